What follows belongs to an exercise in optimizing a design on an open flow for small area; a production flow would make more cautious choices. At most, simulation tests tie the RTL to the original design; equivalence was not proved. Order is by start time. A run may have started before the one above it ended, and the first run may already hold edits. Some runs may be left out. An edit can pass the tests and still lose a function that they never use. The RTL of runs 1, 3 and 4 was laid out without a check of its function. Power figures rest on the tool's default switching activity, not on a simulated workload.

`flow/config.mk`:
```
export PLATFORM = sky130hd
export DESIGN_NAME = vga_top
export DESIGN_NICKNAME = vga_top
export VERILOG_FILES = /design/flow/design.v
export SDC_FILE = /design/flow/constraint.sdc
export NUM_CORES = 4
export LEC_CHECK = 0
export CAP_MARGIN = 20
export CORE_MARGIN = 2
export CORE_UTILIZATION = 40
export SLEW_MARGIN = 20
```
`flow/run.sh`:
```
#!/bin/bash
# synth_recipe.tcl (not shown) runs the flow's synth.tcl, then flattens the netlist and writes it again
# the make line also repeats each setting of config.mk as NAME=value (left out here)
make -C /OpenROAD-flow-scripts/flow DESIGN_CONFIG=/design/flow/config.mk WORK_HOME=/design/flow/orfs CLKGATE_MAP_FILE= SYNTH_SCRIPT=/design/flow/synth_recipe.tcl finish
```
`flow/design.v`:
```
`timescale 1ns / 1ps
module vga_top(clk, ACL_MISO, ACL_MOSI, ACL_SCLK, ACL_CSN, reset, en, del, switch_input, vga_r, vga_g, vga_b, h_sync, v_sync, LED);
    input clk, reset, en, del;
    input [5:0] switch_input;
    input ACL_MISO; 
    output ACL_MOSI, ACL_SCLK, ACL_CSN;
    output [1:0] LED;
    output reg [3:0] vga_r, vga_g, vga_b;
    output h_sync, v_sync;
    wire ce, ce_fall, ledOn, char, clean_en, clean_del;
    wire [5:0] letter1; 
    wire [5:0] letter2;
    wire [5:0] letter3;
    wire [1:0] acl_data; 
    clk_divider clkDiv (clk, reset, ce, ce_fall);
    accelerometer_SPI acl(
        .clk(clk),
        .rst(reset),
        .ce(ce),
        .ce_fall(ce_fall),
        .miso(ACL_MISO), 
        .sclk(ACL_SCLK), 
        .mosi(ACL_MOSI), 
        .cs(ACL_CSN), 
        .acl_data(acl_data) 
    ); 
    debouncer debEN(clk, reset, en, clean_en);
    debouncer debDEL(clk, reset, del, clean_del);
    letter_decoder ltrd(
        .clk(clk), 
        .rst(reset), 
        .en(clean_en), 
        .del(clean_del), 
        .switch_input(switch_input), 
        .tilt_input(acl_data),   
        .letter1(letter1), 
        .letter2(letter2), 
        .letter3(letter3)
    );
    vga_controller vga_con(clk, reset, ce, letter1, letter2, letter3, h_sync, v_sync, ledOn, char);
    always@(posedge clk)
    if (reset) begin
        vga_r <= 0;
        vga_g <= 0;
        vga_b <= 0;
    end
    else if (ce) begin
        vga_r <= (ledOn) ? (char ? 255: 0) : 0; 
        vga_g <= (ledOn) ? (char ? 255: 0) : 0;
        vga_b <= (ledOn) ? (char ? 0: 255) : 0;
    end    
    assign LED[1:0] = acl_data[1:0];
endmodule
`timescale 1ns / 1ps
module clk_divider(clk, reset, ce, ce_fall);
    input clk, reset;
    output ce, ce_fall;
    reg [1:0] cnt;
    localparam toggleVal = 1;
    reg tempClk;
    assign ce      = ~reset & ~(cnt < toggleVal) & ~tempClk;
    assign ce_fall = ~reset & ~(cnt < toggleVal) &  tempClk;
    always@(posedge clk) begin        
        if (reset) begin
            cnt <=0;
            tempClk <= 0;
        end
        else begin
            if(cnt < toggleVal)
                cnt <= cnt + 1;
            else begin
                cnt <= 0;
                tempClk <= ~tempClk;
            end  
       end
    end
endmodule
`timescale 1ns / 1ps
module debouncer(
    input clk,
    input rst,
    input trigger,
    output reg button  
    );
    reg [20:0]counter;
    localparam [20:0] max_num = 20'b10000000000000000000;
    always @(posedge clk) begin
    if (rst)
    begin
        button <= 1'b0;
        counter <= 0;
    end
    else if (trigger)
    begin
        if (button == 1) 
            begin
            counter <= 0;
            end
        else begin
            if (counter == max_num) 
                begin
                button <= 1'b1;
                end
            else 
                begin
                counter <= counter + 1'b1;
                end
        end
    end
    else
        begin
            button <= 0;
        end
    end
endmodule
`timescale 1ns / 1ps
 module letter_decoder (
    input clk, 
    input rst, 
    input en, 
    input del, 
    input [5:0] switch_input, 
    input [1:0] tilt_input,   
    output reg [5:0]letter1, 
    output reg [5:0]letter2, 
    output reg [5:0]letter3 
    );
    reg [5:0]letter_buffer;  
    reg [1:0] current_position;  
    reg flagDel, flagEN;
    reg [1:0] prev_tilt_input; 
    always @(*) begin
        case (switch_input)
            6'b000000, 6'b000001, 6'b000010, 6'b000011, 
            6'b000100, 6'b000101, 6'b000110, 6'b000111, 
            6'b001000, 6'b001001, 6'b001010, 6'b001011, 
            6'b001100, 6'b001101, 6'b001110, 6'b001111, 
            6'b010000, 6'b010001, 6'b010010, 6'b010011, 
            6'b010100, 6'b010101, 6'b010110, 6'b010111, 
            6'b011000, 6'b011001                            
                    : letter_buffer = switch_input; 
            default: letter_buffer = 6'b111111;    
        endcase
    end 
    always @(posedge clk) begin
        if (rst) begin
            letter1 <= 6'b111111;
            letter2 <= 6'b111111;
            letter3 <= 6'b111111;
            current_position <= 2'b00;
            flagEN <= 0;
            flagDel <= 0;
            prev_tilt_input <= 2'b00;  
        end
        else begin
        if (en & ~flagEN) begin
            case (current_position)
                2'b00: letter1 <= letter_buffer;
                2'b01: letter2 <= letter_buffer;
                2'b10: letter3 <= letter_buffer;
            endcase
            flagEN <= 1;
        end else if (~en) flagEN <= 0;
        if (del & !flagDel) begin
            case (current_position)
                2'b00: 
letter1 <= 6'b111111;  
                2'b01: letter2 <= 6'b111111;  
                2'b10: letter3 <= 6'b111111;  
            endcase
            flagDel <= 1;  
        end else if (!del) flagDel <= 0;  
        if (tilt_input == 2'b01 && prev_tilt_input != 2'b01) begin
            if (current_position > 2'b00)
                current_position <= current_position - 1;
        end
        else if (tilt_input == 2'b10 && prev_tilt_input != 2'b10) begin
            if (current_position < 2'b10)
                current_position <= current_position + 1;
        end
        prev_tilt_input <= tilt_input;
        end
    end
endmodule
`timescale 1ns / 1ps
`timescale 1ns / 1ps
module vga_controller(clk, rst, ce, letter_sel_ONE, letter_sel_TWO, letter_sel_THREE, h_sync, v_sync, led_on, char);
    input clk;
    input rst;   
    input ce;    
    input wire [5:0] letter_sel_ONE;
    input wire [5:0] letter_sel_TWO;
    input wire [5:0] letter_sel_THREE;
    output reg h_sync, v_sync, led_on, char;
    localparam TOTAL_WIDTH = 800;
    localparam TOTAL_HEIGHT = 525;
    localparam ACTIVE_WIDTH = 640;
    localparam ACTIVE_HEIGHT = 480;
    localparam H_SYNC_COLUMN = 704;
    localparam V_SYNC_LINE = 523;
    reg [11:0] widthPos;
    reg [11:0] heightPos;
    wire enable = ((widthPos >=50 & widthPos < 690) & (heightPos >=33 & heightPos < 513)) ? 1'b1: 1'b0;
    wire bmapenableONE = ((widthPos >= 220 & widthPos < 300) & ( heightPos >= 160 & heightPos < 320)) ? 1'b1: 1'b0;
    wire bmapenableTWO = ((widthPos >= 320 & widthPos < 400) & ( heightPos >= 160 & heightPos < 320)) ? 1'b1: 1'b0;
    wire bmapenableTHREE = ((widthPos >= 420 & widthPos < 500) & ( heightPos >= 160 & heightPos < 320)) ? 1'b1: 1'b0;
    wire [5:0] curr_letter_sel;
    assign curr_letter_sel = bmapenableONE ? letter_sel_ONE : (bmapenableTWO ? letter_sel_TWO : letter_sel_THREE);
    reg [2:0] x;
    reg [3:0] y; 
    reg [7:0] bmap [0:15];    
    always @(posedge clk) if (ce) begin
        case (curr_letter_sel)
            6'b000000:
            begin
                bmap[0] <= 8'b00000000;	
                bmap[1] <= 8'b00000000;	
                bmap[2] <= 8'b00010000;	 
                bmap[3] <= 8'b00111000;	 
                bmap[4] <= 8'b01101100;	 
                bmap[5] <= 8'b11000110;	 
                bmap[6] <= 8'b11000110;	 
                bmap[7] <= 8'b11111110;	 
                bmap[8] <= 8'b11111110;	 
                bmap[9] <= 8'b11000110;	 
                bmap[10] <= 8'b11000110;	 
                bmap[11] <= 8'b11000110;	 
                bmap[12] <= 8'b00000000;	
                bmap[13] <= 8'b00000000;	
                bmap[14] <= 8'b00000000;	
                bmap[15] <= 8'b00000000;	
            end
            6'b000001:
            begin
                bmap[0] <= 8'b00000000;	
                bmap[1] <= 8'b00000000;	
                bmap[2] <= 8'b11111100;	 
                bmap[3] <= 8'b11111110;	 
                bmap[4] <= 8'b11000110;	 
                bmap[5] <= 8'b11000110;	 
                bmap[6] <= 8'b11111100;	 
                bmap[7] <= 8'b11111100;	 
                bmap[8] <= 8'b11000110;	 
                bmap[9] <= 8'b11000110;	 
                bmap[10] <= 8'b11111110;	 
                bmap[11] <= 8'b11111100;	 
                bmap[12] <= 8'b00000000;	
                bmap[13] <= 8'b00000000;	
                bmap[14] <= 8'b00000000;	
                bmap[15] <= 8'b00000000;	
            end
            6'b000010:
            begin
                bmap[0] <= 8'b00000000;	
                bmap[1] <= 8'b00000000;	
                bmap[2] <= 8'b01111100;	 
                bmap[3] <= 8'b11111110;	 
                bmap[4] <= 8'b11000000;	 
                bmap[5] <= 8'b11000000;	 
                bmap[6] <= 8'b11000000;	 
                bmap[7] <= 8'b11000000;	 
                bmap[8] <= 8'b11000000;	 
                bmap[9] <= 8'b11000000;	 
                bmap[10] <= 8'b11111110;	 
                bmap[11] <= 8'b01111100;	 
                bmap[12] <= 8'b00000000;	
                bmap[13] <= 8'b00000000;	
                bmap[14] <= 8'b00000000;	
                bmap[15] <= 8'b00000000;	
            end
            6'b000011:
            begin
                bmap[0] <= 8'b00000000;	
                bmap[1] <= 8'b00000000;	
                bmap[2] <= 8'b11111100;	 
                bmap[3] <= 8'b11111110;	 
                bmap[4] <= 8'b11000110;	 
                bmap[5] <= 8'b11000110;	 
                bmap[6] <= 8'b11000110;	 
                bmap[7] <= 8'b11000110;	 
                bmap[8] <= 8'b11000110;	 
                bmap[9] <= 8'b11000110;	 
                bmap[10] <= 8'b11111110;	 
                bmap[11] <= 8'b11111100;	 
                bmap[12] <= 8'b00000000;	
                bmap[13] <= 8'b00000000;	
                bmap[14] <= 8'b00000000;	
                bmap[15] <= 8'b00000000;	
            end
            6'b000100:
            begin
                bmap[0] <= 8'b00000000;	
                bmap[1] <= 8'b00000000;	
                bmap[2] <= 8'b11111110;	 
                bmap[3] <= 8'b11111110;	 
                bmap[4] <= 8'b11000000;	 
                bmap[5] <= 8'b11000000;	 
                bmap[6] <= 8'b11111100;	 
                bmap[7] <= 8'b11111100;	 
                bmap[8] <= 8'b11000000;	 
                bmap[9] <= 8'b11000000;	 
                bmap[10] <= 8'b11111110;	 
                bmap[11] <= 8'b11111110;	 
                bmap[12] <= 8'b00000000;	
                bmap[13] <= 8'b00000000;	
                bmap[14] <= 8'b00000000;	
                bmap[15] <= 8'b00000000;	
            end
            6'b000101:
            begin
                bmap[0] <= 8'b00000000;	
                bmap[1] <= 8'b00000000;	
                bmap[2] <= 8'b11111110;	 
                bmap[3] <= 8'b11111110;	 
                bmap[4] <= 8'b11000000;	 
                bmap[5] <= 8'b11000000;	 
                bmap[6] <= 8'b11111100;	 
                bmap[7] <= 8'b11111100;	 
                bmap[8] <= 8'b11000000;	 
                bmap[9] <= 8'b11000000;	 
                bmap[10] <= 8'b11000000;	 
                bmap[11] <= 8'b11000000;	 
                bmap[12] <= 8'b00000000;	
                bmap[13] <= 8'b00000000;	
                bmap[14] <= 8'b00000000;	
                bmap[15] <= 8'b00000000;	
            end
            6'b000110:
            begin
                bmap[0] <= 8'b00000000;	
                bmap[1] <= 8'b00000000;	
                bmap[2] <= 8'b01111100;	 
                bmap[3] <= 8'b11111110;	 
                bmap[4] <= 8'b11000000;	 
                bmap[5] <= 8'b11000000;	 
                bmap[6] <= 8'b11111110;	 
                bmap[7] <= 8'b11111110;	 
                bmap[8] <= 8'b11000110;	 
                bmap[9] <= 8'b11000110;	 
                bmap[10] <= 8'b11111110;	 
                bmap[11] <= 8'b01110110;	 
                bmap[12] <= 8'b00000000;	
                bmap[13] <= 8'b00000000;	
                bmap[14] <= 8'b00000000;	
                bmap[15] <= 8'b00000000;	
            end
            6'b000111:
            begin
                bmap[0] <= 8'b00000000;	
                bmap[1] <= 8'b00000000;	
                bmap[2] <= 8'b11000110;	 
                bmap[3] <= 8'b11000110;	 
                bmap[4] <= 8'b11000110;	 
                bmap[5] <= 8'b11000110;	 
                bmap[6] <=  8'b11111110;	 
                bmap[7] <=  8'b11111110;	 
                bmap[8] <= 8'b11000110;	 
                bmap[9] <= 8'b11000110;	 
                bmap[10] <= 8'b11000110;	 
                bmap[11] <= 8'b11000110;	 
                bmap[12] <= 8'b00000000;	
                bmap[13] <= 8'b00000000;	
                bmap[14] <= 8'b00000000;	
                bmap[15] <= 8'b00000000;	
            end
            6'b001000:
            begin
                bmap[0] <= 8'b00000000;	
                bmap[1] <= 8'b00000000;	
                bmap[2] <= 8'b11111110;	 
                bmap[3] <= 8'b11111110;	 
                bmap[4] <= 8'b00110000;	 
                bmap[5] <= 8'b00110000;	 
                bmap[6] <=  8'b00110000;	 
                bmap[7] <=  8'b00110000;	 
                bmap[8] <= 8'b00110000;	 
                bmap[9] <= 8'b00110000;	 
                bmap[10] <= 8'b11111110;	 
                bmap[11] <= 8'b11111110;	 
                bmap[12] <= 8'b00000000;	
                bmap[13] <= 8'b00000000;	
                bmap[14] <= 8'b00000000;	
                bmap[15] <= 8'b00000000;	
            end
            6'b001001:
            begin
                bmap[0] <= 8'b00000000;	
                bmap[1] <= 8'b00000000;	
                bmap[2] <= 8'b11111110;	 
                bmap[3] <= 8'b11111110;	 
                bmap[4] <= 8'b00011000;	 
                bmap[5] <= 8'b00011000;	 
                bmap[6] <=  8'b00011000;	 
                bmap[7] <=  8'b00011000;	 
                bmap[8] <= 8'b00011000;	 
                bmap[9] <= 8'b00011000;	 
                bmap[10] <= 8'b11111000;	 
                bmap[11] <= 8'b01111000;	 
                bmap[12] <= 8'b00000000;	
                bmap[13] <= 8'b00000000;	
                bmap[14] <= 8'b00000000;	
                bmap[15] <= 8'b00000000;	
            end
            6'b001010:
            begin
                bmap[0] <= 8'b00000000;	
                bmap[1] <= 8'b00000000;	
                bmap[2] <= 8'b11000110;	 
                bmap[3] <=  8'b11001100;	 
                bmap[4] <= 8'b11011000;	 
                bmap[5] <= 8'b11110000;	 
                bmap[6] <=  8'b11100000;	 
                bmap[7] <=  8'b11100000;	 
                bmap[8] <=  8'b11110000;	 
                bmap[9] <= 8'b11011000;	 
                bmap[10] <= 8'b11001100;	 
                bmap[11] <= 8'b11000110;	 
                bmap[12] <= 8'b00000000;	
                bmap[13] <= 8'b00000000;	
                bmap[14] <= 8'b00000000;	
                bmap[15] <= 8'b00000000;	
            end
            6'b001011:
            begin
                bmap[0] <= 8'b00000000;	
                bmap[1] <= 8'b00000000;	
                bmap[2] <= 8'b11000000;	 
                bmap[3] <=  8'b11000000;	 
                bmap[4] <=  8'b11000000;	 
                bmap[5] <=  8'b11000000;	 
                bmap[6] <=  8'b11000000;	 
                bmap[7] <=  8'b11000000;	 
                bmap[8] <=  8'b11000000;	 
                bmap[9] <=  8'b11000000;	 
                bmap[10] <= 8'b11111110;	 
                bmap[11] <= 8'b11111110;	 
                bmap[12] <= 8'b00000000;	
                bmap[13] <= 8'b00000000;	
                bmap[14] <= 8'b00000000;	
                bmap[15] <= 8'b00000000;	
            end
            6'b001100:
            begin
                bmap[0] <= 8'b00000000;	
                bmap[1] <= 8'b00000000;	
                bmap[2] <=8'b11000110;	 
                bmap[3] <= 8'b11000110;	 
                bmap[4] <= 8'b11101110;	 
                bmap[5] <=  8'b11111110;	 
                bmap[6] <=  8'b11010110;	 
                bmap[7] <=  8'b11000110;	 
                bmap[8] <=  8'b11000110;	 
                bmap[9] <=  8'b11000110;	 
                bmap[10] <= 8'b11000110;	 
                bmap[11] <= 8'b11000110;	 
                bmap[12] <= 8'b00000000;	
                bmap[13] <= 8'b00000000;	
                bmap[14] <= 8'b00000000;	
                bmap[15] <= 8'b00000000;	
            end
            6'b001101:
            begin
                bmap[0] <= 8'b00000000;	
                bmap[1] <= 8'b00000000;	
                bmap[2] <= 8'b11000110;	 
                bmap[3] <= 8'b11000110;	 
                bmap[4] <= 8'b11100110;	 
                bmap[5] <= 8'b11110110;	 
                bmap[6] <=  8'b11111110;	 
                bmap[7] <=  8'b11011110;	 
                bmap[8] <= 8'b11001110;	 
                bmap[9] <= 8'b11000110;	 
                bmap[10] <= 8'b11000110;	 
                bmap[11] <= 8'b11000110;	 
                bmap[12] <= 8'b00000000;	
                bmap[13] <= 8'b00000000;	
                bmap[14] <= 8'b00000000;	
                bmap[15] <= 8'b00000000;	
            end
            6'b001110:
            begin
                bmap[0] <= 8'b00000000;	
                bmap[1] <= 8'b00000000;	
                bmap[2] <= 8'b01111100;	 
                bmap[3] <= 8'b11111110;	 
                bmap[4] <= 8'b11000110;	 
                bmap[5] <= 8'b11000110;	 
                bmap[6] <=  8'b11000110;	 
                bmap[7] <=  8'b11000110;	 
                bmap[8] <= 8'b11000110;	 
                bmap[9] <= 8'b11000110;	 
                bmap[10] <= 8'b11111110;	 
                bmap[11] <= 8'b01111100;	 
                bmap[12] <= 8'b00000000;	
                bmap[13] <= 8'b00000000;	
                bmap[14] <= 8'b00000000;	
                bmap[15] <= 8'b00000000;	
            end
            6'b001111:
            begin
                bmap[0] <= 8'b00000000;	
                bmap[1] <= 8'b00000000;	
                bmap[2] <= 8'b11111100;	 
                bmap[3] <= 8'b11111110;	 
                bmap[4] <= 8'b11000110;	 
                bmap[5] <= 8'b11000110;	 
                bmap[6] <=  8'b11111110;	 
                bmap[7] <=  8'b11111100;	 
                bmap[8] <= 8'b11000000;	 
                bmap[9] <= 8'b11000000;	 
                bmap[10] <= 8'b11000000;	 
                bmap[11] <= 8'b11000000;	 
                bmap[12] <= 8'b00000000;	
                bmap[13] <= 8'b00000000;	
                bmap[14] <= 8'b00000000;	
                bmap[15] <= 8'b00000000;	
            end
            6'b010000:
            begin
                bmap[0] <= 8'b00000000;	
                bmap[1] <= 8'b00000000;	
                bmap[2] <= 8'b11111100;	 
                bmap[3] <= 8'b11111110;	 
                bmap[4] <= 8'b11000110;	 
                bmap[5] <= 8'b11000110;	 
                bmap[6] <=  8'b11000110;	 
                bmap[7] <=  8'b11000110;	 
                bmap[8] <=  8'b11010110;	 
                bmap[9] <= 8'b11111110;	 
                bmap[10] <= 8'b01101100;	 
                bmap[11] <= 8'b00000110;	 
                bmap[12] <= 8'b00000000;	
                bmap[13] <= 8'b00000000;	
                bmap[14] <= 8'b00000000;	
                bmap[15] <= 8'b00000000;	
            end
            6'b010001:
            begin
                bmap[0] <= 8'b00000000;	
                bmap[1] <= 8'b00000000;	
                bmap[2] <= 8'b11111100;	 
                bmap[3] <= 8'b11111110;	 
                bmap[4] <= 8'b11000110;	 
                bmap[5] <= 8'b11000110;	 
                bmap[6] <= 8'b11111110;	 
                bmap[7] <= 8'b11111100;	 
                bmap[8] <= 8'b11011000;	 
                bmap[9] <=  8'b11001100;	 
                bmap[10] <= 8'b11000110;	 
                bmap[11] <= 8'b11000110;	 
                bmap[12] <= 8'b00000000;	
                bmap[13] <= 8'b00000000;	
                bmap[14] <= 8'b00000000;	
                bmap[15] <= 8'b00000000;	
            end
            6'b010010:
            begin
                bmap[0] <= 8'b00000000;	
                bmap[1] <= 8'b00000000;	
                bmap[2] <= 8'b01111100;	 
                bmap[3] <= 8'b11111110;	 
                bmap[4] <= 8'b11000000;	 
                bmap[5] <=  8'b11000000;	 
                bmap[6] <=  8'b11111100;	 
                bmap[7] <=  8'b01111110;	 
                bmap[8] <= 8'b00000110;	 
                bmap[9] <= 8'b00000110;	 
                bmap[10] <= 8'b11111110;	 
                bmap[11] <= 8'b01111100;	 
                bmap[12] <= 8'b00000000;	
                bmap[13] <= 8'b00000000;	
                bmap[14] <= 8'b00000000;	
                bmap[15] <= 8'b00000000;	
            end
            6'b010011:
            begin
                bmap[0] <= 8'b00000000;	
                bmap[1] <= 8'b00000000;	
                bmap[2] <= 8'b11111110;	 
                bmap[3] <= 8'b11111110;	 
                bmap[4] <= 8'b00110000;	 
                bmap[5] <= 8'b00110000;	 
                bmap[6] <=  8'b00110000;	 
                bmap[7] <=  8'b00110000;	 
                bmap[8] <= 8'b00110000;	 
                bmap[9] <= 8'b00110000;	 
                bmap[10] <= 8'b00110000;	 
                bmap[11] <= 8'b00110000;	 
                bmap[12] <= 8'b00000000;	
                bmap[13] <= 8'b00000000;	
                bmap[14] <= 8'b00000000;	
                bmap[15] <= 8'b00000000;	
            end
            6'b010100:
            begin
                bmap[0] <= 8'b00000000;	
                bmap[1] <= 8'b00000000;	
                bmap[2] <=8'b11000110;	 
                bmap[3] <= 8'b11000110;	 
                bmap[4] <= 8'b11000110;	 
                bmap[5] <= 8'b11000110;	 
                bmap[6] <=  8'b11000110;	 
                bmap[7] <=  8'b11000110;	 
                bmap[8] <= 8'b11000110;	 
                bmap[9] <= 8'b11000110;	 
                bmap[10] <= 8'b11111110;	 
                bmap[11] <= 8'b01111100;	 
                bmap[12] <= 8'b00000000;	
                bmap[13] <= 8'b00000000;	
                bmap[14] <= 8'b00000000;	
                bmap[15] <= 8'b00000000;	
            end
            6'b010101: 
            begin
                bmap[0] <= 8'b00000000;	
                bmap[1] <= 8'b00000000;	
                bmap[2] <= 8'b11000110;	 
                bmap[3] <= 8'b11000110;	 
                bmap[4] <= 8'b11000110;	 
                bmap[5] <=8'b11000110;	 
                bmap[6] <=8'b11000110;	 
                bmap[7] <= 8'b11000110;	 
                bmap[8] <= 8'b11000110;	 
                bmap[9] <= 8'b01101100;	 
                bmap[10] <= 8'b00111000;	 
                bmap[11] <= 8'b00010000;	 
                bmap[12] <= 8'b00000000;	
                bmap[13] <= 8'b00000000;	
                bmap[14] <= 8'b00000000;	
                bmap[15] <= 8'b00000000;	
            end
            6'b010110:
            begin
                bmap[0] <= 8'b00000000;	
                bmap[1] <= 8'b00000000;	
                bmap[2] <= 8'b11000110;	 
                bmap[3] <= 8'b11000110;	 
                bmap[4] <= 8'b11000110;	 
                bmap[5] <= 8'b11000110;	 
                bmap[6] <= 8'b11000110;	 
                bmap[7] <= 8'b11000110;	 
                bmap[8] <= 8'b11010110;	 
                bmap[9] <= 8'b11111110;	 
                bmap[10] <= 8'b11101110;	 
                bmap[11] <= 8'b11000110;	 
                bmap[12] <= 8'b00000000;	
                bmap[13] <= 8'b00000000;	
                bmap[14] <= 8'b00000000;	
                bmap[15] <= 8'b00000000;	
            end
            6'b010111:
            begin
                bmap[0] <= 8'b00000000;	
                bmap[1] <= 8'b00000000;	
                bmap[2] <= 8'b11000110;	 
                bmap[3] <=  8'b11000110;	 
                bmap[4] <= 8'b01101100;	 
                bmap[5] <= 8'b00111000;	 
                bmap[6] <=  8'b00111000;	 
                bmap[7] <=  8'b00111000;	 
                bmap[8] <= 8'b00111000;	 
                bmap[9] <= 8'b01101100;	 
                bmap[10] <= 8'b11000110;	 
                bmap[11] <= 8'b11000110;	 
                bmap[12] <= 8'b00000000;	
                bmap[13] <= 8'b00000000;	
                bmap[14] <= 8'b00000000;	
                bmap[15] <= 8'b00000000;	
            end
            6'b011000:
            begin
                bmap[0] <= 8'b00000000;	
                bmap[1] <= 8'b00000000;	
                bmap[2] <= 8'b11000110;	 
                bmap[3] <= 8'b11000110;	 
                bmap[4] <= 8'b01101100;	 
                bmap[5] <= 8'b00111000;	 
                bmap[6] <=  8'b00011000;	 
                bmap[7] <=  8'b00011000;	 
                bmap[8] <= 8'b00011000;	 
                bmap[9] <= 8'b00011000;	 
                bmap[10] <= 8'b00011000;	 
                bmap[11] <= 8'b00011000;	 
                bmap[12] <= 8'b00000000;	
                bmap[13] <= 8'b00000000;	
                bmap[14] <= 8'b00000000;	
                bmap[15] <= 8'b00000000;	
            end
            6'b011001:
            begin
                bmap[0] <= 8'b00000000;	
                bmap[1] <= 8'b00000000;	
                bmap[2] <= 8'b11111110;	 
                bmap[3] <= 8'b11111110;	 
                bmap[4] <= 8'b00000110;	 
                bmap[5] <= 8'b00001100;	 
                bmap[6] <=  8'b00011000;	 
                bmap[7] <=  8'b00110000;	 
                bmap[8] <= 8'b01100000;	 
                bmap[9] <= 8'b11000000;	 
                bmap[10] <= 8'b11111110;	 
                bmap[11] <= 8'b11111110;	 
                bmap[12] <= 8'b00000000;	
                bmap[13] <= 8'b00000000;	
                bmap[14] <= 8'b00000000;	
                bmap[15] <= 8'b00000000;	
            end
            6'b111111:  
            begin
                bmap[0]   <= 8'b00000000;
                bmap[1]   <= 8'b00000000;
                bmap[2]   <= 8'b00000000;
                bmap[3]   <= 8'b00000000;
                bmap[4]   <= 8'b00000000;
                bmap[5]   <= 8'b00000000;
                bmap[6]   <= 8'b00000000;
                bmap[7]   <= 8'b00000000;
                bmap[8]   <= 8'b00000000;
                bmap[9]   <= 8'b00000000;
                bmap[10]  <= 8'b00000000;
                bmap[11]  <= 8'b00000000;
                bmap[12]  <= 8'b00000000;
                bmap[13]  <= 8'b00000000;
                bmap[14]  <= 8'b00000000;
                bmap[15]  <= 8'b00000000;
            end          
        endcase
    end
    always@(posedge clk)
    if (rst) begin
        widthPos <= 0;
        heightPos <= 0;
    end
    else if (ce)
    begin
        if(widthPos < TOTAL_WIDTH -1)
        begin 
            widthPos <= widthPos + 1;
        end
        else
        begin
            widthPos <=0;
            if(heightPos < TOTAL_HEIGHT -1)
            begin
                heightPos <= heightPos + 1;
            end
            else
            begin
                 heightPos <= 0;
            end       
        end
    end
    always@(posedge clk)
    if (rst)
        h_sync <= 1'b0;
    else if (ce)
    begin
        if (widthPos < H_SYNC_COLUMN)
        begin
            h_sync <= 1'b1;
        end
        else
        begin
            h_sync <= 1'b0;
        end
    end
    always@(posedge clk)
    if (rst)
        v_sync <= 1'b0;
    else if (ce)
    begin
        if (heightPos < V_SYNC_LINE)
        begin
            v_sync <= 1'b1;
        end
        else
        begin
            v_sync <= 1'b0;
        end
   end
    always @(*) begin
        if (bmapenableONE) begin
            x = (widthPos - 220)/10;
            y = (heightPos - 160)/10;
        end
        else if (bmapenableTWO) begin
            x = (widthPos - 320)/10;
            y = (heightPos - 160)/10;
        end
        else if (bmapenableTHREE) begin
            x = (widthPos - 420)/10;
            y = (heightPos - 160)/10;
        end
        else begin
            x = 0;
            y = 0;
        end
    end
    always@(posedge clk)
    if (rst) begin
        led_on <= 1'b0;
        char <= 1'b0;
    end
    else if (ce) begin
        if (enable) begin
            if(bmapenableONE) begin
                led_on <= 1'b1;
                char <= bmap[y][3'd7 - x];
            end
            else if ( bmapenableTWO) begin
                led_on <= 1'b1;
                char <= bmap[y][3'd7 - x];
            end            
            else if (bmapenableTHREE) begin
                led_on <= 1'b1;
                char <= bmap[y][3'd7 - x];
            end
            else begin
                led_on <= 1'b1;
                char <= 1'b0;
            end
        end
        else begin
            led_on <= 1'b0;
            char <= 1'b0;
        end
    end
endmodule
`timescale 1ns / 1ps
module accelerometer_SPI(
    input clk,                   
    input rst,                   
    input ce,                    
    input ce_fall,               
    input miso,                  
	output sclk,				 
    output reg mosi,              
    output reg cs,               
    output [1:0] acl_data  
    );
	reg sclk_control;		
	reg clk_counter;
	reg clk_reg;	
	always @(posedge clk) begin
		if (rst) begin
			clk_counter <= 1'b0;
			clk_reg <= 1'b1;
		end
		else if (ce) begin
		clk_counter <= clk_counter + 1;
		if(clk_counter == 1'b1)
			clk_reg <= ~clk_reg;          
		end
	end
	localparam [7:0] write_instr = 8'h0A;			 
	localparam [7:0] mode_reg_addr = 8'h2D;			 
	localparam [7:0] mode_wr_data = 8'h02;			 
    localparam [7:0] read_instr = 8'h0B;			 
    localparam [7:0] x_LSB_addr = 8'h0E;			 
    reg [1:0] temp_DATA;			    
    reg [15:0] X;						 
    reg [15:0] Y;					     
    reg [15:0] Z;						 
    reg [31:0] counter;         		 
    wire latch_data;
    localparam [6:0] POWER_UP    = 7'h00,		 
					 BEGIN_SPIW  = 7'h01,		
					 SEND_WCMD7   = 7'h02,		 
					 SEND_WCMD6   = 7'h03,
					 SEND_WCMD5   = 7'h04,
					 SEND_WCMD4   = 7'h05,
					 SEND_WCMD3   = 7'h06,
					 SEND_WCMD2   = 7'h07,
					 SEND_WCMD1   = 7'h08,
					 SEND_WCMD0   = 7'h09,
					 SEND_WADDR7  = 7'h0A,		
					 SEND_WADDR6  = 7'h0B,
					 SEND_WADDR5  = 7'h0C,
					 SEND_WADDR4  = 7'h0D,
					 SEND_WADDR3  = 7'h0E,
					 SEND_WADDR2  = 7'h0F,
					 SEND_WADDR1  = 7'h10,
					 SEND_WADDR0  = 7'h11,
					 SEND_BYTE7  = 7'h12,		
					 SEND_BYTE6  = 7'h13,
					 SEND_BYTE5  = 7'h14,
					 SEND_BYTE4  = 7'h15,
					 SEND_BYTE3  = 7'h16,
					 SEND_BYTE2  = 7'h17,
					 SEND_BYTE1  = 7'h18,
					 SEND_BYTE0  = 7'h19,
					 WAIT        = 7'h1A,
					 BEGIN_SPIR  = 7'h1B,
					 SEND_RCMD7  = 7'h1C,		
					 SEND_RCMD6  = 7'h1D,
					 SEND_RCMD5  = 7'h1E,
					 SEND_RCMD4  = 7'h1F,
					 SEND_RCMD3  = 7'h20,
					 SEND_RCMD2  = 7'h21,
                     SEND_RCMD1  = 7'h22,
					 SEND_RCMD0  = 7'h23,
					 SEND_RADDR7 = 7'h24,		
					 SEND_RADDR6 = 7'h25,
					 SEND_RADDR5 = 7'h26,
					 SEND_RADDR4 = 7'h27,
					 SEND_RADDR3 = 7'h28,
					 SEND_RADDR2 = 7'h29,
                     SEND_RADDR1 = 7'h2A,
                     SEND_RADDR0 = 7'h2B,
					 REC_XLSB7	 = 7'h2C,
					 REC_XLSB6	 = 7'h2D,
					 REC_XLSB5	 = 7'h2E,
					 REC_XLSB4	 = 7'h2F,
					 REC_XLSB3	 = 7'h30,
					 REC_XLSB2	 = 7'h31,
					 REC_XLSB1	 = 7'h32,
					 REC_XLSB0	 = 7'h33,
					 REC_XMSB7	 = 7'h34,
					 REC_XMSB6	 = 7'h35,
					 REC_XMSB5	 = 7'h36,
					 REC_XMSB4	 = 7'h37,
					 REC_XMSB3	 = 7'h38,
					 REC_XMSB2	 = 7'h39,
					 REC_XMSB1	 = 7'h3A,
					 REC_XMSB0	 = 7'h3B,
					 REC_YLSB7	 = 7'h3C,
					 REC_YLSB6	 = 7'h3D,
					 REC_YLSB5	 = 7'h3E,
					 REC_YLSB4	 = 7'h3F,
					 REC_YLSB3	 = 7'h40,
					 REC_YLSB2	 = 7'h41,
					 REC_YLSB1	 = 7'h42,
					 REC_YLSB0	 = 7'h43,
					 REC_YMSB7	 = 7'h44,
					 REC_YMSB6	 = 7'h45,
					 REC_YMSB5	 = 7'h46,
					 REC_YMSB4	 = 7'h47,
					 REC_YMSB3	 = 7'h48,
					 REC_YMSB2	 = 7'h49,
					 REC_YMSB1	 = 7'h4A,
					 REC_YMSB0	 = 7'h4B,
					 REC_ZLSB7	 = 7'h4C,
					 REC_ZLSB6	 = 7'h4D,
					 REC_ZLSB5	 = 7'h4E,
					 REC_ZLSB4	 = 7'h4F,
					 REC_ZLSB3	 = 7'h50,
					 REC_ZLSB2	 = 7'h51,
					 REC_ZLSB1	 = 7'h52,
					 REC_ZLSB0	 = 7'h53,
					 REC_ZMSB7	 = 7'h54,
					 REC_ZMSB6	 = 7'h55,
					 REC_ZMSB5	 = 7'h56,
					 REC_ZMSB4	 = 7'h57,
					 REC_ZMSB3	 = 7'h58,
					 REC_ZMSB2	 = 7'h59,
					 REC_ZMSB1	 = 7'h5A,
					 REC_ZMSB0	 = 7'h5B,
					 END_SPI	 = 7'h5C;	 
    reg [6:0] state_reg;          
    always @(posedge clk) begin
      if (rst) begin
        state_reg <= POWER_UP;
        counter <= 32'b0;
        cs <= 1'b1;
        mosi <= 1'b0;
        sclk_control <= 1'b0;
        X <= 16'b0;
        Y <= 16'b0;
        Z <= 16'b0;
      end
      else if (ce) begin
        counter <= counter + 1;                              
        case(state_reg)
            POWER_UP    : begin
                            if(counter == 32'd23999)		 
                                state_reg <= BEGIN_SPIW;
			end
			BEGIN_SPIW	: begin						 
							if(counter == 32'd24001) begin
								state_reg <= SEND_WCMD7;
								cs <= 1'b0;			 
							end	
			end
            SEND_WCMD7    : begin					 
							sclk_control <= 1'b1;	 
							mosi <= write_instr[7];	 
							if(counter == 32'd24005)
								state_reg <= SEND_WCMD6;
            end
			SEND_WCMD6    : begin					 
							mosi <= write_instr[6];	 
							if(counter == 32'd24009)
								state_reg <= SEND_WCMD5;
            end
			SEND_WCMD5    : begin					 
							mosi <= write_instr[5];	 
							if(counter == 32'd24013)
								state_reg <= SEND_WCMD4;
            end
			SEND_WCMD4    : begin					 
							mosi <= write_instr[4];	 
							if(counter == 32'd24017)
								state_reg <= SEND_WCMD3;
            end
			SEND_WCMD3    : begin					 
							mosi <= write_instr[3];	 
							if(counter == 32'd24021)
								state_reg <= SEND_WCMD2;
            end
			SEND_WCMD2    : begin					 
							mosi <= write_instr[2];	 
							if(counter == 32'd24025)
								state_reg <= SEND_WCMD1;
            end
			SEND_WCMD1    : begin					 
							mosi <= write_instr[1];	 
							if(counter == 32'd24029)
								state_reg <= SEND_WCMD0;
            end
			SEND_WCMD0    : begin					 
							mosi <= write_instr[0];	 
							if(counter == 32'd24033)
								state_reg <= SEND_WADDR7;
            end
            SEND_WADDR7   : begin						 
							mosi <= mode_reg_addr[7];	 
							if(counter == 32'd24037)
								state_reg <= SEND_WADDR6;							
            end
			SEND_WADDR6   : begin						 
							mosi <= mode_reg_addr[6];	 
							if(counter == 32'd24041)
								state_reg <= SEND_WADDR5;
            end
			SEND_WADDR5   : begin						 
							mosi <= mode_reg_addr[5];	 
							if(counter == 32'd24045)
								state_reg <= SEND_WADDR4;
            end
			SEND_WADDR4   : begin						 
							mosi <= mode_reg_addr[4];	 
							if(counter == 32'd24049)
								state_reg <= SEND_WADDR3;
            end
			SEND_WADDR3   : begin						 
							mosi <= mode_reg_addr[3];	 
							if(counter == 32'd24053)
								state_reg <= SEND_WADDR2;
            end
			SEND_WADDR2   : begin						 
							mosi <= mode_reg_addr[2];	 
							if(counter == 32'd24057)
								state_reg <= SEND_WADDR1;
            end
			SEND_WADDR1   : begin						 
							mosi <= mode_reg_addr[1];	 
							if(counter == 32'd24061)
								state_reg <= SEND_WADDR0;
            end
			SEND_WADDR0   : begin						 
							mosi <= mode_reg_addr[0];	 
							if(counter == 32'd24065)
								state_reg <= SEND_BYTE7;
            end
			SEND_BYTE7	: begin							 
							mosi <= mode_wr_data[7];	 
							if(counter == 32'd24069)
								state_reg <= SEND_BYTE6;
			end
			SEND_BYTE6	: begin							 
							mosi <= mode_wr_data[6];	 
							if(counter == 32'd24073)
								state_reg <= SEND_BYTE5;
			end
			SEND_BYTE5	: begin							 
							mosi <= mode_wr_data[5];	 
							if(counter == 32'd24077)
								state_reg <= SEND_BYTE4;
			end
            SEND_BYTE4	: begin							 
							mosi <= mode_wr_data[4];	 
							if(counter == 32'd24081)
								state_reg <= SEND_BYTE3;
			end
            SEND_BYTE3	: begin							 
							mosi <= mode_wr_data[3];	 
							if(counter == 32'd24085)
								state_reg <= SEND_BYTE2;
			end
            SEND_BYTE2	: begin							 
							mosi <= mode_wr_data[2];	 
							if(counter == 32'd24089)
								state_reg <= SEND_BYTE1;
			end
			SEND_BYTE1	: begin							 
							mosi <= mode_wr_data[1];	 
							if(counter == 32'd24093)
								state_reg <= SEND_BYTE0;
			end
            SEND_BYTE0	: begin							 
							mosi <= mode_wr_data[0];	 
							if(counter == 32'd24097) begin
								state_reg <= WAIT;
								counter <= 32'd0;
								cs <= 1'b1;			 
								sclk_control <= 1'b0;	 
							end
			end
			WAIT		: begin							 
							if(counter == 32'd160002) begin
								counter <= 32'd0;
								state_reg <= BEGIN_SPIR;
								end
			end
			BEGIN_SPIR	: begin							 
							if(counter == 32'd1) begin
								state_reg <= SEND_RCMD7;
								cs <= 1'b0;				 
								sclk_control <= 1'b1;	 
							end
			end
			SEND_RCMD7 	: begin							 
							mosi <= read_instr[7];		 
							if(counter == 32'd4)
								state_reg <= SEND_RCMD6;
			end
			SEND_RCMD6 	: begin							 
							mosi <= read_instr[6];		 
							if(counter == 32'd8)
								state_reg <= SEND_RCMD5;
			end 
			SEND_RCMD5 	: begin							 
							mosi <= read_instr[5];		 
							if(counter == 32'd12)
								state_reg <= SEND_RCMD4;
			end 
			SEND_RCMD4 	: begin							 
							mosi <= read_instr[4];		 
							if(counter == 32'd16)
								state_reg <= SEND_RCMD3;
			end 
			SEND_RCMD3 	: begin							 
							mosi <= read_instr[3];		 
							if(counter == 32'd20)
								state_reg <= SEND_RCMD2;
			end 
			SEND_RCMD2 	: begin							 
							mosi <= read_instr[2];		 
							if(counter == 32'd24)
								state_reg <= SEND_RCMD1;
			end 
			SEND_RCMD1 	: begin							 
							mosi <= read_instr[1];		 
							if(counter == 32'd28)
								state_reg <= SEND_RCMD0;
			end 
			SEND_RCMD0 	: begin							 
							mosi <= read_instr[0];		 
							if(counter == 32'd32)
								state_reg <= SEND_RADDR7;
			end 
			SEND_RADDR7 : begin							 
							mosi <= x_LSB_addr[7];		 
							if(counter == 32'd36)
								state_reg <= SEND_RADDR6;
			end
			SEND_RADDR6 : begin							 
							mosi <= x_LSB_addr[6];		 
							if(counter == 32'd40)
								state_reg <= SEND_RADDR5;
			end
			SEND_RADDR5 : begin							 
							mosi <= x_LSB_addr[5];		 
							if(counter == 32'd44)
								state_reg <= SEND_RADDR4;
			end
			SEND_RADDR4 : begin							 
							mosi <= x_LSB_addr[4];		 
							if(counter == 32'd48)
								state_reg <= SEND_RADDR3;
			end
			SEND_RADDR3 : begin							 
							mosi <= x_LSB_addr[3];		 
							if(counter == 32'd52)
								state_reg <= SEND_RADDR2;
			end
			SEND_RADDR2 : begin							 
							mosi <= x_LSB_addr[2];		 
							if(counter == 32'd56)
								state_reg <= SEND_RADDR1;
			end
			SEND_RADDR1 : begin							 
							mosi <= x_LSB_addr[1];		 
							if(counter == 32'd60)
								state_reg <= SEND_RADDR0;
			end
			SEND_RADDR0 : begin							 
							mosi <= x_LSB_addr[0];		 
							if(counter == 32'd64)
								state_reg <= REC_XLSB7;
			end
			REC_XLSB7 	: begin							 
							X[7] <= miso;				 
							if(counter == 32'd68)
								state_reg <= REC_XLSB6;
			end	
			REC_XLSB6 	: begin							 
							X[6] <= miso;				 
							if(counter == 32'd72)
								state_reg <= REC_XLSB5;
			end	
			REC_XLSB5 	: begin							 
							X[5] <= miso;				 
							if(counter == 32'd76)
								state_reg <= REC_XLSB4;
			end	
			REC_XLSB4 	: begin							 
							X[4] <= miso;				 
							if(counter == 32'd80)
								state_reg <= REC_XLSB3;
			end	
			REC_XLSB3 	: begin							 
							X[3] <= miso;				 
							if(counter == 32'd84)
								state_reg <= REC_XLSB2;
			end	
			REC_XLSB2 	: begin							 
							X[2] <= miso;				 
							if(counter == 32'd88)
								state_reg <= REC_XLSB1;
			end	
			REC_XLSB1 	: begin							 
							X[1] <= miso;				 
							if(counter == 32'd92)
								state_reg <= REC_XLSB0;
			end	
			REC_XLSB0 	: begin							 
							X[0] <= miso;				 
							if(counter == 32'd96)
								state_reg <= REC_XMSB7;
			end	
			REC_XMSB7 	: begin							 
							X[15] <= miso;				 
							if(counter == 32'd100)
								state_reg <= REC_XMSB6;
			end	
			REC_XMSB6 	: begin							 
							X[14] <= miso;				 
							if(counter == 32'd104)
								state_reg <= REC_XMSB5;
			end	
			REC_XMSB5 	: begin							 
							X[13] <= miso;				 
							if(counter == 32'd108)
								state_reg <= REC_XMSB4;
			end	
			REC_XMSB4 	: begin							 
							X[12] <= miso;				 
							if(counter == 32'd112)
								state_reg <= REC_XMSB3;
			end	
			REC_XMSB3 	: begin							 
							X[11] <= miso;				 
							if(counter == 32'd116)
								state_reg <= REC_XMSB2;
			end	
			REC_XMSB2 	: begin							 
							X[10] <= miso;				 
							if(counter == 32'd120)
								state_reg <= REC_XMSB1;
			end	
			REC_XMSB1 	: begin							 
							X[9] <= miso;				 
							if(counter == 32'd124)
								state_reg <= REC_XMSB0;
			end	
			REC_XMSB0 	: begin							 
							X[8] <= miso;				 
							if(counter == 32'd128)
								state_reg <= REC_YLSB7;
			end	
			REC_YLSB7 	: begin							 
							Y[7] <= miso;				 
							if(counter == 32'd132)
								state_reg <= REC_YLSB6;
			end	
			REC_YLSB6 	: begin							 
							Y[6] <= miso;				 
							if(counter == 32'd136)
								state_reg <= REC_YLSB5;
			end	
			REC_YLSB5 	: begin							 
							Y[5] <= miso;				 
							if(counter == 32'd140)
								state_reg <= REC_YLSB4;
			end	
			REC_YLSB4 	: begin							 
							Y[4] <= miso;				 
							if(counter == 32'd144)
								state_reg <= REC_YLSB3;
			end	
			REC_YLSB3 	: begin							 
							Y[3] <= miso;				 
							if(counter == 32'd148)
								state_reg <= REC_YLSB2;
			end	
			REC_YLSB2 	: begin							 
							Y[2] <= miso;				 
							if(counter == 32'd152)
								state_reg <= REC_YLSB1;
			end	
			REC_YLSB1 	: begin							 
							Y[1] <= miso;				 
							if(counter == 32'd156)
								state_reg <= REC_YLSB0;
			end	
			REC_YLSB0 	: begin							 
							Y[0] <= miso;				 
							if(counter == 32'd160)
								state_reg <= REC_YMSB7;
			end	
			REC_YMSB7 	: begin							 
							Y[15] <= miso;				 
							if(counter == 32'd164)
								state_reg <= REC_YMSB6;
			end	
			REC_YMSB6 	: begin							 
							Y[14] <= miso;				 
							if(counter == 32'd168)
								state_reg <= REC_YMSB5;
			end	
			REC_YMSB5 	: begin							 
							Y[13] <= miso;				 
							if(counter == 32'd172)
								state_reg <= REC_YMSB4;
			end	
			REC_YMSB4 	: begin							 
							Y[12] <= miso;				 
							if(counter == 32'd176)
								state_reg <= REC_YMSB3;
			end	
			REC_YMSB3 	: begin							 
							Y[11] <= miso;				 
							if(counter == 32'd180)
								state_reg <= REC_YMSB2;
			end	
			REC_YMSB2 	: begin							 
							Y[10] <= miso;				 
							if(counter == 32'd184)
								state_reg <= REC_YMSB1;
			end	
			REC_YMSB1 	: begin							 
							Y[9] <= miso;				 
							if(counter == 32'd188)
								state_reg <= REC_YMSB0;
			end	
			REC_YMSB0 	: begin							 
							Y[8] <= miso;				 
							if(counter == 32'd192)
								state_reg <= REC_ZLSB7;
			end	
			REC_ZLSB7 	: begin							 
							Z[7] <= miso;				 
							if(counter == 32'd196)
								state_reg <= REC_ZLSB6;
			end	
			REC_ZLSB6 	: begin							 
							Z[6] <= miso;				 
							if(counter == 32'd200)
								state_reg <= REC_ZLSB5;			
			end	
			REC_ZLSB5 	: begin							 
							Z[5] <= miso;				 
							if(counter == 32'd204)
								state_reg <= REC_ZLSB4;			
			end	
			REC_ZLSB4 	: begin							 
							Z[4] <= miso;				 
							if(counter == 32'd208)
								state_reg <= REC_ZLSB3;		
			end	
			REC_ZLSB3 	: begin							 
							Z[3] <= miso;				 
							if(counter == 32'd212)
								state_reg <= REC_ZLSB2;			
			end	
			REC_ZLSB2 	: begin							 
							Z[2] <= miso;				 
							if(counter == 32'd216)
								state_reg <= REC_ZLSB1;			
			end	
			REC_ZLSB1 	: begin							 
							Z[1] <= miso;				 
							if(counter == 32'd220)
								state_reg <= REC_ZLSB0;			
			end	
			REC_ZLSB0 	: begin							 
							Z[0] <= miso;				 
							if(counter == 32'd224)
								state_reg <= REC_ZMSB7;			
			end	
			REC_ZMSB7 	: begin							 
							Z[15] <= miso;				 
							if(counter == 32'd228)
								state_reg <= REC_ZMSB6;
			end	
			REC_ZMSB6 	: begin							 
							Z[14] <= miso;				 
							if(counter == 32'd232)
								state_reg <= REC_ZMSB5;		
			end	
			REC_ZMSB5 	: begin							 
							Z[13] <= miso;				 
							if(counter == 32'd236)
								state_reg <= REC_ZMSB4;			
			end	
			REC_ZMSB4 	: begin							 
							Z[12] <= miso;				 
							if(counter == 32'd240)
								state_reg <= REC_ZMSB3;			
			end	
			REC_ZMSB3 	: begin							 
							Z[11] <= miso;				 
							if(counter == 32'd244)
								state_reg <= REC_ZMSB2;			
			end	
			REC_ZMSB2 	: begin							 
							Z[10] <= miso;				 
							if(counter == 32'd248)
								state_reg <= REC_ZMSB1;
			end	
			REC_ZMSB1 	: begin							 
							Z[9] <= miso;				 
							if(counter == 32'd252)
								state_reg <= REC_ZMSB0;
			end	
			REC_ZMSB0 	: begin							 
							Z[8] <= miso;				 
							if(counter == 32'd256) begin
								cs <= 1'b1;				 
								sclk_control <= 1'b0;	 
								state_reg <= END_SPI;
							end
			end	
			END_SPI 	: begin							 
							if(counter == 32'd40259) begin
								counter <= 32'd0;				 
								state_reg <= BEGIN_SPIR;		 
							end
			end		
        endcase
      end
    end
    always @(posedge clk)
        if (rst)
            temp_DATA <= 2'b00;
        else if(ce_fall && latch_data) begin		 
            if (Y[11] == 1'b0 & Y[10:7] >= 2'b11) begin          
                temp_DATA <= 2'b01; 
            end 
            else if (Y[11] == 1'b1 & ~Y[10:7] >= 2'b11) begin     
                temp_DATA <= 2'b10; 
            end 
            else begin  
                temp_DATA <= 2'b00;
            end
		end
    assign acl_data = temp_DATA;
	assign latch_data = ((state_reg == END_SPI) && (counter == 32'd258)) ? 1 : 0;
	assign sclk = (sclk_control) ? clk_reg : 0;
endmodule
```
`flow/constraint.sdc`:
```
create_clock -name core_clock -period 10.0 [get_ports {clk}]
set_input_delay 2.0000 -clock core_clock [delete_from_list [all_inputs] [get_ports {clk}]]
set_output_delay 2.0000 -clock core_clock [all_outputs]
set_load 0.01 [all_outputs]
```
==> results by group, run 1 <==
Detailed routing
  • Initial DRC count: 2,151
  • Vias per inst: 6.355
  • Routed wire length: about 63,000 µm
  • DRC viols: 0
  • Via Count: ~20,000
  • Post-DRT Antenna Nets: 0
  • DR pass1 iterations: 8
  • WL/cell: 20.22 µm

Worst hold path
  • Hold depth: 2
  • Hold/Removal Path Class: flip-flop to flip-flop

Cells and area
  • Fillers: 4,819
  • Area delta synth->final: 7.828%
  • Max FFs per register: 64
  • Reg with most FFs: vga_con.bmap
  • Regs by FF count: vga_con.bmap (64), acl.counter (32)
  • Layout cells sized above 1: 7.324%
  • Number of diodes: 0
  • Layout Nets: between 2,000 and 3,000

Floorplanning
  • Initial core utilization: 40.65%
  • Core Box Area: 0.04675 mm²
  • Die area: 0.04927 mm²
  • Die width: between 200 and 250 µm
  • Io pins: 30
  • Core Rows: 79
  • Die Height: 222.0 µm

Logic synthesis
  • Post-synthesis register bit count: 216
  • Post-synth top cells: nor2_1, nand2_1, a21oi_1, o21ai_0, dfxtp_1
  • Count leader, synth: nor2_1
  • Cell area after synthesis: 0.01900 mm²
  • Unique masters post-synth: between 100 and 150
  • Largest area contributor in the netlist: dfxtp_1
  • Top_reg_cell synth: dfxtp_1
  • Yosys warns: 7
  • Synth top area share: 16.01%
  • Post-synth net total: 2,642
  • Seq/Total Area, Yosys: around a quarter
  • Mapped Avg Cell Area: 7.321 µm²
  • Synth area leaders: dfxtp_1, edfxtp_1, nor2_1
  • Mapped Cells: 2,596
  • EDFF count, synth: 64
  • Async set or reset register ratio after synthesis: 0%

CTS
  • Worst-path clk slew: 0.06 ns
  • # Post-CTS Setup Buffers: 0
  • Post-CTS Hold Fix Bufs: 0
  • CTS Sinks: around 220
  • # H-tree levels: 1
  • Clock root cell: clkbuf_16
  • CTS tree: built
  • Max Buffers Root-to-Sink: 3
  • CTS buffer count: 27
  • Clock latency on the worst-skew pair: 0.57 ns
  • Resized Gates After CTS: 0

Power and ir drop
  • Internal power: around 1.7 mW
  • P_sw: 0.6391 mW
  • Pwr Total: 2.293 mW
  • Worst vdd ir: about 0.10 mV
  • Reg power frac: 43.6%
  • Switching share of total power: 27.87%
  • PD cells: between 100 and 150 mW/mm²
  • Clk network pwr share: between 40% and 50%
  • Comb pwr share: 12.3%
  • Pleak: around 7 nW

Timing
  • # setup viols final: 0
  • Fin Clk Skew: 0.02286 ns
  • Final Hold Viols: 0
  • WHS: between 0.4 and 0.5 ns
  • Final period utilization: between 70% and 80%
  • Max_slew headroom: 26.30%
  • RSZ-0062 raised after global routing: false
  • Setup TNS: 0 ns
  • Final Max Slew Viols: 0
  • Final Critical Period: a little over 7 ns
  • Final worst setup slack: 2.838 ns
  • Worst Max-Slew Pin Slew: 1.101 ns
  • Max frequency: 139.6 MHz

Placed design
  • Port Buffer Count: 29
  • Hpwl dp: roughly 45,000 µm
  • Setup Slack @ Placement: 3.049 ns
  • Gpl congestion: 0.9562

Setup path
  • Cell count of the worst reg-to-reg path: 19
  • Critical path required time: 10.49 ns
  • Max incr delay on CP: 0.84 ns
  • Worst setup EP type: flip-flop
  • WP data arrival: 7.65 ns
  • Critical-path cell list: clkinv_1, ha_1, nand2b_1, a31o_2, a221oi_2, xnor2_1, nor4_1, a211oi_1, nor3_1, nor2_1, mux2i_1, o21ai_1, or3_1, o2111a_1, o21ai_0, or4b_4, mux2_4, a211oi_2, a22o_1
  • CP max stage cell: dfxtp_1
  • Critical Path Start Type: flip-flop
  • Maximum fanout along the worst path: 22
  • Critical path class: flip-flop to flip-flop

Run status
  • Outcome: no timing/DRC/antenna violations

Global route
  • Pin count of the biggest net entering global routing: 50
  • First-pass GRT wire length: approximately 100,000 µm
  • Initial antenna violation count: 1
  • Total track usage: 24.72%
  • Grt ovf: 0
  • Vias in the first global route: 18,043

Run
  • Max-Cap Viols: 0
-- power by group through the flow --
stage / Combinational (mW) / Sequential, mW / Clock (mW)
after CTS: 0.277 / 1.00 / 1.04
after detailed placement: 0.276 / 1.02 / 0
final: 0.281 / 1.00 / 1.01
after global placement: 0.275 / 1.02 / 0
after floorplan: 0.180 / 1.00 / 0
after global routing: 0.303 / 1.01 / 1.07
-- worst paths after layout --
kind / slack, ns / start / to
hold reg to reg: 0.45 / acl.cs$_SDFFE_PP1P_ / acl.cs$_SDFFE_PP1P_
hold / removal: 0.45 / acl.cs$_SDFFE_PP1P_ / acl.cs$_SDFFE_PP1P_
setup reg to reg: 2.84 / vga_con.widthPos[2]$_SDFFE_PP0P_ / vga_con.char$_SDFFE_PP0P_
setup / recovery: 2.84 / vga_con.widthPos[2]$_SDFFE_PP0P_ / vga_con.char$_SDFFE_PP0P_
-- critical path, delay by kind of cell, from the launching register on --
kind            cells  cell delay (ns)
mux                 2             1.12
simple gates        6             1.88
buf+inv             1             0.52
xor+xnor            1             0.79
fa+ha+maj           1             0.50
compound gates      8             1.44
flops               1             0.84
-- layout make-up --
| class | instances | area [µm²] | area share, % |
|---|---|---|---|
| clock inverter | 21 | 244.0 | 1.191 |
| inverter | 53 | 198.9 | 0.9708 |
| multi-input combinational | 2138 | 13050 | 63.67 |
| sequential | 216 | 4966 | 24.23 |
| clock buffer | 29 | 683.2 | 3.334 |
| timing repair buffer | 69 | 593.1 | 2.894 |
| tap | 607 | 759.5 | 3.706 |
-- metal layers --
layer  up-vias  part of all wire (%)  global-route usage, %  wire (µm)
met5         -                 0.041                      0         26
met4         2                   2.9                  7.498       1860
met3       148                   8.1                  3.141       5127
met2       956                    43                  37.11      26960
met1      9349                    46                  36.62      29390
li1       9455                     -                      -          -
-- cells in the final DEF (no fill, tap or decap), types with 10 or more instances in the layout --
master and n:
a211oi_1 35, a21o_1 12, a21oi_1 210, a221oi_1 10
a22oi_1 26, a311oi_1 11, a31oi_1 41, and2_1 22
and3_1 43, buf_4 39, clkbuf_16 27, clkdlybuf4s50_1 28
clkinv_1 11, dfxtp_1 151, edfxtp_1 64, ha_1 35
inv_1 42, mux2_2 12, mux2i_1 38, nand2_1 278
nand2b_1 23, nand3_1 111, nand4_1 37, nor2_1 351
nor2b_1 37, nor3_1 70, nor4_1 33, o2111ai_1 10
o211ai_1 44, o21a_1 23, o21ai_0 158, o21ai_1 18
o22ai_1 37, o31ai_1 13, or2_2 12, or3_1 15
xnor2_1 69, xor2_1 62
-- stage by stage --
step / std cells / utilization [%] / area (µm²)
after detailed placement: 3083 / 41.85 / 19570
final: 3133 / 43.83 / 20490
after floorplan: 2596 / - / 19000
after CTS: 3133 / 43.83 / 20490
after global routing: 3133 / 43.83 / 20490
after global placement: 3082 / 41.82 / 19550
-- logic make-up (layout without fill, tap and decap cells) --
family | count (synthesis) | in the layout | share of synthesized area, %
AO/OA/AOI/OAI | 818 | 818 | 29.21
adder cells (fa/ha/maj) | 35 | 35 | 2.304
buffers and inverters | 242 | 172 | 5.491
multiplexers | 53 | 53 | 2.982
flip-flops | 216 | 216 | 26.12
AND/OR/NAND/NOR | 1098 | 1098 | 27.59
XOR/XNOR | 134 | 134 | 6.294
==> run 2, diff against run 1 <==
==> flow/design.v (replaced) <==
`timescale 1ns / 1ps
module vga_top(clk, ACL_MISO, ACL_MOSI, ACL_SCLK, ACL_CSN, reset, en, del, switch_input, vga_r, vga_g, vga_b, h_sync, v_sync, LED);
    input clk, reset, en, del;
    input [5:0] switch_input;
    input ACL_MISO;
    output ACL_MOSI, ACL_SCLK, ACL_CSN;
    output [1:0] LED;
    output [3:0] vga_r, vga_g, vga_b;
    output h_sync, v_sync;
    wire ce, ce_fall, ledOn, char, moved;
    wire clean_en, clean_del, en_press, del_press;
    wire [4:0] letter1, letter2, letter3;
    wire [1:0] acl_data;
    clk_divider clkDiv (clk, reset, ce, ce_fall);
    accelerometer_SPI acl(
        .clk(clk),
        .rst(reset),
        .ce(ce),
        .ce_fall(ce_fall),
        .miso(ACL_MISO),
        .sclk(ACL_SCLK),
        .mosi(ACL_MOSI),
        .cs(ACL_CSN),
        .acl_data(acl_data),
        .moved(moved)
    );
    debouncer debEN(clk, reset, en, clean_en, en_press);
    debouncer debDEL(clk, reset, del, clean_del, del_press);
    letter_decoder ltrd(
        .clk(clk),
        .rst(reset),
        .en(en_press),
        .del(del_press),
        .switch_input(switch_input),
        .tilt_input(acl_data),
        .moved(moved),
        .letter1(letter1),
        .letter2(letter2),
        .letter3(letter3)
    );
    vga_controller vga_con(clk, reset, ce, letter1, letter2, letter3, h_sync, v_sync, ledOn, char);
    reg lit_r, lit_b;
    always @(posedge clk)
        if (reset) begin
            lit_r <= 1'b0;
            lit_b <= 1'b0;
        end
        else if (ce) begin
            lit_r <= char;
            lit_b <= ledOn & ~char;
        end
    assign vga_r = {4{lit_r}};
    assign vga_g = {4{lit_r}};
    assign vga_b = {4{lit_b}};
    assign LED[1:0] = acl_data[1:0];
endmodule
`timescale 1ns / 1ps
module clk_divider(clk, reset, ce, ce_fall);
    input clk, reset;
    output ce, ce_fall;
    reg cnt;
    reg tog;
    assign ce      = cnt & ~tog;
    assign ce_fall = cnt &  tog;
    always @(posedge clk)
        if (reset) begin
            cnt <= 1'b0;
            tog <= 1'b0;
        end
        else begin
            cnt <= ~cnt;
            if (cnt)
                tog <= ~tog;
        end
endmodule
`timescale 1ns / 1ps
module debouncer(
    input clk,
    input rst,
    input trigger,
    output reg button,
    output pulse
    );
    reg [19:0] lfsr;
    wire at_max = (lfsr == 20'h7FE00);
    wire fb = ~(lfsr[19] ^ lfsr[16]);
    assign pulse = button & at_max;
    always @(posedge clk)
        if (rst) begin
            button <= 1'b0;
            lfsr <= 20'd0;
        end
        else if (trigger) begin
            if (button)
                lfsr <= 20'd0;
            else if (at_max)
                button <= 1'b1;
            else
                lfsr <= {lfsr[18:0], fb};
        end
        else
            button <= 1'b0;
endmodule
`timescale 1ns / 1ps
module letter_decoder (
    input clk,
    input rst,
    input en,                   
    input del,                  
    input [5:0] switch_input,
    input [1:0] tilt_input,
    input moved,
    output reg [4:0] letter1,
    output reg [4:0] letter2,
    output reg [4:0] letter3
    );
    reg [1:0] current_position;
    wire [4:0] letter_buffer = (switch_input < 6'd26) ? switch_input[4:0] : 5'd31;
    always @(posedge clk)
        if (rst) begin
            letter1 <= 5'd31;
            letter2 <= 5'd31;
            letter3 <= 5'd31;
            current_position <= 2'd0;
        end
        else begin
            if (del) begin
                case (current_position)
                    2'd0: letter1 <= 5'd31;
                    2'd1: letter2 <= 5'd31;
                    2'd2: letter3 <= 5'd31;
                    default: ;
                endcase
            end
            else if (en) begin
                case (current_position)
                    2'd0: letter1 <= letter_buffer;
                    2'd1: letter2 <= letter_buffer;
                    2'd2: letter3 <= letter_buffer;
                    default: ;
                endcase
            end
            if (moved) begin
                if (tilt_input == 2'b01) begin
                    if (current_position != 2'd0)
                        current_position <= current_position - 2'd1;
                end
                else if (tilt_input == 2'b10) begin
                    if (current_position[1] == 1'b0)
                        current_position <= current_position + 2'd1;
                end
            end
        end
endmodule
`timescale 1ns / 1ps
module vga_controller(clk, rst, ce, letter_sel_ONE, letter_sel_TWO, letter_sel_THREE, h_sync, v_sync, led_on, char);
    input clk;
    input rst;
    input ce;
    input wire [4:0] letter_sel_ONE;
    input wire [4:0] letter_sel_TWO;
    input wire [4:0] letter_sel_THREE;
    output h_sync, v_sync, led_on;
    output reg char;
    reg [3:0] wu;    
    reg [3:0] wt;    
    reg [2:0] wh;    
    reg [3:0] hu;    
    reg [5:0] ht;    
    wire wu9  = wu[3] & wu[0];
    wire wt9  = wt[3] & wt[0];
    wire wend = wu9 & wt9 & (&wh);                       
    wire hu9  = hu[3] & hu[0];
    wire hend = ht[5] & ht[4] & ht[2] & hu[2] & ~hu[1] & ~hu[0];    
    always @(posedge clk)
        if (rst) begin
            wu <= 4'd0;
            wt <= 4'd0;
            wh <= 3'd0;
            hu <= 4'd0;
            ht <= 6'd0;
        end
        else if (ce) begin
            wu <= wu9 ? 4'd0 : wu + 4'd1;
            if (wu9) begin
                wt <= wt9 ? 4'd0 : wt + 4'd1;
                if (wt9)
                    wh <= wh + 3'd1;
            end
            if (wend) begin
                if (hend) begin
                    hu <= 4'd0;
                    ht <= 6'd0;
                end
                else begin
                    hu <= hu9 ? 4'd0 : hu + 4'd1;
                    if (hu9)
                        ht <= ht + 6'd1;
                end
            end
        end
    wire hin   = (ht[5:4] == 2'b01);
    wire wtin  = wt[3] | wt[2] | wt[1];                  
    wire one   = hin & wtin & (wh == 3'd2);
    wire two   = hin & wtin & (wh == 3'd3);
    wire three = hin & wtin & (wh == 3'd4);
    wire [4:0] sel = one ? letter_sel_ONE : (two ? letter_sel_TWO : letter_sel_THREE);
    wire [2:0] x = wt[2:0] - 3'd2;
    wire [3:0] y = ht[3:0];
    reg [4:0] prev_sel;
    reg [7:0] row;
    always @(*) begin
        row = 8'b00000000;
        case ({prev_sel, y})
            9'd2: row = 8'b00010000;
            9'd3: row = 8'b00111000;
            9'd4: row = 8'b01101100;
            9'd5: row = 8'b11000110;
            9'd6: row = 8'b11000110;
            9'd7: row = 8'b11111110;
            9'd8: row = 8'b11111110;
            9'd9: row = 8'b11000110;
            9'd10: row = 8'b11000110;
            9'd11: row = 8'b11000110;
            9'd18: row = 8'b11111100;
            9'd19: row = 8'b11111110;
            9'd20: row = 8'b11000110;
            9'd21: row = 8'b11000110;
            9'd22: row = 8'b11111100;
            9'd23: row = 8'b11111100;
            9'd24: row = 8'b11000110;
            9'd25: row = 8'b11000110;
            9'd26: row = 8'b11111110;
            9'd27: row = 8'b11111100;
            9'd34: row = 8'b01111100;
            9'd35: row = 8'b11111110;
            9'd36: row = 8'b11000000;
            9'd37: row = 8'b11000000;
            9'd38: row = 8'b11000000;
            9'd39: row = 8'b11000000;
            9'd40: row = 8'b11000000;
            9'd41: row = 8'b11000000;
            9'd42: row = 8'b11111110;
            9'd43: row = 8'b01111100;
            9'd50: row = 8'b11111100;
            9'd51: row = 8'b11111110;
            9'd52: row = 8'b11000110;
            9'd53: row = 8'b11000110;
            9'd54: row = 8'b11000110;
            9'd55: row = 8'b11000110;
            9'd56: row = 8'b11000110;
            9'd57: row = 8'b11000110;
            9'd58: row = 8'b11111110;
            9'd59: row = 8'b11111100;
            9'd66: row = 8'b11111110;
            9'd67: row = 8'b11111110;
            9'd68: row = 8'b11000000;
            9'd69: row = 8'b11000000;
            9'd70: row = 8'b11111100;
            9'd71: row = 8'b11111100;
            9'd72: row = 8'b11000000;
            9'd73: row = 8'b11000000;
            9'd74: row = 8'b11111110;
            9'd75: row = 8'b11111110;
            9'd82: row = 8'b11111110;
            9'd83: row = 8'b11111110;
            9'd84: row = 8'b11000000;
            9'd85: row = 8'b11000000;
            9'd86: row = 8'b11111100;
            9'd87: row = 8'b11111100;
            9'd88: row = 8'b11000000;
            9'd89: row = 8'b11000000;
            9'd90: row = 8'b11000000;
            9'd91: row = 8'b11000000;
            9'd98: row = 8'b01111100;
            9'd99: row = 8'b11111110;
            9'd100: row = 8'b11000000;
            9'd101: row = 8'b11000000;
            9'd102: row = 8'b11111110;
            9'd103: row = 8'b11111110;
            9'd104: row = 8'b11000110;
            9'd105: row = 8'b11000110;
            9'd106: row = 8'b11111110;
            9'd107: row = 8'b01110110;
            9'd114: row = 8'b11000110;
            9'd115: row = 8'b11000110;
            9'd116: row = 8'b11000110;
            9'd117: row = 8'b11000110;
            9'd118: row = 8'b11111110;
            9'd119: row = 8'b11111110;
            9'd120: row = 8'b11000110;
            9'd121: row = 8'b11000110;
            9'd122: row = 8'b11000110;
            9'd123: row = 8'b11000110;
            9'd130: row = 8'b11111110;
            9'd131: row = 8'b11111110;
            9'd132: row = 8'b00110000;
            9'd133: row = 8'b00110000;
            9'd134: row = 8'b00110000;
            9'd135: row = 8'b00110000;
            9'd136: row = 8'b00110000;
            9'd137: row = 8'b00110000;
            9'd138: row = 8'b11111110;
            9'd139: row = 8'b11111110;
            9'd146: row = 8'b11111110;
            9'd147: row = 8'b11111110;
            9'd148: row = 8'b00011000;
            9'd149: row = 8'b00011000;
            9'd150: row = 8'b00011000;
            9'd151: row = 8'b00011000;
            9'd152: row = 8'b00011000;
            9'd153: row = 8'b00011000;
            9'd154: row = 8'b11111000;
            9'd155: row = 8'b01111000;
            9'd162: row = 8'b11000110;
            9'd163: row = 8'b11001100;
            9'd164: row = 8'b11011000;
            9'd165: row = 8'b11110000;
            9'd166: row = 8'b11100000;
            9'd167: row = 8'b11100000;
            9'd168: row = 8'b11110000;
            9'd169: row = 8'b11011000;
            9'd170: row = 8'b11001100;
            9'd171: row = 8'b11000110;
            9'd178: row = 8'b11000000;
            9'd179: row = 8'b11000000;
            9'd180: row = 8'b11000000;
            9'd181: row = 8'b11000000;
            9'd182: row = 8'b11000000;
            9'd183: row = 8'b11000000;
            9'd184: row = 8'b11000000;
            9'd185: row = 8'b11000000;
            9'd186: row = 8'b11111110;
            9'd187: row = 8'b11111110;
            9'd194: row = 8'b11000110;
            9'd195: row = 8'b11000110;
            9'd196: row = 8'b11101110;
            9'd197: row = 8'b11111110;
            9'd198: row = 8'b11010110;
            9'd199: row = 8'b11000110;
            9'd200: row = 8'b11000110;
            9'd201: row = 8'b11000110;
            9'd202: row = 8'b11000110;
            9'd203: row = 8'b11000110;
            9'd210: row = 8'b11000110;
            9'd211: row = 8'b11000110;
            9'd212: row = 8'b11100110;
            9'd213: row = 8'b11110110;
            9'd214: row = 8'b11111110;
            9'd215: row = 8'b11011110;
            9'd216: row = 8'b11001110;
            9'd217: row = 8'b11000110;
            9'd218: row = 8'b11000110;
            9'd219: row = 8'b11000110;
            9'd226: row = 8'b01111100;
            9'd227: row = 8'b11111110;
            9'd228: row = 8'b11000110;
            9'd229: row = 8'b11000110;
            9'd230: row = 8'b11000110;
            9'd231: row = 8'b11000110;
            9'd232: row = 8'b11000110;
            9'd233: row = 8'b11000110;
            9'd234: row = 8'b11111110;
            9'd235: row = 8'b01111100;
            9'd242: row = 8'b11111100;
            9'd243: row = 8'b11111110;
            9'd244: row = 8'b11000110;
            9'd245: row = 8'b11000110;
            9'd246: row = 8'b11111110;
            9'd247: row = 8'b11111100;
            9'd248: row = 8'b11000000;
            9'd249: row = 8'b11000000;
            9'd250: row = 8'b11000000;
            9'd251: row = 8'b11000000;
            9'd258: row = 8'b11111100;
            9'd259: row = 8'b11111110;
            9'd260: row = 8'b11000110;
            9'd261: row = 8'b11000110;
            9'd262: row = 8'b11000110;
            9'd263: row = 8'b11000110;
            9'd264: row = 8'b11010110;
            9'd265: row = 8'b11111110;
            9'd266: row = 8'b01101100;
            9'd267: row = 8'b00000110;
            9'd274: row = 8'b11111100;
            9'd275: row = 8'b11111110;
            9'd276: row = 8'b11000110;
            9'd277: row = 8'b11000110;
            9'd278: row = 8'b11111110;
            9'd279: row = 8'b11111100;
            9'd280: row = 8'b11011000;
            9'd281: row = 8'b11001100;
            9'd282: row = 8'b11000110;
            9'd283: row = 8'b11000110;
            9'd290: row = 8'b01111100;
            9'd291: row = 8'b11111110;
            9'd292: row = 8'b11000000;
            9'd293: row = 8'b11000000;
            9'd294: row = 8'b11111100;
            9'd295: row = 8'b01111110;
            9'd296: row = 8'b00000110;
            9'd297: row = 8'b00000110;
            9'd298: row = 8'b11111110;
            9'd299: row = 8'b01111100;
            9'd306: row = 8'b11111110;
            9'd307: row = 8'b11111110;
            9'd308: row = 8'b00110000;
            9'd309: row = 8'b00110000;
            9'd310: row = 8'b00110000;
            9'd311: row = 8'b00110000;
            9'd312: row = 8'b00110000;
            9'd313: row = 8'b00110000;
            9'd314: row = 8'b00110000;
            9'd315: row = 8'b00110000;
            9'd322: row = 8'b11000110;
            9'd323: row = 8'b11000110;
            9'd324: row = 8'b11000110;
            9'd325: row = 8'b11000110;
            9'd326: row = 8'b11000110;
            9'd327: row = 8'b11000110;
            9'd328: row = 8'b11000110;
            9'd329: row = 8'b11000110;
            9'd330: row = 8'b11111110;
            9'd331: row = 8'b01111100;
            9'd338: row = 8'b11000110;
            9'd339: row = 8'b11000110;
            9'd340: row = 8'b11000110;
            9'd341: row = 8'b11000110;
            9'd342: row = 8'b11000110;
            9'd343: row = 8'b11000110;
            9'd344: row = 8'b11000110;
            9'd345: row = 8'b01101100;
            9'd346: row = 8'b00111000;
            9'd347: row = 8'b00010000;
            9'd354: row = 8'b11000110;
            9'd355: row = 8'b11000110;
            9'd356: row = 8'b11000110;
            9'd357: row = 8'b11000110;
            9'd358: row = 8'b11000110;
            9'd359: row = 8'b11000110;
            9'd360: row = 8'b11010110;
            9'd361: row = 8'b11111110;
            9'd362: row = 8'b11101110;
            9'd363: row = 8'b11000110;
            9'd370: row = 8'b11000110;
            9'd371: row = 8'b11000110;
            9'd372: row = 8'b01101100;
            9'd373: row = 8'b00111000;
            9'd374: row = 8'b00111000;
            9'd375: row = 8'b00111000;
            9'd376: row = 8'b00111000;
            9'd377: row = 8'b01101100;
            9'd378: row = 8'b11000110;
            9'd379: row = 8'b11000110;
            9'd386: row = 8'b11000110;
            9'd387: row = 8'b11000110;
            9'd388: row = 8'b01101100;
            9'd389: row = 8'b00111000;
            9'd390: row = 8'b00011000;
            9'd391: row = 8'b00011000;
            9'd392: row = 8'b00011000;
            9'd393: row = 8'b00011000;
            9'd394: row = 8'b00011000;
            9'd395: row = 8'b00011000;
            9'd402: row = 8'b11111110;
            9'd403: row = 8'b11111110;
            9'd404: row = 8'b00000110;
            9'd405: row = 8'b00001100;
            9'd406: row = 8'b00011000;
            9'd407: row = 8'b00110000;
            9'd408: row = 8'b01100000;
            9'd409: row = 8'b11000000;
            9'd410: row = 8'b11111110;
            9'd411: row = 8'b11111110;
            default: row = 8'b00000000;
        endcase
    end
    wire bit_on = row[3'd7 - x];
    always @(posedge clk)
        if (ce)
            prev_sel <= sel;
    always @(posedge clk)
        if (rst)
            char <= 1'b0;
        else if (ce)
            char <= (one | two | three) & bit_on;
    wire w_zero = (wh == 3'd0) & (wt == 4'd0) & (wu == 4'd0);
    wire ge51   = (wh != 3'd0) | (wt > 4'd5) | ((wt == 4'd5) & (wu != 4'd0));
    wire le690  = (wh < 3'd6) | ((wh == 3'd6) & ((wt < 4'd9) | (wu == 4'd0)));
    wire ge33   = (ht > 6'd3) | ((ht == 6'd3) & (hu >= 4'd3));
    wire le512  = (ht < 6'd51) | ((ht == 6'd51) & (hu < 4'd3));
    assign led_on = ge51 & le690 & ge33 & le512;
    assign h_sync = ~w_zero & ((wh != 3'd7) | ((wt == 4'd0) & (wu <= 4'd4)));
    wire h_zero = (ht == 6'd0) & (hu == 4'd0);
    wire h_le522 = (ht != 6'd52) | (hu <= 4'd2);
    wire h_le523 = (ht != 6'd52) | (hu <= 4'd3);
    assign v_sync = w_zero ? (~h_zero & h_le523) : h_le522;
endmodule
`timescale 1ns / 1ps
module accelerometer_SPI(
    input clk,
    input rst,
    input ce,
    input ce_fall,
    input miso,
    output sclk,
    output mosi,
    output cs,
    output reg [1:0] acl_data,
    output reg moved            
    );
    localparam [17:0] CNT_RESET = 18'd217;       
    localparam [17:0] CNT_LAST  = 18'd224577;    
    localparam [17:0] CNT_LOOP  = 18'd184318;    
    reg [17:0] cnt;
    always @(posedge clk)
        if (rst)
            cnt <= CNT_RESET;
        else if (ce)
            cnt <= (cnt == CNT_LAST) ? CNT_LOOP : cnt + 18'd1;
    assign cs = ~((cnt >= 18'd24219 && cnt <= 18'd24314) ||
                  (cnt >= 18'd184320 && cnt <= 18'd184574));
    assign sclk = ~cs & (cnt[1] ^ cnt[0]);
    wire [15:0] slot = cnt[17:2];
    assign mosi = (slot == 16'd6059) | (slot == 16'd6061) | (slot == 16'd6065) |
                  (slot == 16'd6067) | (slot == 16'd6068) | (slot == 16'd6070) |
                  (slot == 16'd6077) |
                  (slot == 16'd46084) | (slot == 16'd46086) | (slot == 16'd46087) |
                  (slot == 16'd46092) | (slot == 16'd46093) | (slot == 16'd46094);
    reg y7, sgn, big;
    wire cap = ce && (cnt[17:8] == 10'd720) && (cnt[1:0] == 2'd2);
    wire [5:0] k = cnt[7:2];
    always @(posedge clk)
        if (cap) begin
            if (k == 6'd32) y7 <= miso;
            if (k == 6'd44) sgn <= miso;
            if (k == 6'd45) big <= miso ^ sgn;
            if (k == 6'd46) big <= big | (miso ^ sgn);
            if (k == 6'd47) big <= big | ((miso ^ sgn) & (y7 ^ sgn));
        end
    wire latch = ce_fall && (cnt == 18'd184576);
    wire [1:0] tilt = big ? (sgn ? 2'b10 : 2'b01) : 2'b00;
    always @(posedge clk)
        if (rst) begin
            acl_data <= 2'b00;
            moved <= 1'b0;
        end
        else begin
            moved <= latch && (tilt != acl_data);
            if (latch)
                acl_data <= tilt;
        end
endmodule
==> run 2 against run 1 <==
Clock-buffer cell count is 4 lower. Global-route usage fell by 5.1 points. Clock skew down 0.011 ns. Combinational power down 85%. Critical path depth down 10.
==> results by group, run 2 <==
Cells and area
  • Most frequent cells in the layout: dfxtp_1, nor2_1, nand2_1
  • Number of diodes: 0 (unchanged)
  • Layout cells sized above 1: 5.302% (-2.0 points)
  • Multi-input gate area: 0.004778 mm² (-63%)
  • Fillers: 1,886 (-61%)
  • Commonest non-fill, non-tap cell in the layout: dfxtp_1
  • Register area: 0.002364 mm² (-52%)
  • Area delta synth->final: 9.898%
  • Regs by FF count: debDEL.lfsr (20), debEN.lfsr (20), acl.cnt (18)
  • Layout Nets: 988 (-61%)

Timing
  • # setup viols final: 0 (unchanged)
  • Fin Clk Skew: 0.01194 ns (-0.01091 ns)
  • Final Hold Viols: 0 (unchanged)
  • Final period utilization: 52.28% (-19 points)
  • RSZ-0062 raised after global routing: false
  • Max_slew headroom: 28.30% (+2.0 points)
  • Max frequency: 191.3 MHz (+37%)
  • Worst Max-Slew Pin Slew: 1.075 ns (-0.02598 ns)
  • Setup TNS: 0 ns (unchanged)
  • Final Max Slew Viols: 0 (unchanged)
  • Final Critical Period: 5.228 ns (-1.934 ns)

CTS
  • Post-CTS Hold Fix Bufs: 0 (unchanged)
  • # H-tree levels: 4 (+3)
  • CTS tree: built
  • # Post-CTS Setup Buffers: 0 (unchanged)
  • Worst-path clk slew: 0.06 ns (about the same)
  • Max Buffers Root-to-Sink: 2 (-1)
  • CTS Sinks: 114 (-47%)
  • Clock root cell: clkbuf_16
  • CTS buffer count: 17 (-37%)
  • Clock latency on the worst-skew pair: 0.42 ns (-0.15 ns)
  • Resized Gates After CTS: 0 (unchanged)

Global route
  • Pin count of the biggest net entering global routing: 83 (+66%)
  • Grt ovf: 0 (unchanged)
  • Vias in the first global route: 6,182 (-66%)
  • Initial antenna violation count: 1 (unchanged)
  • Total track usage: 19.63% (-5.1 points)
  • First-pass GRT wire length: 32,320 µm (-68%)

Logic synthesis
  • Cell area after synthesis: 0.007736 mm² (-59%)
  • Post-synth top cells: dfxtp_1, nor2_1, nand2_1, a21oi_1, o21ai_0
  • Largest area contributor in the netlist: dfxtp_1
  • Unique masters post-synth: 75 (-39%)
  • Async set or reset register ratio after synthesis: 0% (unchanged)
  • Post-synth net total: 1,020 (-61%)
  • Mapped Avg Cell Area: 8.025 µm² (+9.6%)
  • Top_reg_cell synth: dfxtp_1
  • Yosys warns: 6 (-1)
  • Synth top area share: 27.43% (+11 points)
  • Mapped Cells: 964 (-63%)
  • Seq/Total Area, Yosys: 30.54% (+4.4 points)
  • Post-synthesis register bit count: 114 (-47%)
  • Count leader, synth: dfxtp_1
  • EDFF count, synth: 8 (-88%)
  • Synth area leaders: dfxtp_1, ha_1, nor2_1

Power and ir drop
  • Reg power frac: 42.2% (-1.4 points)
  • Internal power: 0.8759 mW (-47%)
  • P_sw: 0.2350 mW (-63%)
  • Pleak: 3.110 nW (-56%)
  • PD cells: 130.7 mW/mm² (+17%)
  • Worst vdd ir: 0.1234 mV (+18%)
  • Pwr Total: 1.111 mW (-52%)
  • Comb pwr share: 3.9% (-8.4 points)
  • Clk network pwr share: 53.9% (+9.7 points)
  • Switching share of total power: 21.16% (-6.7 points)

Setup path
  • Maximum fanout along the worst path: 14 (-36%)
  • WP data arrival: 3.23 ns (-4.42 ns)
  • Critical-path cell list: inv_1, ha_1, nor4b_1, inv_1, nor3_1, nor3_1, o311a_1, o21ai_0, clkdlybuf4s50_1
  • Max incr delay on CP: 0.60 ns (-0.24 ns)
  • CP max stage cell: clkdlybuf4s50_1
  • Critical Path Start Type: flip-flop
  • Critical path required time: 8.00 ns (-2.49 ns)
  • Critical path class: flip-flop to primary output
  • Worst setup EP type: primary output

Placed design
  • Port Buffer Count: 29 (unchanged)
  • Gpl congestion: 0.9450 (-1.2%)
  • Hpwl dp: 13,400 µm (-70%)

Floorplanning
  • Io pins: 30 (unchanged)
  • Core Box Area: 0.01883 mm² (-60%)
  • Die width: 143.1 µm (-36%)
  • Die Height: 143.1 µm (-36%)
  • Die area: 0.02047 mm² (-58%)
  • Initial core utilization: 41.08% (+0.43 points)
  • Core Rows: 50 (-37%)

Detailed routing
  • Initial DRC count: 840 (-61%)
  • DRC viols: 0 (unchanged)
  • Post-DRT Antenna Nets: 0 (unchanged)
  • DR pass1 iterations: 5 (-3)
  • Routed wire length: 19,930 µm (-69%)
  • Via Count: 6,977 (-65%)
  • WL/cell: 16.57 µm (-18%)
  • Vias per inst: 5.800 (-8.7%)

Run status
  • Outcome: no timing/DRC/antenna violations

Worst hold path
  • Hold/Removal Path Class: flip-flop to flip-flop

Run
  • Max-Cap Viols: 0 (unchanged)
[run 2: final cells by class]
| class | count | share of cell area, % |
|---|---|---|
| clock buffer | 25 | 5.960 |
| clock inverter | 5 | 0.8830 |
| multi-input combinational | 732 | 56.20 |
| inverter | 32 | 1.413 |
| sequential | 114 | 27.80 |
| timing repair buffer | 35 | 3.915 |
| tap | 260 | 3.826 |
[run 2: cells by family after synthesis]
group	Yosys count	share of synthesized area [%]
multiplexers	20	2.636
buffers and inverters	118	7.796
adder cells (fa/ha/maj)	45	7.278
AND/OR/NAND/NOR	368	24.91
XOR/XNOR	25	2.830
flip-flops	114	30.54
AO/OA/AOI/OAI	274	24.02
[run 2: worst max-delay path: cells and delay by family (launching register included)]
family	cells	cell delay [ns]
buffers and inverters	3	0.89
and+or+nand+nor	3	0.73
AOI/OAI and AO/OA	2	0.57
DFF	1	0.45
adders and majority gates	1	0.17
[run 2: metrics by stage]
stage          setup slack, ns  instances  util, %  hold slack [ns]  cell area, µm²
2_1_floorplan            5.983        964        -           0.4218            7736
3_3_place_gp             5.230       1173    42.06           0.4351            7920
3_5_place_dp             5.222       1173    42.06           0.4469            7920
4_1_cts                  4.773       1203    45.15           0.4634            8502
5_1_grt                  4.526       1203    45.15           0.4994            8502
6_report                 4.772       1203    45.15           0.4649            8502
[run 2: metal layers]
metal  GRT usage (%)  vias up  routed length, µm
met5               0        -                 17
met4           6.774        2                314
met3           5.198       34               1443
met2           28.25      267               8589
met1           28.14     3229               9565
li1                -     3445                  -
[run 2: path summary, 6_finish.rpt]
| check | endpoint | slack [ns] | cells after the start | start |
|---|---|---|---|---|
| worst max-delay path | v_sync | 4.77 | 9 | vga_con.wt[0]$_SDFFE_PP0P_ |
| worst min-delay path | clkDiv.cnt$_SDFF_PP0_ | 0.46 | 1 | clkDiv.cnt$_SDFF_PP0_ |
| worst max register to register | vga_con.char$_SDFFE_PP0P_ | 6.44 | 9 | vga_con.ht[1]$_SDFFE_PP0P_ |
| worst min register to register | clkDiv.cnt$_SDFF_PP0_ | 0.46 | 1 | clkDiv.cnt$_SDFF_PP0_ |
[run 2: power by group through the flow]
stage	Sequential (mW)	Combinational [mW]	Clock [mW]
after detailed placement	0.478	0.0434	0
after floorplan	0.476	0.0300	0
final	0.468	0.0434	0.599
after global placement	0.477	0.0436	0
after CTS	0.468	0.0437	0.613
after global routing	0.468	0.0482	0.635
==> run 3, diff against run 2 <==
--- a/flow/design.v
+++ b/flow/design.v
@@ -174,7 +174,7 @@
     wire hend = ht[5] & ht[4] & ht[2] & hu[2] & ~hu[1] & ~hu[0];    
     always @(posedge clk)
         if (rst) begin
-            wu <= 4'd0;
+            wu <= 4'd1;
             wt <= 4'd0;
             wh <= 3'd0;
             hu <= 4'd0;
@@ -201,17 +201,16 @@
         end
     wire hin   = (ht[5:4] == 2'b01);
     wire wtin  = wt[3] | wt[2] | wt[1];                  
-    wire one   = hin & wtin & (wh == 3'd2);
-    wire two   = hin & wtin & (wh == 3'd3);
-    wire three = hin & wtin & (wh == 3'd4);
-    wire [4:0] sel = one ? letter_sel_ONE : (two ? letter_sel_TWO : letter_sel_THREE);
+    wire inreg = hin & wtin & ((wh == 3'd2) | (wh == 3'd3) | (wh == 3'd4));
+    wire first = (wt == 4'd2) & (wu == 4'd0);
+    wire [4:0] sel = (wh == 3'd2 && !first) ? letter_sel_ONE :
+                     (wh == 3'd3 && !first) ? letter_sel_TWO : letter_sel_THREE;
     wire [2:0] x = wt[2:0] - 3'd2;
     wire [3:0] y = ht[3:0];
-    reg [4:0] prev_sel;
     reg [7:0] row;
     always @(*) begin
         row = 8'b00000000;
-        case ({prev_sel, y})
+        case ({sel, y})
             9'd2: row = 8'b00010000;
             9'd3: row = 8'b00111000;
             9'd4: row = 8'b01101100;
@@ -475,26 +474,29 @@
             default: row = 8'b00000000;
         endcase
     end
-    wire bit_on = row[3'd7 - x];
+    reg q;
     always @(posedge clk)
-        if (ce)
-            prev_sel <= sel;
-    always @(posedge clk)
-        if (rst)
+        if (rst) begin
+            q <= 1'b0;
             char <= 1'b0;
-        else if (ce)
-            char <= (one | two | three) & bit_on;
-    wire w_zero = (wh == 3'd0) & (wt == 4'd0) & (wu == 4'd0);
-    wire ge51   = (wh != 3'd0) | (wt > 4'd5) | ((wt == 4'd5) & (wu != 4'd0));
-    wire le690  = (wh < 3'd6) | ((wh == 3'd6) & ((wt < 4'd9) | (wu == 4'd0)));
-    wire ge33   = (ht > 6'd3) | ((ht == 6'd3) & (hu >= 4'd3));
-    wire le512  = (ht < 6'd51) | ((ht == 6'd51) & (hu < 4'd3));
-    assign led_on = ge51 & le690 & ge33 & le512;
-    assign h_sync = ~w_zero & ((wh != 3'd7) | ((wt == 4'd0) & (wu <= 4'd4)));
-    wire h_zero = (ht == 6'd0) & (hu == 4'd0);
-    wire h_le522 = (ht != 6'd52) | (hu <= 4'd2);
-    wire h_le523 = (ht != 6'd52) | (hu <= 4'd3);
-    assign v_sync = w_zero ? (~h_zero & h_le523) : h_le522;
+        end
+        else if (ce) begin
+            q <= inreg & row[3'd7 - x];
+            char <= q;
+        end
+    wire col_ge2   = (wh != 3'd0) | (wt != 4'd0) | (wu >= 4'd2);
+    wire col_le705 = (wh != 3'd7) | ((wt == 4'd0) & (wu <= 4'd5));
+    wire col_le1   = (wh == 3'd0) & (wt == 4'd0) & (wu <= 4'd1);
+    wire col_ge52  = (wh != 3'd0) | (wt >= 4'd6) | ((wt == 4'd5) & (wu >= 4'd2));
+    wire col_le691 = (wh <= 3'd5) | ((wh == 3'd6) & ((wt <= 4'd8) | (wu <= 4'd1)));
+    wire line_ge33  = (ht >= 6'd4) | ((ht == 6'd3) & (hu >= 4'd3));
+    wire line_le512 = (ht <= 6'd50) | ((ht == 6'd51) & (hu <= 4'd2));
+    wire line_ge1   = (ht != 6'd0) | (hu != 4'd0);
+    wire line_le522 = (ht != 6'd52) | (hu <= 4'd2);
+    wire line_le523 = (ht != 6'd52) | (hu <= 4'd3);
+    assign led_on = col_ge52 & col_le691 & line_ge33 & line_le512;
+    assign h_sync = col_ge2 & col_le705;
+    assign v_sync = col_le1 ? (line_ge1 & line_le523) : line_le522;
 endmodule
 `timescale 1ns / 1ps
 module accelerometer_SPI(
--- a/flow/config.mk
+++ b/flow/config.mk
@@ -8,4 +8,6 @@
 export CAP_MARGIN = 20
 export CORE_MARGIN = 2
 export CORE_UTILIZATION = 40
+export CTS_CLUSTER_DIAMETER = 500
+export CTS_CLUSTER_SIZE = 100
 export SLEW_MARGIN = 20
==> run 3 against run 2 <==
Fmax increased by 0.98%. Design area down 6.0%. Global-route usage shrank 0.44 points.
==> results by group, run 3 <==
Logic synthesis
  • Post-synth top cells: nor2_1, dfxtp_1, nand2_1, a21oi_1, ha_1
  • Synth top area share: 28.76% (+1.3 points)
  • EDFF count, synth: 3 (-5)
  • Mapped Avg Cell Area: 7.638 µm² (-4.8%)
  • Mapped Cells: 975 (+1.1%)
  • Yosys warns: 6 (unchanged)
  • Top_reg_cell synth: dfxtp_1
  • Seq/Total Area, Yosys: 29.97% (-0.56 points)
  • Post-synth net total: 1,034 (+1.4%)
  • Post-synthesis register bit count: 110 (-3.5%)
  • Async set or reset register ratio after synthesis: 0% (unchanged)
  • Synth area leaders: dfxtp_1, ha_1, nor2_1
  • Count leader, synth: nor2_1
  • Cell area after synthesis: 0.007447 mm² (-3.7%)
  • Largest area contributor in the netlist: dfxtp_1
  • Unique masters post-synth: 77 (+2.7%)

Power and ir drop
  • Pleak: 2.886 nW (-7.2%)
  • P_sw: 0.2113 mW (-10%)
  • Comb pwr share: 5.4% (+1.5 points)
  • Pwr Total: 0.8460 mW (-24%)
  • Internal power: 0.6348 mW (-28%)
  • Switching share of total power: 24.97% (+3.8 points)
  • PD cells: 105.9 mW/mm² (-19%)
  • Worst vdd ir: 0.1046 mV (-15%)
  • Reg power frac: 53.1% (+11 points)
  • Clk network pwr share: 41.5% (-12 points)

Placed design
  • Hpwl dp: 12,900 µm (-3.7%)
  • Port Buffer Count: 29 (unchanged)
  • Gpl congestion: 0.9028 (-4.5%)
  • # placed instances: 1,163 (-0.85%)
  • Setup Slack @ Placement: 5.221 ns (-0.0006900 ns)

Timing
  • Final period utilization: 51.77% (-0.51 points)
  • Max_slew headroom: 31.14% (+2.8 points)
  • RSZ-0062 raised after global routing: false
  • Final Critical Period: 5.177 ns (-0.05060 ns)
  • Worst Max-Slew Pin Slew: 1.033 ns (-0.04249 ns)
  • Max frequency: 193.2 MHz (+0.98%)
  • # setup viols final: 0 (unchanged)
  • Fin Clk Skew: 0.008761 ns (-0.003182 ns)
  • Final Hold Viols: 0 (unchanged)
  • Final Max Slew Viols: 0 (unchanged)
  • Final worst setup slack: 4.823 ns (+0.05060 ns)
  • Setup TNS: 0 ns (unchanged)

Setup path
  • Critical Path Start Type: flip-flop
  • Critical path required time: 8.00 ns (about the same)
  • Worst setup EP type: primary output
  • CP max stage cell: dfxtp_1
  • Crit. Startpoint: vga_con.ht[2]$_SDFFE_PP0P_
  • Critical path class: flip-flop to primary output
  • WP data arrival: 3.18 ns (-0.05 ns)
  • Max incr delay on CP: 0.84 ns (+0.24 ns)
  • Critical-path cell list: clkinv_1, ha_1, and3_1, a41oi_1, clkdlybuf4s50_1
  • R2R Path Start: vga_con.wt[0]$_SDFFE_PP0P_
  • Maximum fanout along the worst path: 23 (+9)

Detailed routing
  • Routed wire length: 18,790 µm (-5.7%)
  • DR pass1 iterations: 6 (+1)
  • Via Count: 6,969 (-0.11%)
  • Post-DRT Antenna Nets: 0 (unchanged)
  • WL/cell: 15.94 µm (-3.8%)
  • Initial DRC count: 770 (-8.3%)
  • Vias per inst: 5.911 (+1.9%)
  • DRC viols: 0 (unchanged)

Cells and area
  • Layout Nets: 1,004 (+1.6%)
  • Number of diodes: 0 (unchanged)
  • Final core utilization: 44.17% (-0.98 points)
  • Commonest non-fill, non-tap cell in the layout: nor2_1
  • Regs by FF count: debDEL.lfsr (20), debEN.lfsr (20), acl.cnt (18)
  • Most frequent cells in the layout: nor2_1, dfxtp_1, nand2_1
  • Non-Filler Instances: 1,179 (-2.0%)
  • Area delta synth->final: 7.275%
  • Layout cells sized above 1: 3.789% (-1.5 points)

CTS
  • CTS tree: built
  • Clock latency on the worst-skew pair: 0.36 ns (-0.06 ns)
  • # H-tree levels: 3 (-1)
  • CTS Sinks: 110 (-3.5%)
  • Resized Gates After CTS: 0 (unchanged)
  • # Post-CTS Setup Buffers: 0 (unchanged)
  • Worst-path clk slew: 0.08 ns (+0.02 ns)
  • CTS buffer count: 9 (-8)
  • Max Buffers Root-to-Sink: 2 (unchanged)
  • Clock root cell: clkbuf_16
  • Post-CTS Hold Fix Bufs: 0 (unchanged)

Floorplanning
  • Die Height: 140.4 µm (-1.8%)
  • Core Box Area: 0.01809 mm² (-4.0%)
  • Die width: 140.4 µm (-1.8%)
  • Io pins: 30 (unchanged)
  • Core Rows: 49 (-2.0%)
  • Initial core utilization: 41.18% (+0.093 points)
  • Die area: 0.01972 mm² (-3.6%)

Global route
  • Total track usage: 19.20% (-0.44 points)
  • Grt ovf: 0 (unchanged)
  • Initial antenna violation count: 0 (-1)
  • Vias in the first global route: 6,204 (+0.36%)
  • Pin count of the biggest net entering global routing: 98 (+18%)
  • First-pass GRT wire length: 31,660 µm (-2.0%)

Worst hold path
  • Hold/Removal Path Class: flip-flop to flip-flop
  • Hold path start: ltrd.letter2[1]$_SDFFE_PP1P_

Run
  • Max-Cap Viols: 0 (unchanged)

Run status
  • Outcome: no timing/DRC/antenna violations
-- run 3: layer usage --
metal | part of all wire [%] | vias up | GRT usage (%)
li1 | - | 3473 | -
met1 | 47 | 3204 | 27.45
met2 | 44 | 241 | 28.51
met3 | 5.9 | 51 | 3.350
met4 | 3.1 | 0 | 7.921
met5 | 0 | - | 0
-- run 3: through the flow --
step / instance area (µm²) / hold slack, ns
floorplan: 7447 / 0.4263
global placement: 7700 / 0.4375
detailed placement: 7700 / 0.4414
CTS: 7989 / 0.4601
global route: 7989 / 0.4723
finish: 7989 / 0.4614
-- run 3: worst paths after layout --
| check | to | slack (ns) | cells after the start |
|---|---|---|---|
| max | v_sync | 4.82 | 5 |
| min | ltrd.letter2[1]$_SDFFE_PP1P_ | 0.46 | 1 |
| max reg2reg | vga_con.q$_SDFFE_PP0P_ | 5.74 | 12 |
| min reg2reg | ltrd.letter2[1]$_SDFFE_PP1P_ | 0.46 | 1 |
-- run 3: power groups by stage --
| stage | Clock [mW] | Combinational [mW] | Sequential [mW] |
|---|---|---|---|
| final | 0.351 | 0.0458 | 0.449 |
| after global placement | 0 | 0.0465 | 0.459 |
| after global routing | 0.380 | 0.0521 | 0.450 |
| after detailed placement | 0 | 0.0464 | 0.459 |
| after floorplan | 0 | 0.0324 | 0.457 |
| after CTS | 0.363 | 0.0466 | 0.449 |
-- run 3: layout make-up --
class | instances | area, µm²
clock inverters | 7 | 63.81
inverters | 24 | 90.09
repair buffers | 36 | 340.3
flip-flops and latches | 110 | 2232
well taps | 229 | 286.5
fillers | 1820 | 10100
multi-input cells | 764 | 4751
clock buffers | 9 | 225.2
-- run 3: kinds of logic after synthesis --
group / synth area share (%)
mux: 1.529
fa+ha+maj: 8.065
flops: 29.97
buf+inv: 6.334
simple gates: 26.03
compound gates: 24.78
xor+xnor: 3.293
-- run 3: worst max-delay path: cells and delay by family (launching register included) --
family / cells / cell delay (ns)
buffers and inverters: 2 / 1.14
flip-flops: 1 / 0.84
adder cells (fa/ha/maj): 1 / 0.41
AO/OA/AOI/OAI: 1 / 0.25
AND/OR/NAND/NOR: 1 / 0.18
==> run 4, diff against run 3 <==
--- a/flow/config.mk
+++ b/flow/config.mk
@@ -8,6 +8,7 @@
 export CAP_MARGIN = 20
 export CORE_MARGIN = 2
 export CORE_UTILIZATION = 40
+export CTS_BUF_LIST = sky130_fd_sc_hd__clkbuf_4 sky130_fd_sc_hd__clkbuf_8
 export CTS_CLUSTER_DIAMETER = 500
-export CTS_CLUSTER_SIZE = 100
+export CTS_CLUSTER_SIZE = 60
 export SLEW_MARGIN = 20
==> run 4 against run 3 <==
Clock skew is 0.0052 ns higher. Critical path depth stayed put. Sequential cell count stayed put. First-iteration DRC count is 0.65% higher. Critical path type unchanged. Combinational power hardly changed. Clock-buffer cell count stayed put. Largest power group unchanged. Total power is 11% lower. Synthesized area stayed put.
==> results by group, run 4 <==
Logic synthesis
  • Largest area contributor in the netlist: dfxtp_1
  • Synth area leaders: dfxtp_1, ha_1, nor2_1
  • Seq/Total Area, Yosys: 29.97% (unchanged)
  • Async set or reset register ratio after synthesis: 0% (unchanged)
  • Synth top area share: 28.76% (unchanged)
  • Cell area after synthesis: 0.007447 mm² (unchanged)
  • Mapped Cells: 975 (unchanged)
  • Mapped Avg Cell Area: 7.638 µm² (unchanged)
  • Top_reg_cell synth: dfxtp_1
  • Unique masters post-synth: 77 (unchanged)
  • Post-synthesis register bit count: 110 (unchanged)
  • Post-synth top cells: nor2_1, dfxtp_1, nand2_1, a21oi_1, ha_1
  • EDFF count, synth: 3 (unchanged)
  • Count leader, synth: nor2_1
  • Yosys warns: 6 (unchanged)
  • Post-synth net total: 1,034 (unchanged)

Timing
  • Worst Max-Slew Pin Slew: 1.028 ns (-0.004824 ns)
  • Max_slew headroom: 31.46% (+0.32 points)
  • Final Max Slew Viols: 0 (unchanged)
  • Final Critical Period: 5.209 ns (+0.03134 ns)
  • Max frequency: 192.0 MHz (-0.60%)
  • Fin Clk Skew: 0.01393 ns (+0.005169 ns)
  • Setup TNS: 0 ns (unchanged)
  • Final period utilization: 52.09% (+0.31 points)
  • Final Hold Viols: 0 (unchanged)
  • RSZ-0062 raised after global routing: false
  • # setup viols final: 0 (unchanged)
  • Final worst setup slack: 4.791 ns (-0.03134 ns)
  • WHS: 0.4707 ns (+0.009322 ns)

Setup path
  • WP data arrival: 3.21 ns (+0.03 ns)
  • Maximum fanout along the worst path: 23 (unchanged)
  • Worst setup EP type: primary output
  • Critical Path Start Type: flip-flop
  • Critical path class: flip-flop to primary output
  • Critical path required time: 8.00 ns (about the same)
  • R2R Setup Slk: 5.74 ns (about the same)

CTS
  • Resized Gates After CTS: 0 (unchanged)
  • Max Buffers Root-to-Sink: 2 (unchanged)
  • # H-tree levels: 3 (unchanged)
  • Worst-path clk slew: 0.11 ns (+0.03 ns)
  • # Post-CTS Setup Buffers: 0 (unchanged)
  • Post-CTS Hold Fix Bufs: 0 (unchanged)
  • Clock latency on the worst-skew pair: 0.39 ns (+0.03 ns)
  • Clock root cell: clkbuf_8
  • CTS buffer count: 9 (unchanged)
  • CTS tree: built
  • CTS Sinks: 110 (unchanged)

Cells and area
  • Commonest non-fill, non-tap cell in the layout: nor2_1
  • Most frequent cells in the layout: nor2_1, dfxtp_1, nand2_1
  • Regs by FF count: debDEL.lfsr (20), debEN.lfsr (20), acl.cnt (18)
  • Area delta synth->final: 5.914%
  • Layout cells sized above 1: 3.789% (unchanged)
  • Number of diodes: 0 (unchanged)
  • Layout Nets: 1,004 (unchanged)

Global route
  • Total track usage: 19.10% (-0.095 points)
  • First-pass GRT wire length: 31,520 µm (-0.46%)
  • Pin count of the biggest net entering global routing: 98 (unchanged)
  • Vias in the first global route: 6,225 (+0.34%)
  • Grt ovf: 0 (unchanged)
  • Initial antenna violation count: 0 (unchanged)

Placed design
  • Gpl congestion: 0.9028 (unchanged)
  • Port Buffer Count: 29 (unchanged)
  • Hpwl dp: 12,900 µm (unchanged)
  • Setup Slack @ Placement: 5.221 ns (unchanged)

Floorplanning
  • Die area: 0.01972 mm² (unchanged)
  • Core Box Area: 0.01809 mm² (unchanged)
  • Core Rows: 49 (unchanged)
  • Die width: 140.4 µm (unchanged)
  • Io pins: 30 (unchanged)
  • Initial core utilization: 41.18% (unchanged)
  • Die Height: 140.4 µm (unchanged)

Detailed routing
  • Initial DRC count: 775 (+0.65%)
  • DRC viols: 0 (unchanged)
  • WL/cell: 15.81 µm (-0.79%)
  • DR pass1 iterations: 6 (unchanged)
  • Via Count: 6,938 (-0.44%)
  • Routed wire length: 18,650 µm (-0.79%)
  • Post-DRT Antenna Nets: 0 (unchanged)
  • Vias per inst: 5.885 (-0.44%)

Worst hold path
  • Hold/Removal Path Class: flip-flop to flip-flop

Run status
  • Outcome: no timing/DRC/antenna violations

Power and ir drop
  • Pleak: 2.840 nW (-1.6%)
  • PD cells: 96.00 mW/mm² (-9.4%)
  • Worst vdd ir: 0.07720 mV (-26%)

Run
  • Max-Cap Viols: 0 (unchanged)
run 4: layout make-up:
cell class / count / area [µm²]
Fill cell: 1832 / 10200
Multi-Input combinational cell: 764 / 4751
Sequential cell: 110 / 2232
Timing Repair Buffer: 36 / 340.3
Tap cell: 229 / 286.5
Clock buffer: 9 / 123.9
Inverter: 24 / 90.09
Clock inverter: 7 / 63.81
run 4: metal layers:
layer  global-route usage, %  vias to the layer above  part of all wire (%)  wire length [µm]
li1                        -                     3474                     -                 -
met1                   27.19                     3182                    47              8810
met2                   28.56                      242                    44              8146
met3                   3.761                       40                   6.3              1181
met4                   7.124                        0                   2.7               505
met5                       0                        -                     0                 0
run 4: stage by stage:
stage / instance area (µm²) / power (mW) / cells / util [%]
after global routing: 7888 / 0.7915 / 1179 / 43.61
after global placement: 7700 / 0.5057 / 1163 / 42.57
after CTS: 7888 / 0.7693 / 1179 / 43.61
after detailed placement: 7700 / 0.5058 / 1163 / 42.57
final: 7888 / 0.7572 / 1179 / 43.61
after floorplan: 7447 / 0.4897 / 975 / -
run 4: critical path, cell delays in order (launching register included):
cell	delay [ns]
dfxtp_1	0.85
clkinv_1	0.55
ha_1	0.41
and3_1	0.18
a41oi_1	0.24
clkdlybuf4s50_1	0.58
run 4: path summary, 6_finish.rpt:
check	startpoint	to	cells past startpoint
worst min-delay path	ltrd.letter2[0]$_SDFFE_PP1P_	ltrd.letter2[0]$_SDFFE_PP1P_	1
worst min register to register	ltrd.letter2[0]$_SDFFE_PP1P_	ltrd.letter2[0]$_SDFFE_PP1P_	1
worst max-delay path	vga_con.ht[2]$_SDFFE_PP0P_	v_sync	5
worst max register to register	vga_con.wt[0]$_SDFFE_PP0P_	vga_con.q$_SDFFE_PP0P_	12
run 4: cells by family after synthesis:
kind of cell | Yosys count | synth area share [%]
flops | 110 | 29.97
compound gates | 272 | 24.78
xor+xnor | 28 | 3.293
buf+inv | 101 | 6.334
mux | 11 | 1.529
fa+ha+maj | 48 | 8.065
simple gates | 405 | 26.03
run 4: power by group:
part	leakage, nW	internal, mW	switching (mW)
clock network	0.0934	0.0955	0.167
logic	1.85	0.0172	0.0286
registers	0.892	0.444	0.00542
==> run 5, diff against run 4 <==
--- a/flow/design.v
+++ b/flow/design.v
@@ -169,9 +169,12 @@
     reg [5:0] ht;    
     wire wu9  = wu[3] & wu[0];
     wire wt9  = wt[3] & wt[0];
-    wire wend = wu9 & wt9 & (&wh);                       
     wire hu9  = hu[3] & hu[0];
     wire hend = ht[5] & ht[4] & ht[2] & hu[2] & ~hu[1] & ~hu[0];    
+    wire c_wt = ce & wu9;
+    wire c_wh = c_wt & wt9;
+    wire c_h  = c_wh & (&wh);                            
+    wire c_ht = c_h & hu9;
     always @(posedge clk)
         if (rst) begin
             wu <= 4'd1;
@@ -180,23 +183,17 @@
             hu <= 4'd0;
             ht <= 6'd0;
         end
-        else if (ce) begin
-            wu <= wu9 ? 4'd0 : wu + 4'd1;
-            if (wu9) begin
-                wt <= wt9 ? 4'd0 : wt + 4'd1;
-                if (wt9)
-                    wh <= wh + 3'd1;
+        else begin
+            wu <= c_wt ? 4'd0 : wu + {3'd0, ce};
+            wt <= c_wh ? 4'd0 : wt + {3'd0, c_wt};
+            wh <= wh + {2'd0, c_wh};
+            if (c_h && hend) begin
+                hu <= 4'd0;
+                ht <= 6'd0;
             end
-            if (wend) begin
-                if (hend) begin
-                    hu <= 4'd0;
-                    ht <= 6'd0;
-                end
-                else begin
-                    hu <= hu9 ? 4'd0 : hu + 4'd1;
-                    if (hu9)
-                        ht <= ht + 6'd1;
-                end
+            else begin
+                hu <= c_ht ? 4'd0 : hu + {3'd0, c_h};
+                ht <= ht + {5'd0, c_ht};
             end
         end
     wire hin   = (ht[5:4] == 2'b01);
@@ -518,8 +515,10 @@
     always @(posedge clk)
         if (rst)
             cnt <= CNT_RESET;
-        else if (ce)
-            cnt <= (cnt == CNT_LAST) ? CNT_LOOP : cnt + 18'd1;
+        else if (ce && cnt == CNT_LAST)
+            cnt <= CNT_LOOP;
+        else
+            cnt <= cnt + {17'd0, ce};
     assign cs = ~((cnt >= 18'd24219 && cnt <= 18'd24314) ||
                   (cnt >= 18'd184320 && cnt <= 18'd184574));
     assign sclk = ~cs & (cnt[1] ^ cnt[0]);
==> flow/flow/run.sh (new file) <==
#!/bin/bash
# Own layout flow: the standard synthesis; then the combinational logic
# of that netlist is synthesised again with a stronger ABC script (deepsyn),
# keeping every register cell as it is; then the standard layout from
# the new netlist. Each tool's output goes to a log of its own here.
set -euo pipefail
W=$(cd "$(dirname "$0")/.." && pwd)
F=$W/flow
cd "$W"
R=$W/orfs/results/${FLOW_PLATFORM:-sky130hd}/vga_top/base
YOSYS=$(command -v yosys || echo "$FLOW_HOME/../tools/install/yosys/bin/yosys")
LIB=$FLOW_HOME/platforms/sky130hd/lib/sky130_fd_sc_hd__tt_025C_1v80.lib
DEEP_S=${DEEP_S:-240}

bash standard.sh synth > "$W/synth.log" 2>&1
cp "$R/1_2_yosys.v" "$W/1_2_yosys.std.v"

ok=1
python3 "$F/mk_techmap.py" "$LIB" "$W/comb_map.v" > "$W/techmap.log" 2>&1 || ok=0
printf 'set_driving_cell sky130_fd_sc_hd__buf_1\nset_load 5\n' > "$W/abc.constr"
sed "s/@DEEP_S@/$DEEP_S/" "$F/resyn.abc" > "$W/resyn.abc"
if [[ $ok == 1 ]]; then
  "$YOSYS" -l "$W/resyn.log" -p "
    read_liberty -lib $LIB
    read_verilog $W/1_2_yosys.std.v
    hierarchy -top $FLOW_TOP
    techmap -map $W/comb_map.v
    techmap
    opt -purge
    abc -script $W/resyn.abc -liberty $LIB -dont_use *probe* -dont_use *lpflow* -constr $W/abc.constr -D 10000
    opt_clean -purge
    hilomap -singleton -hicell sky130_fd_sc_hd__conb_1 HI -locell sky130_fd_sc_hd__conb_1 LO
    insbuf -buf sky130_fd_sc_hd__buf_4 A X
    write_verilog -noattr -nohex -nodec $W/1_2_yosys.resyn.v
    stat -liberty $LIB
  " > /dev/null 2>&1 || ok=0
fi
# keep the new netlist only if it has the same register cells, by name and type
regs() { grep -oE '^\s*sky130_fd_sc_hd__[a-z]*df[a-z]*_[0-9]+\s+\S+' "$1" | awk '{print $1, $2}' | sort; }
if [[ $ok == 1 ]] && [[ -s $W/1_2_yosys.resyn.v ]] && diff <(regs "$W/1_2_yosys.std.v") <(regs "$W/1_2_yosys.resyn.v") > "$W/regs.diff" && [[ $(regs "$W/1_2_yosys.std.v" | wc -l) -gt 0 ]]; then
  cp "$W/1_2_yosys.resyn.v" "$R/1_2_yosys.v"
  echo "using the re-synthesised netlist" > "$W/resyn.choice"
else
  echo "using the standard netlist" > "$W/resyn.choice"
fi
rm -f "$R/1_synth.odb" "$R/1_synth.sdc"
bash standard.sh > "$W/layout.log" 2>&1
==> flow/flow/mk_techmap.py (new file) <==
# Writes a Yosys techmap file that replaces each combinational cell of a
# liberty file by its logic function: mk_techmap.py LIB OUT.v
import re,sys
lib=open(sys.argv[1]).read()
out=[]
for m in re.finditer(r'\n\s*cell\s*\(\s*"?(sky130_fd_sc_hd__\w+)"?\s*\)\s*\{',lib):
    name=m.group(1); start=m.end()
    # find cell body by brace matching
    d=1;i=start
    while d>0:
        if lib[i]=='{': d+=1
        elif lib[i]=='}': d-=1
        i+=1
    body=lib[start:i]
    if re.search(r'\b(ff|latch|statetable)\s*\(',body) or 'three_state' in body: continue
    pins=[]; funcs={}
    for pm in re.finditer(r'\n\s*pin\s*\(\s*"?(\w+)"?\s*\)\s*\{',body):
        pn=pm.group(1); s=pm.end(); dd=1; j=s
        while dd>0:
            if body[j]=='{': dd+=1
            elif body[j]=='}': dd-=1
            j+=1
        pb=body[s:j]
        dirm=re.search(r'direction\s*:\s*"?(\w+)"?',pb)
        fm=re.search(r'\bfunction\s*:\s*"([^"]*)"',pb)
        pins.append((pn,dirm.group(1) if dirm else None))
        if fm: funcs[pn]=fm.group(1)
    outs=[p for p,d in pins if d=='output']
    if not outs or any(o not in funcs for o in outs): continue
    ins=[p for p,d in pins if d=='input']
    L=[f"module {name}({', '.join(ins+outs)});"]
    for p in ins: L.append(f"  input {p};")
    for p in outs:
        f=funcs[p].replace('!','~')
        f=re.sub(r'\)\s*\(',') & (',f)
        L.append(f"  output {p};\n  assign {p} = {f};")
    L.append("endmodule")
    out.append("\n".join(L))
open(sys.argv[2],'w').write("\n\n".join(out)+"\n")
print(len(out), 'combinational cells mapped to logic')
==> flow/flow/resyn.abc (new file) <==
strash
&get -n
&deepsyn -T @DEEP_S@
&st
&dch
&nf -R 1000
&put
topo
stime -c
==> flow/standard.sh (new file) <==
#!/bin/bash
# synth_recipe.tcl (not shown) runs the flow's synth.tcl, then flattens the netlist and writes it again
# the make line also repeats each setting of config.mk as NAME=value (left out here)
make -C /OpenROAD-flow-scripts/flow DESIGN_CONFIG=/design/flow/config.mk WORK_HOME=/design/flow/orfs CLKGATE_MAP_FILE= SYNTH_SCRIPT=/design/flow/synth_recipe.tcl "${@:-finish}"
--- a/flow/config.mk
+++ b/flow/config.mk
@@ -8,7 +8,4 @@
 export CAP_MARGIN = 20
 export CORE_MARGIN = 2
 export CORE_UTILIZATION = 40
-export CTS_BUF_LIST = sky130_fd_sc_hd__clkbuf_4 sky130_fd_sc_hd__clkbuf_8
-export CTS_CLUSTER_DIAMETER = 500
-export CTS_CLUSTER_SIZE = 60
 export SLEW_MARGIN = 20
removed: flow/run.sh
==> run 5 against run 4 <==
Still clean. Clock skew decreased by 0.0073 ns. Non-clock buffer count increased by 5. Fmax increased by 9.2%. Synthesized cell count decreased by 34%. Synthesized area decreased by 28%. Final cell count decreased by 27%. Routed wire length decreased by 26%. Combinational power decreased by 13%. Via count decreased by 27%. Highest routed layer unchanged. Sequential cell count unchanged. Global-route usage increased by 1.1 points. Sequential power about the same.
==> results by group, run 5 <==
Run
  • Max-Cap Viols: 0 (unchanged)

Run status
  • Outcome: no timing/DRC/antenna violations

Cells and area
  • Number of diodes: 0 (unchanged)
  • Final core utilization: 47.09% (+3.5 points)
  • Regs by FF count: debDEL.lfsr (20), debEN.lfsr (20), acl.cnt (18)
  • Layout cells sized above 1: 4.360% (+0.57 points)
  • Commonest non-fill, non-tap cell in the layout: dfxtp_1
  • Area delta synth->final: 15.73%
  • Multi-input gate area: 0.003005 mm² (-37%)
  • Layout Nets: 694 (-31%)
  • Register area: 0.002232 mm² (unchanged)
  • Most frequent cells in the layout: dfxtp_1, nor2_1, a21oi_1
  • Non-Filler Instances: 864 (-27%)
  • Fillers: 1,303 (-29%)

Timing
  • Setup TNS: 0 ns (unchanged)
  • RSZ-0062 raised after global routing: false
  • Final Critical Period: 4.768 ns (-0.4404 ns)
  • Final Max Slew Viols: 0 (unchanged)
  • Max frequency: 209.7 MHz (+9.2%)
  • Max_slew headroom: 46.74% (+15 points)
  • Final period utilization: 47.68% (-4.4 points)
  • Worst Max-Slew Pin Slew: 0.7915 ns (-0.2366 ns)
  • Fin Clk Skew: 0.006660 ns (-0.007271 ns)
  • Final Hold Viols: 0 (unchanged)
  • # setup viols final: 0 (unchanged)

CTS
  • Resized Gates After CTS: 0 (unchanged)
  • # Post-CTS Setup Buffers: 0 (unchanged)
  • Post-CTS Hold Fix Bufs: 0 (unchanged)
  • Clock latency on the worst-skew pair: 0.36 ns (-0.03 ns)
  • # H-tree levels: 3 (unchanged)
  • Worst-path clk slew: 0.08 ns (-0.03 ns)
  • CTS buffer count: 9 (unchanged)
  • CTS tree: built
  • Max Buffers Root-to-Sink: 2 (unchanged)
  • CTS Sinks: 110 (unchanged)
  • Clock root cell: clkbuf_16

Setup path
  • WP data arrival: 2.77 ns (-0.44 ns)
  • R2R Path Start: vga_con.wu[1]$_SDFF_PP0_
  • Crit. Startpoint: vga_con.wh[0]$_SDFF_PP0_
  • Critical-path cell list: nor4_1, nand4_1, nor4_1, a21oi_1, or4_1, clkdlybuf4s50_1
  • Worst reg2reg path endpoint: vga_con.q$_SDFFE_PP0P_
  • Worst setup EP type: primary output
  • R2R Setup Slk: 5.82 ns (+0.08 ns)
  • CP max stage cell: clkdlybuf4s50_1
  • Cell count of the worst reg-to-reg path: 19 (+7)
  • Critical path required time: 8.00 ns (about the same)
  • Setup crit end: v_sync
  • Maximum fanout along the worst path: 12 (-48%)
  • Max incr delay on CP: 0.49 ns (-0.36 ns)
  • Worst path most repeated cell: nor4_1
  • Critical path class: flip-flop to primary output
  • Critical Path Start Type: flip-flop

Detailed routing
  • Wire length on met3: 833 µm (-29%)
  • Vias per inst: 5.887 (about the same)
  • DR pass1 iterations: 5 (-1)
  • Post-DRT Antenna Nets: 0 (unchanged)
  • Routed wire length: 13,720 µm (-26%)
  • WL/cell: 15.88 µm (+0.39%)
  • Initial DRC count: 541 (-30%)
  • Via Count: 5,086 (-27%)
  • Met1 WL: 6291 µm (-29%)
  • Top routing layer used: met4
  • Metal2 WL: 6198 µm (-24%)
  • DRC viols: 0 (unchanged)

Placed design
  • Gpl congestion: 0.9446 (+4.6%)
  • # placed instances: 848 (-27%)
  • Port Buffer Count: 29 (unchanged)
  • Hpwl dp: 9991 µm (-23%)

Logic synthesis
  • Mapped Avg Cell Area: 8.313 µm² (+8.8%)
  • Mapped Cells: 643 (-34%)
  • Yosys warns: 6 (unchanged)
  • Post-synth net total: 654 (-37%)
  • Cell area after synthesis: 0.005345 mm² (-28%)

Power and ir drop
  • Worst vdd ir: 0.1104 mV (+43%)
  • PD cells: 139.8 mW/mm² (+46%)
  • Pleak: 2.154 nW (-24%)
  • Pwr Total: 0.8646 mW (+14%)

Global route
  • Total track usage: 20.21% (+1.1 points)
  • Initial antenna violation count: 0 (unchanged)
  • Pin count of the biggest net entering global routing: 43 (-56%)
  • Vias in the first global route: 4,751 (-24%)
  • First-pass GRT wire length: 23,560 µm (-25%)
  • Grt ovf: 0 (unchanged)

Worst hold path
  • Hold/Removal Path Class: flip-flop to flip-flop
  • Hold depth: 2 (+1)

Floorplanning
  • Die width: 119.6 µm (-15%)
  • Core Box Area: 0.01314 mm² (-27%)
  • Core Rows: 42 (-14%)
  • Die Height: 119.6 µm (-15%)
  • Die area: 0.01430 mm² (-27%)
  • Io pins: 30 (unchanged)
  • Initial core utilization: 40.69% (-0.49 points)
## run 5: final cells by class
| class | count | area share (%) |
|---|---|---|
| multi-input cells | 513 | 48.58 |
| flip-flops and latches | 110 | 36.08 |
| repair buffers | 41 | 6.149 |
| clock buffers | 9 | 3.641 |
| well taps | 176 | 3.560 |
| clock inverters | 7 | 1.497 |
| inverters | 8 | 0.4854 |
## run 5: how the worst min path moves through the flow
stage | slack (ns) | end | from
4_1_cts | 0.48 | vga_con.q$_SDFFE_PP0P_ | vga_con.q$_SDFFE_PP0P_
5_1_grt | 0.51 | clkDiv.tog$_SDFFE_PP0P_ | clkDiv.tog$_SDFFE_PP0P_
3_5_place_dp | 0.46 | clkDiv.tog$_SDFFE_PP0P_ | clkDiv.tog$_SDFFE_PP0P_
6_report | 0.48 | vga_con.q$_SDFFE_PP0P_ | vga_con.q$_SDFFE_PP0P_
2_1_floorplan | 0.43 | vga_con.q$_SDFFE_PP0P_ | vga_con.q$_SDFFE_PP0P_
3_3_place_gp | 0.45 | clkDiv.tog$_SDFFE_PP0P_ | clkDiv.tog$_SDFFE_PP0P_
## run 5: where the power goes
group	internal, mW	switching, mW
Sequential	0.444	0.00528
Combinational	0.0166	0.0232
Clock	0.201	0.175
## run 5: through the flow
step	setup WS [ns]	hold WS, ns	instance area, µm²
floorplan	6.002	0.4260	5345
global placement	5.691	0.4507	5868
detailed placement	5.626	0.4632	5868
CTS	5.222	0.4806	6186
global route	5.036	0.5105	6186
finish	5.232	0.4778	6186
## run 5: routing by layer
| layer | vias up | GRT usage, % |
|---|---|---|
| li1 | 2515 | - |
| met1 | 2357 | 26.63 |
| met2 | 183 | 32.46 |
| met3 | 31 | 4.373 |
| met4 | 0 | 7.721 |
| met5 | - | 0 |
## run 5: critical path: cells and delay by family (launching register included)
family	cells	cell delay [ns]
buffers and inverters	1	0.49
flip-flops	1	0.46
AND/OR/NAND/NOR	4	1.34
AO/OA/AOI/OAI	1	0.11
==> run 6, diff against run 5 <==
--- a/flow/design.v
+++ b/flow/design.v
@@ -39,16 +39,13 @@
         .letter3(letter3)
     );
     vga_controller vga_con(clk, reset, ce, letter1, letter2, letter3, h_sync, v_sync, ledOn, char);
-    reg lit_r, lit_b;
+    reg lit_r;
     always @(posedge clk)
-        if (reset) begin
+        if (reset)
             lit_r <= 1'b0;
-            lit_b <= 1'b0;
-        end
-        else if (ce) begin
+        else if (ce)
             lit_r <= char;
-            lit_b <= ledOn & ~char;
-        end
+    wire lit_b = ledOn & ~lit_r;
     assign vga_r = {4{lit_r}};
     assign vga_g = {4{lit_r}};
     assign vga_b = {4{lit_b}};
@@ -484,14 +481,14 @@
     wire col_ge2   = (wh != 3'd0) | (wt != 4'd0) | (wu >= 4'd2);
     wire col_le705 = (wh != 3'd7) | ((wt == 4'd0) & (wu <= 4'd5));
     wire col_le1   = (wh == 3'd0) & (wt == 4'd0) & (wu <= 4'd1);
-    wire col_ge52  = (wh != 3'd0) | (wt >= 4'd6) | ((wt == 4'd5) & (wu >= 4'd2));
-    wire col_le691 = (wh <= 3'd5) | ((wh == 3'd6) & ((wt <= 4'd8) | (wu <= 4'd1)));
+    wire col_ge53  = (wh != 3'd0) | (wt >= 4'd6) | ((wt == 4'd5) & (wu >= 4'd3));
+    wire col_le692 = (wh <= 3'd5) | ((wh == 3'd6) & ((wt <= 4'd8) | (wu <= 4'd2)));
     wire line_ge33  = (ht >= 6'd4) | ((ht == 6'd3) & (hu >= 4'd3));
     wire line_le512 = (ht <= 6'd50) | ((ht == 6'd51) & (hu <= 4'd2));
     wire line_ge1   = (ht != 6'd0) | (hu != 4'd0);
     wire line_le522 = (ht != 6'd52) | (hu <= 4'd2);
     wire line_le523 = (ht != 6'd52) | (hu <= 4'd3);
-    assign led_on = col_ge52 & col_le691 & line_ge33 & line_le512;
+    assign led_on = col_ge53 & col_le692 & line_ge33 & line_le512;
     assign h_sync = col_ge2 & col_le705;
     assign v_sync = col_le1 ? (line_ge1 & line_le523) : line_le522;
 endmodule
--- a/flow/flow/run.sh
+++ b/flow/flow/run.sh
@@ -2,7 +2,8 @@
 # Own layout flow: the standard synthesis; then the combinational logic
 # of that netlist is synthesised again with a stronger ABC script (deepsyn),
 # keeping every register cell as it is; then the standard layout from
-# the new netlist. Each tool's output goes to a log of its own here.
+# the new netlist, with a lighter clock tree and port buffers. Each tool's
+# output goes to a log of its own here.
 set -euo pipefail
 W=$(cd "$(dirname "$0")/.." && pwd)
 F=$W/flow
@@ -30,7 +31,7 @@
     abc -script $W/resyn.abc -liberty $LIB -dont_use *probe* -dont_use *lpflow* -constr $W/abc.constr -D 10000
     opt_clean -purge
     hilomap -singleton -hicell sky130_fd_sc_hd__conb_1 HI -locell sky130_fd_sc_hd__conb_1 LO
-    insbuf -buf sky130_fd_sc_hd__buf_4 A X
+    insbuf -buf sky130_fd_sc_hd__buf_1 A X
     write_verilog -noattr -nohex -nodec $W/1_2_yosys.resyn.v
     stat -liberty $LIB
   " > /dev/null 2>&1 || ok=0
@@ -44,4 +45,8 @@
   echo "using the standard netlist" > "$W/resyn.choice"
 fi
 rm -f "$R/1_synth.odb" "$R/1_synth.sdc"
-bash standard.sh > "$W/layout.log" 2>&1
+# clock tree of clkbuf_8 without dummy loads; port buffers of buf_1
+bash standard.sh \
+  "CTS_ARGS=-sink_clustering_enable -repair_clock_nets -dont_use_dummy_load -buf_list sky130_fd_sc_hd__clkbuf_8 -root_buf sky130_fd_sc_hd__clkbuf_8 -tree_buf sky130_fd_sc_hd__clkbuf_8 -sink_clustering_buffer sky130_fd_sc_hd__clkbuf_8" \
+  "BUFFER_PORTS_ARGS=-buffer_cell sky130_fd_sc_hd__buf_1" \
+  finish > "$W/layout.log" 2>&1
==> flow/flow/resyn.abc (replaced) <==
strash
&get -n
&deepsyn -T @DEEP_S@
&st
&dch
&nf -R 1000
&put
mfs3 -a
topo
stime -c
==> run 6 against run 5 <==
Sequential power shrank 1%. Via count shrank 3.7%. Final cell count shrank 1.2%. Fmax grew 12%. First-iteration DRC count shrank 39%. Routed wire length shrank 7.2%.
==> results by group, run 6 <==
Logic synthesis
  • Yosys warns: 6 (unchanged)
  • Cell area after synthesis: 0.005180 mm² (-3.1%)
  • Mapped Avg Cell Area: 7.981 µm² (-4.0%)
  • Mapped Cells: 649 (+0.93%)
  • Post-synth net total: 660 (+0.92%)

CTS
  • Clock root cell: clkbuf_8
  • CTS tree: built
  • Clock latency on the worst-skew pair: 0.38 ns (+0.02 ns)
  • CTS buffer count: 9 (unchanged)
  • Worst-path clk slew: 0.08 ns (about the same)
  • # Post-CTS Setup Buffers: 0 (unchanged)
  • Post-CTS Hold Fix Bufs: 0 (unchanged)
  • # H-tree levels: 3 (unchanged)
  • Resized Gates After CTS: 0 (unchanged)
  • Max Buffers Root-to-Sink: 2 (unchanged)
  • CTS Sinks: 109 (-0.91%)

Floorplanning
  • Initial core utilization: 41.05% (+0.36 points)
  • Core Rows: 41 (-2.4%)
  • Die width: 117.8 µm (-1.5%)
  • Die area: 0.01388 mm² (-3.0%)
  • Core Box Area: 0.01262 mm² (-3.9%)
  • Die Height: 117.8 µm (-1.5%)
  • Io pins: 30 (unchanged)

Global route
  • Initial antenna violation count: 0 (unchanged)
  • Pin count of the biggest net entering global routing: 42 (-2.3%)
  • Grt ovf: 0 (unchanged)
  • Vias in the first global route: 4,436 (-6.6%)
  • Total track usage: 18.26% (-2.0 points)
  • First-pass GRT wire length: 21,230 µm (-9.9%)

Timing
  • # setup viols final: 0 (unchanged)
  • Final Max Slew Viols: 0 (unchanged)
  • Worst Max-Slew Pin Slew: 0.8537 ns (+0.06211 ns)
  • Setup TNS: 0 ns (unchanged)
  • Final period utilization: 42.66% (-5.0 points)
  • Max_slew headroom: 42.56% (-4.2 points)
  • Final Hold Viols: 0 (unchanged)
  • WHS: 0.4601 ns (-0.01767 ns)
  • Max frequency: 234.4 MHz (+12%)
  • Fin Clk Skew: 0.02475 ns (+0.01809 ns)
  • RSZ-0062 raised after global routing: false
  • Final Critical Period: 4.266 ns (-0.5021 ns)

Run
  • Max-Cap Viols: 0 (unchanged)

Cells and area
  • Non-Filler Cell Area, Final: 0.005654 mm² (-8.6%)
  • Number of diodes: 0 (unchanged)
  • Commonest non-fill, non-tap cell in the layout: dfxtp_1
  • Regs by FF count: debDEL.lfsr (20), debEN.lfsr (20), acl.cnt (18)
  • Area delta synth->final: 9.155%
  • Layout cells sized above 1: 2.933% (-1.4 points)
  • Layout Nets: 695 (+0.14%)
  • Most frequent cells in the layout: dfxtp_1, nor2_1, nand2_1

Setup path
  • Cell count of the worst reg-to-reg path: 22 (+3)
  • CP max stage cell: nor2_1
  • Max incr delay on CP: 0.56 ns (+0.07 ns)
  • WP data arrival: 2.27 ns (-0.50 ns)
  • Worst setup EP type: primary output
  • Critical path required time: 8.00 ns (about the same)
  • Critical Path Start Type: flip-flop
  • R2R Setup Slk: 5.78 ns (-0.04 ns)
  • Critical-path cell list: nor2_1, nand2_1, nand2_1, mux2i_1, nor3_1, buf_1
  • Critical path class: flip-flop to primary output
  • Maximum fanout along the worst path: 17 (+5)
  • Worst path most repeated cell: nand2_1

Power and ir drop
  • Pleak: 2.014 nW (-6.5%)
  • PD cells: 122.9 mW/mm² (-12%)
  • Worst vdd ir: 0.07909 mV (-28%)

Detailed routing
  • Via Count: 4,898 (-3.7%)
  • Vias per inst: 5.735 (-2.6%)
  • WL/cell: 14.91 µm (-6.1%)
  • DRC viols: 0 (unchanged)
  • Routed wire length: 12,740 µm (-7.2%)
  • Post-DRT Antenna Nets: 0 (unchanged)
  • DR pass1 iterations: 5 (unchanged)
  • Initial DRC count: 328 (-39%)

Placed design
  • Gpl congestion: 0.9954 (+5.4%)
  • Port Buffer Count: 29 (unchanged)
  • Post-Place Cell Area: 0.005530 mm² (-5.8%)
  • Hpwl dp: 9063 µm (-9.3%)

Run status
  • Outcome: no timing/DRC/antenna violations

Worst hold path
  • Hold/Removal Path Class: flip-flop to flip-flop
  • Hold depth: 1 (-1)
## run 6: final timing paths
kind	endpoint	startpoint
setup reg to reg	vga_con.q$_SDFFE_PP0P_	vga_con.wt[0]$_SDFF_PP0_
hold reg to reg	clkDiv.cnt$_SDFF_PP0_	clkDiv.cnt$_SDFF_PP0_
setup / recovery	vga_b[0]	vga_con.ht[2]$_SDFF_PP0_
hold / removal	clkDiv.cnt$_SDFF_PP0_	clkDiv.cnt$_SDFF_PP0_
## run 6: area by class of cell
cell class,count,area [µm²]
multi-input combinational,511,2877
timing repair buffer,36,162.7
fill,1312,6965
clock buffer,9,123.9
sequential,109,2212
tap,172,215.2
inverter,17,63.81
## run 6: power breakdown
group	internal, mW	leakage, nW	switching (mW)
sequential	0.440	0.884	0.00464
combinational	0.0119	1.07	0.0232
clock	0.0812	0.0647	0.134
## run 6: metrics by stage
step                cells  setup slack [ns]  power (mW)  util (%)
floorplan             649             5.874      0.4754         -
global placement      845             5.966      0.4886     43.82
detailed placement    845             5.884      0.4898     43.82
CTS                   854             5.702      0.7046     44.80
global route          854             5.313      0.7248     44.80
finish                854             5.734      0.6948     44.80
## run 6: worst max-delay path: cells and delay by family, from the launching register on
| kind | cells | cell delay (ns) |
|---|---|---|
| buffers and inverters | 1 | 0.20 |
| DFF | 1 | 0.51 |
| muxes | 1 | 0.08 |
| and+or+nand+nor | 4 | 1.10 |
## run 6: layer usage
metal | global-route usage [%] | wire length, µm | vias to the layer above
li1 | - | - | 2460
met1 | 24.17 | 6091 | 2270
met2 | 29.00 | 5717 | 130
met3 | 3.198 | 564 | 38
met4 | 8.434 | 363 | 0
met5 | 0 | 0 | -
==> run 7, diff against run 6 <==
--- a/flow/design.v
+++ b/flow/design.v
@@ -112,7 +112,7 @@
     output reg [4:0] letter3
     );
     reg [1:0] current_position;
-    wire [4:0] letter_buffer = (switch_input < 6'd26) ? switch_input[4:0] : 5'd31;
+    wire [4:0] letter_buffer = switch_input[5] ? 5'd31 : switch_input[4:0];
     always @(posedge clk)
         if (rst) begin
             letter1 <= 5'd31;
==> flow/flow/run.sh (replaced) <==
#!/bin/bash
# Own layout flow: the standard synthesis; then the combinational logic
# of that netlist is synthesised again with stronger ABC scripts (deepsyn,
# a few seeds in parallel, the smallest result kept), keeping every register
# cell as it is; then the standard layout from the new netlist, with a
# lighter clock tree and port buffers. Each tool's output goes to a log of
# its own here.
set -euo pipefail
W=$(cd "$(dirname "$0")/.." && pwd)
F=$W/flow
cd "$W"
R=$W/orfs/results/${FLOW_PLATFORM:-sky130hd}/vga_top/base
YOSYS=$(command -v yosys || echo "$FLOW_HOME/../tools/install/yosys/bin/yosys")
LIB=$FLOW_HOME/platforms/sky130hd/lib/sky130_fd_sc_hd__tt_025C_1v80.lib
DEEP_S=${DEEP_S:-600}
SEEDS=${SEEDS:-"1 2 3 4"}

bash standard.sh synth > "$W/synth.log" 2>&1
cp "$R/1_2_yosys.v" "$W/1_2_yosys.std.v"

python3 "$F/mk_techmap.py" "$LIB" "$W/comb_map.v" > "$W/techmap.log" 2>&1 || true
printf 'set_driving_cell sky130_fd_sc_hd__buf_1\nset_load 5\n' > "$W/abc.constr"

# resyn SEED SCRIPT: writes $W/resyn_SEED.v and $W/resyn_SEED.area
resyn() {
  local s=$1 script=$2
  sed -e "s/@DEEP_S@/$DEEP_S/" -e "s/@SEED@/$s/" "$F/$script" > "$W/resyn_$s.abc"
  "$YOSYS" -l "$W/resyn_$s.log" -p "
    read_liberty -lib $LIB
    read_verilog $W/1_2_yosys.std.v
    hierarchy -top $FLOW_TOP
    techmap -map $W/comb_map.v
    techmap
    opt -purge
    abc -script $W/resyn_$s.abc -liberty $LIB -dont_use *probe* -dont_use *lpflow* -constr $W/abc.constr -D 10000
    opt_clean -purge
    hilomap -singleton -hicell sky130_fd_sc_hd__conb_1 HI -locell sky130_fd_sc_hd__conb_1 LO
    insbuf -buf sky130_fd_sc_hd__buf_1 A X
    write_verilog -noattr -nohex -nodec $W/resyn_$s.v
    tee -o $W/resyn_$s.stat stat -liberty $LIB
  " > /dev/null 2>&1 || return 0
  grep -E "Chip area" "$W/resyn_$s.stat" | awk '{print $NF}' > "$W/resyn_$s.area" || true
}
if [[ -s $W/comb_map.v ]]; then
  for s in $SEEDS; do
    ( resyn "$s" resyn.abc; [[ -s $W/resyn_$s.area ]] || resyn "$s" resyn_safe.abc ) &
  done
  wait
fi

# keep a new netlist only if it has the same register cells, by name and type
regs() { grep -oE '^\s*sky130_fd_sc_hd__[a-z]*df[a-z]*_[0-9]+\s+\S+' "$1" | awk '{print $1, $2}' | sort; }
regs "$W/1_2_yosys.std.v" > "$W/regs.std"
best=""; best_area=""
for s in $SEEDS; do
  [[ -s $W/resyn_$s.area && -s $W/resyn_$s.v ]] || continue
  regs "$W/resyn_$s.v" > "$W/regs.$s"
  if [[ -s $W/regs.std ]] && cmp -s "$W/regs.std" "$W/regs.$s"; then
    a=$(cat "$W/resyn_$s.area")
    if [[ -z $best ]] || python3 -c "import sys; sys.exit(0 if float('$a') < float('$best_area') else 1)"; then
      best=$s; best_area=$a
    fi
  fi
done
if [[ -n $best ]]; then
  cp "$W/resyn_$best.v" "$R/1_2_yosys.v"
  echo "using the re-synthesised netlist of seed $best (area $best_area)" > "$W/resyn.choice"
else
  echo "using the standard netlist" > "$W/resyn.choice"
fi
rm -f "$R/1_synth.odb" "$R/1_synth.sdc"

# clock tree of clkbuf_8 without dummy loads; port buffers of buf_1
bash standard.sh \
  "CTS_ARGS=-sink_clustering_enable -repair_clock_nets -dont_use_dummy_load -buf_list sky130_fd_sc_hd__clkbuf_8 -root_buf sky130_fd_sc_hd__clkbuf_8 -tree_buf sky130_fd_sc_hd__clkbuf_8 -sink_clustering_buffer sky130_fd_sc_hd__clkbuf_8" \
  "BUFFER_PORTS_ARGS=-buffer_cell sky130_fd_sc_hd__buf_1" \
  finish > "$W/layout.log" 2>&1
==> flow/flow/resyn.abc (replaced) <==
strash
&get -n
&deepsyn -T @DEEP_S@ -S @SEED@
&st
&dch
&nf -R 1000
&put
mfs3 -a
topo
stime -c
==> flow/flow/resyn_safe.abc (new file) <==
strash
&get -n
&deepsyn -T @DEEP_S@ -S @SEED@
&st
&dch
&nf -R 1000
&put
topo
stime -c
==> run 7 against run 6 <==
Critical path depth is 1 higher. Sequential cell count unchanged. Synthesized cell count fell by 3.1%. Critical path type unchanged. Largest power group unchanged. Highest routed layer unchanged.
==> results by group, run 7 <==
Setup path
  • Max incr delay on CP: 0.69 ns (+0.13 ns)
  • R2R Setup Slk: 5.53 ns (-0.25 ns)
  • Critical path class: flip-flop to primary output
  • Worst setup EP type: primary output
  • Worst Path Buf+Inv: 3 (+2)
  • Cell family with most CP delay: buffers and inverters
  • CP max stage cell: dfxtp_1
  • Setup crit end: vga_b[2]
  • CP Depth: 7 (+1)
  • Critical path required time: 8.00 ns (about the same)
  • Critical Path Start Type: flip-flop
  • R2R Path Start: vga_con.wt[2]$_SDFF_PP0_
  • Critical-path cell list: clkinv_1, nand2_1, clkinv_1, o21ai_0, o21ai_0, nor3_1, buf_1
  • Cell count of the worst reg-to-reg path: 20 (-9.1%)
  • Crit. Startpoint: vga_con.ht[2]$_SDFF_PP0_
  • WP data arrival: 2.75 ns (+0.48 ns)
  • Maximum fanout along the worst path: 17 (unchanged)
  • Worst reg2reg path endpoint: vga_con.q$_SDFFE_PP0P_

Global route
  • Grt ovf: 0 (unchanged)
  • Total track usage: 19.37% (+1.1 points)
  • Initial antenna violation count: 0 (unchanged)
  • First-pass GRT wire length: 21,050 µm (-0.85%)
  • Vias in the first global route: 4,455 (+0.43%)
  • Pin count of the biggest net entering global routing: 42 (unchanged)

Detailed routing
  • DR pass1 iterations: 6 (+1)
  • WL/cell: 15.21 µm (+2.0%)
  • Post-DRT Antenna Nets: 0 (unchanged)
  • DRC viols: 0 (unchanged)
  • Via Count: 4,894 (-0.082%)
  • Vias per inst: 5.861 (+2.2%)
  • Initial DRC count: 407 (+24%)
  • Routed wire length: 12,700 µm (-0.25%)

CTS
  • Clock root cell: clkbuf_8
  • Resized Gates After CTS: 0 (unchanged)
  • CTS tree: built
  • CTS buffer count: 9 (unchanged)
  • Post-CTS Hold Fix Bufs: 0 (unchanged)
  • # Post-CTS Setup Buffers: 0 (unchanged)
  • Max Buffers Root-to-Sink: 2 (unchanged)
  • # H-tree levels: 3 (unchanged)
  • Clock latency on the worst-skew pair: 0.39 ns (about the same)
  • CTS Sinks: 109 (unchanged)
  • Worst-path clk slew: 0.08 ns (about the same)

Timing
  • Fin Clk Skew: 0.02184 ns (-0.002918 ns)
  • Setup TNS: 0 ns (unchanged)
  • Max_slew headroom: 39.03% (-3.5 points)
  • # setup viols final: 0 (unchanged)
  • RSZ-0062 raised after global routing: false
  • Worst Max-Slew Pin Slew: 0.9062 ns (+0.05252 ns)
  • Final Critical Period: 4.746 ns (+0.4799 ns)
  • Final Hold Viols: 0 (unchanged)
  • Final Max Slew Viols: 0 (unchanged)
  • Max frequency: 210.7 MHz (-10%)
  • Final period utilization: 47.46% (+4.8 points)

Logic synthesis
  • Mapped Avg Cell Area: 8.128 µm² (+1.8%)
  • Yosys warns: 6 (unchanged)
  • Mapped Cells: 629 (-3.1%)
  • Post-synth net total: 640 (-3.0%)
  • Cell area after synthesis: 0.005112 mm² (-1.3%)

Cells and area
  • Commonest non-fill, non-tap cell in the layout: dfxtp_1
  • Layout cells sized above 1: 3.017% (+0.084 points)
  • Fillers: 1,273 (-3.0%)
  • Non-Filler Cell Area, Final: 0.005589 mm² (-1.2%)
  • Area delta synth->final: 9.325%
  • Number of diodes: 0 (unchanged)
  • Most frequent cells in the layout: dfxtp_1, nor2_1, nand2_1
  • Layout Nets: 676 (-2.7%)
  • Regs by FF count: debDEL.lfsr (20), debEN.lfsr (20), acl.cnt (18)

Power and ir drop
  • PD cells: 124.4 mW/mm² (+1.2%)
  • Comb pwr share: 5.1% (about the same)
  • Worst vdd ir: 0.09426 mV (+19%)
  • Internal power: 0.5329 mW (about the same)
  • Clk network pwr share: 30.9% (about the same)
  • P_sw: 0.1622 mW (+0.20%)
  • Pleak: 1.918 nW (-4.8%)
  • Switching share of total power: 23.33% (+0.034 points)
  • Reg power frac: 64.0% (about the same)

Floorplanning
  • Core Box Area: 0.01257 mm² (-0.41%)
  • Die width: 117.1 µm (-0.63%)
  • Io pins: 30 (unchanged)
  • Die area: 0.01370 mm² (-1.3%)
  • Initial core utilization: 40.68% (-0.37 points)
  • Core Rows: 41 (unchanged)
  • Die Height: 117.1 µm (-0.63%)

Run
  • Max-Cap Viols: 0 (unchanged)

Placed design
  • Port Buffer Count: 29 (unchanged)
  • Gpl congestion: 0.9430 (-5.3%)
  • Hpwl dp: 9182 µm (+1.3%)
  • Post-Place Cell Area: 0.005465 mm² (-1.2%)

Run status
  • Outcome: no timing/DRC/antenna violations

Worst hold path
  • Hold/Removal Path Class: flip-flop to flip-flop
[run 7: final cells by class]
class / count / area, µm² / share of cell area (%)
clock buffer: 9 / 123.9 / 2.216
multi-input combinational: 493 / 2811 / 50.30
inverter: 15 / 56.30 / 1.007
tap: 172 / 215.2 / 3.850
timing repair buffer: 37 / 170.2 / 3.045
sequential: 109 / 2212 / 39.58
[run 7: power groups by stage]
| stage | Combinational [mW] | Sequential (mW) | Clock, mW |
|---|---|---|---|
| after floorplan | 0.0224 | 0.453 | 0 |
| after detailed placement | 0.0359 | 0.455 | 0 |
| after CTS | 0.0360 | 0.445 | 0.224 |
| final | 0.0355 | 0.445 | 0.215 |
| after global placement | 0.0350 | 0.455 | 0 |
| after global routing | 0.0401 | 0.446 | 0.235 |
[run 7: layer usage]
metal	track usage (%)	wire (µm)	vias up
met5	0	0	-
met4	9.412	290	0
met3	3.708	640	31
met2	30.67	5728	143
met1	25.47	6045	2274
li1	-	-	2446
[run 7: worst register-to-register path, stage by stage, from the launching register on]
cell	delay (ns)
dfxtp_1	0.41
or4_1	0.54
nor2_1	0.12
nor2_1	0.11
nand2_1	0.18
o22a_1	0.16
o21a_1	0.43
clkinv_1	0.24
nand2_1	0.32
nor3_1	0.08
nor2_1	0.18
a21oi_1	0.12
a221o_1	0.39
nand2_1	0.09
a32oi_1	0.05
a41o_1	0.24
nand2_1	0.06
a31oi_1	0.08
o32ai_1	0.28
a32o_1	0.20
a32o_1	0.14
[run 7: per-stage QoR]
step | instances | utilization (%) | worst slack, ns | total power, mW | hold slack (ns)
after floorplan | 629 | - | 5.948 | 0.4758 | 0.4176
after global placement | 826 | 43.48 | 5.622 | 0.4897 | 0.4325
after detailed placement | 826 | 43.48 | 5.643 | 0.4909 | 0.4596
after CTS | 835 | 44.47 | 5.221 | 0.7044 | 0.4836
after global routing | 835 | 44.47 | 4.932 | 0.7214 | 0.4956
final | 835 | 44.47 | 5.254 | 0.6951 | 0.4736
[run 7: worst min path at each step]
| stage | slack [ns] | start | cells past startpoint | endpoint |
|---|---|---|---|---|
| 5_1_grt | 0.50 | clkDiv.tog$_SDFFE_PP0P_ | 1 | clkDiv.tog$_SDFFE_PP0P_ |
| 4_1_cts | 0.48 | vga_con.char$_SDFFE_PP0P_ | 1 | vga_con.char$_SDFFE_PP0P_ |
| 3_5_place_dp | 0.46 | vga_con.char$_SDFFE_PP0P_ | 1 | vga_con.char$_SDFFE_PP0P_ |
| 2_1_floorplan | 0.42 | clkDiv.tog$_SDFFE_PP0P_ | 1 | clkDiv.tog$_SDFFE_PP0P_ |
| 3_3_place_gp | 0.43 | clkDiv.tog$_SDFFE_PP0P_ | 1 | clkDiv.tog$_SDFFE_PP0P_ |
| 6_report | 0.47 | clkDiv.tog$_SDFFE_PP0P_ | 1 | clkDiv.tog$_SDFFE_PP0P_ |
==> run 8, diff against run 7 <==
--- a/flow/flow/run.sh
+++ b/flow/flow/run.sh
@@ -1,7 +1,7 @@
 #!/bin/bash
 # Own layout flow: the standard synthesis; then the combinational logic
-# of that netlist is synthesised again with stronger ABC scripts (deepsyn,
-# a few seeds in parallel, the smallest result kept), keeping every register
+# of that netlist is synthesised again with stronger ABC scripts (deepsyn
+# with a dozen seeds, NUM_CORES at a time, the smallest result kept), keeping every register
 # cell as it is; then the standard layout from the new netlist, with a
 # lighter clock tree and port buffers. Each tool's output goes to a log of
 # its own here.
@@ -12,8 +12,9 @@
 R=$W/orfs/results/${FLOW_PLATFORM:-sky130hd}/vga_top/base
 YOSYS=$(command -v yosys || echo "$FLOW_HOME/../tools/install/yosys/bin/yosys")
 LIB=$FLOW_HOME/platforms/sky130hd/lib/sky130_fd_sc_hd__tt_025C_1v80.lib
-DEEP_S=${DEEP_S:-600}
-SEEDS=${SEEDS:-"1 2 3 4"}
+DEEP_S=${DEEP_S:-400}
+SEEDS=${SEEDS:-"1 2 3 4 5 6 7 8 9 10 11 12"}
+JOBS=${NUM_CORES:-4}
 
 bash standard.sh synth > "$W/synth.log" 2>&1
 cp "$R/1_2_yosys.v" "$W/1_2_yosys.std.v"
@@ -43,6 +44,7 @@
 }
 if [[ -s $W/comb_map.v ]]; then
   for s in $SEEDS; do
+    while (( $(jobs -rp | wc -l) >= JOBS )); do wait -n || true; done
     ( resyn "$s" resyn.abc; [[ -s $W/resyn_$s.area ]] || resyn "$s" resyn_safe.abc ) &
   done
   wait
==> run 8 against run 7 <==
Largest power group unchanged. Critical path type unchanged. Synthesized area did not move. Routed wire length stayed put. Combinational power barely moved. Utilization unchanged. Clock skew unchanged. Sequential cell count stayed put. Synthesized cell count did not move. Setup slack unchanged. Clock-buffer cell count did not move. Non-clock buffer count unchanged. Still clean on timing, DRC and antenna. Highest routed layer unchanged. Clock power about the same. Critical path depth unchanged.
==> results by group, run 8 <==
Cells and area
  • Layout cells sized above 1: 3.017% (unchanged)
  • Non-Filler Instances: 835 (unchanged)
  • Layout Nets: 676 (unchanged)
  • Commonest non-fill, non-tap cell in the layout: dfxtp_1
  • Regs by FF count: debDEL.lfsr (20), debEN.lfsr (20), acl.cnt (18)
  • Most frequent cells in the layout: dfxtp_1, nor2_1, nand2_1
  • Area delta synth->final: 9.325% (unchanged)
  • Number of diodes: 0 (unchanged)

Detailed routing
  • Initial DRC count: 407 (unchanged)
  • Vias per inst: 5.861 (unchanged)
  • DR pass1 iterations: 6 (unchanged)
  • Routed wire length: 12,700 µm (unchanged)
  • Via Count: 4,894 (unchanged)
  • DRC viols: 0 (unchanged)
  • Post-DRT Antenna Nets: 0 (unchanged)
  • WL/cell: 15.21 µm (unchanged)

Placed design
  • Port Buffer Count: 29 (unchanged)
  • # placed instances: 826 (unchanged)
  • Hpwl dp: 9182 µm (unchanged)
  • Gpl congestion: 0.9430 (unchanged)

CTS
  • Max Buffers Root-to-Sink: 2 (unchanged)
  • # H-tree levels: 3 (unchanged)
  • Clock latency on the worst-skew pair: 0.39 ns (about the same)
  • Resized Gates After CTS: 0 (unchanged)
  • Clock root cell: clkbuf_8
  • Worst-path clk slew: 0.08 ns (about the same)
  • Post-CTS Hold Fix Bufs: 0 (unchanged)
  • CTS tree: built
  • CTS Sinks: 109 (unchanged)
  • # Post-CTS Setup Buffers: 0 (unchanged)
  • CTS buffer count: 9 (unchanged)

Timing
  • # setup viols final: 0 (unchanged)
  • Final Hold Viols: 0 (unchanged)
  • Max_slew headroom: 39.03% (unchanged)
  • WHS: 0.4736 ns (unchanged)
  • Fin Clk Skew: 0.02184 ns (unchanged)
  • Final Max Slew Viols: 0 (unchanged)
  • Setup TNS: 0 ns (unchanged)
  • Final period utilization: 47.46% (unchanged)
  • Final Critical Period: 4.746 ns (unchanged)
  • Max frequency: 210.7 MHz (unchanged)
  • RSZ-0062 raised after global routing: false
  • Worst Max-Slew Pin Slew: 0.9062 ns (unchanged)

Global route
  • Initial antenna violation count: 0 (unchanged)
  • Total track usage: 19.37% (unchanged)
  • Grt ovf: 0 (unchanged)
  • Vias in the first global route: 4,455 (unchanged)
  • First-pass GRT wire length: 21,050 µm (unchanged)
  • Pin count of the biggest net entering global routing: 42 (unchanged)

Floorplanning
  • Core Box Area: 0.01257 mm² (unchanged)
  • Die width: 117.1 µm (unchanged)
  • Die Height: 117.1 µm (unchanged)
  • Io pins: 30 (unchanged)
  • Initial core utilization: 40.68% (unchanged)
  • Die area: 0.01370 mm² (unchanged)
  • Core Rows: 41 (unchanged)

Run status
  • Outcome: no timing/DRC/antenna violations

Logic synthesis
  • Mapped Avg Cell Area: 8.128 µm² (unchanged)
  • Cell area after synthesis: 0.005112 mm² (unchanged)
  • Mapped Cells: 629 (unchanged)
  • Yosys warns: 6 (unchanged)
  • Post-synth net total: 640 (unchanged)

Worst hold path
  • Hold/Removal Path Class: flip-flop to flip-flop

Power and ir drop
  • Pwr Total: 0.6951 mW (unchanged)
  • PD cells: 124.4 mW/mm² (unchanged)
  • Worst vdd ir: 0.09426 mV (unchanged)
  • Pleak: 1.918 nW (unchanged)

Setup path
  • R2R Setup Slk: 5.53 ns (about the same)
  • Critical path class: flip-flop to primary output
  • Worst setup EP type: primary output
  • Maximum fanout along the worst path: 17 (unchanged)
  • Critical path required time: 8.00 ns (about the same)
  • Critical Path Start Type: flip-flop
  • WP data arrival: 2.75 ns (about the same)

Run
  • Max-Cap Viols: 0 (unchanged)
## run 8: cell counts in the layout (fill, tap and decap cells not counted)
Identical to the previous run, type by type.
## run 8: layout make-up
type | instances | area (µm²)
Inverter | 15 | 56.30
Tap cell | 172 | 215.2
Clock buffer | 9 | 123.9
Timing Repair Buffer | 37 | 170.2
Multi-Input combinational cell | 493 | 2811
Fill cell | 1273 | 6979
Sequential cell | 109 | 2212
## run 8: final timing paths
| check | startpoint | endpoint | cells past startpoint |
|---|---|---|---|
| hold reg to reg | clkDiv.tog$_SDFFE_PP0P_ | clkDiv.tog$_SDFFE_PP0P_ | 1 |
| setup reg to reg | vga_con.wt[2]$_SDFF_PP0_ | vga_con.q$_SDFFE_PP0P_ | 20 |
| setup / recovery | vga_con.ht[2]$_SDFF_PP0_ | vga_b[2] | 7 |
| hold / removal | clkDiv.tog$_SDFFE_PP0P_ | clkDiv.tog$_SDFFE_PP0P_ | 1 |
## run 8: worst max-delay path, stage by stage, from the launching register on
cell	delay (ns)
dfxtp_1	0.69
clkinv_1	0.43
nand2_1	0.34
clkinv_1	0.17
o21ai_0	0.13
o21ai_0	0.13
nor3_1	0.31
buf_1	0.19
## run 8: through the flow
| stage | utilization [%] | worst slack [ns] | cell area (µm²) |
|---|---|---|---|
| 2_1_floorplan | - | 5.948 | 5112 |
| 3_3_place_gp | 43.48 | 5.622 | 5465 |
| 3_5_place_dp | 43.48 | 5.643 | 5465 |
| 4_1_cts | 44.47 | 5.221 | 5589 |
| 5_1_grt | 44.47 | 4.932 | 5589 |
| 6_report | 44.47 | 5.254 | 5589 |
## run 8: routing by layer
| layer | vias up | wire [µm] | GRT usage [%] |
|---|---|---|---|
| met2 | 143 | 5728 | 30.67 |
| met5 | - | 0 | 0 |
| met4 | 0 | 290 | 9.412 |
| met1 | 2274 | 6045 | 25.47 |
| li1 | 2446 | - | - |
| met3 | 31 | 640 | 3.708 |
## run 8: power by group
group | total, mW | internal [mW] | leakage [nW] | switching (mW)
sequential | 0.445 | 0.440 | 0.884 | 0.00524
combinational | 0.0355 | 0.0121 | 0.969 | 0.0234
clock | 0.215 | 0.0812 | 0.0647 | 0.133
==> run 9, diff against run 8 <==
--- a/flow/design.v
+++ b/flow/design.v
@@ -196,7 +196,7 @@
     wire hin   = (ht[5:4] == 2'b01);
     wire wtin  = wt[3] | wt[2] | wt[1];                  
     wire inreg = hin & wtin & ((wh == 3'd2) | (wh == 3'd3) | (wh == 3'd4));
-    wire first = (wt == 4'd2) & (wu == 4'd0);
+    wire first = wt[1] & ~wt[0] & ~wt[2] & ~(wu[3] | wu[2] | wu[1] | wu[0]);    
     wire [4:0] sel = (wh == 3'd2 && !first) ? letter_sel_ONE :
                      (wh == 3'd3 && !first) ? letter_sel_TWO : letter_sel_THREE;
     wire [2:0] x = wt[2:0] - 3'd2;
@@ -478,16 +478,23 @@
             q <= inreg & row[3'd7 - x];
             char <= q;
         end
-    wire col_ge2   = (wh != 3'd0) | (wt != 4'd0) | (wu >= 4'd2);
-    wire col_le705 = (wh != 3'd7) | ((wt == 4'd0) & (wu <= 4'd5));
-    wire col_le1   = (wh == 3'd0) & (wt == 4'd0) & (wu <= 4'd1);
-    wire col_ge53  = (wh != 3'd0) | (wt >= 4'd6) | ((wt == 4'd5) & (wu >= 4'd3));
-    wire col_le692 = (wh <= 3'd5) | ((wh == 3'd6) & ((wt <= 4'd8) | (wu <= 4'd2)));
-    wire line_ge33  = (ht >= 6'd4) | ((ht == 6'd3) & (hu >= 4'd3));
-    wire line_le512 = (ht <= 6'd50) | ((ht == 6'd51) & (hu <= 4'd2));
-    wire line_ge1   = (ht != 6'd0) | (hu != 4'd0);
-    wire line_le522 = (ht != 6'd52) | (hu <= 4'd2);
-    wire line_le523 = (ht != 6'd52) | (hu <= 4'd3);
+    wire wh0 = ~(wh[2] | wh[1] | wh[0]);
+    wire wt0 = ~(wt[3] | wt[2] | wt[1] | wt[0]);
+    wire col_ge2   = ~wh0 | ~wt0 | wu[3] | wu[2] | wu[1];
+    wire col_le705 = ~(&wh) | (wt0 & ~(wu[3] | (wu[2] & wu[1])));
+    wire col_le1   = wh0 & wt0 & ~(wu[3] | wu[2] | wu[1]);
+    wire col_ge53  = ~wh0 | wt[3] | (wt[2] & wt[1]) |
+                     (wt[2] & ~wt[1] & wt[0] & (wu[3] | wu[2] | (wu[1] & wu[0])));
+    wire col_le692 = ~(wh[2] & wh[1]) | (~wh[0] & (~(wt[3] & wt[0]) | ~(wu[3] | wu[2] | (wu[1] & wu[0]))));
+    wire ht_ge4 = ht[5] | ht[4] | ht[3] | ht[2];
+    wire ht_3   = ~ht_ge4 & ht[1] & ht[0];
+    wire ht_52  = ht[5] & ht[4] & ht[2];
+    wire ht_51  = ht[5] & ht[4] & ht[1] & ht[0];
+    wire line_ge33  = ht_ge4 | (ht_3 & (hu[3] | hu[2] | (hu[1] & hu[0])));
+    wire line_le512 = ~(ht_52 | ht_51) | (ht_51 & ~(hu[3] | hu[2] | (hu[1] & hu[0])));
+    wire line_ge1   = ht[5] | ht[4] | ht[3] | ht[2] | ht[1] | ht[0] | hu[3] | hu[2] | hu[1] | hu[0];
+    wire line_le522 = ~ht_52 | ~(hu[3] | hu[2] | (hu[1] & hu[0]));
+    wire line_le523 = ~ht_52 | ~(hu[3] | hu[2]);
     assign led_on = col_ge53 & col_le692 & line_ge33 & line_le512;
     assign h_sync = col_ge2 & col_le705;
     assign v_sync = col_le1 ? (line_ge1 & line_le523) : line_le522;
==> run 9 against run 8 <==
Die area up 0.44%. Critical path depth up 13. Final cell count fell by 0.96%. Global-route usage increased by 0.40 points. Clock skew is 0.0079 ns higher. Clock-buffer cell count stayed put. Total power up 1.4%. Non-clock buffer count unchanged. Combinational power rose by 3%. Critical endpoint is now vga_con.q$_SDFFE_PP0P_.
==> results by group, run 9 <==
Timing
  • Final Hold Viols: 0 (unchanged)
  • Setup TNS: 0 ns (unchanged)
  • RSZ-0062 raised after global routing: false
  • Worst Max-Slew Pin Slew: 0.7965 ns (-0.1097 ns)
  • Max_slew headroom: 46.42% (+7.4 points)
  • Fin Clk Skew: 0.02970 ns (+0.007864 ns)
  • Max frequency: 189.9 MHz (-9.9%)
  • Final Max Slew Viols: 0 (unchanged)
  • Final period utilization: 52.66% (+5.2 points)
  • Final Critical Period: 5.266 ns (+0.5199 ns)
  • # setup viols final: 0 (unchanged)

Floorplanning
  • Die area: 0.01376 mm² (+0.44%)
  • Io pins: 30 (unchanged)
  • Core Box Area: 0.01257 mm² (unchanged)
  • Core Rows: 41 (unchanged)
  • Initial core utilization: 40.87% (+0.19 points)
  • Die width: 117.3 µm (+0.22%)
  • Die Height: 117.3 µm (+0.22%)

Cells and area
  • Area delta synth->final: 9.281% (about the same)
  • Commonest non-fill, non-tap cell in the layout: dfxtp_1
  • Most frequent cells in the layout: dfxtp_1, nor2_1, a21oi_1
  • Non-Filler Cell Area, Final: 0.005613 mm² (+0.43%)
  • Layout Nets: 668 (-1.2%)
  • Regs by FF count: debDEL.lfsr (20), debEN.lfsr (20), acl.cnt (18)
  • Number of diodes: 0 (unchanged)
  • Layout cells sized above 1: 3.053% (+0.037 points)
  • Final core utilization: 44.66% (+0.19 points)

CTS
  • CTS Sinks: 109 (unchanged)
  • CTS buffer count: 9 (unchanged)
  • Worst-path clk slew: 0.10 ns (+0.02 ns)
  • Clock root cell: clkbuf_8
  • CTS tree: built
  • # H-tree levels: 3 (unchanged)
  • Resized Gates After CTS: 0 (unchanged)
  • # Post-CTS Setup Buffers: 0 (unchanged)
  • Clock latency on the worst-skew pair: 0.39 ns (about the same)
  • Max Buffers Root-to-Sink: 2 (unchanged)
  • Post-CTS Hold Fix Bufs: 0 (unchanged)

Setup path
  • Critical path required time: 10.31 ns (+2.31 ns)
  • Worst Path Buf+Inv: 1 (-2)
  • Max incr delay on CP: 0.64 ns (-0.05 ns)
  • Critical Path Start Type: flip-flop
  • Cell count of the worst reg-to-reg path: 20 (unchanged)
  • Worst path most repeated cell: nor2_1
  • WP data arrival: 5.57 ns (+2.82 ns)
  • CP Depth: 20 (+13)
  • Critical-path cell list: or2_0, nor2_1, a21boi_0, nand2b_1, o22a_1, o21a_1, clkinv_1, nor2_1, a221oi_1, and3_1, nor2_1, nor2_1, o31ai_1, a21oi_1, a21oi_1, a311o_1, a311oi_1, nor3_1, a2111oi_0, a32o_1
  • Cell family with most CP delay: compound AO/OA/AOI/OAI gates
  • Worst setup EP type: flip-flop
  • Maximum fanout along the worst path: 14 (-3)
  • Critical path class: flip-flop to flip-flop
  • CP max stage cell: a21boi_0

Detailed routing
  • DRC viols: 0 (unchanged)
  • Vias per inst: 5.913 (+0.88%)
  • Via Count: 4,890 (-0.082%)
  • Post-DRT Antenna Nets: 0 (unchanged)
  • Initial DRC count: 365 (-10%)
  • WL/cell: 16.39 µm (+7.7%)
  • DR pass1 iterations: 5 (-1)
  • Routed wire length: 13,560 µm (+6.7%)

Placed design
  • Port Buffer Count: 29 (unchanged)
  • Gpl congestion: 0.9850 (+4.5%)
  • Post-Place Cell Area: 0.005489 mm² (+0.43%)
  • Hpwl dp: 9785 µm (+6.6%)

Global route
  • Pin count of the biggest net entering global routing: 42 (unchanged)
  • Initial antenna violation count: 0 (unchanged)
  • First-pass GRT wire length: 22,410 µm (+6.5%)
  • Total track usage: 19.77% (+0.40 points)
  • Vias in the first global route: 4,553 (+2.2%)
  • Grt ovf: 0 (unchanged)

Logic synthesis
  • Cell area after synthesis: 0.005136 mm² (+0.47%)
  • Post-synth net total: 632 (-1.3%)
  • Mapped Avg Cell Area: 8.271 µm² (+1.8%)
  • Yosys warns: 6 (unchanged)
  • Mapped Cells: 621 (-1.3%)

Run status
  • Outcome: no timing/DRC/antenna violations

Power and ir drop
  • Pleak: 1.886 nW (-1.6%)
  • PD cells: 125.6 mW/mm² (+1.0%)
  • Worst vdd ir: 0.06952 mV (-26%)

Worst hold path
  • Hold/Removal Path Class: flip-flop to flip-flop
  • Hold depth: 1 (unchanged)

Run
  • Max-Cap Viols: 0 (unchanged)
-- run 9: final timing paths --
| check | from | endpoint | slack [ns] |
|---|---|---|---|
| min reg2reg | clkDiv.cnt$_SDFF_PP0_ | clkDiv.cnt$_SDFF_PP0_ | 0.48 |
| max reg2reg | vga_con.wu[1]$_SDFF_PP0_ | vga_con.q$_SDFFE_PP0P_ | 4.73 |
| max | vga_con.wu[1]$_SDFF_PP0_ | vga_con.q$_SDFFE_PP0P_ | 4.73 |
| min | clkDiv.cnt$_SDFF_PP0_ | clkDiv.cnt$_SDFF_PP0_ | 0.48 |
-- run 9: report_power, final --
part           leakage (nW)  switching (mW)  internal, mW
clock network        0.0647           0.138        0.0812
logic                 0.938          0.0237        0.0128
registers             0.884         0.00779         0.442
total                  1.89           0.169         0.536
-- run 9: area by class of cell --
type                       count  area, µm²
multi-input combinational    485       2835
tap                          172      215.2
timing repair buffer          37      170.2
fill                        1261       6955
sequential                   109       2212
inverter                      15      56.30
clock buffer                   9      123.9
-- run 9: per-stage QoR --
step / worst slack [ns] / hold slack [ns] / instances / total power, mW
global placement: 4.998 / 0.4422 / 818 / 0.4951
detailed placement: 4.817 / 0.4633 / 818 / 0.4960
global route: 4.221 / 0.5069 / 827 / 0.7373
floorplan: 5.692 / 0.4208 / 621 / 0.4805
CTS: 4.791 / 0.4837 / 827 / 0.7110
finish: 4.734 / 0.4825 / 827 / 0.7051
-- run 9: layer usage --
| metal | track usage, % | part of all wire (%) |
|---|---|---|
| met1 | 25.62 | 45 |
| met4 | 8.208 | 3.0 |
| met5 | 0 | 0 |
| met2 | 31.51 | 47 |
| met3 | 4.912 | 5.1 |

-- re-timing with driven ports --
The flow's constraints put no driver on any port. The routed layouts listed below were extracted and timed again, unchanged, in two steps. Step 1 (the two cells are an assumption about what drives the block):
set clk [get_ports {clk}]
set_driving_cell -lib_cell sky130_fd_sc_hd__clkbuf_16 $clk
set_driving_cell -lib_cell sky130_fd_sc_hd__buf_2 [delete_from_list [all_inputs] $clk]
Step 2 times the ports against the registers' clock, not the clock port: input delays grow and output delays shrink by t, the midpoint of the rising clock arrivals with the driver on. Slacks: no drivers / after step 1 / after step 2; pairs: no drivers / after step 1.
run | t, ns | setup slack, ns | worst hold slack (ns) | clock arrival spread, ns | slew at the worst register clock pin (ns)
run 1 | 0.621 | 2.838 / 2.838 / 2.838 | 0.446 / 0.446 / 0.446 | 0.028 / 0.027 | 0.07 / 0.07
run 2 | 0.454 | 4.772 / 4.728 / 5.182 | 0.465 / 0.465 / 0.465 | 0.013 / 0.013 | 0.06 / 0.06
run 3 | 0.394 | 4.823 / 4.783 / 5.177 | 0.461 / 0.461 / 0.461 | 0.011 / 0.010 | 0.08 / 0.08
run 4 | 0.416 | 4.791 / 4.757 / 5.173 | 0.471 / 0.471 / 0.471 | 0.019 / 0.018 | 0.12 / 0.12
run 5 | 0.393 | 5.232 / 5.191 / 5.583 | 0.478 / 0.478 / 0.478 | 0.006 / 0.007 | 0.08 / 0.08
run 6 | 0.405 | 5.734 / 5.701 / 5.785 | 0.460 / 0.460 / 0.460 | 0.037 / 0.037 | 0.11 / 0.11
run 7 | 0.407 | 5.254 / 5.220 / 5.535 | 0.474 / 0.474 / 0.474 | 0.025 / 0.025 | 0.11 / 0.11
run 8 | 0.407 | 5.254 / 5.220 / 5.535 | 0.474 / 0.474 / 0.474 | 0.025 / 0.025 | 0.11 / 0.11
run 9 | 0.412 | 4.734 / 4.734 / 4.734 | 0.482 / 0.482 / 0.482 | 0.031 / 0.031 | 0.11 / 0.11
After both steps setup and hold are still met in every run listed.
